From an optimization exercise on the open Yosys and OpenROAD flow, aimed at small area; shortcuts taken in it are not production practice.
Where RTL was checked, it was by simulation tests only, not by an equivalence proof against the original.
The runs stand in the order in which they began. Some may have run side by side, so a run need not build on the results above it, and the first need not be the original design.
The series may have gaps, and a smaller design here may also do less where the tests do not look.
Only the layout flow was run in runs 1, 6, 7, 16, 17, 19, 20, 22, 23 and 26; the RTL was not checked for function there.
The clock cells of runs 13 to 26 come from the design's own scripts or RTL, not from TritonCTS.
The flow treats the clock pin as an ideal source. Dropping or thinning the clock tree relies on that and would not hold on a real chip.
Power and IR drop assume default switching activity.

**run.sh**
```bash
#!/bin/bash
# synth_recipe.tcl (not shown) runs the flow's synth.tcl, then flattens the netlist and writes it again
# the make line also repeats each setting of config.mk as NAME=value (left out here)
make -C /OpenROAD-flow-scripts/flow DESIGN_CONFIG=/design/flow/config.mk WORK_HOME=/design/flow/orfs CLKGATE_MAP_FILE= SYNTH_SCRIPT=/design/flow/synth_recipe.tcl finish
```
**config.mk**
```make
export PLATFORM = sky130hd
export DESIGN_NAME = ir_encoder
export DESIGN_NICKNAME = ir_encoder
export VERILOG_FILES = /design/flow/design.v
export SDC_FILE = /design/flow/constraint.sdc
export NUM_CORES = 4
export LEC_CHECK = 0
export CAP_MARGIN = 20
export CORE_MARGIN = 2
export CORE_UTILIZATION = 40
export PLACE_DENSITY = 0.6
export SLEW_MARGIN = 20
```
**design.v**
```verilog
module ir_encoder (
    input wire rst,         
    input wire clk,         
    input wire [31:0] cmd,  
    input wire valid,       
    output reg ready,       
    output reg ir_output    
);
localparam [2:0]
    IDLE        = 3'd0,     
    START_MOD   = 3'd1,     
    START_SPACE = 3'd2,     
    ACTIVE      = 3'd3,     
    PAUSE       = 3'd4,     
    GAP		= 3'd5;     
localparam
    CARRIER_DIV = 347,  
    DATA_DIV    = 13888,  
    START_TICKS = 112500,  
    STOP_TICKS  = 5000000;  
reg [15:0] carrier_cnt;
reg carrier_36k;
always @(posedge clk or posedge rst) begin
    if(rst) begin
        carrier_cnt <= 0;
        carrier_36k <= 0;
    end else begin
        if(carrier_cnt >= CARRIER_DIV-1) begin
            carrier_cnt <= 0;
            carrier_36k <= ~carrier_36k;
        end else begin
            carrier_cnt <= carrier_cnt + 1;
        end
    end
end
reg [31:0] shift_reg;
reg [5:0]  bit_cnt;
reg [23:0] main_cnt;
reg [27:0] gap_cnt;
reg [2:0]  state;
always @(posedge clk or posedge rst) begin
    if(rst) begin
        ready     <= 1'b1;
        ir_output <= 1'b0;
        shift_reg <= 0;
        bit_cnt   <= 0;
        main_cnt  <= 0;
	gap_cnt   <= 0;
        state     <= IDLE;
    end else begin
        case(state)
            IDLE: begin
                ir_output <= 1'b0;
                if(valid && ready) begin
                    shift_reg <= cmd;
                    ready     <= 1'b0;
                    main_cnt  <= 0;
                    state     <= START_MOD;
                end
            end
            START_MOD: begin
                ir_output <= carrier_36k;
                if(main_cnt == START_TICKS) begin
                    main_cnt <= 0;
                    state    <= START_SPACE;
                end else begin
                    main_cnt <= main_cnt + 1;
                end
            end
            START_SPACE: begin
                ir_output <= 1'b0;
                if(main_cnt == START_TICKS) begin
                    main_cnt   <= 0;
                    bit_cnt    <= 0;
                    state      <= ACTIVE;
                end else begin
                    main_cnt <= main_cnt + 1;
                end
            end
            ACTIVE: begin
                ir_output <= carrier_36k;
                if(main_cnt == DATA_DIV-1) begin
                    main_cnt <= 0;
                    state    <= PAUSE;
                end else begin
                    main_cnt <= main_cnt + 1;
                end
            end
            PAUSE: begin
                ir_output <= 1'b0;
                if(main_cnt == (shift_reg[0] ? (DATA_DIV*3)-1 : DATA_DIV-1)) begin 
                    main_cnt <= 0;
                    shift_reg <= {1'b0, shift_reg[31:1]};  
                    bit_cnt   <= bit_cnt + 1;
                    if(bit_cnt == 32) begin
                        state <= GAP; 
			gap_cnt <= 1'b0;
                    end else begin
                        state <= ACTIVE;
                    end
                end else begin
                    main_cnt <= main_cnt + 1;
                end
            end
	    GAP: begin
                ir_output <= 1'b0;
                if(gap_cnt == STOP_TICKS-1) begin
                    ready <= 1'b1;
                    state <= IDLE;
                end else begin
                    gap_cnt <= gap_cnt + 1;
                end
            end
        endcase
    end
end
endmodule                                  
```
**constraint.sdc**
```tcl
create_clock -name core_clock -period 40.0 [get_ports {clk}]
set_input_delay 8.0000 -clock core_clock [delete_from_list [all_inputs] [get_ports {clk}]]
set_output_delay 8.0000 -clock core_clock [all_outputs]
set_load 0.01 [all_outputs]
```
==> results.txt, run 1 <==
run status no timing/DRC/antenna violations; initial antenna violation count 0; # H-tree levels 3; pre-CTS worst setup slack 29.46 ns; fmax 100 MHz; Worst Setup Slack, final 30.00 ns; gr ovfl total 0; drt drc 0; Post-Syn Area 5580 um2; # resized after CTS 0; FF-to-FF End gap_cnt[0]$_DFFE_PP0P_; Hold Vio Cnt, Final 0; routed vias 4173; die area 14900 um2; Seq cells post-synth 112; Worst Clk Skew 0.00814 ns; final wirelength 11.0 mm; worst path required time 40.21 ns; Clock transition at path regs 0.08 ns; reg2reg setup slack 36.68 ns; CORE AREA 13800 um2; Worst Tran Pin Value 1.08 ns; post-synthesis async set-or-reset flop share 100%; synth warn 1; vias per cell 5.26; gp weighted congestion 0.791; 1st-pass router iterations 4; Hold Path Stages 1; Final period util 25.0%; Pins Over Slew Limit 0; cell count after synthesis 578; largest net degree at the start of global routing 85; Non-Filler Instances 794; worst skew pair latency 0.35 ns; Hold WC Path Type register to register; placed insts 777; crit path time final 10.0 ns; synth unique cells 58; Hold-fix buffers, CTS 0; Synth area leaders dfrtp_1 (50%), mux2i_1 (6.1%), nand2_1 (5.0%), xor2_1 (4.9%), nor2_1 (4.3%); Setup Buffers After CTS 0; Hold Slack 0.478 ns; PwrDens 34.1 nW/um2; Post-Layout Inst Area 6470 um2; WL per Instance 13.8 um; final core utilization 47.0%; clk buf depth 2; commonest cells in the netlist dfrtp_1 (111), nand2_1 (74), nor2_1 (64); hold endpoint carrier_36k$_DFFE_PP0N_; layout cell share with drive strength beyond 1 5.37%; RSZ-0062 raised after global routing no; Peak supply drop 0.0000230 V; Starting Density 40.5%; Yosys top cell by area dfrtp_1; total CTS buffers 9; synthesis-to-layout area growth 16.0%; critical path capture point type register; fin nets 651; number of I/O port buffers 36; Syn Area/Cell 9.65 um2; DP Wirelength 7.44 mm; row count 43; crit path DAT 10.21 ns; top-count cell post-synth dfrtp_1; CP Class input pin to register; CP startpoint kind input pin; first-pass GRT wire length 19.2 mm; drt first-iter violations 328; n_diodes 0; hold_sp carrier_36k$_DFFE_PP0N_; placed inst area 6110 um2; P_leak 2.76 nW; CTS tree done; Tot GR Track Use 15.9%; number of flops mapped to enable cells by yosys 0; clk root buf clkbuf_16; setup TNS 0 ns; max reg flops 32; CP Max Fanout 12; number of global-route vias before repair 4064; CTS Sinks 112; Die H 122 um; Critical R2R Launch main_cnt[6]$_DFFE_PP0P_; relative slew slack 28.1%; top cell type's share of synthesized area 49.8%; io pins 37; post-synthesis sequential area ratio 50.3%; total power 221 uW; Die Wd 122 um; total of max-cap violations 0; Final ANT Viol Nets 0; Setup Viol. Count Final 0; Worst R2R Path Depth 6; Post-synth top flop dfrtp_1
==> final cells by class <==
cell class,count,area (um2)
fillers,1341,7300
clock inverters,7,101
flip-flops and latches,112,2800
multi-input cells,437,2660
clock buffers,9,225
repair buffers,40,414
inverters,9,36.3
well taps,180,225
==> metal layers <==
layer | vias to the layer above | global-route usage, % | wire length [um]
met5 | - | 0 | 0
met4 | 0 | 4.09 | 89
met3 | 6 | 4.59 | 355
met2 | 52 | 25.0 | 5210
met1 | 2026 | 21.8 | 5340
li1 | 2089 | - | -
==> worst max-delay path, cell delays in order <==
cell and delay (ns):
clkdlybuf4s50_1 0.51, a2111oi_0 0.16, a21o_1 0.32, nor4_1 0.74
and4_1 0.30, xnor2_1 0.12, nor2_1 0.05
==> cells by family (layout without fill, tap and decap cells) <==
group           after synthesis  count (layout)  synth area share, %
xor+xnor                     44              44                 6.91
other cells                   1               7               0.0672
compound gates               87              87                 9.13
simple gates                256             256                 22.9
flops                       112             112                 50.3
buf+inv                      35              65                 2.65
fa+ha+maj                     7               7                 1.57
mux                          36              36                 6.51
==> worst max-delay path by stage <==
stage           from                        to  slack (ns)
3_3_place_gp   valid  main_cnt[13]$_DFFE_PP0P_       29.60
6_report       valid  main_cnt[14]$_DFFE_PP0P_       30.00
3_5_place_dp   valid  main_cnt[23]$_DFFE_PP0P_       29.46
4_1_cts        valid  main_cnt[23]$_DFFE_PP0P_       29.84
2_1_floorplan    rst    bit_cnt[0]$_DFFE_PP0P_       29.04
5_1_grt        valid  main_cnt[22]$_DFFE_PP0P_       29.74
==> cells in the final DEF (no fill, tap or decap), drive strengths merged, types with 9 or more instances in the layout <==
cell type      count
a21oi             18
and3              12
clkbuf             9
clkdlybuf4s50     36
dfrtp            111
inv               12
mux2i             34
nand2             74
nand3             27
nand4             18
nor2              65
nor3               9
nor4              11
o21ai             45
or3                9
xnor2             13
xor2              31
==> report_power, final <==
| part | internal [mW] | total (mW) | switching (mW) |
|---|---|---|---|
| Combinational | 0.00419 | 0.00783 | 0.00364 |
| Sequential | 0.114 | 0.115 | 0.000577 |
| Clock | 0.0556 | 0.0985 | 0.0429 |
| Total | 0.174 | 0.221 | 0.0471 |
==> run 2: changes to the inputs <==
==> design.v (replaced) <==
module ir_encoder (
    input wire rst,         
    input wire clk,         
    input wire [31:0] cmd,  
    input wire valid,       
    output reg ready,       
    output reg ir_output    
);
reg [8:0] cc;
reg       car;
wire cc_end = cc[8] & cc[6] & cc[4] & cc[3] & cc[1];
always @(posedge clk or posedge rst) begin
    if (rst) begin
        cc  <= 9'd0;
        car <= 1'b0;
    end else begin
        cc <= cc_end ? 9'd0 : cc + 9'd1;
        if (cc_end) car <= ~car;
    end
end
reg [16:0] m;
reg        mod, st, gap;
reg [32:0] r;
wire last  = ~|r[32:1];
wire bitv  = r[0] & ~last;
wire jdone = ~r[3] & r[2];       
wire t_start = m[16] & m[15] & m[13] & m[12] & m[10] & m[9] & m[8] & m[6] & m[5] & m[4] & m[2];  
wire t_short = m[13] & m[12] & m[10] & m[9] & m[5] & m[4] & m[3] & m[2] & m[1] & m[0];           
wire t_long  = m[15] & m[13] & m[9] & m[7] & m[5] & m[4] & m[3] & m[2] & m[1] & m[0];            
wire t_gap   = m[16] & m[13] & m[12] & m[8] & m[5] & m[3] & m[2];                                 
wire t  = st ? t_start : gap ? t_gap : (mod | ~bitv) ? t_short : t_long;
wire sh = t & ~mod & ~st;        
always @(posedge clk or posedge rst) begin
    if (rst) begin
        ready     <= 1'b1;
        ir_output <= 1'b0;
    end else begin
        ready     <= ready ? ~valid : (gap & t & jdone);
        ir_output <= mod & car;
    end
end
always @(posedge clk) begin
    m   <= (ready | t) ? 17'd0 : m + 17'd1;
    mod <= ready ? valid : (t ? (~mod & ~gap & (st | ~last)) : mod);
    st  <= ready | (st & ~(t & ~mod));
    gap <= ~ready & (gap | (t & ~st & ~mod & last));
    if (ready)
        r <= {1'b1, cmd};
    else if (sh)
        r <= {gap & ~r[0], r[32:1]};
end
endmodule
==> run 2 against run 1 <==
Net effect:
- area after synthesis decreased by 47%
- flip-flop and latch count decreased by 47
- clock skew shrank 0.0018 ns
- clock power is 44% lower
- first-iteration DRC count decreased by 66%
- via count shrank 52%
- sequential share of layout area grew 3.6 points
- largest power group unchanged
- utilization up 3.0 points
- non-clock buffer count decreased by 3
- global-route usage decreased by 1.5 points
- critical path depth shrank 6
- largest cell class unchanged
- critical path type is now register to output pin
- die area shrank 46%
==> results.txt, run 2 <==
run status no timing/DRC/antenna violations (unchanged); number of flops mapped to enable cells by yosys 33 (was 0); n_diodes 0 (unchanged); initial antenna violation count 0 (unchanged); critical path capture point type output pin (was register); CTS tree done (unchanged); clk buf depth 2 (unchanged); layout cell share with drive strength beyond 1 18.8% (was 5.37%); WL per Instance 14.1 um (was 13.8 um); Final ANT Viol Nets 0 (unchanged); commonest non-fill, non-tap cells in the layout clkdlybuf4s50_1 (36), edfxtp_1 (33), mux2_2 (31) (was dfrtp_1 (111), nand2_1 (74), nor2_1 (63)); Die Wd 89.9 um (was 122 um); die area 8080 um2 (was 14900 um2); crit path cell chain clkdlybuf4s50_1 (was clkdlybuf4s50_1 -> a2111oi_0 -> a21o_1 -> nor4_1 -> and4_1 -> xnor2_1 -> nor2_1); Post-synth top flop edfxtp_1 (was dfrtp_1); fin nets 325 (was 651); Critical Path Slowest Stage Cell dfstp_2 (was nor4_1); number of global-route vias before repair 1974 (was 4064); synth warn 1 (unchanged); Seq cells post-synth 65 (was 112); total CTS buffers 9 (unchanged); Syn Area/Cell 11.9 um2 (was 9.65 um2); Starting Density 40.9% (was 40.5%); commonest cells in the netlist edfxtp_1 (33), mux2_2 (31), dfxtp_1 (20) (was dfrtp_1 (111), nand2_1 (74), nor2_1 (64)); CP Class register to output pin (was input pin to register); # resized after CTS 0 (unchanged); Final period util 25.3% (was 25.0%); total of max-cap violations 0 (unchanged); Hold WC Path Type register to register (unchanged); CP startpoint kind register (was input pin); post-synthesis async set-or-reset flop share 18.5% (was 100%); relative slew slack 44.3% (was 28.1%); PwrDens 40.2 nW/um2 (was 34.1 nW/um2); synth unique cells 40 (was 58); P_leak 1.21 nW (was 2.76 nW); DP Wirelength 3.73 mm (was 7.44 mm); CP Max Fanout 41 (was 12); top cell type's share of synthesized area 33.6% (was 49.8%); Worst Clk Skew 0.00631 ns (was 0.00814 ns); synthesis-to-layout area growth 22.2% (was 16.0%); Setup Viol. Count Final 0 (unchanged); commonest non-fill, non-tap cell in the layout clkdlybuf4s50_1 (was dfrtp_1); post-synthesis sequential area ratio 57.4% (was 50.3%); max reg flops 33 (was 32); gr ovfl total 0 (unchanged); drt drc 0 (unchanged); Yosys top cell by area edfxtp_1 (was dfrtp_1); clk root buf clkbuf_8 (was clkbuf_16); gp weighted congestion 0.795 (was 0.791); drt first-iter violations 112 (was 328); first-pass GRT wire length 9.31 mm (was 19.2 mm); Post-Syn Area 2950 um2 (was 5580 um2); Setup Buffers After CTS 0 (unchanged); Worst Tran Pin Value 0.836 ns (was 1.08 ns); number of I/O port buffers 36 (unchanged); number of cells on the critical path 1 (was 7); Tot GR Track Use 14.4% (was 15.9%); routed vias 1999 (was 4173); largest net degree at the start of global routing 42 (was 85); row count 31 (was 43); Pins Over Slew Limit 0 (unchanged); crit path DAT 2.11 ns (was 10.21 ns); WP buf/inv 1 (unchanged); Worst R2R Path Depth 6 (unchanged); vias per cell 5.10 (was 5.26); fmax 99.0 MHz (was 100 MHz); worst path required time 32.00 ns (was 40.21 ns); cell count after synthesis 247 (was 578); Clock transition at path regs 0.07 ns (was 0.08 ns); 1st-pass router iterations 4 (unchanged); crit path time final 10.11 ns (was 10.0 ns); Peak supply drop 0.0000297 V (was 0.0000230 V); RSZ-0062 raised after global routing no (unchanged); Die H 89.9 um (was 122 um); placed insts 376 (was 777); Hold Path Stages 1 (unchanged); CTS Sinks 65 (was 112); # H-tree levels 3 (unchanged); crit-path leading delay family flip-flops (was simple AND/OR/NAND/NOR gates); final wirelength 5.54 mm (was 11.0 mm); top-count cell post-synth edfxtp_1 (was dfrtp_1); worst skew pair latency 0.33 ns (was 0.35 ns); Non-Filler Instances 392 (was 794); Hold Vio Cnt, Final 0 (unchanged); io pins 37 (unchanged); setup TNS 0 ns (unchanged); CORE AREA 7210 um2 (was 13800 um2); Hold-fix buffers, CTS 0 (unchanged); worst stage delay on the critical path 1.09 ns (was 0.74 ns); Synth area leaders edfxtp_1 (34%), dfxtp_1 (14%), mux2_2 (12%), dfrtp_1 (9.3%), xnor2_1 (3.3%) (was dfrtp_1 (50%), mux2i_1 (6.1%), nand2_1 (5.0%), xor2_1 (4.9%), nor2_1 (4.3%))
-- run 2: cell count changes in the layout (fill, tap and decap cells not counted), moves of 10 or more --
cell,delta
nand3_1,-21
dfxtp_1,+20
clkbuf_8,+10
mux2i_1,-33
mux2_2,+29
nor2_1,-44
edfxtp_1,+33
nand2_1,-60
dfrtp_1,-100
nor3_1,+10
a21oi_1,-17
and3_1,-12
xor2_1,-20
o21ai_0,-35
-- run 2: final cells by class --
class	instances	area [um2]
clock buffer	11	141
inverter	6	22.5
clock inverter	5	55.1
timing repair buffer	37	368
tap	99	124
sequential	65	1690
multi-input combinational	169	1200
fill	671	3610
-- run 2: worst paths after layout --
path                                 start         endpoint  slack [ns]
max                        ready$_DFF_PP1_            ready       29.90
min                        car$_DFFE_PP0P_  car$_DFFE_PP0P_        0.46
max reg2reg                r[15]$_DFFE_PP_  r[29]$_DFFE_PP_       37.45
min in group asynchronous              rst  cc[5]$_DFF_PP0_        7.96
max in group asynchronous              rst  ready$_DFF_PP1_       31.71
min reg2reg                car$_DFFE_PP0P_  car$_DFFE_PP0P_        0.46
-- run 2: cells by family (layout without fill, tap and decap cells) --
logic type	count (synthesis)	count (layout)	share of synthesized area (%)
AO/OA/AOI/OAI	14	14	2.97
flip-flops	65	65	57.4
buffers and inverters	13	59	1.99
AND/OR/NAND/NOR	99	99	18.1
XOR/XNOR	22	22	6.53
adder cells (fa/ha/maj)	2	2	0.848
multiplexers	32	32	12.2
-- run 2: metal layers --
| layer | global-route usage (%) | share of wire, % | wire length, um | vias to the layer above |
|---|---|---|---|---|
| met5 | 0 | 0 | 0 | - |
| met4 | 6.15 | 1.6 | 90 | 0 |
| met3 | 4.02 | 2.8 | 154 | 9 |
| met2 | 21.4 | 46 | 2540 | 26 |
| met1 | 20.0 | 50 | 2760 | 965 |
| li1 | - | - | - | 999 |
-- run 2: power breakdown --
group	total [mW]	internal, mW	switching [mW]
Clock	0.0553	0.0303	0.0250
Combinational	0.0120	0.00715	0.00485
Sequential	0.0777	0.0732	0.00454
-- run 2: through the flow --
| stage | utilization [%] | hold WS, ns | worst slack [ns] | area [um2] | power, mW |
|---|---|---|---|---|---|
| after floorplan | - | 0.434 | 31.45 | 2950 | 0.0855 |
| after global placement | 47.2 | 0.451 | 30.22 | 3400 | 0.0909 |
| after detailed placement | 47.2 | 0.453 | 30.22 | 3410 | 0.0912 |
| after CTS | 50.0 | 0.466 | 29.84 | 3600 | 0.147 |
| after global routing | 50.0 | 0.482 | 29.78 | 3600 | 0.152 |
| final | 50.0 | 0.461 | 29.90 | 3600 | 0.145 |
==> run 3: changes to the inputs <==
==> flow/run.sh (new file) <==
#!/bin/bash
set -euo pipefail
export BUFFER_PORTS_ARGS="-buffer_cell sky130_fd_sc_hd__buf_1"
export CTS_ARGS="-sink_clustering_enable -repair_clock_nets -dont_use_dummy_load -buf_list {sky130_fd_sc_hd__clkbuf_2 sky130_fd_sc_hd__clkbuf_4} -root_buf sky130_fd_sc_hd__clkbuf_4"
bash standard.sh > standard.log 2>&1
==> standard.sh (new file) <==
#!/bin/bash
# synth_recipe.tcl (not shown) runs the flow's synth.tcl, then flattens the netlist and writes it again
# the make line also repeats each setting of config.mk as NAME=value (left out here)
make -C /OpenROAD-flow-scripts/flow DESIGN_CONFIG=/design/flow/config.mk WORK_HOME=/design/flow/orfs CLKGATE_MAP_FILE= SYNTH_SCRIPT=/design/flow/synth_recipe.tcl "${@:-finish}"
removed: run.sh
==> run 3 against run 2 <==
Net effect:
- global-route usage is 0.92 points lower
- cell area is 9.7% lower
- via count is 1.0% lower
- flip-flop and latch count stayed put
- largest cell class unchanged
- clock skew is 0.019 ns higher
- non-clock buffer count is 1 higher
- total power is 19% lower
- synthesized cell count stayed put
==> results.txt, run 3 <==
M1 wire length 2.60 mm (was 2.76 mm); run status no timing/DRC/antenna violations (unchanged); number of filler cells placed in the layout 717 (was 671); Die H 89.9 um (unchanged); die area 8080 um2 (unchanged); clk root buf clkbuf_4 (was clkbuf_8); Critical Path Slowest Stage Cell dfstp_2 (unchanged); largest net degree at the start of global routing 42 (unchanged); Post-Syn Area 2950 um2 (unchanged); setup TNS 0 ns (unchanged); fmax 103 MHz (was 99.0 MHz); Synth area leaders edfxtp_1 (34%), dfxtp_1 (14%), mux2_2 (12%), dfrtp_1 (9.3%), xnor2_1 (3.3%) (unchanged); number of I/O port buffers 36 (unchanged); CP Max Fanout 41 (unchanged); critical path capture point type output pin (unchanged); commonest non-fill, non-tap cells in the layout buf_1 (36), edfxtp_1 (33), mux2_2 (31) (was clkdlybuf4s50_1 (36), edfxtp_1 (33), mux2_2 (31)); gp weighted congestion 0.787 (was 0.795); worst path required time 32.00 ns (about the same); clk buf depth 2 (unchanged); initial antenna violation count 0 (unchanged); Syn Area/Cell 11.9 um2 (unchanged); # H-tree levels 3 (unchanged); Setup Viol. Count Final 0 (unchanged); WL per Instance 13.7 um (was 14.1 um); io pins 37 (unchanged); synth warn 1 (unchanged); Setup Buffers After CTS 0 (unchanged); number of global-route vias before repair 1865 (was 1974); first-pass GRT wire length 8.67 mm (was 9.31 mm); Worst Tran Pin Value 0.847 ns (was 0.836 ns); layout cell share with drive strength beyond 1 17.1% (was 18.8%); WP buf/inv 1 (unchanged); gr ovfl total 0 (unchanged); total CTS buffers 9 (unchanged); Worst Clk Skew 0.0250 ns (was 0.00631 ns); Pins Over Slew Limit 0 (unchanged); post-synthesis sequential area ratio 57.4% (unchanged); n_diodes 0 (unchanged); vias per cell 5.13 (was 5.10); Final period util 24.2% (was 25.3%); total of max-cap violations 0 (unchanged); row count 31 (unchanged); worst skew pair latency 0.38 ns (was 0.33 ns); commonest non-fill, non-tap cell in the layout buf_1 (was clkdlybuf4s50_1); top cell type's share of synthesized area 33.6% (unchanged); crit-path leading delay family flip-flops (unchanged); synth unique cells 40 (unchanged); Post-synth top flop edfxtp_1 (unchanged); metal2 WL 2.43 mm (was 2.54 mm); Psw 28.3 uW (was 34.4 uW); CP Class register to output pin (unchanged); crit path DAT 1.67 ns (was 2.11 ns); Starting Density 40.9% (unchanged); P_leak 1.06 nW (was 1.21 nW); CP startpoint kind register (unchanged); Final ANT Viol Nets 0 (unchanged); Peak supply drop 0.0000186 V (was 0.0000297 V); drt first-iter violations 99 (was 112); Hold WC Path Type register to register (unchanged); Tot GR Track Use 13.5% (was 14.4%); max reg flops 33 (unchanged); PwrDens 36.0 nW/um2 (was 40.2 nW/um2); top-count cell post-synth edfxtp_1 (unchanged); 1st-pass router iterations 4 (unchanged); CTS Sinks 65 (unchanged); switching portion of total power 24.2% (was 23.7%); crit path time final 9.67 ns (was 10.11 ns); synthesis-to-layout area growth 10.4% (was 22.2%); worst stage delay on the critical path 1.10 ns (was 1.09 ns); relative slew slack 43.5% (was 44.3%); Hold Slack 0.465 ns (was 0.461 ns); Yosys top cell by area edfxtp_1 (unchanged); CORE AREA 7210 um2 (unchanged); Clock transition at path regs 0.08 ns (was 0.07 ns); Die Wd 89.9 um (unchanged); Routed met3 length 204 um (was 154 um); part of the power in combinational logic 8.5% (was 8.3%); commonest cells in the netlist edfxtp_1 (33), mux2_2 (31), dfxtp_1 (20) (unchanged); CTS tree done (unchanged); Hold-fix buffers, CTS 0 (unchanged); cell count after synthesis 247 (unchanged); Seq cells post-synth 65 (unchanged); fin nets 326 (was 325); RSZ-0062 raised after global routing no (unchanged); DP Wirelength 3.64 mm (was 3.73 mm); routed vias 1979 (was 1999); highest metal used met4 (unchanged); post-synthesis async set-or-reset flop share 18.5% (unchanged); sequential power share 66.3% (was 53.6%); crit path cell chain buf_1 (was clkdlybuf4s50_1); P_int 88.7 uW (was 111 uW); final wirelength 5.30 mm (was 5.54 mm); Hold Vio Cnt, Final 0 (unchanged); # resized after CTS 0 (unchanged); clock network power share 25.2% (was 38.1%); number of flops mapped to enable cells by yosys 33 (unchanged); drt drc 0 (unchanged)
-- run 3: cell count changes in the layout (fill, tap and decap cells not counted), moves of 2 or more --
cell,before,now
buf_1,0,36
clkdlybuf4s50_1,36,0
clkbuf_8,10,0
clkbuf_4,0,9
clkinv_2,2,0
clkinvlp_4,2,0
-- run 3: stage by stage --
step	utilization (%)	cells	power [mW]	instance area, um2	setup slack [ns]
after floorplan	-	247	0.0855	2950	31.45
after global placement	44.1	376	0.0885	3180	30.68
after detailed placement	44.2	377	0.0891	3190	30.69
after CTS	45.1	386	0.119	3250	30.26
after global routing	45.1	386	0.123	3250	30.21
final	45.1	386	0.117	3250	30.33
-- run 3: final cells by class --
| cell class | instances | area (um2) | share of cell area, % |
|---|---|---|---|
| Timing Repair Buffer | 38 | 150 | 4.61 |
| Clock buffer | 9 | 67.6 | 2.08 |
| Multi-Input combinational cell | 169 | 1200 | 36.8 |
| Tap cell | 99 | 124 | 3.81 |
| Inverter | 6 | 22.5 | 0.692 |
| Sequential cell | 65 | 1690 | 52.0 |
-- run 3: final timing paths --
kind / from / endpoint / slack, ns / cells after the start
min in group asynchronous: rst / cc[5]$_DFF_PP0_ / 7.58 / 2
max in group asynchronous: rst / ready$_DFF_PP1_ / 32.06 / 2
worst max-delay path: ready$_DFF_PP1_ / ready / 30.33 / 1
worst min register to register: car$_DFFE_PP0P_ / car$_DFFE_PP0P_ / 0.47 / 1
worst max register to register: r[15]$_DFFE_PP_ / r[31]$_DFFE_PP_ / 37.48 / 6
worst min-delay path: car$_DFFE_PP0P_ / car$_DFFE_PP0P_ / 0.47 / 1
-- run 3: kinds of logic (layout without fill, tap and decap cells) --
kind of cell	count (synthesis)	in the layout	synth area share, %
xor+xnor	22	22	6.53
fa+ha+maj	2	2	0.848
mux	32	32	12.2
compound gates	14	14	2.97
flops	65	65	57.4
buf+inv	13	53	1.99
simple gates	99	99	18.1
-- run 3: power groups by stage --
stage / registers, mW / logic, mW / clock network, mW
after floorplan: 0.0780 / 0.00752 / 0
after global placement: 0.0788 / 0.00966 / 0
after CTS: 0.0776 / 0.0101 / 0.0310
final: 0.0776 / 0.00998 / 0.0295
after detailed placement: 0.0791 / 0.0100 / 0
after global routing: 0.0781 / 0.0113 / 0.0335
-- run 3: layer usage --
layer	GRT usage, %	vias to the layer above
li1	-	1003
met1	18.5	935
met2	19.8	34
met3	3.69	7
met4	6.92	0
met5	0	-
==> run 4: changes to the inputs <==
==> flow/run.sh (replaced) <==
#!/bin/bash
set -euo pipefail
export BUFFER_PORTS_ARGS="-buffer_cell sky130_fd_sc_hd__buf_1"
export CTS_ARGS="-repair_clock_nets -dont_use_dummy_load -buf_list {sky130_fd_sc_hd__clkbuf_4 sky130_fd_sc_hd__clkbuf_8} -root_buf sky130_fd_sc_hd__clkbuf_4"
bash standard.sh > standard.log 2>&1
==> run 4 against run 3 <==
Net effect:
- still clean
- maximum frequency unchanged
- sequential power about the same
- sequential share of layout area unchanged
==> results.txt, run 4 <==
Peak supply drop 0.0000186 V (unchanged); largest family of logic cells by synthesized area simple AND/OR/NAND/NOR gates (unchanged); CP Max Fanout 41 (unchanged); top-count cell post-synth edfxtp_1 (unchanged); Pins Over Slew Limit 0 (unchanged); total of max-cap violations 0 (unchanged); critical path capture point type output pin (unchanged); first-pass GRT wire length 8.67 mm (unchanged); gp weighted congestion 0.787 (unchanged); Worst Tran Pin Value 0.847 ns (unchanged); vias per cell 5.13 (unchanged); FF-to-FF End r[31]$_DFFE_PP_ (unchanged); clk buf depth 2 (unchanged); crit path cell chain buf_1 (unchanged); # resized after CTS 0 (unchanged); setup TNS 0 ns (unchanged); io pins 37 (unchanged); drt first-iter violations 99 (unchanged); drt drc 0 (unchanged); clock network power share 25.2% (about the same); DP Wirelength 3.64 mm (unchanged); row count 31 (unchanged); Worst R2R Path Depth 6 (unchanged); Seq cells post-synth 65 (unchanged); relative slew slack 43.5% (unchanged); Die H 89.9 um (unchanged); Synth area leaders edfxtp_1 (34%), dfxtp_1 (14%), mux2_2 (12%), dfrtp_1 (9.3%), xnor2_1 (3.3%) (unchanged); worst path required time 32.00 ns (about the same); Starting Density 40.9% (unchanged); Critical R2R Launch r[15]$_DFFE_PP_ (unchanged); Final period util 24.2% (unchanged); clk root buf clkbuf_4 (unchanged); commonest non-fill, non-tap cells in the layout buf_1 (36), edfxtp_1 (33), mux2_2 (31) (unchanged); XOR/XNOR Fraction of Synth Area 6.53% (unchanged); Critical Path Slowest Stage Cell dfstp_2 (unchanged); n_diodes 0 (unchanged); WL per Instance 13.7 um (unchanged); PwrDens 36.0 nW/um2 (unchanged); sequential power share 66.3% (about the same); Synth Area in Simple Gates 18.1% (unchanged); Worst Clk Skew 0.0250 ns (unchanged); Post-Syn Area 2950 um2 (unchanged); reg2reg setup slack 37.48 ns (about the same); synth unique cells 40 (unchanged); Compound-Gate Fraction of Synth Area 2.97% (unchanged); final wirelength 5.30 mm (unchanged); mux cell area share after synthesis 12.2% (unchanged); CP endpoint ready (unchanged); # H-tree levels 3 (unchanged); Yosys top cell by area edfxtp_1 (unchanged); Setup Buffers After CTS 0 (unchanged); Syn Area/Cell 11.9 um2 (unchanged); part of the power in combinational logic 8.5% (about the same); commonest non-fill, non-tap cell in the layout buf_1 (unchanged); crit path time final 9.67 ns (unchanged); synthesis-to-layout area growth 10.4% (unchanged); gr ovfl total 0 (unchanged); adder-cell share of the synthesized area 0.849% (unchanged); crit path DAT 1.67 ns (about the same); WP buf/inv 1 (unchanged); cell count after synthesis 247 (unchanged); max reg flops 33 (unchanged); fmax 103 MHz (unchanged); post-synthesis async set-or-reset flop share 18.5% (unchanged); worst stage delay on the critical path 1.10 ns (about the same); Clock transition at path regs 0.08 ns (about the same); Post-synth top flop edfxtp_1 (unchanged); fin nets 326 (unchanged); number of filler cells placed in the layout 717 (unchanged); crit-path leading delay family flip-flops (unchanged); RSZ-0062 raised after global routing no (unchanged); synth warn 1 (unchanged); CP Class register to output pin (unchanged); top cell type's share of synthesized area 33.6% (unchanged); Hold-fix buffers, CTS 0 (unchanged); Worst Setup SP ready$_DFF_PP1_ (unchanged); routed vias 1979 (unchanged); Hold Slack 0.465 ns (unchanged); CTS tree done (unchanged); Hold WC Path Type register to register (unchanged); number of I/O port buffers 36 (unchanged); layout cell share with drive strength beyond 1 17.1% (unchanged); 1st-pass router iterations 4 (unchanged); Psw 28.3 uW (unchanged); P_leak 1.06 nW (unchanged); P_int 88.7 uW (unchanged); number of flops mapped to enable cells by yosys 33 (unchanged); CP startpoint kind register (unchanged); run status no timing/DRC/antenna violations (unchanged); post-synthesis sequential area ratio 57.4% (unchanged); number of global-route vias before repair 1865 (unchanged); Die Wd 89.9 um (unchanged); commonest cells in the netlist edfxtp_1 (33), mux2_2 (31), dfxtp_1 (20) (unchanged); Setup Viol. Count Final 0 (unchanged); total CTS buffers 9 (unchanged); switching portion of total power 24.2% (unchanged); Hold Vio Cnt, Final 0 (unchanged); CTS Sinks 65 (unchanged); Tot GR Track Use 13.5% (unchanged); largest net degree at the start of global routing 42 (unchanged); initial antenna violation count 0 (unchanged); number of cells on the critical path 1 (unchanged); Final ANT Viol Nets 0 (unchanged); die area 8080 um2 (unchanged); worst skew pair latency 0.38 ns (about the same); CORE AREA 7210 um2 (unchanged)
==> run 4: cell counts in the layout (fill, tap and decap cells not counted) <==
Identical to the previous run, type by type.
==> run 4: kinds of logic after synthesis <==
logic type      Yosys count
simple gates             99
flops                    65
mux                      32
xor+xnor                 22
compound gates           14
buf+inv                  13
fa+ha+maj                 2
==> run 4: power by group through the flow <==
stage / registers (mW) / clock network, mW / logic (mW)
finish: 0.0776 / 0.0295 / 0.00998
global route: 0.0781 / 0.0335 / 0.0113
detailed placement: 0.0791 / 0 / 0.0100
floorplan: 0.0780 / 0 / 0.00752
CTS: 0.0776 / 0.0310 / 0.0101
global placement: 0.0788 / 0 / 0.00966
==> run 4: layer usage <==
layer	global-route usage, %	vias to the layer above	routed length [um]
met5	0	-	0
met4	6.92	0	68
met3	3.69	7	204
met2	19.8	34	2430
met1	18.5	935	2600
li1	-	1003	-
==> run 4: area by class of cell <==
class,instances,area [um2],share of cell area (%)
Clock buffer,9,67.6,2.08
Inverter,6,22.5,0.692
Multi-Input combinational cell,169,1200,36.8
Sequential cell,65,1690,52.0
Tap cell,99,124,3.81
Timing Repair Buffer,38,150,4.61
==> run 4: worst min path at each step <==
stage | from | endpoint | slack, ns | cells past startpoint
3_3_place_gp | car$_DFFE_PP0P_ | car$_DFFE_PP0P_ | 0.45 | 1
6_report | car$_DFFE_PP0P_ | car$_DFFE_PP0P_ | 0.47 | 1
2_1_floorplan | car$_DFFE_PP0P_ | car$_DFFE_PP0P_ | 0.43 | 1
4_1_cts | car$_DFFE_PP0P_ | car$_DFFE_PP0P_ | 0.47 | 1
3_5_place_dp | car$_DFFE_PP0P_ | car$_DFFE_PP0P_ | 0.46 | 1
5_1_grt | car$_DFFE_PP0P_ | car$_DFFE_PP0P_ | 0.49 | 1
==> run 4: metrics by stage <==
step / setup WS, ns / cells / total power [mW] / cell area, um2 / utilization [%]
after global placement: 30.68 / 376 / 0.0885 / 3180 / 44.1
after detailed placement: 30.69 / 377 / 0.0891 / 3190 / 44.2
after global routing: 30.21 / 386 / 0.123 / 3250 / 45.1
after floorplan: 31.45 / 247 / 0.0855 / 2950 / -
final: 30.33 / 386 / 0.117 / 3250 / 45.1
after CTS: 30.26 / 386 / 0.119 / 3250 / 45.1
==> run 5: changes to the inputs <==
==> flow/run.sh (replaced) <==
#!/bin/bash
set -euo pipefail
export BUFFER_PORTS_ARGS="-buffer_cell sky130_fd_sc_hd__buf_1"
export CTS_ARGS="-sink_clustering_enable -sink_clustering_size 30 -sink_clustering_max_diameter 300 -repair_clock_nets -dont_use_dummy_load -buf_list {sky130_fd_sc_hd__clkbuf_4 sky130_fd_sc_hd__clkbuf_8} -root_buf sky130_fd_sc_hd__clkbuf_4"
bash standard.sh > standard.log 2>&1
==> run 5 against run 4 <==
Net effect:
- sequential power is essentially flat
- cell count is the same
- first-iteration DRC count unchanged
- via count did not move
- non-clock buffer count unchanged
- clock power barely moved
- critical path type unchanged
- critical endpoint unchanged
- largest cell class unchanged
==> results.txt, run 5 <==
Non-Filler Instances 386 (unchanged); Clock transition at path regs 0.08 ns (about the same); total of max-cap violations 0 (unchanged); Starting Density 40.9% (unchanged); CTS Sinks 65 (unchanged); Final ANT Viol Nets 0 (unchanged); post-synthesis async set-or-reset flop share 18.5% (unchanged); RSZ-0062 raised after global routing no (unchanged); final wirelength 5.30 mm (unchanged); routed vias 1979 (unchanged); largest family of logic cells by synthesized area simple AND/OR/NAND/NOR gates (unchanged); Hold-fix buffers, CTS 0 (unchanged); synth warn 1 (unchanged); n_diodes 0 (unchanged); Yosys top cell by area edfxtp_1 (unchanged); placed insts 377 (unchanged); Worst Clk Skew 0.0250 ns (unchanged); Worst Tran Pin Value 0.847 ns (unchanged); die area 8080 um2 (unchanged); max reg flops 33 (unchanged); # H-tree levels 3 (unchanged); Worst Setup Slack, final 30.33 ns (unchanged); largest net degree at the start of global routing 42 (unchanged); clk buf depth 2 (unchanged); commonest non-fill, non-tap cells in the layout buf_1 (36), edfxtp_1 (33), mux2_2 (31) (unchanged); Hold WC Path Type register to register (unchanged); Setup Buffers After CTS 0 (unchanged); synthesis-to-layout area growth 10.4% (unchanged); number of I/O port buffers 36 (unchanged); gp weighted congestion 0.787 (unchanged); top-count cell post-synth edfxtp_1 (unchanged); Die H 89.9 um (unchanged); DP Wirelength 3.64 mm (unchanged); 1st-pass router iterations 4 (unchanged); PwrDens 36.0 nW/um2 (unchanged); commonest cells in the netlist edfxtp_1 (33), mux2_2 (31), dfxtp_1 (20) (unchanged); drt first-iter violations 99 (unchanged); # resized after CTS 0 (unchanged); Critical Path Slowest Stage Cell dfstp_2 (unchanged); pre-CTS worst setup slack 30.69 ns (unchanged); number of global-route vias before repair 1865 (unchanged); synth unique cells 40 (unchanged); relative slew slack 43.5% (unchanged); first-pass GRT wire length 8.67 mm (unchanged); crit path cell chain buf_1 (unchanged); clk root buf clkbuf_4 (unchanged); Post-Syn Area 2950 um2 (unchanged); XOR/XNOR Fraction of Synth Area 6.53% (unchanged); layout cell share with drive strength beyond 1 17.1% (unchanged); commonest non-fill, non-tap cell in the layout buf_1 (unchanged); Seq cells post-synth 65 (unchanged); cell count after synthesis 247 (unchanged); crit path time final 9.67 ns (unchanged); row count 31 (unchanged); Hold Slack 0.465 ns (unchanged); Pins Over Slew Limit 0 (unchanged); crit-path leading delay family flip-flops (unchanged); worst skew pair latency 0.38 ns (about the same); io pins 37 (unchanged); mux cell area share after synthesis 12.2% (unchanged); number of flops mapped to enable cells by yosys 33 (unchanged); Compound-Gate Fraction of Synth Area 2.97% (unchanged); worst path required time 32.00 ns (about the same); Syn Area/Cell 11.9 um2 (unchanged); total power 117 uW (unchanged); critical path capture point type output pin (unchanged); Synth Area in Simple Gates 18.1% (unchanged); Tot GR Track Use 13.5% (unchanged); total CTS buffers 9 (unchanged); fin nets 326 (unchanged); CP Max Fanout 41 (unchanged); vias per cell 5.13 (unchanged); drt drc 0 (unchanged); WL per Instance 13.7 um (unchanged); fmax 103 MHz (unchanged); worst stage delay on the critical path 1.10 ns (about the same); crit path DAT 1.67 ns (about the same); Synth area leaders edfxtp_1 (34%), dfxtp_1 (14%), mux2_2 (12%), dfrtp_1 (9.3%), xnor2_1 (3.3%) (unchanged); CP startpoint kind register (unchanged); Hold Vio Cnt, Final 0 (unchanged); CORE AREA 7210 um2 (unchanged); gr ovfl total 0 (unchanged); Setup Viol. Count Final 0 (unchanged); Die Wd 89.9 um (unchanged); top cell type's share of synthesized area 33.6% (unchanged); initial antenna violation count 0 (unchanged); adder-cell share of the synthesized area 0.849% (unchanged); Final period util 24.2% (unchanged); P_leak 1.06 nW (unchanged); CP Class register to output pin (unchanged); run status no timing/DRC/antenna violations (unchanged); WP buf/inv 1 (unchanged); Post-synth top flop edfxtp_1 (unchanged); CTS tree done (unchanged); Peak supply drop 0.0000186 V (unchanged); post-synthesis sequential area ratio 57.4% (unchanged); setup TNS 0 ns (unchanged)
## run 5: logic make-up after synthesis
kind of cell,after synthesis
AND/OR/NAND/NOR,99
flip-flops,65
multiplexers,32
XOR/XNOR,22
AO/OA/AOI/OAI,14
buffers and inverters,13
adder cells (fa/ha/maj),2
## run 5: per-stage QoR
step           util, %  instance area (um2)
6_report          45.1                 3250
5_1_grt           45.1                 3250
4_1_cts           45.1                 3250
3_5_place_dp      44.2                 3190
3_3_place_gp      44.1                 3180
2_1_floorplan        -                 2950
## run 5: final timing paths
check,startpoint,end,slack [ns],cells past startpoint
min in group asynchronous,rst,cc[5]$_DFF_PP0_,7.58,2
worst max register to register,r[15]$_DFFE_PP_,r[31]$_DFFE_PP_,37.48,6
worst min register to register,car$_DFFE_PP0P_,car$_DFFE_PP0P_,0.47,1
max in group asynchronous,rst,ready$_DFF_PP1_,32.06,2
worst max-delay path,ready$_DFF_PP1_,ready,30.33,1
worst min-delay path,car$_DFFE_PP0P_,car$_DFFE_PP0P_,0.47,1
## run 5: report_power, final
part | switching (mW) | internal, mW
sequential | 0.00443 | 0.0731
combinational | 0.00488 | 0.00510
clock | 0.0190 | 0.0105
## run 5: final cells by class
cell class / count / area (um2)
Fill cell: 717 / 3960
Sequential cell: 65 / 1690
Multi-Input combinational cell: 169 / 1200
Timing Repair Buffer: 38 / 150
Tap cell: 99 / 124
Clock buffer: 9 / 67.6
Inverter: 6 / 22.5
## run 5: per-layer routing
metal  GRT usage (%)  vias up  share of wire [%]
met3            3.69        7                3.8
li1                -     1003                  -
met5               0        -                  0
met2            19.8       34                 46
met4            6.92        0                1.3
met1            18.5      935                 49
==> run 6: changes to the inputs <==
==> design.v (replaced) <==
module ir_encoder (
    input wire rst,         
    input wire clk,         
    input wire [31:0] cmd,  
    input wire valid,       
    output reg ready,       
    output reg ir_output    
);
localparam [8:0] CC_P = 9'h155;    
localparam [8:0] CC_E = 9'h1d9;    
localparam [8:0] CC_K = 9'h1db;    
reg  [8:0] ccq;
reg        car;
wire [8:0] cc     = ccq ^ CC_P;
wire       cc_end = ((cc ^ CC_E) & CC_K) == 9'd0;
always @(posedge clk or posedge rst) begin
    if (rst) begin
        ccq <= 9'd0;
        car <= 1'b0;
    end else begin
        ccq <= cc_end ? 9'd0 : ({cc[7:0], cc[8] ^ cc[4]} ^ CC_P);
        if (cc_end) car <= ~car;
    end
end
localparam [16:0] M_P  = 17'h15555;   
localparam [16:0] M_S0 = 17'd69568;
localparam [16:0] E_START = 17'd92158, K_START = 17'h1bfff;  
localparam [16:0] E_SHORT = 17'd5462,  K_SHORT = 17'h1db1e;  
localparam [16:0] E_LONG  = 17'd99312, K_LONG  = 17'h1dbbf;  
localparam [16:0] E_GAP   = 17'd50310, K_GAP   = 17'h1ddef;  
reg  [16:0] mq;
wire [16:0] m = mq ^ M_P;
reg        mod, st, gap;
reg [32:0] r;
wire last  = ~|r[32:1];
wire bitv  = r[0] & ~last;
wire jdone = ~r[3] & r[2];       
wire t_start = ((m ^ E_START) & K_START) == 17'd0;
wire t_short = ((m ^ E_SHORT) & K_SHORT) == 17'd0;
wire t_long  = ((m ^ E_LONG)  & K_LONG)  == 17'd0;
wire t_gap   = ((m ^ E_GAP)   & K_GAP)   == 17'd0;
wire t  = st ? t_start : gap ? t_gap : (mod | ~bitv) ? t_short : t_long;
wire sh = t & ~mod & ~st;        
always @(posedge clk or posedge rst) begin
    if (rst) begin
        ready     <= 1'b1;
        ir_output <= 1'b0;
    end else begin
        ready     <= ready ? ~valid : (gap & t & jdone);
        ir_output <= mod & car;
    end
end
always @(posedge clk) begin
    mq  <= ((ready | t) ? M_S0 : {m[15:0], m[16] ^ m[2]}) ^ M_P;
    mod <= ready ? valid : (t ? (~mod & ~gap & (st | ~last)) : mod);
    st  <= ready | (st & ~(t & ~mod));
    gap <= ~ready & (gap | (t & ~st & ~mod & last));
    if (ready)
        r <= {1'b1, cmd};
    else if (sh)
        r <= {gap & ~r[0], r[32:1]};
end
endmodule
==> run.sh (new file) <==
#!/bin/bash
# synth_recipe.tcl (not shown) runs the flow's synth.tcl, then flattens the netlist and writes it again
# the make line also repeats each setting of config.mk as NAME=value (left out here)
make -C /OpenROAD-flow-scripts/flow DESIGN_CONFIG=/design/flow/config.mk WORK_HOME=/design/flow/orfs CLKGATE_MAP_FILE= SYNTH_SCRIPT=/design/flow/synth_recipe.tcl finish
removed: flow/run.sh
removed: standard.sh
==> run 6 against run 5 <==
Net effect:
- worst setup slack got worse by 0.51 ns
- count of clock-buffer cells in the layout rose by 5
- combinational power is 24% higher
- critical endpoint unchanged
- highest routed layer unchanged
- cell area up 0.23%
- routed wire length decreased by 11%
- critical path depth is the same
==> results.txt, run 6 <==
initial antenna violation count 0 (unchanged); drt drc 0 (unchanged); commonest non-fill, non-tap cell in the layout clkdlybuf4s50_1 (was buf_1); io pins 37 (unchanged); Routed met3 length 201 um (was 204 um); Post-Layout Inst Area 3260 um2 (was 3250 um2); crit path DAT 2.18 ns (was 1.67 ns); Psw 35.1 uW (was 28.3 uW); Yosys top cell by area edfxtp_1 (unchanged); PwrDens 46.2 nW/um2 (was 36.0 nW/um2); number of global-route vias before repair 1610 (was 1865); CTS Sinks 65 (unchanged); Critical Path Slowest Stage Cell dfstp_2 (unchanged); Post-Syn Area 2630 um2 (was 2950 um2); highest metal used met4 (unchanged); Pins Over Slew Limit 0 (unchanged); Synth area leaders edfxtp_1 (38%), dfxtp_1 (15%), mux2_2 (14%), dfrtp_1 (10%), nor2_1 (2.9%) (was edfxtp_1 (34%), dfxtp_1 (14%), mux2_2 (12%), dfrtp_1 (9.3%), xnor2_1 (3.3%)); number of filler cells placed in the layout 543 (was 717); post-synthesis sequential area ratio 64.5% (was 57.4%); XOR/XNOR Fraction of Synth Area 1.00% (was 6.53%); critical path capture point type output pin (unchanged); part of the power in combinational logic 8.2% (was 8.5%); Setup Buffers After CTS 0 (unchanged); Setup Viol. Count Final 0 (unchanged); area of the multi-input gates 880 um2 (was 1200 um2); fin nets 272 (was 326); number of cells on the critical path 1 (unchanged); worst path required time 32.00 ns (about the same); P_leak 1.18 nW (was 1.06 nW); WL per Instance 14.7 um (was 13.7 um); Final ANT Viol Nets 0 (unchanged); clk buf depth 2 (unchanged); crit path time final 10.18 ns (was 9.67 ns); synth unique cells 38 (was 40); synth warn 1 (unchanged); Final period util 25.5% (was 24.2%); setup TNS 0 ns (unchanged); gp weighted congestion 0.755 (was 0.787); total CTS buffers 9 (unchanged); relative slew slack 39.9% (was 43.5%); Starting Density 41.4% (was 40.9%); commonest cells in the netlist edfxtp_1 (33), mux2_2 (32), dfxtp_1 (20), nor2_1 (20), nand2_1 (14) (was edfxtp_1 (33), mux2_2 (31), dfxtp_1 (20)); 1st-pass router iterations 4 (unchanged); Hold Vio Cnt, Final 0 (unchanged); placed inst area 3070 um2 (was 3190 um2); fmax 98.2 MHz (was 103 MHz); CP Max Fanout 42 (was 41); adder-cell share of the synthesized area 0% (was 0.849%); DP Wirelength 3.23 mm (was 3.64 mm); Seq cells post-synth 65 (unchanged); worst stage delay on the critical path 1.13 ns (was 1.10 ns); Die Wd 85.0 um (was 89.9 um); CTS tree done (unchanged); crit path cell chain clkdlybuf4s50_1 (was buf_1); number of flops mapped to enable cells by yosys 33 (unchanged); run status no timing/DRC/antenna violations (unchanged); Critical R2R Launch r[18]$_DFFE_PP_ (was r[15]$_DFFE_PP_); synthesis-to-layout area growth 24.2% (was 10.4%); drt first-iter violations 95 (was 99); P_int 116 uW (was 88.7 uW); Worst R2R Path Depth 7 (was 6); # resized after CTS 0 (unchanged); Compound-Gate Fraction of Synth Area 4.24% (was 2.97%); Peak supply drop 0.0000341 V (was 0.0000186 V); total power 151 uW (was 117 uW); vias per cell 4.96 (was 5.13); post-synthesis async set-or-reset flop share 18.5% (unchanged); switching portion of total power 23.3% (was 24.2%); final wirelength 4.70 mm (was 5.30 mm); Hold WC Path Type register to register (unchanged); # H-tree levels 3 (unchanged); CORE AREA 6350 um2 (was 7210 um2); Clock transition at path regs 0.07 ns (was 0.08 ns); largest net degree at the start of global routing 43 (was 42); register area 1690 um2 (unchanged); top cell type's share of synthesized area 37.7% (was 33.6%); Syn Area/Cell 13.5 um2 (was 11.9 um2); sequential power share 56.5% (was 66.3%); Hold Path Stages 1 (unchanged); placed insts 303 (was 377); RSZ-0062 raised after global routing no (unchanged); mux cell area share after synthesis 14.7% (was 12.2%); Post-synth top flop edfxtp_1 (unchanged); first-pass GRT wire length 7.53 mm (was 8.67 mm); Worst Tran Pin Value 0.902 ns (was 0.847 ns); worst skew pair latency 0.34 ns (was 0.38 ns); final core utilization 51.4% (was 45.1%); clock network power share 35.2% (was 25.2%); Synth Area in Simple Gates 13.6% (was 18.1%); top-count cell post-synth edfxtp_1 (unchanged); hold_sp ccq[3]$_DFF_PP0_ (was car$_DFFE_PP0P_); gr ovfl total 0 (unchanged); Worst Setup SP ready$_DFF_PP1_ (unchanged); layout cell share with drive strength beyond 1 22.3% (was 17.1%); CP Class register to output pin (unchanged); Hold-fix buffers, CTS 0 (unchanged); clk root buf clkbuf_8 (was clkbuf_4); Worst Clk Skew 0.00940 ns (was 0.0250 ns); number of I/O port buffers 36 (unchanged); max reg flops 33 (unchanged); cell count after synthesis 195 (was 247); M1 wire length 2.32 mm (was 2.60 mm); n_diodes 0 (unchanged); Die H 85.0 um (was 89.9 um); commonest non-fill, non-tap cells in the layout clkdlybuf4s50_1 (36), edfxtp_1 (33), mux2_2 (32) (was buf_1 (36), edfxtp_1 (33), mux2_2 (31)); metal2 WL 2.03 mm (was 2.43 mm); Tot GR Track Use 13.9% (was 13.5%); die area 7230 um2 (was 8080 um2); total of max-cap violations 0 (unchanged); routed vias 1583 (was 1979); CP startpoint kind register (unchanged); largest family of logic cells by synthesized area multiplexers (was simple AND/OR/NAND/NOR gates); crit-path leading delay family flip-flops (unchanged); WP buf/inv 1 (unchanged); row count 29 (was 31); Non-Filler Instances 319 (was 386)
run 6: logic make-up (layout without fill, tap and decap cells):
family                    Yosys count  count (layout)
muxes                              34              34
xor gates and xnor gates            3               3
DFF                                65              65
AOI/OAI and AO/OA                  14              14
buffers and inverters              13              60
and+or+nand+nor                    66              66
run 6: path summary, 6_finish.rpt:
check | endpoint | slack, ns
worst max-delay path | ready | 29.82
worst min-delay path | ccq[4]$_DFF_PP0_ | 0.39
worst max register to register | r[25]$_DFFE_PP_ | 37.41
worst min register to register | ccq[4]$_DFF_PP0_ | 0.39
max in group asynchronous | ready$_DFF_PP1_ | 31.71
min in group asynchronous | ccq[6]$_DFF_PP0_ | 7.95
run 6: layer usage:
layer | global-route usage, % | up-vias
li1 | - | 803
met1 | 17.8 | 737
met5 | 0 | -
met4 | 9.52 | 0
met2 | 20.3 | 30
met3 | 3.89 | 13
run 6: per-stage QoR:
stage               hold WS, ns  setup slack (ns)
floorplan                 0.358             31.47
global placement          0.379             30.18
detailed placement        0.377             30.18
CTS                       0.391             29.80
global route              0.403             29.72
finish                    0.393             29.82
run 6: power by group through the flow:
| stage | combinational (mW) | clock [mW] | sequential [mW] |
|---|---|---|---|
| 3_3_place_gp | 0.0122 | 0 | 0.0867 |
| 3_5_place_dp | 0.0125 | 0 | 0.0865 |
| 6_report | 0.0124 | 0.0531 | 0.0852 |
| 4_1_cts | 0.0126 | 0.0543 | 0.0852 |
| 5_1_grt | 0.0141 | 0.0573 | 0.0862 |
| 2_1_floorplan | 0.00775 | 0 | 0.0844 |
run 6: final cells by class:
class	count	area share, %
clock buffer	14	5.64
clock inverter	2	0.307
inverter	7	0.959
multi-input combinational	117	27.0
sequential	65	51.9
tap	77	2.95
timing repair buffer	37	11.3
==> run 7: changes to the inputs <==
--- a/design.v
+++ b/design.v
@@ -31,16 +31,20 @@
 reg  [16:0] mq;
 wire [16:0] m = mq ^ M_P;
 reg        mod, st, gap;
-reg [32:0] r;
-wire last  = ~|r[32:1];
-wire bitv  = r[0] & ~last;
-wire jdone = ~r[3] & r[2];       
+reg [32:0] q;                    
+wire last  = &q[32:1];           
+wire bitv  = ~q[0] & ~last;
+wire jdone = q[3] & ~q[2];       
 wire t_start = ((m ^ E_START) & K_START) == 17'd0;
 wire t_short = ((m ^ E_SHORT) & K_SHORT) == 17'd0;
 wire t_long  = ((m ^ E_LONG)  & K_LONG)  == 17'd0;
 wire t_gap   = ((m ^ E_GAP)   & K_GAP)   == 17'd0;
 wire t  = st ? t_start : gap ? t_gap : (mod | ~bitv) ? t_short : t_long;
 wire sh = t & ~mod & ~st;        
+wire        sa     = ~ready & sh;
+wire        ho     = ~ready & ~sh;
+wire [32:0] q_sh   = {~(gap & q[0]), q[32:1]};
+wire [32:0] q_keep = ~(({33{sa}} & q_sh) | ({33{ho}} & q));
 always @(posedge clk or posedge rst) begin
     if (rst) begin
         ready     <= 1'b1;
@@ -55,9 +59,6 @@
     mod <= ready ? valid : (t ? (~mod & ~gap & (st | ~last)) : mod);
     st  <= ready | (st & ~(t & ~mod));
     gap <= ~ready & (gap | (t & ~st & ~mod & last));
-    if (ready)
-        r <= {1'b1, cmd};
-    else if (sh)
-        r <= {gap & ~r[0], r[32:1]};
+    q   <= ~(({33{~ready}} | {1'b1, cmd}) & q_keep);
 end
 endmodule
==> run 7 against run 6 <==
Net effect:
- sequential power up 9.6%
- via count up 20%
- still clean on timing, DRC and antenna
- total power up 17%
- highest routed layer unchanged
- register-to-register slack worse by 0.13 ns
- clock power up 18%
- utilization about the same
==> results.txt, run 7 <==
post-synthesis async set-or-reset flop share 18.5% (unchanged); crit path cell chain clkdlybuf4s50_1 (unchanged); RSZ-0062 raised after global routing no (unchanged); register area 1370 um2 (was 1690 um2); Non-Filler Instances 358 (was 319); DP Wirelength 3.51 mm (was 3.23 mm); relative slew slack 30.6% (was 39.9%); initial antenna violation count 0 (unchanged); cell count after synthesis 238 (was 195); top-count cell post-synth mux2i_1 (was edfxtp_1); total CTS buffers 9 (unchanged); CORE AREA 6420 um2 (was 6350 um2); max reg flops 33 (unchanged); commonest non-fill, non-tap cells in the layout mux2i_1 (62), dfxtp_1 (52), clkdlybuf4s50_1 (36) (was clkdlybuf4s50_1 (36), edfxtp_1 (33), mux2_2 (32)); layout cell share with drive strength beyond 1 8.90% (was 22.3%); fmax 105 MHz (was 98.2 MHz); Worst Setup Slack, final 30.47 ns (was 29.82 ns); final core utilization 51.3% (was 51.4%); WL per Instance 14.2 um (was 14.7 um); Critical Path Slowest Stage Cell dfstp_2 (unchanged); crit path time final 9.53 ns (was 10.18 ns); vias per cell 5.29 (was 4.96); total of max-cap violations 0 (unchanged); CP startpoint kind register (unchanged); # H-tree levels 3 (unchanged); Worst Clk Skew 0.0117 ns (was 0.00940 ns); switching portion of total power 26.2% (was 23.3%); routed vias 1894 (was 1583); worst stage delay on the critical path 0.63 ns (was 1.13 ns); commonest cells in the netlist mux2i_1 (62), dfxtp_1 (52), nor2_1 (20) (was edfxtp_1 (33), mux2_2 (32), dfxtp_1 (20), nor2_1 (20), nand2_1 (14)); CTS Sinks 65 (unchanged); clk buf depth 2 (unchanged); FF-to-FF End q[29]$_DFF_P_ (was r[25]$_DFFE_PP_); hold endpoint mq[14]$_DFF_P_ (was ccq[4]$_DFF_PP0_); CP Class register to output pin (unchanged); clock network power share 35.4% (was 35.2%); Hold Path Stages 1 (unchanged); # resized after CTS 0 (unchanged); P_int 130 uW (was 116 uW); synth unique cells 45 (was 38); commonest non-fill, non-tap cell in the layout mux2i_1 (was clkdlybuf4s50_1); largest net degree at the start of global routing 36 (was 43); part of the power in combinational logic 11.6% (was 8.2%); PwrDens 53.5 nW/um2 (was 46.2 nW/um2); Hold-fix buffers, CTS 0 (unchanged); gp weighted congestion 0.804 (was 0.755); Starting Density 41.8% (was 41.4%); Post-synth top flop dfxtp_1 (was edfxtp_1); critical path capture point type output pin (unchanged); Seq cells post-synth 65 (unchanged); Final period util 23.8% (was 25.5%); Critical R2R Launch q[17]$_DFF_P_ (was r[18]$_DFFE_PP_); post-synthesis sequential area ratio 51.2% (was 64.5%); die area 7380 um2 (was 7230 um2); drt first-iter violations 65 (was 95); hold_sp mq[13]$_SDFF_PP0_ (was ccq[3]$_DFF_PP0_); Worst Tran Pin Value 1.04 ns (was 0.902 ns); synthesis-to-layout area growth 22.9% (was 24.2%); Die Wd 85.9 um (was 85.0 um); Hold Vio Cnt, Final 0 (unchanged); gr ovfl total 0 (unchanged); CP Max Fanout 9 (was 42); placed inst area 3070 um2 (unchanged); Hold WC Path Type register to register (unchanged); 1st-pass router iterations 23 (was 4); Post-Syn Area 2680 um2 (was 2630 um2); io pins 37 (unchanged); P_leak 1.68 nW (was 1.18 nW); Worst R2R Path Depth 6 (was 7); Psw 46.2 uW (was 35.1 uW); drt drc 0 (unchanged); top cell type's share of synthesized area 38.8% (was 37.7%); worst path required time 32.00 ns (about the same); first-pass GRT wire length 9.05 mm (was 7.53 mm); Tot GR Track Use 15.8% (was 13.9%); total power 176 uW (was 151 uW); Clock transition at path regs 0.07 ns (about the same); Synth area leaders dfxtp_1 (39%), mux2i_1 (23%), dfrtp_1 (10%), nand4_1 (2.8%), nor2_1 (2.8%) (was edfxtp_1 (38%), dfxtp_1 (15%), mux2_2 (14%), dfrtp_1 (10%), nor2_1 (2.9%)); Syn Area/Cell 11.3 um2 (was 13.5 um2); Peak supply drop 0.0000289 V (was 0.0000341 V); crit path DAT 1.53 ns (was 2.18 ns); Hold Slack 0.380 ns (was 0.393 ns); sequential power share 53.0% (was 56.5%); row count 29 (unchanged); setup TNS 0 ns (unchanged); number of I/O port buffers 36 (unchanged); area of the multi-input gates 1210 um2 (was 880 um2); reg2reg setup slack 37.28 ns (was 37.41 ns); Setup Viol. Count Final 0 (unchanged); Yosys top cell by area dfxtp_1 (was edfxtp_1); n_diodes 0 (unchanged); Die H 85.9 um (was 85.0 um); number of global-route vias before repair 1905 (was 1610); WP buf/inv 1 (unchanged); Final ANT Viol Nets 0 (unchanged); placed insts 342 (was 303); pre-CTS worst setup slack 30.82 ns (was 30.18 ns); fin nets 311 (was 272); CTS tree done (unchanged); Setup Buffers After CTS 0 (unchanged); final wirelength 5.10 mm (was 4.70 mm); synth warn 1 (unchanged); clk root buf clkbuf_8 (unchanged); crit-path leading delay family flip-flops (unchanged); Pins Over Slew Limit 0 (unchanged); run status no timing/DRC/antenna violations (unchanged); number of flops mapped to enable cells by yosys 1 (was 33); worst skew pair latency 0.34 ns (about the same); number of filler cells placed in the layout 610 (was 543); Post-Layout Inst Area 3300 um2 (was 3260 um2)
[run 7: cell count changes in the layout (fill, tap and decap cells not counted), sizes merged, moves of 5 or more]
| cell | change |
|---|---|
| dfxtp | +32 |
| nor4 | -5 |
| nand4 | +7 |
| edfxtp | -32 |
| mux2i | +61 |
| mux2 | -32 |
[run 7: power groups by stage]
stage | Sequential, mW | Combinational (mW) | Clock, mW
after floorplan | 0.0898 | 0.0152 | 0
after global placement | 0.0946 | 0.0202 | 0
after detailed placement | 0.0945 | 0.0207 | 0
after CTS | 0.0931 | 0.0208 | 0.0649
after global routing | 0.0954 | 0.0234 | 0.0671
final | 0.0934 | 0.0205 | 0.0624
[run 7: worst max path at each step]
stage	cells past startpoint	slack, ns	to	startpoint
finish	1	30.47	ready	ready$_DFF_PP1_
CTS	1	30.43	ready	ready$_DFF_PP1_
floorplan	0	31.47	ready	ready$_DFF_PP1_
global placement	1	30.83	ready	ready$_DFF_PP1_
global route	1	30.38	ready	ready$_DFF_PP1_
detailed placement	1	30.82	ready	ready$_DFF_PP1_
[run 7: cells by family (layout without fill, tap and decap cells)]
kind of cell | after synthesis | after routing | synth area share (%)
simple gates | 78 | 78 | 17.2
flops | 65 | 65 | 51.2
mux | 63 | 63 | 23.6
buf+inv | 15 | 58 | 3.59
compound gates | 14 | 14 | 3.55
xor+xnor | 3 | 3 | 0.980
[run 7: area by class of cell]
class                      instances  share of cell area [%]
clock buffer                      11                    4.59
tap                               77                    2.92
multi-input combinational        158                    36.8
timing repair buffer              36                    10.9
inverter                           6                   0.759
sequential                        65                    41.6
clock inverter                     5                    2.35
[run 7: layer usage]
metal  share of wire (%)  vias up  track usage (%)
met3                 5.4        7             5.00
li1                    -      941                -
met2                  45       52             23.9
met4                 1.5        0             7.36
met1                  48      894             20.7
met5                   0        -                0
==> run 8: changes to the inputs <==
--- a/design.v
+++ b/design.v
@@ -44,7 +44,19 @@
 wire        sa     = ~ready & sh;
 wire        ho     = ~ready & ~sh;
 wire [32:0] q_sh   = {~(gap & q[0]), q[32:1]};
-wire [32:0] q_keep = ~(({33{sa}} & q_sh) | ({33{ho}} & q));
+wire        nready = ~ready;
+wire [32:0] q_nx;
+genvar i;
+generate
+    for (i = 0; i < 33; i = i + 1) begin : g_r
+        ir_encoder_rbit u_rbit (
+            .nready(nready), .sa(sa), .ho(ho),
+            .ld(i == 32 ? 1'b1 : cmd[i % 32]),
+            .sh_in(q_sh[i]), .hold_in(q[i]),
+            .q_nx(q_nx[i])
+        );
+    end
+endgenerate
 always @(posedge clk or posedge rst) begin
     if (rst) begin
         ready     <= 1'b1;
@@ -59,6 +71,17 @@
     mod <= ready ? valid : (t ? (~mod & ~gap & (st | ~last)) : mod);
     st  <= ready | (st & ~(t & ~mod));
     gap <= ~ready & (gap | (t & ~st & ~mod & last));
-    q   <= ~(({33{~ready}} | {1'b1, cmd}) & q_keep);
+    q   <= q_nx;
 end
 endmodule
+module ir_encoder_rbit (
+    input  wire nready,
+    input  wire sa,
+    input  wire ho,
+    input  wire ld,
+    input  wire sh_in,
+    input  wire hold_in,
+    output wire q_nx
+);
+    assign q_nx = ~((nready | ld) & ~((sa & sh_in) | (ho & hold_in)));
+endmodule
--- a/config.mk
+++ b/config.mk
@@ -10,3 +10,4 @@
 export CORE_UTILIZATION = 40
 export PLACE_DENSITY = 0.6
 export SLEW_MARGIN = 20
+export SYNTH_HIERARCHICAL = 1
==> run 8 against run 7 <==
Net effect:
- die area down 11%
- utilization barely moved
- synthesized cell count fell by 8.4%
- still clean on timing, DRC and antenna
- area after synthesis fell by 12%
- global-route usage down 0.14 points
- clock skew shrank 0.0044 ns
- count of clock-buffer cells in the layout shrank 1
- sequential share of layout area is 4.4 points higher
==> results.txt, run 8 <==
CP startpoint kind register (unchanged); cell count after synthesis 218 (was 238); top-count cell post-synth dfxtp_1 (was mux2i_1); Final ANT Viol Nets 0 (unchanged); total of max-cap violations 0 (unchanged); layout cell share with drive strength beyond 1 14.1% (was 8.90%); synth warn 7 (was 1); DP Wirelength 3.28 mm (was 3.51 mm); Critical Path Slowest Stage Cell dfstp_2 (unchanged); routed vias 1828 (was 1894); CP endpoint ready (unchanged); RSZ-0062 raised after global routing no (unchanged); Seq cells post-synth 65 (unchanged); Setup Viol. Count Final 0 (unchanged); Die Wd 81.0 um (was 85.9 um); Non-Filler Instances 344 (was 358); number of I/O port buffers 36 (unchanged); Pins Over Slew Limit 0 (unchanged); worst stage delay on the critical path 0.66 ns (was 0.63 ns); Setup Buffers After CTS 0 (unchanged); worst path required time 32.00 ns (about the same); Hold Path Stages 1 (unchanged); FF-to-FF End q[19]$_DFF_P_ (was q[29]$_DFF_P_); WP buf/inv 1 (unchanged); number of cells on the critical path 1 (unchanged); synthesis-to-layout area growth 25.8% (was 22.9%); worst skew pair latency 0.33 ns (was 0.34 ns); Post-synth top flop dfxtp_1 (unchanged); reg2reg setup slack 37.72 ns (was 37.28 ns); vias per cell 5.31 (was 5.29); synth unique cells 41 (was 45); grt met1 use 20.2% (was 20.7%); Yosys top cell by area dfxtp_1 (unchanged); WL per Instance 13.5 um (was 14.2 um); clk buf depth 2 (unchanged); Synth area leaders dfxtp_1 (44%), dfrtp_1 (12%), a22oi_1 (10%), o21ai_1 (7.0%), nand4_1 (2.6%) (was dfxtp_1 (39%), mux2i_1 (23%), dfrtp_1 (10%), nand4_1 (2.8%), nor2_1 (2.8%)); GRT met3 Usage 4.00% (was 5.00%); gr ovfl total 0 (unchanged); Worst Clk Skew 0.00732 ns (was 0.0117 ns); Die H 81.0 um (was 85.9 um); initial antenna violation count 0 (unchanged); drt drc 0 (unchanged); Tot GR Track Use 15.7% (was 15.8%); CP Max Fanout 10 (was 9); # H-tree levels 3 (unchanged); Worst Setup SP ready$_DFF_PP1_ (unchanged); post-synthesis sequential area ratio 57.9% (was 51.2%); gp weighted congestion 0.830 (was 0.804); Top Usage Layer GRT met2 (unchanged); commonest non-fill, non-tap cell in the layout dfxtp_1 (was mux2i_1); io pins 37 (unchanged); run status no timing/DRC/antenna violations (unchanged); CP Class register to output pin (unchanged); Critical R2R Launch q[17]$_DFF_P_ (unchanged); Hold WC Path Type register to register (unchanged); CTS Sinks 65 (unchanged); fmax 105 MHz (about the same); Clock transition at path regs 0.07 ns (about the same); Global Route met2 Usage 24.0% (was 23.9%); clk root buf clkbuf_8 (unchanged); total CTS buffers 9 (unchanged); drt first-iter violations 106 (was 65); top cell type's share of synthesized area 43.9% (was 38.8%); CTS tree done (unchanged); CORE AREA 5820 um2 (was 6420 um2); Worst R2R Path Depth 9 (was 6); Starting Density 40.8% (was 41.8%); max reg flops 33 (unchanged); crit path cell chain clkdlybuf4s50_1 (unchanged); n_diodes 0 (unchanged); commonest cells in the netlist dfxtp_1 (52), a22oi_1 (33), o21ai_1 (33) (was mux2i_1 (62), dfxtp_1 (52), nor2_1 (20)); crit path time final 9.56 ns (was 9.53 ns); critical path capture point type output pin (unchanged); crit-path leading delay family flip-flops (unchanged); crit path DAT 1.56 ns (was 1.53 ns); row count 28 (was 29); number of global-route vias before repair 1709 (was 1905); Worst Tran Pin Value 0.612 ns (was 1.04 ns); Hold Vio Cnt, Final 0 (unchanged); setup TNS 0 ns (unchanged); Final period util 23.9% (was 23.8%); Post-Syn Area 2370 um2 (was 2680 um2); # resized after CTS 0 (unchanged); fin nets 299 (was 311); Hold-fix buffers, CTS 0 (unchanged); Syn Area/Cell 10.9 um2 (was 11.3 um2); 1st-pass router iterations 4 (was 23); relative slew slack 59.1% (was 30.6%); die area 6560 um2 (was 7380 um2); first-pass GRT wire length 7.81 mm (was 9.05 mm); post-synthesis async set-or-reset flop share 18.5% (unchanged); largest net degree at the start of global routing 36 (unchanged); number of filler cells placed in the layout 566 (was 610); placed insts 328 (was 342); number of flops mapped to enable cells by yosys 1 (unchanged); final wirelength 4.64 mm (was 5.10 mm); commonest non-fill, non-tap cells in the layout dfxtp_1 (52), clkdlybuf4s50_1 (36), a22oi_1 (33), o21ai_1 (33), dfrtp_1 (11) (was mux2i_1 (62), dfxtp_1 (52), clkdlybuf4s50_1 (36))
## run 8: cell types whose count changed after synthesis, sizes merged, moves of 5 or more
cell / delta
buf: -5
o21ai: +30
nand2: -5
a22oi: +33
mux2i: -61
## run 8: worst reg2reg max path: cells and delay by family, from the launching register on
kind	cells	cell delay (ns)
and+or+nand+nor	4	0.74
muxes	1	0.27
buffers and inverters	1	0.23
DFF	1	0.38
AOI/OAI and AO/OA	3	0.52
## run 8: stage by stage
stage               hold slack (ns)  area [um2]  util, %  setup slack (ns)
finish                        0.399        2980     51.3             30.44
global route                  0.414        2980     51.3             30.37
CTS                           0.399        2980     51.3             30.43
detailed placement            0.389        2820     48.5             30.79
global placement              0.381        2820     48.5             30.82
floorplan                     0.363        2370        -             31.47
## run 8: Yosys stat by module (local to each module, per instance)
module	flip-flops and latches	cells inside	times used	area (um2)
ir_encoder_rbit	0	2	33	12.5
ir_encoder	65	152	1	1960
## run 8: final cells by class
| class | instances | area (um2) | area share, % |
|---|---|---|---|
| Sequential cell | 65 | 1370 | 46.0 |
| Clock buffer | 10 | 128 | 4.28 |
| Clock inverter | 6 | 35.0 | 1.17 |
| Multi-Input combinational cell | 145 | 960 | 32.2 |
| Inverter | 5 | 18.8 | 0.629 |
| Tap cell | 75 | 93.8 | 3.15 |
| Timing Repair Buffer | 38 | 375 | 12.6 |
## run 8: layer usage
layer  wire (um)  vias up
li1            -      920
met3         182        9
met4          78        0
met5           0        -
met2        2100       41
met1        2280      858
## run 8: worst min path at each step
stage                      start          endpoint  slack [ns]
2_1_floorplan  mq[13]$_SDFF_PP0_    mq[14]$_DFF_P_        0.36
3_3_place_gp    ccq[2]$_DFF_PP0_  ccq[3]$_DFF_PP0_        0.38
3_5_place_dp    ccq[2]$_DFF_PP0_  ccq[3]$_DFF_PP0_        0.39
4_1_cts         ccq[2]$_DFF_PP0_  ccq[3]$_DFF_PP0_        0.40
5_1_grt         ccq[5]$_DFF_PP0_  ccq[6]$_DFF_PP0_        0.41
6_report        ccq[5]$_DFF_PP0_  ccq[6]$_DFF_PP0_        0.40
## run 8: cell families (layout without fill, tap and decap cells)
group / Yosys count / after routing / share of synthesized area (%)
XOR/XNOR: 3 / 3 / 1.11
other: 1 / 1 / 0.158
AND/OR/NAND/NOR: 64 / 64 / 17.2
multiplexers: 1 / 1 / 0.950
flip-flops: 65 / 65 / 57.9
buffers and inverters: 8 / 59 / 2.01
AO/OA/AOI/OAI: 76 / 76 / 20.7
Power of run 8 is not shown: the default activity estimate is doubtful for this run.
==> run 9: changes to the inputs <==
==> flow/run.sh (new file) <==
#!/bin/bash
set -euo pipefail
export BUFFER_PORTS_ARGS="-buffer_cell sky130_fd_sc_hd__buf_1"
export CTS_ARGS="-sink_clustering_enable -repair_clock_nets -dont_use_dummy_load -buf_list {sky130_fd_sc_hd__clkbuf_2 sky130_fd_sc_hd__clkbuf_4} -root_buf sky130_fd_sc_hd__clkbuf_4"
bash standard.sh > standard.log 2>&1
==> standard.sh (new file) <==
#!/bin/bash
# synth_recipe.tcl (not shown) runs the flow's synth.tcl, then flattens the netlist and writes it again
# the make line also repeats each setting of config.mk as NAME=value (left out here)
make -C /OpenROAD-flow-scripts/flow DESIGN_CONFIG=/design/flow/config.mk WORK_HOME=/design/flow/orfs CLKGATE_MAP_FILE= SYNTH_SCRIPT=/design/flow/synth_recipe.tcl "${@:-finish}"
removed: run.sh
==> run 9 against run 8 <==
Net effect:
- count of clock-buffer cells in the layout is 1 lower
- critical endpoint unchanged
- highest routed layer unchanged
- flip-flop and latch count stayed put
- maximum frequency is 3.9% higher
- still clean
- register-to-register slack hardly changed
==> results.txt, run 9 <==
run status no timing/DRC/antenna violations (unchanged); Pins Over Slew Limit 0 (unchanged); clk buf depth 2 (unchanged); DP Wirelength 3.14 mm (was 3.28 mm); fmax 109 MHz (was 105 MHz); WP buf/inv 1 (unchanged); Synth area leaders dfxtp_1 (44%), dfrtp_1 (12%), a22oi_1 (10%), o21ai_1 (7.0%), nand4_1 (2.6%) (unchanged); initial antenna violation count 0 (unchanged); Post-synth top flop dfxtp_1 (unchanged); n_diodes 0 (unchanged); Final period util 23.0% (was 23.9%); worst stage delay on the critical path 0.65 ns (was 0.66 ns); Setup Viol. Count Final 0 (unchanged); cell count after synthesis 218 (unchanged); max reg flops 33 (unchanged); gr ovfl total 0 (unchanged); die area 6560 um2 (unchanged); commonest non-fill, non-tap cell in the layout dfxtp_1 (unchanged); clk root buf clkbuf_4 (was clkbuf_8); commonest cells in the netlist dfxtp_1 (52), a22oi_1 (33), o21ai_1 (33) (unchanged); # resized after CTS 0 (unchanged); Setup Buffers After CTS 0 (unchanged); post-synthesis async set-or-reset flop share 18.5% (unchanged); Yosys top cell by area dfxtp_1 (unchanged); drt first-iter violations 156 (was 106); vias per cell 5.38 (was 5.31); layout cell share with drive strength beyond 1 12.2% (was 14.1%); # H-tree levels 3 (unchanged); Hold Vio Cnt, Final 0 (unchanged); Die Wd 81.0 um (unchanged); worst skew pair latency 0.40 ns (was 0.33 ns); Post-Syn Area 2370 um2 (unchanged); crit path time final 9.20 ns (was 9.56 ns); CP Class register to output pin (unchanged); top cell type's share of synthesized area 43.9% (unchanged); CP Max Fanout 10 (unchanged); number of global-route vias before repair 1714 (was 1709); Clock transition at path regs 0.08 ns (was 0.07 ns); drt drc 0 (unchanged); CTS Sinks 65 (unchanged); io pins 37 (unchanged); worst path required time 32.00 ns (about the same); total CTS buffers 9 (unchanged); row count 28 (unchanged); CTS tree done (unchanged); Critical Path Slowest Stage Cell dfstp_2 (unchanged); relative slew slack 64.2% (was 59.1%); routed vias 1817 (was 1828); Tot GR Track Use 16.4% (was 15.7%); total of max-cap violations 0 (unchanged); Worst Clk Skew 0.0235 ns (was 0.00732 ns); Die H 81.0 um (unchanged); Hold-fix buffers, CTS 0 (unchanged); Final ANT Viol Nets 0 (unchanged); Starting Density 40.8% (unchanged); synth unique cells 41 (unchanged); Seq cells post-synth 65 (unchanged); synth warn 7 (unchanged); Worst Tran Pin Value 0.536 ns (was 0.612 ns); CP startpoint kind register (unchanged); number of I/O port buffers 36 (unchanged); commonest non-fill, non-tap cells in the layout dfxtp_1 (52), buf_1 (36), a22oi_1 (33), o21ai_1 (33), dfrtp_1 (11) (was dfxtp_1 (52), clkdlybuf4s50_1 (36), a22oi_1 (33), o21ai_1 (33), dfrtp_1 (11)); critical path capture point type output pin (unchanged); largest net degree at the start of global routing 34 (was 36); first-pass GRT wire length 8.13 mm (was 7.81 mm); top-count cell post-synth dfxtp_1 (unchanged); 1st-pass router iterations 5 (was 4); synthesis-to-layout area growth 13.5% (was 25.8%); crit path cell chain buf_1 (was clkdlybuf4s50_1); number of flops mapped to enable cells by yosys 1 (unchanged); gp weighted congestion 0.795 (was 0.830); fin nets 300 (was 299); RSZ-0062 raised after global routing no (unchanged); crit path DAT 1.20 ns (was 1.56 ns); Syn Area/Cell 10.9 um2 (unchanged); CORE AREA 5820 um2 (unchanged); Hold WC Path Type register to register (unchanged); WL per Instance 13.7 um (was 13.5 um); final wirelength 4.64 mm (about the same); setup TNS 0 ns (unchanged); crit-path leading delay family flip-flops (unchanged); post-synthesis sequential area ratio 57.9% (unchanged)
==> run 9: cell types whose count changed in the layout (fill, tap and decap cells not counted), moves of 2 or more <==
cell	before	now
buf_1	0	36
clkdlybuf4s50_1	36	0
clkbuf_4	0	9
clkbuf_8	9	0
clkinv_2	4	0
clkinvlp_4	2	0
==> run 9: cell type report <==
type,count,area [um2]
Clock buffer,9,67.6
Fill cell,594,3130
Inverter,5,18.8
Multi-Input combinational cell,145,960
Sequential cell,65,1370
Tap cell,75,93.8
Timing Repair Buffer,39,178
==> run 9: worst paths after layout <==
path,end,cells after the start,startpoint,slack [ns]
max,ready,1,ready$_DFF_PP1_,30.80
min,ccq[6]$_DFF_PP0_,1,ccq[5]$_DFF_PP0_,0.39
max reg2reg,q[19]$_DFF_P_,9,mq[2]$_DFF_P_,37.71
min reg2reg,ccq[6]$_DFF_PP0_,1,ccq[5]$_DFF_PP0_,0.39
max in group asynchronous,ready$_DFF_PP1_,2,rst,32.09
min in group asynchronous,ir_output$_DFF_PP0_,2,rst,7.58
==> run 9: routing by layer <==
metal | global-route usage (%) | up-vias | share of wire (%)
met2 | 23.0 | 57 | 44
met3 | 5.22 | 8 | 6.0
met1 | 22.0 | 835 | 48
li1 | - | 917 | -
met4 | 9.83 | 0 | 1.7
met5 | 0 | - | 0
==> run 9: logic make-up after synthesis <==
logic type	after synthesis	share of synthesized area, %
flops	65	57.9
xor+xnor	3	1.11
simple gates	64	17.2
mux	1	0.950
buf+inv	8	2.01
compound gates	76	20.7
other cells	1	0.158
==> run 9: through the flow <==
step / cells / worst slack, ns / util, % / instance area, um2 / hold WS, ns
3_3_place_gp: 328 / 31.21 / 44.6 / 2590 / 0.379
4_1_cts: 338 / 30.77 / 46.3 / 2690 / 0.395
3_5_place_dp: 329 / 31.20 / 45.1 / 2620 / 0.381
6_report: 338 / 30.80 / 46.3 / 2690 / 0.395
2_1_floorplan: 218 / 31.47 / - / 2370 / 0.363
5_1_grt: 338 / 30.70 / 46.3 / 2690 / 0.419
==> run 9: per-module statistics from Yosys (local to each module, per instance) <==
module | flip-flops and latches | area (um2) | cells inside | copies in the design
ir_encoder | 65 | 1960 | 152 | 1
ir_encoder_rbit | 0 | 12.5 | 2 | 33
==> run 9: worst reg2reg max path, delay by kind of cell, from the launching register on <==
kind | cells | cell delay, ns
buf+inv | 1 | 0.23
flops | 1 | 0.40
simple gates | 3 | 0.71
mux | 1 | 0.16
compound gates | 4 | 0.66
Power of run 9 is not shown: the default activity estimate is doubtful for this run.
==> run 10: changes to the inputs <==
==> flow/run.sh (replaced) <==
#!/bin/bash
set -euo pipefail
here=$(pwd)
export PRE_FLOORPLAN_TCL="$here/flow/downsize.tcl"
export REMOVE_ABC_BUFFERS=1
export BUFFER_PORTS_ARGS="-buffer_cell sky130_fd_sc_hd__buf_1"
export CTS_ARGS="-sink_clustering_enable -repair_clock_nets -dont_use_dummy_load -buf_list {sky130_fd_sc_hd__clkbuf_2 sky130_fd_sc_hd__clkbuf_4} -root_buf sky130_fd_sc_hd__clkbuf_4"
bash standard.sh > standard.log 2>&1
==> flow/downsize.tcl (new file) <==
# PRE_FLOORPLAN hook: give every combinational cell from synthesis the
# smallest-area drive strength of its type; repair_design later sizes up
# whatever then needs it. Registers keep their cell types.
set db [ord::get_db]
set block [ord::get_db_block]
set nswap 0
foreach inst [$block getInsts] {
  set master [$inst getMaster]
  set name [$master getName]
  if {![regexp {^(sky130_fd_sc_hd__[a-z0-9]+)_([0-9]+)$} $name -> base drive]} { continue }
  if {[regexp {__(df|edf|sdf|sedf|dl|conb|tap|fill|decap|diode)} $name]} { continue }
  set best $master
  set best_area [expr {[$master getWidth] * [$master getHeight]}]
  foreach d {0 1 2 3 4 6 8 12 16} {
    set cand [$db findMaster "${base}_$d"]
    if {$cand eq "NULL" || $cand eq ""} { continue }
    if {[lsearch -exact $::env(DONT_USE_CELLS) [$cand getName]] >= 0} { continue }
    set a [expr {[$cand getWidth] * [$cand getHeight]}]
    if {$a < $best_area} {
      # same pin names
      set ok 1
      foreach mt [$master getMTerms] { if {[$cand findMTerm [$mt getName]] eq "NULL"} { set ok 0 } }
      if {$ok} { set best $cand; set best_area $a }
    }
  }
  if {$best ne $master} {
    $inst swapMaster $best
    incr nswap
  }
}
puts "downsize.tcl: swapped $nswap cells to smaller drive strengths"
==> run 10 against run 9 <==
Net effect:
- still clean
- cell count down 0.89%
- worst hold slack worse by 0.0072 ns
- routed wire length fell by 3.0%
- first-iteration DRC count shrank 42%
- maximum frequency up 0.18%
- worst setup slack better by 0.016 ns
- global-route usage decreased by 1.2 points
- count of clock-buffer cells in the layout unchanged
- utilization increased by 0.96 points
- via count is 0.55% higher
- synthesized cell count unchanged
==> results.txt, run 10 <==
run status no timing/DRC/antenna violations (unchanged); fmax 109 MHz (about the same); Setup Viol. Count Final 0 (unchanged); Hold-fix buffers, CTS 0 (unchanged); # H-tree levels 3 (unchanged); largest net degree at the start of global routing 36 (was 34); final wirelength 4.50 mm (was 4.64 mm); WP buf/inv 1 (unchanged); first-pass GRT wire length 7.40 mm (was 8.13 mm); Worst R2R Path Depth 9 (unchanged); synth warn 7 (unchanged); layout cell share with drive strength beyond 1 6.46% (was 12.2%); Worst Clk Skew 0.0229 ns (was 0.0235 ns); Hold WC Path Type register to register (unchanged); routed vias 1827 (was 1817); vias per cell 5.45 (was 5.38); cell count after synthesis 218 (unchanged); number of I/O port buffers 36 (unchanged); total CTS buffers 9 (unchanged); io pins 37 (unchanged); n_diodes 0 (unchanged); CP Class register to output pin (unchanged); worst stage delay on the critical path 0.64 ns (was 0.65 ns); register area 1370 um2 (unchanged); gp weighted congestion 0.749 (was 0.795); placed inst area 2510 um2 (was 2620 um2); drt first-iter violations 90 (was 156); total of max-cap violations 0 (unchanged); number of global-route vias before repair 1678 (was 1714); Pins Over Slew Limit 0 (unchanged); clk buf depth 2 (unchanged); relative slew slack 53.4% (was 64.2%); initial antenna violation count 0 (unchanged); number of cells on the critical path 1 (unchanged); crit-path leading delay family flip-flops (unchanged); Die H 79.4 um (was 81.0 um); Starting Density 41.3% (was 40.8%); CP Max Fanout 10 (unchanged); Hold Vio Cnt, Final 0 (unchanged); CTS tree done (unchanged); hold_sp mq[7]$_SDFF_PP1_ (was ccq[5]$_DFF_PP0_); Final period util 23.0% (about the same); crit path time final 9.18 ns (was 9.20 ns); Critical R2R Launch q[3]$_DFF_P_ (was mq[2]$_DFF_P_); setup TNS 0 ns (unchanged); worst path required time 32.00 ns (about the same); area of the multi-input gates 886 um2 (was 960 um2); Worst Tran Pin Value 0.693 ns (was 0.536 ns); WL per Instance 13.4 um (was 13.7 um); crit path cell chain buf_1 (unchanged); critical path capture point type output pin (unchanged); Worst Setup SP ready$_DFF_PP1_ (unchanged); Critical Path Slowest Stage Cell dfstp_2 (unchanged); Post-Layout Inst Area 2600 um2 (was 2690 um2); commonest non-fill, non-tap cells in the layout dfxtp_1 (52), buf_1 (36), a22oi_1 (33), o21ai_1 (33), nor2_1 (19) (was dfxtp_1 (52), buf_1 (36), a22oi_1 (33), o21ai_1 (33), dfrtp_1 (11)); Die Wd 79.4 um (was 81.0 um); Setup Buffers After CTS 0 (unchanged); row count 27 (was 28); Hold Path Stages 1 (unchanged); RSZ-0062 raised after global routing no (unchanged); DP Wirelength 3.07 mm (was 3.14 mm); 1st-pass router iterations 4 (was 5); # resized after CTS 0 (unchanged); CP startpoint kind register (unchanged); drt drc 0 (unchanged); die area 6300 um2 (was 6560 um2); clk root buf clkbuf_4 (unchanged); commonest non-fill, non-tap cell in the layout dfxtp_1 (unchanged); worst skew pair latency 0.38 ns (was 0.40 ns); Tot GR Track Use 15.2% (was 16.4%); crit path DAT 1.18 ns (was 1.20 ns); number of filler cells placed in the layout 548 (was 594); Clock transition at path regs 0.10 ns (was 0.08 ns); max reg flops 33 (unchanged); gr ovfl total 0 (unchanged); CORE AREA 5510 um2 (was 5820 um2); CTS Sinks 65 (unchanged); Final ANT Viol Nets 0 (unchanged); fin nets 300 (unchanged)
run 10: area by class of cell:
type / instances / share of cell area (%)
Sequential cell: 65 / 52.8
Multi-Input combinational cell: 145 / 34.1
Timing Repair Buffer: 39 / 6.35
Tap cell: 72 / 3.46
Clock buffer: 9 / 2.60
Inverter: 5 / 0.722
run 10: worst paths after layout:
check,end,slack [ns]
max,ready,30.82
min,mq[8]$_DFF_P_,0.39
max reg2reg,q[31]$_DFF_P_,37.45
min reg2reg,mq[8]$_DFF_P_,0.39
max in group asynchronous,ready$_DFF_PP1_,32.07
min in group asynchronous,ccq[2]$_DFF_PP0_,7.58
run 10: per-layer routing:
metal / track usage (%) / part of all wire [%]
met1: 19.4 / 49
met3: 4.52 / 5.2
met4: 8.97 / 1.3
met5: 0 / 0
met2: 22.7 / 44
run 10: stage by stage:
step	worst slack, ns	utilization (%)	instances	hold slack (ns)
after floorplan	31.40	-	215	0.363
after global placement	31.22	45.6	325	0.381
after detailed placement	31.21	45.6	325	0.388
after CTS	30.79	46.8	334	0.387
after global routing	30.75	47.2	335	0.389
final	30.82	47.2	335	0.388
Power of run 10 is not shown: the default activity estimate is doubtful for this run.
==> run 11: changes to the inputs <==
--- a/design.v
+++ b/design.v
@@ -6,20 +6,19 @@
     output reg ready,       
     output reg ir_output    
 );
-localparam [8:0] CC_P = 9'h155;    
-localparam [8:0] CC_E = 9'h1d9;    
-localparam [8:0] CC_K = 9'h1db;    
-reg  [8:0] ccq;
+localparam [8:0] CC_X = 9'd37;
+localparam [8:0] CC_K = 9'h1f6;    
+localparam [8:0] CC_R = 9'd75;     
+reg  [8:0] cc;
 reg        car;
-wire [8:0] cc     = ccq ^ CC_P;
-wire       cc_end = ((cc ^ CC_E) & CC_K) == 9'd0;
+wire       cc_end = ((cc ^ CC_X) & CC_K) == 9'd0;
 always @(posedge clk or posedge rst) begin
     if (rst) begin
-        ccq <= 9'd0;
+        cc  <= CC_R;
         car <= 1'b0;
     end else begin
-        ccq <= cc_end ? 9'd0 : ({cc[7:0], cc[8] ^ cc[4]} ^ CC_P);
-        if (cc_end) car <= ~car;
+        cc  <= {cc[7:0], cc[8] ^ cc[3] ^ cc_end};
+        car <= car ^ cc_end;
     end
 end
 localparam [16:0] M_P  = 17'h15555;   
@@ -48,15 +47,16 @@
 wire [32:0] q_nx;
 genvar i;
 generate
-    for (i = 0; i < 33; i = i + 1) begin : g_r
+    for (i = 0; i < 32; i = i + 1) begin : g_r
         ir_encoder_rbit u_rbit (
             .nready(nready), .sa(sa), .ho(ho),
-            .ld(i == 32 ? 1'b1 : cmd[i % 32]),
+            .ld(cmd[i]),
             .sh_in(q_sh[i]), .hold_in(q[i]),
             .q_nx(q_nx[i])
         );
     end
 endgenerate
+assign q_nx[32] = (sa & q_sh[32]) | (ho & q[32]);
 always @(posedge clk or posedge rst) begin
     if (rst) begin
         ready     <= 1'b1;
--- a/config.mk
+++ b/config.mk
@@ -5,9 +5,10 @@
 export SDC_FILE = /design/flow/constraint.sdc
 export NUM_CORES = 4
 export LEC_CHECK = 0
-export CAP_MARGIN = 20
+export CAP_MARGIN = 0
 export CORE_MARGIN = 2
 export CORE_UTILIZATION = 40
+export GPL_TIMING_DRIVEN = 0
 export PLACE_DENSITY = 0.6
-export SLEW_MARGIN = 20
+export SLEW_MARGIN = 0
 export SYNTH_HIERARCHICAL = 1
==> run 11 against run 10 <==
Net effect:
- global-route usage grew 1.7 points
- routed wire length grew 4.2%
- via count grew 0.33%
- register-to-register slack lost 0.72 ns
- critical path type unchanged
==> results.txt, run 11 <==
clk root buf clkbuf_4 (unchanged); max reg flops 33 (unchanged); CORE AREA 5470 um2 (was 5510 um2); initial antenna violation count 0 (unchanged); Clock transition at path regs 0.10 ns (about the same); crit path cell chain buf_1 (unchanged); total CTS buffers 9 (unchanged); CP Max Fanout 8 (was 10); synth warn 7 (unchanged); 1st-pass router iterations 4 (unchanged); critical path capture point type output pin (unchanged); vias per cell 5.57 (was 5.45); Setup Viol. Count Final 0 (unchanged); Tot GR Track Use 16.9% (was 15.2%); relative slew slack 18.5% (was 53.4%); WL per Instance 14.2 um (was 13.4 um); fmax 109 MHz (about the same); Worst Tran Pin Value 1.22 ns (was 0.693 ns); largest net degree at the start of global routing 39 (was 36); Final ANT Viol Nets 0 (unchanged); Die Wd 79.1 um (was 79.4 um); cell count after synthesis 211 (was 218); drt drc 0 (unchanged); total of max-cap violations 0 (unchanged); pre-CTS worst setup slack 31.22 ns (was 31.21 ns); crit-path leading delay family flip-flops (unchanged); worst stage delay on the critical path 0.63 ns (was 0.64 ns); Final period util 23.0% (about the same); run status no timing/DRC/antenna violations (unchanged); Post-Layout Inst Area 2600 um2 (about the same); DP Wirelength 3.24 mm (was 3.07 mm); worst skew pair latency 0.40 ns (was 0.38 ns); RSZ-0062 raised after global routing no (unchanged); worst path required time 32.00 ns (about the same); row count 27 (unchanged); number of filler cells placed in the layout 540 (was 548); fin nets 294 (was 300); number of global-route vias before repair 1680 (was 1678); gr ovfl total 0 (unchanged); crit path DAT 1.20 ns (was 1.18 ns); Die H 79.1 um (was 79.4 um); # resized after CTS 0 (unchanged); switching portion of total power 27.3%; Worst Clk Skew 0.0301 ns (was 0.0229 ns); final wirelength 4.69 mm (was 4.50 mm); PwrDens 52.4 nW/um2; CTS Sinks 65 (unchanged); P_leak 0.954 nW; Starting Density 41.3% (about the same); Peak supply drop 0.0000234 V; gp weighted congestion 0.839 (was 0.749); Hold-fix buffers, CTS 0 (unchanged); drt first-iter violations 67 (was 90); part of the power in combinational logic 11.3%; layout cell share with drive strength beyond 1 8.17% (was 6.46%); WP buf/inv 1 (unchanged); CP startpoint kind register (unchanged); # H-tree levels 3 (unchanged); Hold WC Path Type register to register (unchanged); Hold Vio Cnt, Final 0 (unchanged); sequential power share 66.9%; clock network power share 21.8%; Setup Buffers After CTS 0 (unchanged); CP Class register to output pin (unchanged); die area 6260 um2 (was 6300 um2); setup TNS 0 ns (unchanged); P_int 99.0 uW; total power 136 uW; commonest non-fill, non-tap cells in the layout dfxtp_1 (52), buf_1 (36), o21ai_1 (35) (was dfxtp_1 (52), buf_1 (36), a22oi_1 (33), o21ai_1 (33), nor2_1 (19)); Pins Over Slew Limit 0 (unchanged); io pins 37 (unchanged); Critical Path Slowest Stage Cell dfstp_2 (unchanged); placed inst area 2530 um2 (was 2510 um2); routed vias 1833 (was 1827); n_diodes 0 (unchanged); number of I/O port buffers 36 (unchanged); commonest non-fill, non-tap cell in the layout dfxtp_1 (unchanged); Psw 37.2 uW; CTS tree done (unchanged); first-pass GRT wire length 8.15 mm (was 7.40 mm); crit path time final 9.20 ns (was 9.18 ns); Hold Slack 0.363 ns (was 0.388 ns); Worst Setup Slack, final 30.80 ns (was 30.82 ns); clk buf depth 2 (unchanged)
-- run 11: cell types whose count changed in the layout (fill, tap and decap cells not counted), sizes merged, moves of 3 or more --
cell,delta
nor2,-7
nand2,+3
dfrtp,-4
nor3b,-3
dfstp,+4
-- run 11: per-layer routing --
layer	wire length, um	up-vias	GRT usage [%]
met2	2040	41	24.1
met3	214	8	7.39
met5	0	-	0
met4	92	0	6.38
li1	-	903	-
met1	2340	881	22.6
-- run 11: area by class of cell --
type / count / area (um2) / area share, %
tap: 72 / 90.1 / 3.47
timing repair buffer: 40 / 185 / 7.13
clock buffer: 9 / 67.6 / 2.60
multi-input combinational: 140 / 867 / 33.4
inverter: 3 / 11.3 / 0.433
sequential: 65 / 1380 / 53.0
-- run 11: worst register-to-register path, stage by stage (launching register included) --
cell and delay (ns):
dfxtp_1 0.37, or4b_1 0.56, or4_1 0.50, a2111o_1 0.41, o211a_2 0.17, nor4_2 0.56
buf_4 0.29, buf_4 0.18, a22oi_1 0.08, o21ai_1 0.07
-- run 11: final timing paths --
kind	cells after the start	slack (ns)	end	startpoint
max	1	30.80	ready	ready$_DFF_PP1_
min reg2reg	0	0.36	cc[1]$_DFF_PP1_	cc[0]$_DFF_PP1_
min in group asynchronous	2	7.56	cc[5]$_DFF_PP0_	rst
max reg2reg	9	36.73	q[7]$_DFF_P_	gap$_DFF_P_
max in group asynchronous	2	32.11	ready$_DFF_PP1_	rst
min	0	0.36	cc[1]$_DFF_PP1_	cc[0]$_DFF_PP1_
-- run 11: power by group through the flow --
| stage | Sequential (mW) | Combinational (mW) | Clock [mW] |
|---|---|---|---|
| 6_report | 0.0911 | 0.0153 | 0.0298 |
| 5_1_grt | 0.0931 | 0.0179 | 0.0338 |
| 4_1_cts | 0.0908 | 0.0157 | 0.0310 |
| 3_5_place_dp | 0.0922 | 0.0156 | 0 |
| 3_3_place_gp | 0.0922 | 0.0150 | 0 |
| 2_1_floorplan | 0.0883 | 0.0124 | 0 |
-- run 11: metrics by stage --
step                      instances  utilization, %
after floorplan                 208               -
after global placement          316            45.2
after detailed placement        320            46.3
after CTS                       329            47.5
after global routing            329            47.5
final                           329            47.5
==> run 12: changes to the inputs <==
--- a/config.mk
+++ b/config.mk
@@ -5,10 +5,9 @@
 export SDC_FILE = /design/flow/constraint.sdc
 export NUM_CORES = 4
 export LEC_CHECK = 0
-export CAP_MARGIN = 0
+export CAP_MARGIN = 20
 export CORE_MARGIN = 2
 export CORE_UTILIZATION = 40
-export GPL_TIMING_DRIVEN = 0
 export PLACE_DENSITY = 0.6
-export SLEW_MARGIN = 0
+export SLEW_MARGIN = 20
 export SYNTH_HIERARCHICAL = 1
==> run 12 against run 11 <==
Net effect:
- flip-flop and latch count stayed put
- first-iteration DRC count is 66% higher
- combinational power hardly changed
- sequential power hardly changed
- largest cell class unchanged
- non-clock buffer count is 1 lower
- highest routed layer unchanged
- worst hold slack worse by 0.0047 ns
- still clean
- utilization is 0.50 points lower
- global-route usage is 0.51 points lower
- die area stayed put
==> results.txt, run 12 <==
crit path cell chain buf_1 (unchanged); Clock transition at path regs 0.10 ns (about the same); cell count after synthesis 211 (unchanged); run status no timing/DRC/antenna violations (unchanged); setup TNS 0 ns (unchanged); Critical Path Slowest Stage Cell dfstp_2 (unchanged); vias per cell 5.44 (was 5.57); total power 135 uW (was 136 uW); CP startpoint kind register (unchanged); worst stage delay on the critical path 0.63 ns (about the same); io pins 37 (unchanged); Setup Viol. Count Final 0 (unchanged); drt drc 0 (unchanged); P_leak 0.938 nW (was 0.954 nW); clk root buf clkbuf_4 (unchanged); Non-Filler Instances 328 (was 329); initial antenna violation count 0 (unchanged); CTS tree done (unchanged); synth warn 7 (unchanged); CORE AREA 5470 um2 (unchanged); clock network power share 21.7% (was 21.8%); drt first-iter violations 111 (was 67); Tot GR Track Use 16.4% (was 16.9%); number of I/O port buffers 36 (unchanged); crit path DAT 1.17 ns (was 1.20 ns); total of max-cap violations 0 (unchanged); pre-CTS worst setup slack 31.22 ns (about the same); PwrDens 52.7 nW/um2 (was 52.4 nW/um2); gr ovfl total 0 (unchanged); die area 6260 um2 (unchanged); worst path required time 32.00 ns (about the same); reg2reg setup slack 37.01 ns (was 36.73 ns); register area 1380 um2 (unchanged); P_int 99.0 uW (about the same); CP Max Fanout 8 (unchanged); Hold-fix buffers, CTS 0 (unchanged); number of filler cells placed in the layout 552 (was 540); relative slew slack 54.6% (was 18.5%); first-pass GRT wire length 7.93 mm (was 8.15 mm); Hold Vio Cnt, Final 0 (unchanged); 1st-pass router iterations 4 (unchanged); total CTS buffers 9 (unchanged); WL per Instance 14.1 um (was 14.2 um); WP buf/inv 1 (unchanged); critical path capture point type output pin (unchanged); Peak supply drop 0.0000191 V (was 0.0000234 V); layout cell share with drive strength beyond 1 7.81% (was 8.17%); n_diodes 0 (unchanged); max reg flops 33 (unchanged); sequential power share 67.0% (was 66.9%); crit path time final 9.17 ns (was 9.20 ns); Final period util 22.9% (was 23.0%); routed vias 1783 (was 1833); fmax 109 MHz (about the same); clk buf depth 2 (unchanged); # resized after CTS 0 (unchanged); Final ANT Viol Nets 0 (unchanged); part of the power in combinational logic 11.2% (was 11.3%); Setup Buffers After CTS 0 (unchanged); commonest non-fill, non-tap cell in the layout dfxtp_1 (unchanged); final core utilization 47.0% (was 47.5%); CTS Sinks 65 (unchanged); gp weighted congestion 0.803 (was 0.839); RSZ-0062 raised after global routing no (unchanged); worst skew pair latency 0.39 ns (was 0.40 ns); area of the multi-input gates 867 um2 (unchanged); largest net degree at the start of global routing 39 (unchanged); Die H 79.1 um (unchanged); placed insts 319 (was 320); CP Class register to output pin (unchanged); fin nets 293 (was 294); crit-path leading delay family flip-flops (unchanged); Worst Setup Slack, final 30.83 ns (was 30.80 ns); Worst Tran Pin Value 0.680 ns (was 1.22 ns); commonest non-fill, non-tap cells in the layout dfxtp_1 (52), buf_1 (36), o21ai_1 (35) (unchanged); Starting Density 41.3% (unchanged); row count 27 (unchanged); # H-tree levels 3 (unchanged); Pins Over Slew Limit 0 (unchanged); final wirelength 4.63 mm (was 4.69 mm); Worst Clk Skew 0.0206 ns (was 0.0301 ns); Hold WC Path Type register to register (unchanged); switching portion of total power 26.9% (was 27.3%); Die Wd 79.1 um (unchanged); number of global-route vias before repair 1741 (was 1680); DP Wirelength 3.10 mm (was 3.24 mm); Psw 36.4 uW (was 37.2 uW)
==> run 12: final cells by class <==
cell class | instances | area share, %
Clock buffer | 9 | 2.63
Tap cell | 72 | 3.50
Timing Repair Buffer | 39 | 6.13
Multi-Input combinational cell | 140 | 33.7
Inverter | 3 | 0.438
Sequential cell | 65 | 53.6
==> run 12: per-layer routing <==
metal	vias up	track usage [%]	wire [um]
met4	0	9.31	110
met3	9	3.52	183
met1	832	21.7	2260
met5	-	0	0
met2	37	24.8	2070
li1	905	-	-
==> run 12: worst paths after layout <==
check / startpoint / to / cells past startpoint
worst max-delay path: ready$_DFF_PP1_ / ready / 1
worst min-delay path: cc[7]$_DFF_PP0_ / cc[8]$_DFF_PP0_ / 0
worst max register to register: gap$_DFF_P_ / q[4]$_DFF_P_ / 9
worst min register to register: cc[7]$_DFF_PP0_ / cc[8]$_DFF_PP0_ / 0
max in group asynchronous: rst / ready$_DFF_PP1_ / 2
min in group asynchronous: rst / cc[2]$_DFF_PP0_ / 2
==> run 12: power by group through the flow <==
| stage | registers (mW) | clock network (mW) | logic, mW |
|---|---|---|---|
| finish | 0.0908 | 0.0294 | 0.0152 |
| global route | 0.0928 | 0.0335 | 0.0177 |
| CTS | 0.0905 | 0.0311 | 0.0155 |
| detailed placement | 0.0918 | 0 | 0.0155 |
| global placement | 0.0921 | 0 | 0.0149 |
| floorplan | 0.0883 | 0 | 0.0124 |
==> run 12: stage by stage <==
stage	hold WS, ns	area (um2)
5_1_grt	0.370	2570
3_3_place_gp	0.346	2500
4_1_cts	0.360	2570
3_5_place_dp	0.349	2500
6_report	0.359	2570
2_1_floorplan	0.345	2250
==> run 13: changes to the inputs <==
==> flow/run.sh (replaced) <==
#!/bin/bash
set -euo pipefail
here=$(pwd)
export PRE_FLOORPLAN_TCL="$here/flow/downsize.tcl"
export POST_CTS_TCL="$here/flow/post_cts.tcl"
export REMOVE_ABC_BUFFERS=1
export BUFFER_PORTS_ARGS="-buffer_cell sky130_fd_sc_hd__buf_1"
export CTS_ARGS="-sink_clustering_enable -repair_clock_nets -dont_use_dummy_load -buf_list {sky130_fd_sc_hd__clkbuf_2 sky130_fd_sc_hd__clkbuf_4} -root_buf sky130_fd_sc_hd__clkbuf_4"
bash standard.sh > standard.log 2>&1
==> flow/mytree.tcl (new file) <==
proc mytree_split {g k} {
  if {$k <= 1} { return [list $g] }
  set pts {}
  set xmin 1e18; set xmax -1e18; set ymin 1e18; set ymax -1e18
  foreach it $g {
    set b [[$it getInst] getBBox]
    set x [expr {([$b xMin]+[$b xMax])/2}]; set y [expr {([$b yMin]+[$b yMax])/2}]
    lappend pts [list $it $x $y]
    set xmin [expr {min($xmin,$x)}]; set xmax [expr {max($xmax,$x)}]
    set ymin [expr {min($ymin,$y)}]; set ymax [expr {max($ymax,$y)}]
  }
  set idx [expr {($xmax-$xmin) >= ($ymax-$ymin) ? 1 : 2}]
  set pts [lsort -real -index $idx $pts]
  set k1 [expr {$k / 2}]
  set h [expr {int(round(double([llength $pts]) * $k1 / $k))}]
  set a {}; set c {}
  for {set i 0} {$i < [llength $pts]} {incr i} { if {$i < $h} { lappend a [lindex $pts $i 0] } else { lappend c [lindex $pts $i 0] } }
  return [concat [mytree_split $a $k1] [mytree_split $c [expr {$k - $k1}]]]
}
# Replace the clock tree with K leaf buffers driven straight from the clock port.
# Sinks are split into K groups by recursive median cuts of their locations.
proc mytree_build {K bufname rootbuf} {
  set db [ord::get_db]
  set block [ord::get_db_block]
  set port_net [$block findNet clk]
  # collect all register clock pins reachable through existing clock buffers
  set sinks {}
  set bufs {}
  set todo [list $port_net]
  while {[llength $todo]} {
    set net [lindex $todo 0]; set todo [lrange $todo 1 end]
    foreach it [$net getITerms] {
      set inst [$it getInst]
      set mname [[$inst getMaster] getName]
      if {[$it isInputSignal] || [$it getIoType] eq "INPUT"} {
        if {[string match "*clkbuf*" $mname] || [string match "*clkinv*" $mname] || [string match "sky130_fd_sc_hd__buf_*" $mname]} {
          if {[lsearch -exact $bufs $inst] < 0} {
            lappend bufs $inst
            set out [$inst findITerm X]
            if {$out ne "NULL" && $out ne ""} { set on [$out getNet]; if {$on ne "NULL"} { lappend todo $on } }
          }
        } else {
          lappend sinks $it
        }
      }
    }
  }
  # remove old buffers and their output nets
  foreach inst $bufs {
    set out [$inst findITerm X]
    set on [$out getNet]
    foreach it [$inst getITerms] { $it disconnect }
    odb::dbInst_destroy $inst
    if {$on ne "NULL" && $on ne $port_net} { odb::dbNet_destroy $on }
  }
  foreach it $sinks { $it disconnect }
  set groups [mytree_split $sinks $K]
  set m [$db findMaster $bufname]
  set drv_net $port_net
  if {$K > 4} {
    set rm [$db findMaster $rootbuf]
    set rnet [odb::dbNet_create $block "clknet_root"]
    $rnet setSigType CLOCK
    set rinst [odb::dbInst_create $block $rm "clkbuf_root"]
    [$rinst findITerm A] connect $port_net
    [$rinst findITerm X] connect $rnet
    set sx 0; set sy 0
    foreach it $sinks { set b [[$it getInst] getBBox]; set sx [expr {$sx + ([$b xMin]+[$b xMax])/2}]; set sy [expr {$sy + ([$b yMin]+[$b yMax])/2}] }
    $rinst setLocation [expr {int($sx/[llength $sinks])}] [expr {int($sy/[llength $sinks])}]
    $rinst setPlacementStatus PLACED
    set drv_net $rnet
  }
  set k 0
  foreach g $groups {
    set sx 0; set sy 0
    foreach it $g { set b [[$it getInst] getBBox]; set sx [expr {$sx + ([$b xMin]+[$b xMax])/2}]; set sy [expr {$sy + ([$b yMin]+[$b yMax])/2}] }
    set n [llength $g]
    set net [odb::dbNet_create $block "clknet_leaf_$k"]
    $net setSigType CLOCK
    set inst [odb::dbInst_create $block $m "clkbuf_leaf_$k"]
    [$inst findITerm A] connect $drv_net
    [$inst findITerm X] connect $net
    foreach it $g { $it connect $net }
    $inst setLocation [expr {int($sx/$n)}] [expr {int($sy/$n)}]
    $inst setPlacementStatus PLACED
    incr k
  }
  puts "mytree: [llength $bufs] old buffers removed, [llength $sinks] sinks in $K groups of $bufname"
}
==> flow/post_cts.tcl (new file) <==
# POST_CTS hook: rebuild the clock tree as one root buffer and six leaf buffers,
# then legalize the new buffers.
source [file join [file dirname [info script]] mytree.tcl]
mytree_build 6 sky130_fd_sc_hd__clkbuf_4 sky130_fd_sc_hd__clkbuf_2
detailed_placement
check_placement -verbose
estimate_parasitics -placement
report_clock_skew
==> run 13 against run 12 <==
Net effect:
- worst hold slack better by 0.0053 ns
- largest cell class unchanged
- total power is 2.8% lower
- routed wire length is 1.4% lower
- cell area is 0.68% lower
- maximum frequency is 0.82% lower
- die area stayed put
- critical path depth stayed put
- register-to-register slack hardly changed
- via count is 0.17% lower
- sequential share of layout area is 0.37 points higher
- critical endpoint unchanged
==> results.txt, run 13 <==
crit-path leading delay family flip-flops (unchanged); CP Class register to output pin (unchanged); Final period util 23.1% (was 22.9%); number of global-route vias before repair 1719 (was 1741); CTS Sinks 65 (unchanged); worst skew pair latency 0.43 ns (was 0.39 ns); initial antenna violation count 0 (unchanged); Worst Clk Skew 0.0109 ns (was 0.0206 ns); gr ovfl total 0 (unchanged); worst path required time 32.00 ns (about the same); grt met1 use 21.6% (was 21.7%); n_diodes 0 (unchanged); first-pass GRT wire length 7.96 mm (was 7.93 mm); Clock transition at path regs 0.11 ns (was 0.10 ns); Setup Viol. Count Final 0 (unchanged); Post-Layout Inst Area 2550 um2 (was 2570 um2); commonest non-fill, non-tap cells in the layout dfxtp_1 (52), buf_1 (36), o21ai_1 (35) (unchanged); Critical Path Slowest Stage Cell dfstp_2 (unchanged); Hold Vio Cnt, Final 0 (unchanged); Starting Density 41.3% (unchanged); PwrDens 51.6 nW/um2 (was 52.7 nW/um2); synth warn 7 (unchanged); relative slew slack 52.5% (was 54.6%); crit path DAT 1.24 ns (was 1.17 ns); Die H 79.1 um (unchanged); final wirelength 4.56 mm (was 4.63 mm); vias per cell 5.46 (was 5.44); max reg flops 33 (unchanged); CP Max Fanout 8 (unchanged); worst stage delay on the critical path 0.64 ns (was 0.63 ns); CORE AREA 5470 um2 (unchanged); Tot GR Track Use 15.6% (was 16.4%); crit path cell chain buf_1 (unchanged); drt first-iter violations 93 (was 111); number of I/O port buffers 36 (unchanged); run status no timing/DRC/antenna violations (unchanged); commonest non-fill, non-tap cell in the layout dfxtp_1 (unchanged); P_leak 0.928 nW (was 0.938 nW); Final ANT Viol Nets 0 (unchanged); total of max-cap violations 0 (unchanged); Die Wd 79.1 um (unchanged); placed inst area 2500 um2 (unchanged); gp weighted congestion 0.803 (unchanged); Hold WC Path Type register to register (unchanged); GRT met3 Usage 2.95% (was 3.52%); setup TNS 0 ns (unchanged); WL per Instance 14.0 um (was 14.1 um); DP Wirelength 3.10 mm (unchanged); Pins Over Slew Limit 0 (unchanged); 1st-pass router iterations 4 (unchanged); cell count after synthesis 211 (unchanged); RSZ-0062 raised after global routing no (unchanged); Worst Tran Pin Value 0.713 ns (was 0.680 ns); fin nets 291 (was 293); Peak supply drop 0.0000201 V (was 0.0000191 V); io pins 37 (unchanged); drt drc 0 (unchanged); largest net degree at the start of global routing 39 (unchanged); fmax 108 MHz (was 109 MHz); CP startpoint kind register (unchanged); die area 6260 um2 (unchanged); Global Route met2 Usage 24.8% (unchanged); row count 27 (unchanged); routed vias 1780 (was 1783); WP buf/inv 1 (unchanged); Top Usage Layer GRT met2 (unchanged); crit path time final 9.24 ns (was 9.17 ns); layout cell share with drive strength beyond 1 7.09% (was 7.81%); critical path capture point type output pin (unchanged)
## run 13: path summary, 6_finish.rpt
check / from / to / slack, ns / cells past startpoint
hold / removal: cc[0]$_DFF_PP1_ / cc[1]$_DFF_PP1_ / 0.36 / 0
setup / recovery: ready$_DFF_PP1_ / ready / 30.76 / 1
hold reg to reg: cc[0]$_DFF_PP1_ / cc[1]$_DFF_PP1_ / 0.36 / 0
setup reg to reg: gap$_DFF_P_ / q[2]$_DFF_P_ / 37.01 / 9
min in group asynchronous: rst / cc[5]$_DFF_PP0_ / 7.52 / 2
max in group asynchronous: rst / cc[1]$_DFF_PP1_ / 32.15 / 2
## run 13: stage by stage
step	utilization [%]	power (mW)	setup slack, ns	hold slack, ns	std cells
2_1_floorplan	-	0.101	31.42	0.345	208
3_3_place_gp	45.7	0.107	31.24	0.346	319
3_5_place_dp	45.7	0.107	31.22	0.349	319
5_1_grt	46.7	0.141	30.66	0.371	326
6_report	46.7	0.132	30.76	0.364	326
## run 13: per-layer routing
| layer | part of all wire, % | routed length [um] |
|---|---|---|
| met1 | 49 | 2220 |
| met4 | 2.0 | 93 |
| met5 | 0 | 0 |
| met2 | 45 | 2050 |
| met3 | 4.4 | 200 |
## run 13: area by class of cell
| class | instances | area, um2 |
|---|---|---|
| buffer | 7 | 50.0 |
| fill | 555 | 2920 |
| inverter | 3 | 11.3 |
| multi-input combinational | 140 | 867 |
| sequential | 65 | 1380 |
| tap | 72 | 90.1 |
| timing repair buffer | 39 | 158 |
## run 13: power breakdown
part           switching, mW  internal, mW  total, mW
Clock                 0.0182       0.00760     0.0258
Combinational        0.00571       0.00947     0.0152
Sequential            0.0116        0.0791     0.0907
Total                 0.0355        0.0961      0.132
==> run 14: changes to the inputs <==
--- a/config.mk
+++ b/config.mk
@@ -7,7 +7,7 @@
 export LEC_CHECK = 0
 export CAP_MARGIN = 20
 export CORE_MARGIN = 2
-export CORE_UTILIZATION = 40
-export PLACE_DENSITY = 0.6
+export CORE_UTILIZATION = 60
+export PLACE_DENSITY = 0.8
 export SLEW_MARGIN = 20
 export SYNTH_HIERARCHICAL = 1
==> run 14 against run 13 <==
Net effect:
- still clean on timing, DRC and antenna
- utilization rose by 23 points
- via count rose by 0.84%
- worst setup slack got worse by 0.0047 ns
- die area fell by 32%
- register-to-register slack got worse by 0.04 ns
- flip-flop and latch count did not move
- cell area fell by 1.3%
- first-iteration DRC count rose by 110%
- cell count fell by 7.7%
- worst hold slack barely moved
- total power fell by 0.27%
- critical path type unchanged
==> results.txt, run 14 <==
DP Wirelength 2.98 mm (was 3.10 mm); commonest non-fill, non-tap cell in the layout dfxtp_1 (unchanged); Pins Over Slew Limit 0 (unchanged); CTS Sinks 65 (unchanged); worst skew pair latency 0.43 ns (about the same); 1st-pass router iterations 4 (unchanged); Final period util 23.1% (about the same); Post-Layout Inst Area 2520 um2 (was 2550 um2); Worst Tran Pin Value 0.682 ns (was 0.713 ns); Die Wd 65.4 um (was 79.1 um); Final ANT Viol Nets 0 (unchanged); drt first-iter violations 196 (was 93); final wirelength 4.34 mm (was 4.56 mm); pre-CTS worst setup slack 31.22 ns (about the same); fmax 108 MHz (about the same); Non-Filler Instances 301 (was 326); run status no timing/DRC/antenna violations (unchanged); crit path cell chain buf_1 (unchanged); Hold WC Path Type register to register (unchanged); commonest non-fill, non-tap cells in the layout dfxtp_1 (52), buf_1 (36), o21ai_1 (35) (unchanged); row count 22 (was 27); vias per cell 5.96 (was 5.46); gr ovfl total 0 (unchanged); fin nets 290 (was 291); relative slew slack 54.4% (was 52.5%); Setup Viol. Count Final 0 (unchanged); Critical Path Slowest Stage Cell dfstp_2 (unchanged); n_diodes 0 (unchanged); placed inst area 2470 um2 (was 2500 um2); routed vias 1795 (was 1780); number of global-route vias before repair 1645 (was 1719); crit path time final 9.25 ns (was 9.24 ns); synth warn 7 (unchanged); Starting Density 62.2% (was 41.3%); Hold Vio Cnt, Final 0 (unchanged); setup TNS 0 ns (unchanged); die area 4270 um2 (was 6260 um2); Peak supply drop 0.0000394 V (was 0.0000201 V); crit-path leading delay family flip-flops (unchanged); total of max-cap violations 0 (unchanged); Die H 65.4 um (was 79.1 um); number of filler cells placed in the layout 306 (was 555); crit path DAT 1.25 ns (was 1.24 ns); Worst Clk Skew 0.0125 ns (was 0.0109 ns); CORE AREA 3630 um2 (was 5470 um2); Tot GR Track Use 21.7% (was 15.6%); CP Class register to output pin (unchanged); cell count after synthesis 211 (unchanged); reg2reg setup slack 36.97 ns (was 37.01 ns); WL per Instance 14.4 um (was 14.0 um); CP Max Fanout 8 (unchanged); RSZ-0062 raised after global routing no (unchanged); Clock transition at path regs 0.10 ns (was 0.11 ns); drt drc 0 (unchanged); io pins 37 (unchanged); max reg flops 33 (unchanged); gp weighted congestion 0.828 (was 0.803); layout cell share with drive strength beyond 1 6.72% (was 7.09%); first-pass GRT wire length 7.45 mm (was 7.96 mm); P_leak 0.926 nW (was 0.928 nW); critical path capture point type output pin (unchanged); initial antenna violation count 0 (unchanged); WP buf/inv 1 (unchanged); worst stage delay on the critical path 0.64 ns (about the same); placed insts 294 (was 319); final core utilization 69.4% (was 46.7%); largest net degree at the start of global routing 39 (unchanged); worst path required time 32.00 ns (about the same); Worst Setup Slack, final 30.75 ns (was 30.76 ns); CP startpoint kind register (unchanged); number of I/O port buffers 36 (unchanged); PwrDens 52.1 nW/um2 (was 51.6 nW/um2)
==> run 14: through the flow <==
step	hold WS [ns]	power [mW]
detailed placement	0.350	0.107
floorplan	0.345	0.101
global placement	0.348	0.106
global route	0.367	0.140
finish	0.364	0.131
==> run 14: where the power goes <==
part	internal (mW)	switching, mW	leakage (nW)
sequential	0.0791	0.0114	0.595
combinational	0.00947	0.00596	0.299
clock	0.00759	0.0178	0.0318
total	0.0961	0.0352	0.926
==> run 14: final cells by class <==
cell class,instances,area (um2),share of cell area (%)
sequential,65,1380,54.6
buffer,7,50.0,1.99
timing repair buffer,38,150,5.96
tap,48,60.1,2.38
inverter,3,11.3,0.447
multi-input combinational,140,872,34.6
==> run 14: path summary, 6_finish.rpt <==
check	from	endpoint	cells after the start
min in group asynchronous	rst	car$_DFF_PP0_	2
worst min-delay path	cc[0]$_DFF_PP1_	cc[1]$_DFF_PP1_	0
max in group asynchronous	rst	cc[1]$_DFF_PP1_	2
worst max register to register	gap$_DFF_P_	q[28]$_DFF_P_	8
worst min register to register	cc[0]$_DFF_PP1_	cc[1]$_DFF_PP1_	0
worst max-delay path	ready$_DFF_PP1_	ready	1
==> run 14: per-layer routing <==
metal | wire (um) | vias to the layer above | GRT usage, % | share of wire, %
met5 | 0 | - | 0 | 0
met4 | 68 | 0 | 4.69 | 1.6
met3 | 230 | 7 | 4.28 | 5.3
met2 | 2030 | 41 | 35.6 | 47
met1 | 2020 | 849 | 30.1 | 46
li1 | - | 898 | - | -
==> run 15: changes to the inputs <==
==> config.mk (replaced) <==
export PLATFORM = sky130hd
export DESIGN_NAME = ir_encoder
export DESIGN_NICKNAME = ir_encoder
export VERILOG_FILES = /design/flow/design.v
export SDC_FILE = /design/flow/constraint.sdc
export NUM_CORES = 4
export LEC_CHECK = 0
export CAP_MARGIN = 0
export CORE_MARGIN = 2
export CORE_UTILIZATION = 40
export PLACE_DENSITY = 0.6
export SLEW_MARGIN = 0
export SYNTH_HIERARCHICAL = 1
==> run 15 against run 14 <==
Net effect:
- still clean on timing, DRC and antenna
- worst hold slack about the same
- clock skew down 0.0017 ns
- first-iteration DRC count down 53%
- combinational power is essentially flat
- sequential power is essentially flat
- global-route usage shrank 6.1 points
- clock power rose by 2%
- synthesized cell count is the same
- critical endpoint unchanged
- highest routed layer unchanged
==> results.txt, run 15 <==
run status no timing/DRC/antenna violations (unchanged); WP buf/inv 1 (unchanged); fmax 108 MHz (about the same); RSZ-0062 raised after global routing no (unchanged); Routed met3 length 200 um (was 230 um); row count 27 (was 22); fin nets 291 (was 290); sequential power share 68.9% (about the same); commonest non-fill, non-tap cells in the layout dfxtp_1 (52), buf_1 (36), o21ai_1 (35) (unchanged); 1st-pass router iterations 4 (unchanged); CORE AREA 5470 um2 (was 3630 um2); Final period util 23.1% (about the same); Tot GR Track Use 15.6% (was 21.7%); Psw 35.5 uW (was 35.2 uW); worst skew pair latency 0.43 ns (about the same); cell count after synthesis 211 (unchanged); number of global-route vias before repair 1719 (was 1645); gr ovfl total 0 (unchanged); crit path time final 9.24 ns (was 9.25 ns); Starting Density 41.3% (was 62.2%); gp weighted congestion 0.803 (was 0.828); M1 wire length 2.22 mm (was 2.02 mm); setup TNS 0 ns (unchanged); Setup Viol. Count Final 0 (unchanged); Die H 79.1 um (was 65.4 um); layout cell share with drive strength beyond 1 7.09% (was 6.72%); Clock transition at path regs 0.11 ns (was 0.10 ns); DP Wirelength 3.10 mm (was 2.98 mm); clock network power share 19.6% (was 19.3%); max reg flops 33 (unchanged); switching portion of total power 27.0% (was 26.8%); Worst Clk Skew 0.0109 ns (was 0.0125 ns); P_leak 0.928 nW (was 0.926 nW); Worst Setup Slack, final 30.76 ns (was 30.75 ns); largest net degree at the start of global routing 39 (unchanged); total power 132 uW (was 131 uW); Hold Slack 0.364 ns (about the same); total of max-cap violations 0 (unchanged); worst path required time 32.00 ns (about the same); metal2 WL 2.05 mm (was 2.03 mm); initial antenna violation count 0 (unchanged); Hold Vio Cnt, Final 0 (unchanged); CTS Sinks 65 (unchanged); crit-path leading delay family flip-flops (unchanged); Final ANT Viol Nets 0 (unchanged); Die Wd 79.1 um (was 65.4 um); synth warn 7 (unchanged); final wirelength 4.56 mm (was 4.34 mm); worst stage delay on the critical path 0.64 ns (about the same); CP startpoint kind register (unchanged); P_int 96.1 uW (about the same); PwrDens 51.6 nW/um2 (was 52.1 nW/um2); critical path capture point type output pin (unchanged); highest metal used met4 (unchanged); Worst Tran Pin Value 0.713 ns (was 0.682 ns); first-pass GRT wire length 7.96 mm (was 7.45 mm); number of I/O port buffers 36 (unchanged); crit path DAT 1.24 ns (was 1.25 ns); crit path cell chain buf_1 (unchanged); part of the power in combinational logic 11.5% (was 11.8%); CP Class register to output pin (unchanged); routed vias 1780 (was 1795); pre-CTS worst setup slack 31.22 ns (about the same); relative slew slack 52.5% (was 54.4%); Hold WC Path Type register to register (unchanged); Peak supply drop 0.0000201 V (was 0.0000394 V); io pins 37 (unchanged); n_diodes 0 (unchanged); commonest non-fill, non-tap cell in the layout dfxtp_1 (unchanged); drt drc 0 (unchanged); vias per cell 5.46 (was 5.96); WL per Instance 14.0 um (was 14.4 um); Critical Path Slowest Stage Cell dfstp_2 (unchanged); die area 6260 um2 (was 4270 um2); Pins Over Slew Limit 0 (unchanged); drt first-iter violations 93 (was 196); CP Max Fanout 8 (unchanged)
[run 15: cell count changes in the layout (fill, tap and decap cells not counted)]
cell / change
buf_4: +1
nor2_2: +1
nor2_4: -1
[run 15: layer usage]
layer	vias to the layer above	global-route usage, %
li1	898	-
met1	842	21.6
met2	33	24.8
met3	7	2.95
met4	0	4.83
met5	-	0
[run 15: final timing paths]
check                           startpoint               to  slack (ns)  cells after the start
setup / recovery           ready$_DFF_PP1_            ready       30.76                      1
hold / removal             cc[0]$_DFF_PP1_  cc[1]$_DFF_PP1_        0.36                      0
setup reg to reg               gap$_DFF_P_     q[2]$_DFF_P_       37.01                      9
hold reg to reg            cc[0]$_DFF_PP1_  cc[1]$_DFF_PP1_        0.36                      0
max in group asynchronous              rst  cc[1]$_DFF_PP1_       32.15                      2
min in group asynchronous              rst  cc[5]$_DFF_PP0_        7.52                      2
[run 15: per-stage QoR]
stage               util (%)  area [um2]  cells
detailed placement      45.7        2500    319
finish                  46.7        2550    326
global placement        45.7        2500    319
floorplan                  -        2250    208
global route            46.7        2550    326
[run 15: final cells by class]
| type | instances | area, um2 |
|---|---|---|
| timing repair buffer | 39 | 158 |
| multi-input combinational | 140 | 867 |
| tap | 72 | 90.1 |
| inverter | 3 | 11.3 |
| buffer | 7 | 50.0 |
| fill | 555 | 2920 |
| sequential | 65 | 1380 |
[run 15: power by group through the flow]
stage / Clock [mW] / Combinational [mW] / Sequential, mW
2_1_floorplan: 0 / 0.0124 / 0.0883
3_3_place_gp: 0 / 0.0149 / 0.0921
3_5_place_dp: 0 / 0.0155 / 0.0918
5_1_grt: 0.0303 / 0.0177 / 0.0928
6_report: 0.0258 / 0.0152 / 0.0907
==> run 16: changes to the inputs <==
--- a/design.v
+++ b/design.v
@@ -25,7 +25,6 @@
 localparam [16:0] M_S0 = 17'd69568;
 localparam [16:0] E_START = 17'd92158, K_START = 17'h1bfff;  
 localparam [16:0] E_SHORT = 17'd5462,  K_SHORT = 17'h1db1e;  
-localparam [16:0] E_LONG  = 17'd99312, K_LONG  = 17'h1dbbf;  
 localparam [16:0] E_GAP   = 17'd50310, K_GAP   = 17'h1ddef;  
 reg  [16:0] mq;
 wire [16:0] m = mq ^ M_P;
@@ -36,10 +35,14 @@
 wire jdone = q[3] & ~q[2];       
 wire t_start = ((m ^ E_START) & K_START) == 17'd0;
 wire t_short = ((m ^ E_SHORT) & K_SHORT) == 17'd0;
-wire t_long  = ((m ^ E_LONG)  & K_LONG)  == 17'd0;
 wire t_gap   = ((m ^ E_GAP)   & K_GAP)   == 17'd0;
-wire t  = st ? t_start : gap ? t_gap : (mod | ~bitv) ? t_short : t_long;
-wire sh = t & ~mod & ~st;        
+wire s_start = st & ~gap;               
+wire s_gap   = gap & ~st & ~mod;         
+wire p0      = ~st & ~mod & ~gap;        
+wire p1      = st & gap;                 
+wire p2      = mod & gap;                
+wire t  = s_start ? t_start : s_gap ? t_gap : t_short;
+wire sh = t & ((p0 & ~bitv) | p2 | s_gap);
 wire        sa     = ~ready & sh;
 wire        ho     = ~ready & ~sh;
 wire [32:0] q_sh   = {~(gap & q[0]), q[32:1]};
@@ -62,15 +65,21 @@
         ready     <= 1'b1;
         ir_output <= 1'b0;
     end else begin
-        ready     <= ready ? ~valid : (gap & t & jdone);
-        ir_output <= mod & car;
+        ready     <= ready ? ~valid : (s_gap & t & jdone);
+        ir_output <= mod & ~gap & car;
     end
 end
 always @(posedge clk) begin
     mq  <= ((ready | t) ? M_S0 : {m[15:0], m[16] ^ m[2]}) ^ M_P;
-    mod <= ready ? valid : (t ? (~mod & ~gap & (st | ~last)) : mod);
-    st  <= ready | (st & ~(t & ~mod));
-    gap <= ~ready & (gap | (t & ~st & ~mod & last));
+    if (ready) begin
+        st  <= 1'b1;
+        mod <= valid;
+        gap <= 1'b0;
+    end else if (t) begin
+        st  <= (st & mod) | (p0 & bitv);
+        mod <= (st & ~mod & ~gap) | (p0 & ~bitv & ~last) | p1 | p2;
+        gap <= (p0 & (bitv | last)) | p1 | s_gap;
+    end
     q   <= q_nx;
 end
 endmodule
--- a/config.mk
+++ b/config.mk
@@ -5,9 +5,9 @@
 export SDC_FILE = /design/flow/constraint.sdc
 export NUM_CORES = 4
 export LEC_CHECK = 0
-export CAP_MARGIN = 0
+export CAP_MARGIN = 20
 export CORE_MARGIN = 2
 export CORE_UTILIZATION = 40
 export PLACE_DENSITY = 0.6
-export SLEW_MARGIN = 0
+export SLEW_MARGIN = 20
 export SYNTH_HIERARCHICAL = 1
==> run 16 against run 15 <==
Net effect:
- flip-flop and latch count did not move
- first-iteration DRC count fell by 7.5%
- worst hold slack got worse by 0.0029 ns
- maximum frequency rose by 0.12%
- cell count rose by 2.1%
- utilization fell by 0.10 points
- critical path type unchanged
- largest power group unchanged
==> results.txt, run 16 <==
worst path required time 32.00 ns (about the same); synth unique cells 38; crit path DAT 1.23 ns (was 1.24 ns); Hold Slack 0.361 ns (was 0.364 ns); Hold WC Path Type register to register (unchanged); first-pass GRT wire length 7.58 mm (was 7.96 mm); Worst Setup Slack, final 30.77 ns (was 30.76 ns); Tot GR Track Use 14.8% (was 15.6%); CP startpoint kind register (unchanged); Worst Clk Skew 0.0145 ns (was 0.0109 ns); CORE AREA 5510 um2 (was 5470 um2); critical path capture point type output pin (unchanged); WP buf/inv 1 (unchanged); Worst Tran Pin Value 0.624 ns (was 0.713 ns); WL per Instance 13.4 um (was 14.0 um); post-synthesis async set-or-reset flop share 18.5%; FF-to-FF End q[20]$_DFF_P_ (was q[2]$_DFF_P_); commonest cells in the netlist dfxtp_1 (52), a22oi_1 (32), o21ai_1 (32); Yosys chip area 2290 um2; XOR/XNOR Fraction of Synth Area 1.15%; Yosys top cell by area dfxtp_1; largest family of logic cells by synthesized area compound AO/OA/AOI/OAI gates; relative slew slack 58.2% (was 52.5%); Critical Path Slowest Stage Cell dfstp_2 (unchanged); hold_sp cc[0]$_DFF_PP1_ (unchanged); Hold Vio Cnt, Final 0 (unchanged); PwrDens 50.6 nW/um2 (was 51.6 nW/um2); top cell type's share of synthesized area 45.5%; fin nets 298 (was 291); commonest non-fill, non-tap cells in the layout dfxtp_1 (52), buf_1 (36), a22oi_1 (32), o21ai_1 (32), nor2_1 (14) (was dfxtp_1 (52), buf_1 (36), o21ai_1 (35)); top-count cell post-synth dfxtp_1; Worst R2R Path Depth 8 (was 9); fmax 108 MHz (about the same); Non-Filler Instances 333 (was 326); max reg flops 33 (unchanged); hold endpoint cc[1]$_DFF_PP1_ (unchanged); synth warn 7 (unchanged); vias per cell 5.39 (was 5.46); Peak supply drop 0.0000178 V (was 0.0000201 V); Synth Area in Simple Gates 14.6%; largest net degree at the start of global routing 37 (was 39); Final period util 23.1% (about the same); Setup Viol. Count Final 0 (unchanged); gp weighted congestion 0.768 (was 0.803); layout cell share with drive strength beyond 1 6.51% (was 7.09%); gr ovfl total 0 (unchanged); number of global-route vias before repair 1640 (was 1719); total power 130 uW (was 132 uW); cell count after synthesis 218 (was 211); Seq cells post-synth 65; final wirelength 4.48 mm (was 4.56 mm); worst stage delay on the critical path 0.63 ns (was 0.64 ns); io pins 37 (unchanged); Die H 79.5 um (was 79.1 um); Hold Path Stages 0 (unchanged); Final ANT Viol Nets 0 (unchanged); crit path cell chain buf_1 (unchanged); worst skew pair latency 0.44 ns (was 0.43 ns); Pins Over Slew Limit 0 (unchanged); drt first-iter violations 86 (was 93); Synth area leaders dfxtp_1 (45%), a22oi_1 (10%), dfrtp_1 (7.7%), o21ai_1 (7.0%), dfstp_2 (5.7%); CP Max Fanout 8 (unchanged); CTS Sinks 65 (unchanged); crit path time final 9.23 ns (was 9.24 ns); Die Wd 79.5 um (was 79.1 um); commonest non-fill, non-tap cell in the layout dfxtp_1 (unchanged); n_diodes 0 (unchanged); number of I/O port buffers 36 (unchanged); Post-synth top flop dfxtp_1; placed inst area 2510 um2 (was 2500 um2); DP Wirelength 3.02 mm (was 3.10 mm); Post-Layout Inst Area 2560 um2 (was 2550 um2); mux cell area share after synthesis 0%; Critical R2R Launch st$_SDFFE_PP1P_ (was gap$_DFF_P_); Compound-Gate Fraction of Synth Area 22.2%; run status no timing/DRC/antenna violations (unchanged); post-synthesis sequential area ratio 60.2%; Starting Density 41.4% (was 41.3%); P_leak 0.949 nW (was 0.928 nW); setup TNS 0 ns (unchanged); initial antenna violation count 0 (unchanged); routed vias 1796 (was 1780); RSZ-0062 raised after global routing no (unchanged); reg2reg setup slack 37.37 ns (was 37.01 ns); number of flops mapped to enable cells by yosys 1; CP Class register to output pin (unchanged); drt drc 0 (unchanged); adder-cell share of the synthesized area 0%; die area 6310 um2 (was 6260 um2); placed insts 326 (was 319); total of max-cap violations 0 (unchanged); Clock transition at path regs 0.10 ns (was 0.11 ns); 1st-pass router iterations 4 (unchanged); crit-path leading delay family flip-flops (unchanged); final core utilization 46.6% (was 46.7%); pre-CTS worst setup slack 31.24 ns (was 31.22 ns); row count 27 (unchanged)
run 16: cell types whose count changed in the layout (fill, tap and decap cells not counted), moves of 3 or more:
cell     change
inv_1        +6
nand2_1      -4
nand4_1      +3
nor2b_1      +3
nor3b_1      +3
o21ai_1      -3
run 16: where the power goes:
group          switching, mW  leakage (nW)  internal [mW]  total, mW
Combinational        0.00605         0.322        0.00854     0.0146
Clock                 0.0186        0.0318        0.00759     0.0262
Sequential           0.00993         0.595         0.0790     0.0890
run 16: area by class of cell:
class	instances	area, um2
multi-input cells	142	862
plain buffers	7	50.0
repair buffers	38	150
flip-flops and latches	65	1380
inverters	9	33.8
fillers	567	2940
well taps	72	90.1
run 16: worst max-delay path by stage:
stage | start | endpoint | slack (ns) | cells past startpoint
2_1_floorplan | ready$_DFF_PP1_ | ready | 31.42 | 0
3_3_place_gp | ready$_DFF_PP1_ | ready | 31.25 | 1
3_5_place_dp | ready$_DFF_PP1_ | ready | 31.24 | 1
5_1_grt | ready$_DFF_PP1_ | ready | 30.71 | 1
6_report | ready$_DFF_PP1_ | ready | 30.77 | 1
run 16: per-layer routing:
metal	vias up	routed length, um	global-route usage, %
li1	917	-	-
met1	835	2250	21.3
met2	36	1900	22.3
met3	8	196	2.60
met4	0	123	5.17
met5	-	0	0
run 16: Yosys stat by module, one instance, submodules excluded:
module,copies in the design,flip-flops and latches
ir_encoder,1,65
ir_encoder_rbit,32,0
run 16: kinds of logic after synthesis:
| kind of cell | after synthesis |
|---|---|
| xor gates and xnor gates | 3 |
| and+or+nand+nor | 61 |
| DFF | 65 |
| AOI/OAI and AO/OA | 78 |
| buffers and inverters | 11 |
==> run 17: changes to the inputs <==
--- a/design.v
+++ b/design.v
@@ -3,7 +3,7 @@
     input wire clk,         
     input wire [31:0] cmd,  
     input wire valid,       
-    output reg ready,       
+    output wire ready,      
     output reg ir_output    
 );
 localparam [8:0] CC_X = 9'd37;
@@ -25,24 +25,22 @@
 localparam [16:0] M_S0 = 17'd69568;
 localparam [16:0] E_START = 17'd92158, K_START = 17'h1bfff;  
 localparam [16:0] E_SHORT = 17'd5462,  K_SHORT = 17'h1db1e;  
+localparam [16:0] E_LONG  = 17'd99312, K_LONG  = 17'h1dbbf;  
 localparam [16:0] E_GAP   = 17'd50310, K_GAP   = 17'h1ddef;  
 reg  [16:0] mq;
 wire [16:0] m = mq ^ M_P;
 reg        mod, st, gap;
+assign ready = st & gap;
 reg [32:0] q;                    
 wire last  = &q[32:1];           
 wire bitv  = ~q[0] & ~last;
 wire jdone = q[3] & ~q[2];       
 wire t_start = ((m ^ E_START) & K_START) == 17'd0;
 wire t_short = ((m ^ E_SHORT) & K_SHORT) == 17'd0;
+wire t_long  = ((m ^ E_LONG)  & K_LONG)  == 17'd0;
 wire t_gap   = ((m ^ E_GAP)   & K_GAP)   == 17'd0;
-wire s_start = st & ~gap;               
-wire s_gap   = gap & ~st & ~mod;         
-wire p0      = ~st & ~mod & ~gap;        
-wire p1      = st & gap;                 
-wire p2      = mod & gap;                
-wire t  = s_start ? t_start : s_gap ? t_gap : t_short;
-wire sh = t & ((p0 & ~bitv) | p2 | s_gap);
+wire t  = (st & ~gap) ? t_start : gap ? t_gap : (mod | ~bitv) ? t_short : t_long;
+wire sh = t & ~mod & ~st;        
 wire        sa     = ~ready & sh;
 wire        ho     = ~ready & ~sh;
 wire [32:0] q_sh   = {~(gap & q[0]), q[32:1]};
@@ -62,24 +60,18 @@
 assign q_nx[32] = (sa & q_sh[32]) | (ho & q[32]);
 always @(posedge clk or posedge rst) begin
     if (rst) begin
-        ready     <= 1'b1;
+        st        <= 1'b1;
+        gap       <= 1'b1;
         ir_output <= 1'b0;
     end else begin
-        ready     <= ready ? ~valid : (s_gap & t & jdone);
-        ir_output <= mod & ~gap & car;
+        st        <= ready | (st & ~(t & ~mod)) | (gap & ~mod & t & jdone);
+        gap       <= ready ? ~valid : (gap | (t & ~st & ~mod & last));
+        ir_output <= mod & car;
     end
 end
 always @(posedge clk) begin
     mq  <= ((ready | t) ? M_S0 : {m[15:0], m[16] ^ m[2]}) ^ M_P;
-    if (ready) begin
-        st  <= 1'b1;
-        mod <= valid;
-        gap <= 1'b0;
-    end else if (t) begin
-        st  <= (st & mod) | (p0 & bitv);
-        mod <= (st & ~mod & ~gap) | (p0 & ~bitv & ~last) | p1 | p2;
-        gap <= (p0 & (bitv | last)) | p1 | s_gap;
-    end
+    mod <= ready ? valid : (t ? (~mod & ~gap & (st | ~last)) : mod);
     q   <= q_nx;
 end
 endmodule
==> run 17 against run 16 <==
Net effect:
- cell area rose by 0.93%
- critical path depth rose by 3
- flip-flop and latch count fell by 1
- routed wire length rose by 4.7%
- critical path type unchanged
- via count rose by 2.8%
- critical endpoint unchanged
- worst setup slack got worse by 0.74 ns
- die area rose by 0.63%
- clock skew fell by 0.0014 ns
==> results.txt, run 17 <==
Hold Vio Cnt, Final 0 (unchanged); die area 6350 um2 (was 6310 um2); Clock transition at path regs 0.11 ns (was 0.10 ns); run status no timing/DRC/antenna violations (unchanged); Hold Slack 0.359 ns (was 0.361 ns); worst path required time 32.00 ns (about the same); CTS Sinks 64 (was 65); reg2reg setup slack 37.33 ns (was 37.37 ns); n_diodes 0 (unchanged); Starting Density 41.6% (was 41.4%); final wirelength 4.69 mm (was 4.48 mm); vias per cell 5.56 (was 5.39); first-pass GRT wire length 7.90 mm (was 7.58 mm); CORE AREA 5510 um2 (unchanged); CP startpoint kind register (unchanged); Die H 79.7 um (was 79.5 um); commonest non-fill, non-tap cells in the layout dfxtp_1 (50), buf_1 (36), o21ai_1 (33), a22oi_1 (33) (was dfxtp_1 (52), buf_1 (36), a22oi_1 (32), o21ai_1 (32), nor2_1 (14)); placed insts 325 (was 326); RSZ-0062 raised after global routing no (unchanged); 1st-pass router iterations 4 (unchanged); register area 1360 um2 (was 1380 um2); drt first-iter violations 127 (was 86); Hold Path Stages 0 (unchanged); gp weighted congestion 0.853 (was 0.768); fmax 100 MHz (was 108 MHz); Worst R2R Path Depth 8 (unchanged); commonest non-fill, non-tap cell in the layout dfxtp_1 (unchanged); crit path time final 9.97 ns (was 9.23 ns); number of filler cells placed in the layout 548 (was 567); initial antenna violation count 0 (unchanged); Worst Clk Skew 0.0131 ns (was 0.0145 ns); Worst Tran Pin Value 1.04 ns (was 0.624 ns); Hold WC Path Type register to register (unchanged); DP Wirelength 3.23 mm (was 3.02 mm); drt drc 0 (unchanged); number of global-route vias before repair 1694 (was 1640); row count 27 (unchanged); Tot GR Track Use 15.5% (was 14.8%); Final period util 24.9% (was 23.1%); Final ANT Viol Nets 0 (unchanged); Non-Filler Instances 332 (was 333); relative slew slack 30.1% (was 58.2%); io pins 37 (unchanged); crit path DAT 1.97 ns (was 1.23 ns); Die Wd 79.7 um (was 79.5 um); routed vias 1846 (was 1796); critical path capture point type output pin (unchanged); total of max-cap violations 0 (unchanged); Critical R2R Launch q[15]$_DFF_P_ (was st$_SDFFE_PP1P_); WL per Instance 14.1 um (was 13.4 um); worst skew pair latency 0.44 ns (about the same); gr ovfl total 0 (unchanged); fin nets 297 (was 298); max reg flops 33 (unchanged); cell count after synthesis 219 (was 218); CP endpoint ready (unchanged); setup TNS 0 ns (unchanged); Setup Viol. Count Final 0 (unchanged); FF-to-FF End q[30]$_DFF_P_ (was q[20]$_DFF_P_); layout cell share with drive strength beyond 1 6.92% (was 6.51%); synth warn 7 (unchanged); number of I/O port buffers 36 (unchanged); area of the multi-input gates 922 um2 (was 862 um2); Pins Over Slew Limit 0 (unchanged); CP Max Fanout 42 (was 8); largest net degree at the start of global routing 43 (was 37); CP Class register to output pin (unchanged); Worst Setup SP st$_DFF_PP1_ (was ready$_DFF_PP1_)
==> run 17: routing by layer <==
metal	global-route usage, %	up-vias	share of wire, %
li1	-	932	-
met1	21.8	856	48
met2	24.1	49	45
met3	2.71	9	4.9
met4	4.83	0	2.0
met5	0	-	0
==> run 17: worst max-delay path: stages (launching register included) <==
cell and delay [ns]:
dfstp_2 0.64, nand2_1 0.08, buf_4 0.27, inv_1 0.35, buf_1 0.19
==> run 17: through the flow <==
step                      cell area (um2)  setup slack [ns]  util, %
final                                2590             30.03     47.0
after global routing                 2590             29.88     47.0
after detailed placement             2540             30.49     46.1
after global placement               2530             30.55     46.0
after floorplan                      2280             30.40        -
==> run 17: cell type report <==
| class | instances | area share (%) |
|---|---|---|
| flip-flops and latches | 64 | 52.7 |
| well taps | 72 | 3.48 |
| multi-input cells | 148 | 35.6 |
| plain buffers | 7 | 1.93 |
| repair buffers | 38 | 5.80 |
| inverters | 3 | 0.435 |
==> run 17: worst min-delay path by stage <==
stage                          from              end  slack, ns
floorplan           cc[0]$_DFF_PP1_  cc[1]$_DFF_PP1_       0.35
global placement    cc[0]$_DFF_PP1_  cc[1]$_DFF_PP1_       0.35
global route        cc[0]$_DFF_PP1_  cc[1]$_DFF_PP1_       0.38
detailed placement  cc[0]$_DFF_PP1_  cc[1]$_DFF_PP1_       0.35
finish              cc[0]$_DFF_PP1_  cc[1]$_DFF_PP1_       0.36
Power of run 17 is not shown: the default activity estimate is doubtful for this run.
==> run 18: changes to the inputs <==
--- a/design.v
+++ b/design.v
@@ -58,6 +58,19 @@
     end
 endgenerate
 assign q_nx[32] = (sa & q_sh[32]) | (ho & q[32]);
+wire        m_clr  = ready | t;
+wire        m_nclr = ~m_clr;
+wire [16:0] m_in   = {m[15:0], m[16] ^ m[2]} ^ M_P;    
+wire [16:0] mq_nx;
+generate
+    for (i = 0; i < 17; i = i + 1) begin : g_m
+        if (((M_S0 ^ M_P) >> i) & 1) begin : g_set
+            ir_encoder_stage1 u_st (.nclr(m_nclr), .dn(~m_in[i]), .y(mq_nx[i]));
+        end else begin : g_rst
+            ir_encoder_stage0 u_st (.clr(m_clr), .dn(~m_in[i]), .y(mq_nx[i]));
+        end
+    end
+endgenerate
 always @(posedge clk or posedge rst) begin
     if (rst) begin
         st        <= 1'b1;
@@ -70,7 +83,7 @@
     end
 end
 always @(posedge clk) begin
-    mq  <= ((ready | t) ? M_S0 : {m[15:0], m[16] ^ m[2]}) ^ M_P;
+    mq  <= mq_nx;
     mod <= ready ? valid : (t ? (~mod & ~gap & (st | ~last)) : mod);
     q   <= q_nx;
 end
@@ -86,3 +99,17 @@
 );
     assign q_nx = ~((nready | ld) & ~((sa & sh_in) | (ho & hold_in)));
 endmodule
+module ir_encoder_stage0 (
+    input  wire clr,
+    input  wire dn,
+    output wire y
+);
+    assign y = ~(clr | dn);
+endmodule
+module ir_encoder_stage1 (
+    input  wire nclr,
+    input  wire dn,
+    output wire y
+);
+    assign y = ~(nclr & dn);
+endmodule
==> run 18 against run 17 <==
Net effect:
- global-route usage shrank 0.33 points
- flip-flop and latch count is the same
- first-iteration DRC count shrank 42%
- highest routed layer unchanged
- critical path depth is the same
- utilization shrank 0.27 points
==> results.txt, run 18 <==
n_diodes 0 (unchanged); placed insts 316 (was 325); Non-Filler Instances 323 (was 332); Post-Layout Inst Area 2540 um2 (was 2590 um2); fin nets 288 (was 297); worst path required time 32.00 ns (about the same); post-synthesis async set-or-reset flop share 20.3%; Final period util 24.2% (was 24.9%); Critical R2R Launch q[3]$_DFF_P_ (was q[15]$_DFF_P_); Hold Slack 0.360 ns (was 0.359 ns); Worst R2R Path Depth 9 (was 8); Synth Area in Simple Gates 15.4%; DP Wirelength 3.01 mm (was 3.23 mm); number of global-route vias before repair 1620 (was 1694); post-synthesis sequential area ratio 60.5%; commonest cells in the netlist dfxtp_1 (50), a22oi_1 (32), o21ai_1 (32); Die H 78.8 um (was 79.7 um); fmax 103 MHz (was 100 MHz); crit path DAT 1.67 ns (was 1.97 ns); Synth area leaders dfxtp_1 (44%), a22oi_1 (11%), dfrtp_1 (7.8%), o21ai_1 (7.1%), dfstp_2 (7.0%); reg2reg setup slack 37.14 ns (was 37.33 ns); drt first-iter violations 74 (was 127); setup TNS 0 ns (unchanged); gp weighted congestion 0.748 (was 0.853); commonest non-fill, non-tap cell in the layout dfxtp_1 (unchanged); row count 27 (unchanged); number of flops mapped to enable cells by yosys 1; FF-to-FF End q[15]$_DFF_P_ (was q[30]$_DFF_P_); Die Wd 78.8 um (was 79.7 um); Clock transition at path regs 0.11 ns (about the same); commonest non-fill, non-tap cells in the layout dfxtp_1 (50), buf_1 (36), a22oi_1 (32), o21ai_1 (32), nor2_1 (12) (was dfxtp_1 (50), buf_1 (36), o21ai_1 (33), a22oi_1 (33)); 1st-pass router iterations 4 (unchanged); WL per Instance 13.8 um (was 14.1 um); drt drc 0 (unchanged); die area 6210 um2 (was 6350 um2); top-count cell post-synth dfxtp_1; Hold WC Path Type register to register (unchanged); cell count after synthesis 207 (was 219); Tot GR Track Use 15.1% (was 15.5%); XOR/XNOR Fraction of Synth Area 1.17%; RSZ-0062 raised after global routing no (unchanged); WP buf/inv 3 (unchanged); number of I/O port buffers 36 (unchanged); Pins Over Slew Limit 0 (unchanged); CP Max Fanout 34 (was 42); initial antenna violation count 0 (unchanged); Worst Clk Skew 0.0132 ns (was 0.0131 ns); hold endpoint cc[1]$_DFF_PP1_ (unchanged); Critical Path Slowest Stage Cell dfstp_2 (unchanged); Hold Vio Cnt, Final 0 (unchanged); CTS Sinks 64 (unchanged); Worst Tran Pin Value 0.723 ns (was 1.04 ns); CP Class register to output pin (unchanged); Compound-Gate Fraction of Synth Area 22.0%; largest net degree at the start of global routing 35 (was 43); Starting Density 41.2% (was 41.6%); Hold Path Stages 0 (unchanged); relative slew slack 51.7% (was 30.1%); crit path cell chain nand2_1 -> buf_4 -> inv_1 -> buf_1 (unchanged); Seq cells post-synth 64; CP startpoint kind register (unchanged); top cell type's share of synthesized area 44.4%; largest family of logic cells by synthesized area compound AO/OA/AOI/OAI gates; placed inst area 2490 um2 (was 2540 um2); final wirelength 4.46 mm (was 4.69 mm); max reg flops 33 (unchanged); Post-synth top flop dfxtp_1; run status no timing/DRC/antenna violations (unchanged); vias per cell 5.34 (was 5.56); total of max-cap violations 0 (unchanged); gr ovfl total 0 (unchanged); Yosys chip area 2250 um2; routed vias 1724 (was 1846); first-pass GRT wire length 7.70 mm (was 7.90 mm); mux cell area share after synthesis 0%; io pins 37 (unchanged); synth warn 7 (unchanged); Yosys top cell by area dfxtp_1; CORE AREA 5440 um2 (was 5510 um2); Final ANT Viol Nets 0 (unchanged); layout cell share with drive strength beyond 1 7.57% (was 6.92%); adder-cell share of the synthesized area 0%; synth unique cells 35; worst skew pair latency 0.43 ns (was 0.44 ns); Setup Viol. Count Final 0 (unchanged); crit-path leading delay family flip-flops (was buffers and inverters); crit path time final 9.67 ns (was 9.97 ns); hold_sp cc[0]$_DFF_PP1_ (unchanged); worst stage delay on the critical path 0.62 ns (was 0.64 ns); critical path capture point type output pin (unchanged); Worst Setup SP st$_DFF_PP1_ (unchanged)
run 18: layout make-up:
class,instances,area [um2]
Buffer,7,50.0
Timing Repair Buffer,39,158
Tap cell,72,90.1
Sequential cell,64,1360
Fill cell,536,2900
Inverter,3,11.3
Multi-Input combinational cell,138,868
run 18: kinds of logic after synthesis:
family,Yosys count
AO/OA/AOI/OAI,77
flip-flops,64
AND/OR/NAND/NOR,58
buffers and inverters,5
XOR/XNOR,3
run 18: routing by layer:
metal | up-vias | track usage, % | share of wire (%)
met2 | 33 | 22.9 | 44
met3 | 4 | 3.52 | 5.0
li1 | 882 | - | -
met5 | - | 0 | 0
met4 | 0 | 3.51 | 0.99
met1 | 805 | 22.0 | 50
run 18: worst max-delay path by stage:
| stage | to | cells after the start |
|---|---|---|
| final | ready | 4 |
| after global routing | ready | 4 |
| after detailed placement | ready | 4 |
| after global placement | ready | 4 |
| after floorplan | ready | 2 |
run 18: metrics by stage:
step                util, %  setup slack [ns]
finish                 46.7             30.33
global route           46.7             30.17
detailed placement     45.8             30.78
global placement       45.7             30.83
floorplan                 -             30.73
run 18: per-module statistics from Yosys, one instance, submodules excluded:
module             flip-flops and latches  copies in the design  cells inside  area, um2
ir_encoder                             64                     1           126       1790
ir_encoder_rbit                         0                    32             2       12.5
ir_encoder_stage0                       0                     9             1       3.75
ir_encoder_stage1                       0                     8             1       3.75
Power of run 18 is not shown: the default activity estimate is doubtful for this run.
==> run 19: changes to the inputs <==
--- a/design.v
+++ b/design.v
@@ -41,23 +41,24 @@
 wire t_gap   = ((m ^ E_GAP)   & K_GAP)   == 17'd0;
 wire t  = (st & ~gap) ? t_start : gap ? t_gap : (mod | ~bitv) ? t_short : t_long;
 wire sh = t & ~mod & ~st;        
-wire        sa     = ~ready & sh;
-wire        ho     = ~ready & ~sh;
+wire [1:0]  sa, ho, nready;
 wire [32:0] q_sh   = {~(gap & q[0]), q[32:1]};
-wire        nready = ~ready;
 wire [32:0] q_nx;
 genvar i;
 generate
+    for (i = 0; i < 2; i = i + 1) begin : g_sel
+        ir_encoder_sel u_sel (.ready(ready), .sh(sh), .sa(sa[i]), .ho(ho[i]), .nready(nready[i]));
+    end
     for (i = 0; i < 32; i = i + 1) begin : g_r
         ir_encoder_rbit u_rbit (
-            .nready(nready), .sa(sa), .ho(ho),
+            .nready(nready[i / 16]), .sa(sa[i / 16]), .ho(ho[i / 16]),
             .ld(cmd[i]),
             .sh_in(q_sh[i]), .hold_in(q[i]),
             .q_nx(q_nx[i])
         );
     end
 endgenerate
-assign q_nx[32] = (sa & q_sh[32]) | (ho & q[32]);
+assign q_nx[32] = (sa[1] & q_sh[32]) | (ho[1] & q[32]);
 wire        m_clr  = ready | t;
 wire        m_nclr = ~m_clr;
 wire [16:0] m_in   = {m[15:0], m[16] ^ m[2]} ^ M_P;    
@@ -113,3 +114,14 @@
 );
     assign y = ~(nclr & dn);
 endmodule
+module ir_encoder_sel (
+    input  wire ready,
+    input  wire sh,
+    output wire sa,
+    output wire ho,
+    output wire nready
+);
+    assign sa     = ~ready & sh;
+    assign ho     = ~ready & ~sh;
+    assign nready = ~ready;
+endmodule
==> run 19 against run 18 <==
Net effect:
- register-to-register slack lost 0.84 ns
- critical endpoint unchanged
- flip-flop and latch count did not move
- global-route usage down 0.67 points
- utilization decreased by 0.46 points
- worst hold slack improved by 0.013 ns
- worst setup slack gained 0.14 ns
- clock skew increased by 0.0012 ns
- maximum frequency grew 1.5%
- die area is 1.4% higher
- sequential share of layout area is 0.13 points lower
- routed wire length fell by 2.7%
==> results.txt, run 19 <==
Setup Viol. Count Final 0 (unchanged); cell count after synthesis 211 (was 207); worst path required time 32.00 ns (about the same); critical path capture point type output pin (unchanged); Pins Over Slew Limit 0 (unchanged); Starting Density 41.3% (was 41.2%); Clock transition at path regs 0.10 ns (was 0.11 ns); Die H 79.4 um (was 78.8 um); n_diodes 0 (unchanged); crit-path leading delay family flip-flops (unchanged); die area 6300 um2 (was 6210 um2); Hold WC Path Type register to register (unchanged); layout cell share with drive strength beyond 1 7.11% (was 7.57%); gp weighted congestion 0.770 (was 0.748); hold_sp cc[0]$_DFF_PP1_ (unchanged); Die Wd 79.4 um (was 78.8 um); hold endpoint cc[1]$_DFF_PP1_ (unchanged); Hold Path Stages 0 (unchanged); routed vias 1727 (was 1724); relative slew slack 26.1% (was 51.7%); reg2reg setup slack 36.30 ns (was 37.14 ns); first-pass GRT wire length 7.40 mm (was 7.70 mm); largest net degree at the start of global routing 18 (was 35); number of I/O port buffers 36 (unchanged); number of global-route vias before repair 1651 (was 1620); Worst Setup Slack, final 30.47 ns (was 30.33 ns); drt first-iter violations 76 (was 74); crit path DAT 1.53 ns (was 1.67 ns); worst stage delay on the critical path 0.62 ns (about the same); io pins 37 (unchanged); Worst R2R Path Depth 8 (was 9); commonest non-fill, non-tap cells in the layout dfxtp_1 (50), buf_1 (36), a22oi_1 (32), o21ai_1 (32), nor2_1 (15) (was dfxtp_1 (50), buf_1 (36), a22oi_1 (32), o21ai_1 (32), nor2_1 (12)); total of max-cap violations 0 (unchanged); DP Wirelength 3.10 mm (was 3.01 mm); final wirelength 4.34 mm (was 4.46 mm); CTS Sinks 64 (unchanged); gr ovfl total 0 (unchanged); setup TNS 0 ns (unchanged); fin nets 290 (was 288); Critical R2R Launch q[3]$_DFF_P_ (unchanged); Hold Vio Cnt, Final 0 (unchanged); pre-CTS worst setup slack 30.94 ns (was 30.78 ns); CP Max Fanout 10 (was 34); WP buf/inv 1 (was 3); Final ANT Viol Nets 0 (unchanged); crit path time final 9.53 ns (was 9.67 ns); worst skew pair latency 0.43 ns (about the same); Final period util 23.8% (was 24.2%); Critical Path Slowest Stage Cell dfstp_2 (unchanged); vias per cell 5.31 (was 5.34); CP Class register to output pin (unchanged); FF-to-FF End q[23]$_DFF_P_ (was q[15]$_DFF_P_); drt drc 0 (unchanged); final core utilization 46.3% (was 46.7%); max reg flops 33 (unchanged); Worst Setup SP gap$_DFF_PP1_ (was st$_DFF_PP1_); Worst Tran Pin Value 1.11 ns (was 0.723 ns); RSZ-0062 raised after global routing no (unchanged); crit path cell chain and2_1 -> buf_1 (was nand2_1 -> buf_4 -> inv_1 -> buf_1); initial antenna violation count 0 (unchanged); WL per Instance 13.3 um (was 13.8 um); Worst Clk Skew 0.0145 ns (was 0.0132 ns); row count 27 (unchanged); CP startpoint kind register (unchanged); Tot GR Track Use 14.5% (was 15.1%); synth warn 7 (unchanged); CORE AREA 5510 um2 (was 5440 um2); fmax 105 MHz (was 103 MHz); run status no timing/DRC/antenna violations (unchanged); 1st-pass router iterations 4 (unchanged); commonest non-fill, non-tap cell in the layout dfxtp_1 (unchanged)
[run 19: cell count changes in the layout (fill, tap and decap cells not counted), moves of 3 or more]
cell,change
nand3b_1,-3
nor2_1,+3
nand2b_1,-3
nand3_1,+3
nor4b_1,-3
buf_4,-3
and4bb_2,+3
[run 19: worst max path at each step]
stage                       end  cells past startpoint
final                     ready                      2
after global routing      ready                      2
after detailed placement  ready                      2
after global placement    ready                      2
after floorplan           ready                      1
[run 19: area by class of cell]
class                      count  area, um2
fill                         553       2960
sequential                    64       1360
multi-input combinational    142        892
timing repair buffer          37        140
tap                           72       90.1
buffer                         7       50.0
inverter                       3       11.3
[run 19: worst reg2reg max path, cell delays in order, from the launching register on]
cell	delay, ns
dfxtp_1	0.40
nand4_1	0.12
nor4_1	0.61
a211oi_1	0.16
o211a_1	0.28
a2111oi_0	0.83
nor2b_1	0.96
a22oi_1	0.16
o21ai_1	0.13
[run 19: per-layer routing]
layer | vias up | routed length [um] | track usage (%)
li1 | 894 | - | -
met1 | 792 | 2150 | 20.5
met2 | 35 | 1900 | 22.3
met3 | 6 | 217 | 3.39
met4 | 0 | 72 | 3.79
met5 | - | 0 | 0
[run 19: per-stage QoR]
step / hold slack, ns / cell area (um2) / instances
6_report: 0.373 / 2550 / 325
5_1_grt: 0.386 / 2550 / 325
3_5_place_dp: 0.347 / 2490 / 318
3_3_place_gp: 0.346 / 2490 / 317
2_1_floorplan: 0.345 / 2260 / 209
Power of run 19 is not shown: the default activity estimate is doubtful for this run.
==> run 20: changes to the inputs <==
--- a/design.v
+++ b/design.v
@@ -32,33 +32,32 @@
 reg        mod, st, gap;
 assign ready = st & gap;
 reg [32:0] q;                    
-wire last  = &q[32:1];           
-wire bitv  = ~q[0] & ~last;
-wire jdone = q[3] & ~q[2];       
+wire last  = ~|q[32:1];          
+wire bitv  = ~q[0];              
+wire jdone = ~q[3] & q[2];       
 wire t_start = ((m ^ E_START) & K_START) == 17'd0;
 wire t_short = ((m ^ E_SHORT) & K_SHORT) == 17'd0;
 wire t_long  = ((m ^ E_LONG)  & K_LONG)  == 17'd0;
 wire t_gap   = ((m ^ E_GAP)   & K_GAP)   == 17'd0;
-wire t  = (st & ~gap) ? t_start : gap ? t_gap : (mod | ~bitv) ? t_short : t_long;
+wire t  = st ? t_start : gap ? t_gap : (mod | ~bitv) ? t_short : t_long;
 wire sh = t & ~mod & ~st;        
-wire [1:0]  sa, ho, nready;
-wire [32:0] q_sh   = {~(gap & q[0]), q[32:1]};
+wire        sa     = sh;
+wire        ho     = ~ready & ~sh;
+wire [32:0] q_sh   = {gap & ~q[0], q[32:1]};
+wire        nready = ~ready;
 wire [32:0] q_nx;
 genvar i;
 generate
-    for (i = 0; i < 2; i = i + 1) begin : g_sel
-        ir_encoder_sel u_sel (.ready(ready), .sh(sh), .sa(sa[i]), .ho(ho[i]), .nready(nready[i]));
-    end
     for (i = 0; i < 32; i = i + 1) begin : g_r
         ir_encoder_rbit u_rbit (
-            .nready(nready[i / 16]), .sa(sa[i / 16]), .ho(ho[i / 16]),
+            .nready(nready), .sa(sa), .ho(ho),
             .ld(cmd[i]),
             .sh_in(q_sh[i]), .hold_in(q[i]),
             .q_nx(q_nx[i])
         );
     end
 endgenerate
-assign q_nx[32] = (sa[1] & q_sh[32]) | (ho[1] & q[32]);
+assign q_nx[32] = ~nready | (sa & q_sh[32]) | (ho & q[32]);
 wire        m_clr  = ready | t;
 wire        m_nclr = ~m_clr;
 wire [16:0] m_in   = {m[15:0], m[16] ^ m[2]} ^ M_P;    
@@ -78,7 +77,7 @@
         gap       <= 1'b1;
         ir_output <= 1'b0;
     end else begin
-        st        <= ready | (st & ~(t & ~mod)) | (gap & ~mod & t & jdone);
+        st        <= ready | (st & ~(t & ~mod)) | (gap & t & jdone);
         gap       <= ready ? ~valid : (gap | (t & ~st & ~mod & last));
         ir_output <= mod & car;
     end
@@ -114,14 +113,3 @@
 );
     assign y = ~(nclr & dn);
 endmodule
-module ir_encoder_sel (
-    input  wire ready,
-    input  wire sh,
-    output wire sa,
-    output wire ho,
-    output wire nready
-);
-    assign sa     = ~ready & sh;
-    assign ho     = ~ready & ~sh;
-    assign nready = ~ready;
-endmodule
==> run 20 against run 19 <==
Net effect:
- synthesized cell count unchanged
- sequential share of layout area increased by 0.11 points
- clock skew rose by 0.00099 ns
- maximum frequency shrank 4.3%
- via count rose by 0.64%
- largest cell class unchanged
- flip-flop and latch count is the same
- highest routed layer unchanged
- still clean
- critical endpoint unchanged
- cell area is 0.20% lower
- critical path depth is 1 higher
- register-to-register slack better by 1.4 ns
- worst setup slack lost 0.43 ns
- worst hold slack worse by 0.011 ns
==> results.txt, run 20 <==
run status no timing/DRC/antenna violations (unchanged); worst path required time 32.00 ns (about the same); gr ovfl total 0 (unchanged); crit path DAT 1.96 ns (was 1.53 ns); die area 6210 um2 (was 6300 um2); max reg flops 33 (unchanged); Clock transition at path regs 0.12 ns (was 0.10 ns); first-pass GRT wire length 7.77 mm (was 7.40 mm); CP Max Fanout 35 (was 10); fmax 100 MHz (was 105 MHz); Worst Setup SP st$_DFF_PP1_ (was gap$_DFF_PP1_); fin nets 292 (was 290); initial antenna violation count 0 (unchanged); WL per Instance 14.0 um (was 13.3 um); Critical R2R Launch mod$_DFFE_PN_ (was q[3]$_DFF_P_); top cell type's share of synthesized area 44.4%; Seq cells post-synth 64; number of filler cells placed in the layout 560 (was 553); Final ANT Viol Nets 0 (unchanged); worst skew pair latency 0.43 ns (about the same); Post-synth top flop dfxtp_1; GRT met3 Usage 3.64% (was 3.39%); number of I/O port buffers 36 (unchanged); layout cell share with drive strength beyond 1 7.06% (was 7.11%); Worst Tran Pin Value 0.675 ns (was 1.11 ns); largest net degree at the start of global routing 36 (was 18); drt first-iter violations 65 (was 76); crit path cell chain nand2_2 -> inv_1 -> buf_1 (was and2_1 -> buf_1); register area 1360 um2 (unchanged); drt drc 0 (unchanged); post-synthesis async set-or-reset flop share 20.3%; Die H 78.8 um (was 79.4 um); Top Usage Layer GRT met2 (unchanged); Tot GR Track Use 15.4% (was 14.5%); vias per cell 5.31 (about the same); gp weighted congestion 0.715 (was 0.770); Starting Density 41.1% (was 41.3%); setup TNS 0 ns (unchanged); CP startpoint kind register (unchanged); post-synthesis sequential area ratio 60.5%; final wirelength 4.59 mm (was 4.34 mm); Setup Viol. Count Final 0 (unchanged); Yosys chip area 2250 um2; total of max-cap violations 0 (unchanged); Worst Clk Skew 0.0154 ns (was 0.0145 ns); cell count after synthesis 211 (unchanged); CP Class register to output pin (unchanged); synth warn 7 (unchanged); commonest cells in the netlist dfxtp_1 (50), o21ai_1 (33), a22oi_1 (32); commonest non-fill, non-tap cell in the layout dfxtp_1 (unchanged); row count 27 (unchanged); hold_sp cc[0]$_DFF_PP1_ (unchanged); Hold WC Path Type register to register (unchanged); Hold Vio Cnt, Final 0 (unchanged); crit-path leading delay family flip-flops (unchanged); FF-to-FF End mq[14]$_DFF_P_ (was q[23]$_DFF_P_); io pins 37 (unchanged); worst stage delay on the critical path 0.70 ns (was 0.62 ns); Yosys top cell by area dfxtp_1; crit path time final 9.96 ns (was 9.53 ns); Final period util 24.9% (was 23.8%); CTS Sinks 64 (unchanged); hold endpoint cc[1]$_DFF_PP1_ (unchanged); WP buf/inv 2 (was 1); Critical Path Slowest Stage Cell dfstp_2 (unchanged); reg2reg setup slack 37.71 ns (was 36.30 ns); grt met1 use 22.6% (was 20.5%); routed vias 1738 (was 1727); Global Route met2 Usage 23.0% (was 22.3%); Hold Path Stages 0 (unchanged); relative slew slack 55.0% (was 26.1%); critical path capture point type output pin (unchanged); top-count cell post-synth dfxtp_1; number of global-route vias before repair 1670 (was 1651); commonest non-fill, non-tap cells in the layout dfxtp_1 (50), buf_1 (36), o21ai_1 (33) (was dfxtp_1 (50), buf_1 (36), a22oi_1 (32), o21ai_1 (32), nor2_1 (15)); DP Wirelength 3.20 mm (was 3.10 mm); n_diodes 0 (unchanged); area of the multi-input gates 877 um2 (was 892 um2); Die Wd 78.8 um (was 79.4 um); Synth area leaders dfxtp_1 (44%), a22oi_1 (11%), dfrtp_1 (7.8%), o21ai_1 (7.3%), dfstp_2 (7.0%); synth unique cells 37; RSZ-0062 raised after global routing no (unchanged); Pins Over Slew Limit 0 (unchanged); 1st-pass router iterations 4 (unchanged); number of flops mapped to enable cells by yosys 1; CORE AREA 5440 um2 (was 5510 um2); Worst R2R Path Depth 6 (was 8)
[run 20: worst max path at each step]
stage,end,slack (ns),cells after the start
2_1_floorplan,ready,30.66,2
3_3_place_gp,ready,30.13,3
3_5_place_dp,ready,30.48,3
5_1_grt,ready,29.83,3
6_report,ready,30.04,3
[run 20: per-stage QoR]
step | hold slack (ns) | utilization (%) | worst slack (ns) | cell area, um2 | std cells
floorplan | 0.345 | - | 30.66 | 2230 | 210
global route | 0.372 | 46.7 | 29.83 | 2540 | 327
detailed placement | 0.347 | 45.8 | 30.48 | 2490 | 320
finish | 0.363 | 46.7 | 30.04 | 2540 | 327
global placement | 0.346 | 45.8 | 30.13 | 2490 | 320
[run 20: layer usage]
metal	vias to the layer above	wire length, um
met5	-	0
met4	0	53
met1	805	2360
met2	36	1970
met3	5	213
li1	892	-
[run 20: layout make-up]
type / instances / area share, %
Multi-Input combinational cell: 143 / 34.5
Inverter: 3 / 0.443
Tap cell: 72 / 3.54
Sequential cell: 64 / 53.6
Timing Repair Buffer: 38 / 5.91
Buffer: 7 / 1.97
[run 20: cell families (layout without fill, tap and decap cells)]
kind of cell | after synthesis | count (layout) | synth area share (%)
AOI/OAI and AO/OA | 77 | 77 | 21.4
xor gates and xnor gates | 3 | 3 | 1.17
buffers and inverters | 4 | 48 | 0.666
DFF | 64 | 64 | 60.5
and+or+nand+nor | 63 | 63 | 16.3
[run 20: modules after synthesis (local to each module, per instance)]
module             flops+latches  times used  cell area, um2
ir_encoder                    64           1            1790
ir_encoder_rbit                0          32            12.5
ir_encoder_stage0              0           9            3.75
ir_encoder_stage1              0           8            3.75
Power of run 20 is not shown: the default activity estimate is doubtful for this run.
==> run 21: changes to the inputs <==
--- a/design.v
+++ b/design.v
@@ -39,9 +39,9 @@
 wire t_short = ((m ^ E_SHORT) & K_SHORT) == 17'd0;
 wire t_long  = ((m ^ E_LONG)  & K_LONG)  == 17'd0;
 wire t_gap   = ((m ^ E_GAP)   & K_GAP)   == 17'd0;
-wire t  = st ? t_start : gap ? t_gap : (mod | ~bitv) ? t_short : t_long;
+wire t  = (st & ~gap) ? t_start : gap ? t_gap : (mod | ~bitv) ? t_short : t_long;
 wire sh = t & ~mod & ~st;        
-wire        sa     = sh;
+wire        sa     = ~ready & sh;
 wire        ho     = ~ready & ~sh;
 wire [32:0] q_sh   = {gap & ~q[0], q[32:1]};
 wire        nready = ~ready;
@@ -77,7 +77,7 @@
         gap       <= 1'b1;
         ir_output <= 1'b0;
     end else begin
-        st        <= ready | (st & ~(t & ~mod)) | (gap & t & jdone);
+        st        <= ready | (st & ~(t & ~mod)) | (gap & ~mod & t & jdone);
         gap       <= ready ? ~valid : (gap | (t & ~st & ~mod & last));
         ir_output <= mod & car;
     end
==> run 21 against run 20 <==
Net effect:
- maximum frequency rose by 0.65%
- worst hold slack improved by 0.00068 ns
- routed wire length fell by 1.7%
- critical path type unchanged
- first-iteration DRC count rose by 120%
==> results.txt, run 21 <==
run status no timing/DRC/antenna violations (unchanged); CORE AREA 5440 um2 (unchanged); crit path time final 9.90 ns (was 9.96 ns); CP Max Fanout 34 (was 35); pre-CTS worst setup slack 30.58 ns (was 30.48 ns); Pins Over Slew Limit 0 (unchanged); critical path capture point type output pin (unchanged); Compound-Gate Fraction of Synth Area 21.1% (was 21.4%); Die Wd 78.5 um (was 78.8 um); gr ovfl total 0 (unchanged); XOR/XNOR Fraction of Synth Area 1.18% (was 1.17%); post-synthesis async set-or-reset flop share 20.3% (unchanged); 1st-pass router iterations 4 (unchanged); Clock transition at path regs 0.11 ns (was 0.12 ns); fin nets 291 (was 292); Tot GR Track Use 15.8% (was 15.4%); reg2reg setup slack 37.59 ns (was 37.71 ns); io pins 37 (unchanged); largest family of logic cells by synthesized area compound AO/OA/AOI/OAI gates (unchanged); fmax 101 MHz (was 100 MHz); commonest cells in the netlist dfxtp_1 (50), a22oi_1 (32), o21ai_1 (32) (was dfxtp_1 (50), o21ai_1 (33), a22oi_1 (32)); worst path required time 32.00 ns (about the same); routed vias 1726 (was 1738); row count 27 (unchanged); die area 6170 um2 (was 6210 um2); Synth area leaders dfxtp_1 (45%), a22oi_1 (11%), dfrtp_1 (7.9%), o21ai_1 (7.2%), dfstp_2 (7.1%) (was dfxtp_1 (44%), a22oi_1 (11%), dfrtp_1 (7.8%), o21ai_1 (7.3%), dfstp_2 (7.0%)); cell count after synthesis 210 (was 211); CTS Sinks 64 (unchanged); CP startpoint kind register (unchanged); synth warn 7 (unchanged); first-pass GRT wire length 7.92 mm (was 7.77 mm); mux cell area share after synthesis 0% (unchanged); WL per Instance 13.8 um (was 14.0 um); initial antenna violation count 0 (unchanged); number of flops mapped to enable cells by yosys 1 (unchanged); hold_sp cc[0]$_DFF_PP1_ (unchanged); DP Wirelength 3.07 mm (was 3.20 mm); Starting Density 40.9% (was 41.1%); top cell type's share of synthesized area 44.9% (was 44.4%); worst skew pair latency 0.43 ns (about the same); FF-to-FF End mq[4]$_DFF_P_ (was mq[14]$_DFF_P_); n_diodes 0 (unchanged); relative slew slack 54.1% (was 55.0%); layout cell share with drive strength beyond 1 6.69% (was 7.06%); setup TNS 0 ns (unchanged); Worst Setup SP gap$_DFF_PP1_ (was st$_DFF_PP1_); Yosys chip area 2230 um2 (was 2250 um2); Hold Vio Cnt, Final 0 (unchanged); adder-cell share of the synthesized area 0% (unchanged); number of I/O port buffers 36 (unchanged); Non-Filler Instances 326 (was 327); top-count cell post-synth dfxtp_1 (unchanged); drt drc 0 (unchanged); placed insts 319 (was 320); Critical R2R Launch gap$_DFF_PP1_ (was mod$_DFFE_PN_); Worst Setup Slack, final 30.10 ns (was 30.04 ns); crit path DAT 1.90 ns (was 1.96 ns); final wirelength 4.51 mm (was 4.59 mm); CP Class register to output pin (unchanged); Yosys top cell by area dfxtp_1 (unchanged); Final ANT Viol Nets 0 (unchanged); RSZ-0062 raised after global routing no (unchanged); Synth Area in Simple Gates 15.5% (was 16.3%); drt first-iter violations 140 (was 65); commonest non-fill, non-tap cell in the layout dfxtp_1 (unchanged); number of global-route vias before repair 1702 (was 1670); post-synthesis sequential area ratio 61.1% (was 60.5%); gp weighted congestion 0.914 (was 0.715); max reg flops 33 (unchanged); Worst Clk Skew 0.0122 ns (was 0.0154 ns); placed inst area 2460 um2 (was 2490 um2); commonest non-fill, non-tap cells in the layout dfxtp_1 (50), buf_1 (36), a22oi_1 (32), o21ai_1 (32), nor2_1 (19) (was dfxtp_1 (50), buf_1 (36), o21ai_1 (33)); Seq cells post-synth 64 (unchanged); Die H 78.5 um (was 78.8 um); Final period util 24.7% (was 24.9%); Setup Viol. Count Final 0 (unchanged); total of max-cap violations 0 (unchanged); CP endpoint ready (unchanged); Post-synth top flop dfxtp_1 (unchanged); largest net degree at the start of global routing 35 (was 36); vias per cell 5.29 (was 5.31); Hold WC Path Type register to register (unchanged); Post-Layout Inst Area 2510 um2 (was 2540 um2); Worst Tran Pin Value 0.687 ns (was 0.675 ns); Worst R2R Path Depth 5 (was 6); synth unique cells 32 (was 37)
run 21: cell types whose count changed after synthesis, sizes merged, moves of 3 or more:
| cell | previous run | this run |
|---|---|---|
| o21ai | 36 | 32 |
| nor2 | 13 | 20 |
| nand2b | 3 | 0 |
| or4 | 0 | 3 |
| nor4b | 3 | 0 |
run 21: modules after synthesis (local to each module, per instance):
module | times used | area [um2] | flip-flops and latches | cells inside
ir_encoder | 1 | 1770 | 64 | 129
ir_encoder_rbit | 32 | 12.5 | 0 | 2
ir_encoder_stage0 | 9 | 3.75 | 0 | 1
ir_encoder_stage1 | 8 | 3.75 | 0 | 1
run 21: kinds of logic after synthesis:
kind of cell / after synthesis
AO/OA/AOI/OAI: 73
flip-flops: 64
AND/OR/NAND/NOR: 64
buffers and inverters: 6
XOR/XNOR: 3
run 21: worst min path at each step:
stage / to / slack [ns] / depth (start not counted)
2_1_floorplan: cc[1]$_DFF_PP1_ / 0.35 / 0
3_3_place_gp: cc[1]$_DFF_PP1_ / 0.35 / 0
3_5_place_dp: cc[1]$_DFF_PP1_ / 0.35 / 0
5_1_grt: cc[1]$_DFF_PP1_ / 0.37 / 0
6_report: cc[1]$_DFF_PP1_ / 0.36 / 0
run 21: area by class of cell:
type,instances,area [um2]
inverter,5,18.8
fill,541,2930
sequential,64,1360
buffer,7,50.0
tap,72,90.1
timing repair buffer,38,150
multi-input combinational,140,841
run 21: per-layer routing:
metal,track usage [%],routed length [um],vias to the layer above
met4,5.26,93,0
met2,24.1,1960,41
met1,22.0,2230,776
met3,3.68,224,10
li1,-,-,899
met5,0,0,-
run 21: worst max-delay path, stage by stage (launching register included):
cell	delay [ns]
dfstp_2	0.62
nand2_2	0.42
inv_1	0.25
buf_1	0.18
run 21: per-stage QoR:
stage          hold slack (ns)  utilization, %
3_3_place_gp             0.346            45.2
3_5_place_dp             0.348            45.3
5_1_grt                  0.372            46.2
6_report                 0.363            46.2
2_1_floorplan            0.345               -
Power of run 21 is not shown: the default activity estimate is doubtful for this run.
==> run 22: changes to the inputs <==
--- a/design.v
+++ b/design.v
@@ -29,8 +29,10 @@
 localparam [16:0] E_GAP   = 17'd50310, K_GAP   = 17'h1ddef;  
 reg  [16:0] mq;
 wire [16:0] m = mq ^ M_P;
-reg        mod, st, gap;
-assign ready = st & gap;
+reg        mod, nst, ngap;         
+wire       st  = ~nst;
+wire       gap = ~ngap;
+assign ready = ~(nst | ngap);
 reg [32:0] q;                    
 wire last  = ~|q[32:1];          
 wire bitv  = ~q[0];              
@@ -39,9 +41,9 @@
 wire t_short = ((m ^ E_SHORT) & K_SHORT) == 17'd0;
 wire t_long  = ((m ^ E_LONG)  & K_LONG)  == 17'd0;
 wire t_gap   = ((m ^ E_GAP)   & K_GAP)   == 17'd0;
-wire t  = (st & ~gap) ? t_start : gap ? t_gap : (mod | ~bitv) ? t_short : t_long;
+wire t  = st ? t_start : gap ? t_gap : (mod | ~bitv) ? t_short : t_long;
 wire sh = t & ~mod & ~st;        
-wire        sa     = ~ready & sh;
+wire        sa     = sh;
 wire        ho     = ~ready & ~sh;
 wire [32:0] q_sh   = {gap & ~q[0], q[32:1]};
 wire        nready = ~ready;
@@ -73,12 +75,12 @@
 endgenerate
 always @(posedge clk or posedge rst) begin
     if (rst) begin
-        st        <= 1'b1;
-        gap       <= 1'b1;
+        nst       <= 1'b0;
+        ngap      <= 1'b0;
         ir_output <= 1'b0;
     end else begin
-        st        <= ready | (st & ~(t & ~mod)) | (gap & ~mod & t & jdone);
-        gap       <= ready ? ~valid : (gap | (t & ~st & ~mod & last));
+        nst       <= ~(ready | (st & ~(t & ~mod)) | (gap & t & jdone));
+        ngap      <= ~(ready ? ~valid : (gap | (t & ~st & ~mod & last)));
         ir_output <= mod & car;
     end
 end
==> run 22 against run 21 <==
Net effect:
- still clean on timing, DRC and antenna
- clock skew down 0.0010 ns
- via count up 1.2%
- cell count is 0.92% lower
- largest cell class unchanged
==> results.txt, run 22 <==
1st-pass router iterations 4 (unchanged); top-count cell post-synth dfxtp_1 (unchanged); Final ANT Viol Nets 0 (unchanged); Pins Over Slew Limit 0 (unchanged); number of flops mapped to enable cells by yosys 1 (unchanged); initial antenna violation count 0 (unchanged); Clock transition at path regs 0.11 ns (about the same); CP startpoint kind register (unchanged); Worst Clk Skew 0.0112 ns (was 0.0122 ns); PwrDens 51.9 nW/um2; worst path required time 32.00 ns (about the same); placed inst area 2460 um2 (unchanged); fmax 107 MHz (was 101 MHz); commonest non-fill, non-tap cells in the layout dfxtp_1 (50), buf_1 (36), a22oi_1 (32), o21ai_1 (32), nor2_1 (13) (was dfxtp_1 (50), buf_1 (36), a22oi_1 (32), o21ai_1 (32), nor2_1 (19)); Setup Viol. Count Final 0 (unchanged); Tot GR Track Use 15.1% (was 15.8%); sequential power share 68.5%; switching portion of total power 27.3%; die area 6150 um2 (was 6170 um2); Starting Density 40.7% (was 40.9%); DP Wirelength 3.09 mm (was 3.07 mm); clock network power share 19.8%; Post-Layout Inst Area 2510 um2 (unchanged); P_int 94.9 uW; Die H 78.4 um (was 78.5 um); fin nets 288 (was 291); crit path DAT 1.31 ns (was 1.90 ns); Final period util 23.3% (was 24.7%); Psw 35.7 uW; vias per cell 5.41 (was 5.29); crit-path leading delay family flip-flops (unchanged); Yosys chip area 2220 um2 (was 2230 um2); total of max-cap violations 0 (unchanged); Peak supply drop 0.0000219 V; Post-Syn Area 2210 um2; crit path time final 9.31 ns (was 9.90 ns); gr ovfl total 0 (unchanged); io pins 37 (unchanged); number of global-route vias before repair 1631 (was 1702); CP Class register to output pin (unchanged); part of the power in combinational logic 11.7%; n_diodes 0 (unchanged); P_leak 0.941 nW; synthesis-to-layout area growth 13.5%; row count 27 (unchanged); gp weighted congestion 0.815 (was 0.914); top cell type's share of synthesized area 45.1% (was 44.9%); setup TNS 0 ns (unchanged); CTS Sinks 64 (unchanged); crit path cell chain nor2_1 -> buf_1 (was nand2_2 -> inv_1 -> buf_1); Yosys top cell by area dfxtp_1 (unchanged); WP buf/inv 1 (was 2); Critical Path Slowest Stage Cell dfrtp_1 (was dfstp_2); post-synthesis sequential area ratio 61.3% (was 61.1%); run status no timing/DRC/antenna violations (unchanged); Post-synth top flop dfxtp_1 (unchanged); number of I/O port buffers 36 (unchanged); Worst Tran Pin Value 0.997 ns (was 0.687 ns); worst stage delay on the critical path 0.45 ns (was 0.62 ns); commonest non-fill, non-tap cell in the layout dfxtp_1 (unchanged); drt first-iter violations 87 (was 140); Seq cells post-synth 64 (unchanged); synth warn 7 (unchanged); RSZ-0062 raised after global routing no (unchanged); layout cell share with drive strength beyond 1 6.37% (was 6.69%); WL per Instance 13.7 um (was 13.8 um); final wirelength 4.44 mm (was 4.51 mm); Die Wd 78.4 um (was 78.5 um); CP Max Fanout 7 (was 34); first-pass GRT wire length 7.57 mm (was 7.92 mm); synth unique cells 36 (was 32); critical path capture point type output pin (unchanged); CORE AREA 5440 um2 (unchanged); max reg flops 33 (unchanged); largest net degree at the start of global routing 33 (was 35); cell count after synthesis 206 (was 210); Hold WC Path Type register to register (unchanged); drt drc 0 (unchanged); worst skew pair latency 0.44 ns (was 0.43 ns); Syn Area/Cell 10.8 um2; Synth area leaders dfxtp_1 (45%), a22oi_1 (11%), dfrtp_1 (10%), o21ai_1 (7.2%), dfstp_2 (4.7%) (was dfxtp_1 (45%), a22oi_1 (11%), dfrtp_1 (7.9%), o21ai_1 (7.2%), dfstp_2 (7.1%)); relative slew slack 32.8% (was 54.1%); Hold Vio Cnt, Final 0 (unchanged); post-synthesis async set-or-reset flop share 20.3% (unchanged); routed vias 1747 (was 1726); commonest cells in the netlist dfxtp_1 (50), a22oi_1 (32), o21ai_1 (32) (unchanged)
==> run 22: final timing paths <==
| path | from | endpoint | cells past startpoint | slack [ns] |
|---|---|---|---|---|
| setup reg to reg | mq[2]$_DFF_P_ | q[4]$_DFF_P_ | 8 | 37.17 |
| hold / removal | cc[0]$_DFF_PP1_ | cc[1]$_DFF_PP1_ | 0 | 0.36 |
| max in group asynchronous | rst | cc[6]$_DFF_PP1_ | 2 | 32.13 |
| min in group asynchronous | rst | cc[2]$_DFF_PP0_ | 2 | 7.52 |
| hold reg to reg | cc[0]$_DFF_PP1_ | cc[1]$_DFF_PP1_ | 0 | 0.36 |
| setup / recovery | nst$_DFF_PP0_ | ready | 2 | 30.69 |
==> run 22: per-module statistics from Yosys (local to each module, per instance) <==
| module | copies in the design | cells inside | flops+latches |
|---|---|---|---|
| ir_encoder | 1 | 125 | 64 |
| ir_encoder_rbit | 32 | 2 | 0 |
| ir_encoder_stage0 | 9 | 1 | 0 |
| ir_encoder_stage1 | 8 | 1 | 0 |
==> run 22: final cells by class <==
type | count | area (um2)
timing repair buffer | 38 | 150
buffer | 7 | 50.0
multi-input combinational | 138 | 847
sequential | 64 | 1360
inverter | 4 | 15.0
fill | 562 | 2930
tap | 72 | 90.1
==> run 22: metrics by stage <==
step           util [%]  std cells  total power, mW  setup WS, ns  hold WS (ns)
6_report           46.2        323            0.131         30.69         0.363
5_1_grt            46.2        323            0.139         30.55         0.368
3_5_place_dp       45.3        316            0.106         31.16         0.348
3_3_place_gp       45.3        316            0.106         31.16         0.346
2_1_floorplan         -        206           0.0997         31.34         0.345
==> run 22: power groups by stage <==
stage               sequential [mW]  combinational [mW]  clock [mW]
finish                       0.0894              0.0153      0.0259
global placement             0.0909              0.0149           0
detailed placement           0.0907              0.0155           0
global route                 0.0916              0.0178      0.0298
floorplan                    0.0872              0.0125           0
==> run 22: per-layer routing <==
| layer | vias up | share of wire, % | GRT usage, % |
|---|---|---|---|
| met5 | - | 0 | 0 |
| met4 | 0 | 0.95 | 3.16 |
| met3 | 4 | 5.6 | 3.45 |
| met2 | 41 | 47 | 24.4 |
| met1 | 818 | 47 | 20.9 |
| li1 | 884 | - | - |
==> run 22: cell families (layout without fill, tap and decap cells) <==
family,after synthesis,count (layout),share of synthesized area (%)
AO/OA/AOI/OAI,77,77,21.7
flip-flops,64,64,61.3
AND/OR/NAND/NOR,58,58,15.1
buffers and inverters,4,49,0.676
XOR/XNOR,3,3,1.18
==> run 22: worst register-to-register path: stages (launching register included) <==
cell and delay, ns:
dfxtp_1 0.37, or4b_1 0.55, or4_1 0.56, and2_0 0.27, nor4_2 0.34, nor2_2 0.07, buf_4 0.23, a22oi_1 0.23
o21ai_1 0.09
==> run 23: changes to the inputs <==
==> design.v (replaced) <==
module ir_encoder (
    input wire rst,         
    input wire clk,         
    input wire [31:0] cmd,  
    input wire valid,       
    output wire ready,      
    output reg ir_output    
);
localparam [8:0] CC_X = 9'd37;
localparam [8:0] CC_K = 9'h1f6;    
localparam [8:0] CC_R = 9'd75;     
reg  [8:0] cc;
reg        car;
wire       cc_end = ((cc ^ CC_X) & CC_K) == 9'd0;
always @(posedge clk or posedge rst) begin
    if (rst) begin
        cc  <= CC_R;
        car <= 1'b0;
    end else begin
        cc  <= {cc[7:0], cc[8] ^ cc[3] ^ cc_end};
        car <= car ^ cc_end;
    end
end
localparam [16:0] M_P     = 17'h15555;   
localparam [16:0] M_E     = 17'd58546;
localparam [16:0] S_START = 17'd91814;   
localparam [16:0] S_SHORT = 17'd83596;   
localparam [16:0] S_LONG  = 17'd85548;   
localparam [16:0] S_GAP   = 17'd91798;   
reg  [16:0] mq;
wire [16:0] m = mq ^ M_P;
reg        mod, st, gap;
assign ready = st & gap;
reg [32:0] q;                    
wire last  = ~|q[32:1];          
wire bitv  = ~q[0];              
wire jdone = ~q[27] & q[26];     
wire t  = m == M_E;               
wire sh = t & ~mod & ~st;        
wire        sa     = ~ready & sh;
wire        ho     = ~ready & ~sh;
wire [32:0] q_sh   = {gap & ~q[0], q[32:1]};
wire        nready = ~ready;
wire [32:0] q_nx;
genvar i;
generate
    for (i = 0; i < 32; i = i + 1) begin : g_r
        ir_encoder_rbit u_rbit (
            .nready(nready), .sa(sa), .ho(ho),
            .ld(cmd[i]),
            .sh_in(q_sh[i]), .hold_in(q[i]),
            .q_nx(q_nx[i])
        );
    end
endgenerate
assign q_nx[32] = ~nready | (sa & q_sh[32]) | (ho & q[32]);
wire        n_start = ready | (st & mod);              
wire        n_gap   = gap | (~st & ~mod & last);       
wire        n_long  = ~st & mod & bitv;                
wire [16:0] s_nx    = (n_start ? S_START : n_gap ? S_GAP : n_long ? S_LONG : S_SHORT) ^ M_P;
wire        m_clr   = ready | t;
wire        m_nclr  = ~m_clr;
wire [16:0] m_kg    = ~({17{m_clr}} & s_nx);
wire [16:0] m_in    = {m[15:0], m[16] ^ m[13]} ^ M_P;    
wire [16:0] mq_nx;
localparam [16:0] V_START = S_START ^ M_P, V_SHORT = S_SHORT ^ M_P,
                  V_LONG  = S_LONG  ^ M_P, V_GAP   = S_GAP   ^ M_P;
generate
    for (i = 0; i < 17; i = i + 1) begin : g_m
        if (V_START[i] == V_SHORT[i] && V_START[i] == V_LONG[i] && V_START[i] == V_GAP[i]) begin : g_c
            if (V_START[i]) begin : g_set
                ir_encoder_stage1 u_st (.nclr(m_nclr), .dn(~m_in[i]), .y(mq_nx[i]));
            end else begin : g_rst
                ir_encoder_stage0 u_st (.clr(m_clr), .dn(~m_in[i]), .y(mq_nx[i]));
            end
        end else begin : g_v
            ir_encoder_stagev u_st (.clr(m_clr), .dn(~m_in[i]), .kg(m_kg[i]), .y(mq_nx[i]));
        end
    end
endgenerate
always @(posedge clk or posedge rst) begin
    if (rst) begin
        st        <= 1'b1;
        gap       <= 1'b1;
        ir_output <= 1'b0;
    end else begin
        st        <= ready | (st & ~(t & ~mod)) | (gap & ~mod & t & jdone);
        gap       <= ready ? ~valid : (gap | (t & ~st & ~mod & last));
        ir_output <= mod & car;
    end
end
always @(posedge clk) begin
    mq  <= mq_nx;
    mod <= ready ? valid : (t ? (~mod & ~gap & (st | ~last)) : mod);
    q   <= q_nx;
end
endmodule
module ir_encoder_rbit (
    input  wire nready,
    input  wire sa,
    input  wire ho,
    input  wire ld,
    input  wire sh_in,
    input  wire hold_in,
    output wire q_nx
);
    assign q_nx = ~((nready | ld) & ~((sa & sh_in) | (ho & hold_in)));
endmodule
module ir_encoder_stage0 (
    input  wire clr,
    input  wire dn,
    output wire y
);
    assign y = ~(clr | dn);
endmodule
module ir_encoder_stage1 (
    input  wire nclr,
    input  wire dn,
    output wire y
);
    assign y = ~(nclr & dn);
endmodule
module ir_encoder_stagev (
    input  wire clr,
    input  wire dn,
    input  wire kg,
    output wire y
);
    assign y = ~((clr | dn) & kg);
endmodule
==> run 23 against run 22 <==
Net effect:
- still clean
- highest routed layer unchanged
- die area up 1.7%
- first-iteration DRC count up 32%
- flip-flop and latch count unchanged
- critical path depth up 1
- utilization up 0.54 points
- register-to-register slack better by 0.74 ns
==> results.txt, run 23 <==
Worst Clk Skew 0.0148 ns (was 0.0112 ns); Final period util 23.7% (was 23.3%); Hold Vio Cnt, Final 0 (unchanged); layout cell share with drive strength beyond 1 8.98% (was 6.37%); total of max-cap violations 0 (unchanged); fmax 106 MHz (was 107 MHz); CP Max Fanout 13 (was 7); relative slew slack 61.2% (was 32.8%); setup TNS 0 ns (unchanged); number of global-route vias before repair 1721 (was 1631); Worst Setup SP gap$_DFF_PP1_ (was nst$_DFF_PP0_); commonest non-fill, non-tap cells in the layout dfxtp_1 (50), o21ai_1 (39), buf_1 (36) (was dfxtp_1 (50), buf_1 (36), a22oi_1 (32), o21ai_1 (32), nor2_1 (13)); first-pass GRT wire length 7.93 mm (was 7.57 mm); crit path cell chain nand2_1 -> inv_1 -> buf_1 (was nor2_1 -> buf_1); CTS Sinks 64 (unchanged); fin nets 293 (was 288); WL per Instance 13.8 um (was 13.7 um); area of the multi-input gates 871 um2 (was 847 um2); DP Wirelength 3.13 mm (was 3.09 mm); synth warn 7 (unchanged); number of cells on the critical path 3 (was 2); Worst Tran Pin Value 0.576 ns (was 0.997 ns); max reg flops 33 (unchanged); cell count after synthesis 212 (was 206); CP Class register to output pin (unchanged); crit path time final 9.47 ns (was 9.31 ns); worst skew pair latency 0.44 ns (about the same); run status no timing/DRC/antenna violations (unchanged); Setup Viol. Count Final 0 (unchanged); Pins Over Slew Limit 0 (unchanged); CORE AREA 5470 um2 (was 5440 um2); crit path DAT 1.47 ns (was 1.31 ns); 1st-pass router iterations 5 (was 4); WP buf/inv 2 (was 1); initial antenna violation count 0 (unchanged); gp weighted congestion 0.850 (was 0.815); Critical R2R Launch mq[4]$_DFF_P_ (was mq[2]$_DFF_P_); Hold WC Path Type register to register (unchanged); Die H 79.1 um (was 78.4 um); worst path required time 32.00 ns (about the same); critical path capture point type output pin (unchanged); final wirelength 4.51 mm (was 4.44 mm); Starting Density 41.2% (was 40.7%); largest net degree at the start of global routing 35 (was 33); Final ANT Viol Nets 0 (unchanged); commonest non-fill, non-tap cell in the layout dfxtp_1 (unchanged); CP startpoint kind register (unchanged); io pins 37 (unchanged); Critical Path Slowest Stage Cell dfstp_2 (was dfrtp_1); number of I/O port buffers 36 (unchanged); drt first-iter violations 115 (was 87); row count 27 (unchanged); Clock transition at path regs 0.11 ns (about the same); reg2reg setup slack 37.91 ns (was 37.17 ns); vias per cell 5.47 (was 5.41); register area 1360 um2 (about the same); gr ovfl total 0 (unchanged); Tot GR Track Use 15.4% (was 15.1%); Die Wd 79.1 um (was 78.4 um); die area 6250 um2 (was 6150 um2); routed vias 1795 (was 1747); RSZ-0062 raised after global routing no (unchanged); worst stage delay on the critical path 0.68 ns (was 0.45 ns); FF-to-FF End q[9]$_DFF_P_ (was q[4]$_DFF_P_); drt drc 0 (unchanged); crit-path leading delay family flip-flops (unchanged); n_diodes 0 (unchanged); Worst R2R Path Depth 7 (was 8); number of filler cells placed in the layout 561 (was 562); CP endpoint ready (unchanged)
[run 23: cell type report]
class,instances,area share (%)
tap,72,3.52
timing repair buffer,40,6.45
multi-input combinational,140,34.0
inverter,5,0.733
sequential,64,53.3
buffer,7,1.96
[run 23: per-stage QoR]
step	std cells	setup slack [ns]	utilization, %	area, um2	hold WS (ns)
final	328	30.53	46.8	2560	0.347
after global routing	328	30.42	46.8	2560	0.338
after detailed placement	321	31.01	45.8	2510	0.349
after global placement	321	31.03	45.8	2510	0.346
after floorplan	209	30.65	-	2240	0.345
[run 23: per-layer routing]
metal,vias to the layer above,GRT usage (%),share of wire [%]
met1,832,23.2,49
met4,0,3.62,1.8
li1,903,-,-
met5,-,0,0
met3,8,2.61,6.1
met2,52,23.2,43
[run 23: worst min path at each step]
stage | startpoint | endpoint | slack, ns | cells after the start
6_report | cc[0]$_DFF_PP1_ | cc[1]$_DFF_PP1_ | 0.35 | 0
3_3_place_gp | cc[0]$_DFF_PP1_ | cc[1]$_DFF_PP1_ | 0.35 | 0
3_5_place_dp | cc[0]$_DFF_PP1_ | cc[1]$_DFF_PP1_ | 0.35 | 0
5_1_grt | cc[0]$_DFF_PP1_ | cc[1]$_DFF_PP1_ | 0.34 | 0
2_1_floorplan | cc[0]$_DFF_PP1_ | cc[1]$_DFF_PP1_ | 0.35 | 0
Power of run 23 is not shown: the default activity estimate is doubtful for this run.
==> run 24: changes to the inputs <==
==> design.v: back to that of run 21 <==
==> flow/post_cts.tcl (replaced) <==
# POST_CTS hook: rebuild the clock tree as one root buffer and five leaf buffers,
# then legalize the new buffers.
source [file join [file dirname [info script]] mytree.tcl]
mytree_build 5 sky130_fd_sc_hd__clkbuf_4 sky130_fd_sc_hd__clkbuf_2
detailed_placement
check_placement -verbose
estimate_parasitics -placement
report_clock_skew
--- a/config.mk
+++ b/config.mk
@@ -7,7 +7,7 @@
 export LEC_CHECK = 0
 export CAP_MARGIN = 20
 export CORE_MARGIN = 2
-export CORE_UTILIZATION = 40
-export PLACE_DENSITY = 0.6
+export CORE_UTILIZATION = 60
+export PLACE_DENSITY = 0.85
 export SLEW_MARGIN = 20
 export SYNTH_HIERARCHICAL = 1
==> run 24 against run 23 <==
Net effect:
- still clean
- sequential share of layout area increased by 1.6 points
- cell area is 2.9% lower
- synthesized cell count decreased by 0.94%
- critical path depth unchanged
- routed wire length increased by 2.5%
- via count rose by 1.7%
- maximum frequency decreased by 4.2%
- worst setup slack worse by 0.42 ns
- die area shrank 33%
- critical path type unchanged
- critical endpoint unchanged
==> results.txt, run 24 <==
initial antenna violation count 0 (unchanged); CTS Sinks 64 (unchanged); Final period util 24.7% (was 23.7%); crit path time final 9.89 ns (was 9.47 ns); WL per Instance 15.4 um (was 13.8 um); Seq cells post-synth 64; CORE AREA 3610 um2 (was 5470 um2); Yosys top cell by area dfxtp_1; final wirelength 4.62 mm (was 4.51 mm); layout cell share with drive strength beyond 1 6.32% (was 8.98%); relative slew slack 56.8% (was 61.2%); top-count cell post-synth dfxtp_1; drt first-iter violations 105 (was 115); io pins 37 (unchanged); number of I/O port buffers 36 (unchanged); Tot GR Track Use 24.4% (was 15.4%); critical path capture point type output pin (unchanged); fmax 101 MHz (was 106 MHz); Final ANT Viol Nets 0 (unchanged); area of the multi-input gates 841 um2 (was 871 um2); CP startpoint kind register (unchanged); RSZ-0062 raised after global routing no (unchanged); commonest cells in the netlist dfxtp_1 (50), a22oi_1 (32), o21ai_1 (32); number of global-route vias before repair 1807 (was 1721); Yosys chip area 2230 um2; Clock transition at path regs 0.12 ns (was 0.11 ns); gr ovfl total 0 (unchanged); number of filler cells placed in the layout 293 (was 561); gp weighted congestion 0.886 (was 0.850); Pins Over Slew Limit 0 (unchanged); Worst Clk Skew 0.00457 ns (was 0.0148 ns); Setup Viol. Count Final 0 (unchanged); cell count after synthesis 210 (was 212); post-synthesis async set-or-reset flop share 20.3%; die area 4210 um2 (was 6250 um2); commonest non-fill, non-tap cells in the layout dfxtp_1 (50), buf_1 (36), a22oi_1 (32), o21ai_1 (32), nor2_1 (19) (was dfxtp_1 (50), o21ai_1 (39), buf_1 (36)); commonest non-fill, non-tap cell in the layout dfxtp_1 (unchanged); row count 22 (was 27); CP Max Fanout 34 (was 13); post-synthesis sequential area ratio 61.1%; Post-synth top flop dfxtp_1; setup TNS 0 ns (unchanged); DP Wirelength 3.26 mm (was 3.13 mm); crit path DAT 1.89 ns (was 1.47 ns); fin nets 290 (was 293); total of max-cap violations 0 (unchanged); Hold WC Path Type register to register (unchanged); largest net degree at the start of global routing 35 (unchanged); run status no timing/DRC/antenna violations (unchanged); Worst Tran Pin Value 0.646 ns (was 0.576 ns); synth unique cells 32; Die H 64.9 um (was 79.1 um); routed vias 1826 (was 1795); Hold Vio Cnt, Final 0 (unchanged); worst path required time 32.00 ns (about the same); top cell type's share of synthesized area 44.9%; synth warn 7 (unchanged); Die Wd 64.9 um (was 79.1 um); drt drc 0 (unchanged); vias per cell 6.07 (was 5.47); worst skew pair latency 0.44 ns (about the same); register area 1360 um2 (unchanged); CP Class register to output pin (unchanged); max reg flops 33 (unchanged); Synth area leaders dfxtp_1 (45%), a22oi_1 (11%), dfrtp_1 (7.9%), o21ai_1 (7.2%), dfstp_2 (7.1%); first-pass GRT wire length 8.10 mm (was 7.93 mm); number of flops mapped to enable cells by yosys 1; 1st-pass router iterations 5 (unchanged); n_diodes 0 (unchanged); Starting Density 61.6% (was 41.2%)
==> run 24: routing by layer <==
layer	GRT usage (%)	wire length [um]
met5	0	0
met4	12.5	178
met3	4.51	269
met2	39.6	2220
met1	31.2	1960
==> run 24: final cells by class <==
type | count | area share [%]
Sequential cell | 64 | 54.9
Multi-Input combinational cell | 140 | 33.9
Timing Repair Buffer | 38 | 6.35
Tap cell | 48 | 2.42
Buffer | 6 | 1.71
Inverter | 5 | 0.756
==> run 24: metrics by stage <==
| step | worst slack, ns | cells | utilization [%] | instance area, um2 | hold slack, ns |
|---|---|---|---|---|---|
| global route | 30.01 | 301 | 68.9 | 2480 | 0.374 |
| detailed placement | 30.25 | 295 | 67.6 | 2440 | 0.349 |
| global placement | 30.27 | 294 | 67.2 | 2420 | 0.346 |
| finish | 30.11 | 301 | 68.9 | 2480 | 0.368 |
| floorplan | 30.71 | 209 | - | 2220 | 0.345 |
==> run 24: path summary, 6_finish.rpt <==
kind                                         to  slack (ns)             from  cells after the start
worst max-delay path                      ready       30.11    gap$_DFF_PP1_                      3
worst min-delay path            cc[1]$_DFF_PP1_        0.37  cc[0]$_DFF_PP1_                      0
max in group asynchronous         gap$_DFF_PP1_       32.13              rst                      2
worst max register to register    mq[9]$_DFF_P_       37.60     st$_DFF_PP1_                      6
worst min register to register  cc[1]$_DFF_PP1_        0.37  cc[0]$_DFF_PP1_                      0
min in group asynchronous       cc[4]$_DFF_PP0_        7.52              rst                      2
==> run 24: cells by family (layout without fill, tap and decap cells) <==
kind of cell,after synthesis,in the layout,synth area share (%)
AND/OR/NAND/NOR,64,64,15.5
XOR/XNOR,3,3,1.18
AO/OA/AOI/OAI,73,73,21.1
buffers and inverters,6,49,1.07
flip-flops,64,64,61.1
==> run 24: per-module statistics from Yosys (local to each module, per instance) <==
module,area [um2],cells,times used,flip-flops and latches
ir_encoder_stage1,3.75,1,8,0
ir_encoder,1770,129,1,64
ir_encoder_stage0,3.75,1,9,0
ir_encoder_rbit,12.5,2,32,0
==> run 24: critical path, stage by stage, from the launching register on <==
cell and delay [ns]:
dfstp_2 0.62, nand2_2 0.39, inv_1 0.25, buf_1 0.17
Power of run 24 is not shown: the default activity estimate is doubtful for this run.
==> run 25: changes to the inputs <==
--- a/design.v
+++ b/design.v
@@ -41,23 +41,24 @@
 wire t_gap   = ((m ^ E_GAP)   & K_GAP)   == 17'd0;
 wire t  = (st & ~gap) ? t_start : gap ? t_gap : (mod | ~bitv) ? t_short : t_long;
 wire sh = t & ~mod & ~st;        
-wire        sa     = ~ready & sh;
-wire        ho     = ~ready & ~sh;
+wire [1:0]  sa, ho, nready;
 wire [32:0] q_sh   = {gap & ~q[0], q[32:1]};
-wire        nready = ~ready;
 wire [32:0] q_nx;
 genvar i;
 generate
+    for (i = 0; i < 2; i = i + 1) begin : g_sel
+        ir_encoder_sel u_sel (.ready(ready), .sh(sh), .sa(sa[i]), .ho(ho[i]), .nready(nready[i]));
+    end
     for (i = 0; i < 32; i = i + 1) begin : g_r
         ir_encoder_rbit u_rbit (
-            .nready(nready), .sa(sa), .ho(ho),
+            .nready(nready[i / 16]), .sa(sa[i / 16]), .ho(ho[i / 16]),
             .ld(cmd[i]),
             .sh_in(q_sh[i]), .hold_in(q[i]),
             .q_nx(q_nx[i])
         );
     end
 endgenerate
-assign q_nx[32] = ~nready | (sa & q_sh[32]) | (ho & q[32]);
+assign q_nx[32] = ready | (sa[1] & q_sh[32]) | (ho[1] & q[32]);
 wire        m_clr  = ready | t;
 wire        m_nclr = ~m_clr;
 wire [16:0] m_in   = {m[15:0], m[16] ^ m[2]} ^ M_P;    
@@ -113,3 +114,14 @@
 );
     assign y = ~(nclr & dn);
 endmodule
+module ir_encoder_sel (
+    input  wire ready,
+    input  wire sh,
+    output wire sa,
+    output wire ho,
+    output wire nready
+);
+    assign sa     = ~ready & sh;
+    assign ho     = ~ready & ~sh;
+    assign nready = ~ready;
+endmodule
==> flow/post_cts.tcl (replaced) <==
# POST_CTS hook: rebuild the clock tree as one root buffer and six leaf buffers,
# then legalize the new buffers.
source [file join [file dirname [info script]] mytree.tcl]
mytree_build 6 sky130_fd_sc_hd__clkbuf_4 sky130_fd_sc_hd__clkbuf_2
detailed_placement
check_placement -verbose
estimate_parasitics -placement
report_clock_skew
--- a/config.mk
+++ b/config.mk
@@ -7,7 +7,7 @@
 export LEC_CHECK = 0
 export CAP_MARGIN = 20
 export CORE_MARGIN = 2
-export CORE_UTILIZATION = 60
-export PLACE_DENSITY = 0.85
+export CORE_UTILIZATION = 40
+export PLACE_DENSITY = 0.6
 export SLEW_MARGIN = 20
 export SYNTH_HIERARCHICAL = 1
==> run 25 against run 24 <==
Net effect:
- worst setup slack improved by 0.34 ns
- utilization decreased by 23 points
- synthesized cell count increased by 3.3%
- critical endpoint unchanged
- routed wire length decreased by 1.7%
- highest routed layer unchanged
==> results.txt, run 25 <==
run status no timing/DRC/antenna violations (unchanged); vias per cell 5.29 (was 6.07); routed vias 1750 (was 1826); worst skew pair latency 0.43 ns (was 0.44 ns); number of filler cells placed in the layout 563 (was 293); Die Wd 78.8 um (was 64.9 um); relative slew slack 28.1% (was 56.8%); CP Class register to output pin (unchanged); Pins Over Slew Limit 0 (unchanged); setup TNS 0 ns (unchanged); max reg flops 33 (unchanged); hold endpoint cc[1]$_DFF_PP1_ (unchanged); DP Wirelength 3.17 mm (was 3.26 mm); first-pass GRT wire length 7.88 mm (was 8.10 mm); WL per Instance 13.7 um (was 15.4 um); synth warn 7 (unchanged); commonest non-fill, non-tap cell in the layout dfxtp_1 (unchanged); die area 6210 um2 (was 4210 um2); drt first-iter violations 86 (was 105); Hold Vio Cnt, Final 0 (unchanged); final wirelength 4.54 mm (was 4.62 mm); placed inst area 2460 um2 (was 2440 um2); Hold WC Path Type register to register (unchanged); 1st-pass router iterations 4 (was 5); CTS Sinks 64 (unchanged); Worst Tran Pin Value 1.08 ns (was 0.646 ns); Worst Clk Skew 0.0147 ns (was 0.00457 ns); RSZ-0062 raised after global routing no (unchanged); initial antenna violation count 0 (unchanged); Hold Path Stages 0 (unchanged); largest net degree at the start of global routing 18 (was 35); critical path capture point type output pin (unchanged); gp weighted congestion 0.794 (was 0.886); fmax 105 MHz (was 101 MHz); Clock transition at path regs 0.11 ns (was 0.12 ns); gr ovfl total 0 (unchanged); cell count after synthesis 217 (was 210); commonest non-fill, non-tap cells in the layout dfxtp_1 (50), buf_1 (36), o21ai_1 (33) (was dfxtp_1 (50), buf_1 (36), a22oi_1 (32), o21ai_1 (32), nor2_1 (19)); io pins 37 (unchanged); row count 27 (was 22); Setup Viol. Count Final 0 (unchanged); crit path DAT 1.54 ns (was 1.89 ns); number of I/O port buffers 36 (unchanged); reg2reg setup slack 36.91 ns (was 37.60 ns); CP startpoint kind register (unchanged); Worst R2R Path Depth 9 (was 6); Hold Slack 0.365 ns (was 0.368 ns); layout cell share with drive strength beyond 1 5.79% (was 6.32%); number of global-route vias before repair 1630 (was 1807); Post-Layout Inst Area 2510 um2 (was 2480 um2); worst path required time 32.00 ns (about the same); fin nets 296 (was 290); Critical R2R Launch mq[15]$_DFF_P_ (was st$_DFF_PP1_); Die H 78.8 um (was 64.9 um); Tot GR Track Use 15.7% (was 24.4%); total of max-cap violations 0 (unchanged); hold_sp cc[0]$_DFF_PP1_ (unchanged); Final ANT Viol Nets 0 (unchanged); final core utilization 46.2% (was 68.9%); FF-to-FF End q[32]$_DFF_P_ (was mq[9]$_DFF_P_); crit path time final 9.54 ns (was 9.89 ns); CP Max Fanout 8 (was 34); drt drc 0 (unchanged); Starting Density 41.2% (was 61.6%); CORE AREA 5440 um2 (was 3610 um2); n_diodes 0 (unchanged); Final period util 23.9% (was 24.7%)
run 25: layout make-up:
class                           instances  area [um2]  share of cell area [%]
Buffer                                  7        50.0                    1.99
Sequential cell                        64        1360                    54.3
Multi-Input combinational cell        148         858                    34.2
Inverter                                4        15.0                   0.598
Tap cell                               72        90.1                    3.59
Timing Repair Buffer                   36         135                    5.38
run 25: through the flow:
step                setup WS, ns  std cells
global placement           30.96        324
global route               30.30        331
detailed placement         30.94        324
finish                     30.46        331
floorplan                  31.17        216
run 25: layer usage:
layer | global-route usage (%) | share of wire [%]
met5 | 0 | 0
met4 | 3.16 | 1.0
met3 | 3.98 | 6.3
met2 | 25.1 | 45
met1 | 21.8 | 47
run 25: worst max path at each step:
stage	start	to	cells after the start	slack [ns]
after floorplan	st$_DFF_PP1_	ready	2	31.17
after detailed placement	st$_DFF_PP1_	ready	3	30.94
after global routing	st$_DFF_PP1_	ready	3	30.30
final	st$_DFF_PP1_	ready	3	30.46
after global placement	st$_DFF_PP1_	ready	3	30.96
run 25: worst max-delay path: stages (launching register included):
cell and delay [ns]:
dfstp_2 0.62, nand2_1 0.10, inv_1 0.21, buf_1 0.19
Power of run 25 is not shown: the default activity estimate is doubtful for this run.
==> run 26: changes to the inputs <==
--- a/design.v
+++ b/design.v
@@ -23,10 +23,10 @@
 end
 localparam [16:0] M_P  = 17'h15555;   
 localparam [16:0] M_S0 = 17'd69568;
+localparam [16:0] M_S0G = 17'd44573;                         
 localparam [16:0] E_START = 17'd92158, K_START = 17'h1bfff;  
 localparam [16:0] E_SHORT = 17'd5462,  K_SHORT = 17'h1db1e;  
 localparam [16:0] E_LONG  = 17'd99312, K_LONG  = 17'h1dbbf;  
-localparam [16:0] E_GAP   = 17'd50310, K_GAP   = 17'h1ddef;  
 reg  [16:0] mq;
 wire [16:0] m = mq ^ M_P;
 reg        mod, st, gap;
@@ -34,12 +34,11 @@
 reg [32:0] q;                    
 wire last  = ~|q[32:1];          
 wire bitv  = ~q[0];              
-wire jdone = ~q[3] & q[2];       
+wire jdone = ~q[17] & q[16];     
 wire t_start = ((m ^ E_START) & K_START) == 17'd0;
 wire t_short = ((m ^ E_SHORT) & K_SHORT) == 17'd0;
 wire t_long  = ((m ^ E_LONG)  & K_LONG)  == 17'd0;
-wire t_gap   = ((m ^ E_GAP)   & K_GAP)   == 17'd0;
-wire t  = (st & ~gap) ? t_start : gap ? t_gap : (mod | ~bitv) ? t_short : t_long;
+wire t  = (st | gap) ? t_start : (mod | ~bitv) ? t_short : t_long;
 wire sh = t & ~mod & ~st;        
 wire [1:0]  sa, ho, nready;
 wire [32:0] q_sh   = {gap & ~q[0], q[32:1]};
@@ -61,11 +60,18 @@
 assign q_nx[32] = ready | (sa[1] & q_sh[32]) | (ho[1] & q[32]);
 wire        m_clr  = ready | t;
 wire        m_nclr = ~m_clr;
+wire        g_nx   = ~st & (gap | (~mod & last));       
+wire        kg_g   = ~(m_clr & g_nx);                    
+wire        kg_ng  = ~(m_clr & ~g_nx);                   
 wire [16:0] m_in   = {m[15:0], m[16] ^ m[2]} ^ M_P;    
 wire [16:0] mq_nx;
 generate
     for (i = 0; i < 17; i = i + 1) begin : g_m
-        if (((M_S0 ^ M_P) >> i) & 1) begin : g_set
+        if ((((M_S0 ^ M_S0G) >> i) & 1) && (((M_S0G ^ M_P) >> i) & 1)) begin : g_g
+            ir_encoder_stagev u_st (.clr(m_clr), .dn(~m_in[i]), .kg(kg_g), .y(mq_nx[i]));
+        end else if (((M_S0 ^ M_S0G) >> i) & 1) begin : g_ng
+            ir_encoder_stagev u_st (.clr(m_clr), .dn(~m_in[i]), .kg(kg_ng), .y(mq_nx[i]));
+        end else if (((M_S0 ^ M_P) >> i) & 1) begin : g_set
             ir_encoder_stage1 u_st (.nclr(m_nclr), .dn(~m_in[i]), .y(mq_nx[i]));
         end else begin : g_rst
             ir_encoder_stage0 u_st (.clr(m_clr), .dn(~m_in[i]), .y(mq_nx[i]));
@@ -125,3 +131,11 @@
     assign ho     = ~ready & ~sh;
     assign nready = ~ready;
 endmodule
+module ir_encoder_stagev (
+    input  wire clr,
+    input  wire dn,
+    input  wire kg,
+    output wire y
+);
+    assign y = ~((clr | dn) & kg);
+endmodule
==> run 26 against run 25 <==
Net effect:
- first-iteration DRC count increased by 13%
- sequential share of layout area shrank 1.3 points
- die area up 2.7%
- synthesized cell count up 1.4%
- critical path depth stayed put
- largest cell class unchanged
==> results.txt, run 26 <==
run status no timing/DRC/antenna violations (unchanged); Hold WC Path Type register to register (unchanged); Yosys top cell by area dfxtp_1; critical path capture point type output pin (unchanged); mux cell area share after synthesis 0%; drt drc 0 (unchanged); Setup Viol. Count Final 0 (unchanged); Final period util 24.5% (was 23.9%); Clock transition at path regs 0.11 ns (about the same); fin nets 298 (was 296); routed vias 1836 (was 1750); die area 6380 um2 (was 6210 um2); 1st-pass router iterations 4 (unchanged); synth unique cells 42; gr ovfl total 0 (unchanged); WL per Instance 14.5 um (was 13.7 um); CORE AREA 5540 um2 (was 5440 um2); post-synthesis async set-or-reset flop share 20.3%; layout cell share with drive strength beyond 1 6.13% (was 5.79%); max reg flops 33 (unchanged); number of flops mapped to enable cells by yosys 1; row count 27 (unchanged); worst skew pair latency 0.46 ns (was 0.43 ns); Synth area leaders dfxtp_1 (43%), a22oi_1 (10%), o21ai_1 (9.5%), dfrtp_1 (7.6%), dfstp_2 (6.8%); setup TNS 0 ns (unchanged); CP Class register to output pin (unchanged); fmax 102 MHz (was 105 MHz); commonest cells in the netlist dfxtp_1 (50), o21ai_1 (44), a22oi_1 (32); Final ANT Viol Nets 0 (unchanged); crit path time final 9.81 ns (was 9.54 ns); relative slew slack 29.7% (was 28.1%); largest family of logic cells by synthesized area compound AO/OA/AOI/OAI gates; Compound-Gate Fraction of Synth Area 25.5%; Die H 79.9 um (was 78.8 um); initial antenna violation count 0 (unchanged); Hold Vio Cnt, Final 0 (unchanged); Global Route met2 Usage 24.6% (was 25.1%); commonest non-fill, non-tap cell in the layout dfxtp_1 (unchanged); number of I/O port buffers 36 (unchanged); Worst Tran Pin Value 1.05 ns (was 1.08 ns); grt met1 use 22.4% (was 21.8%); Die Wd 79.9 um (was 78.8 um); top-count cell post-synth dfxtp_1; GRT met3 Usage 2.60% (was 3.98%); register area 1360 um2 (unchanged); area of the multi-input gates 913 um2 (was 858 um2); Synth Area in Simple Gates 13.1%; CP startpoint kind register (unchanged); Yosys chip area 2310 um2; Starting Density 41.6% (was 41.2%); vias per cell 5.51 (was 5.29); worst path required time 32.00 ns (about the same); number of global-route vias before repair 1711 (was 1630); DP Wirelength 3.31 mm (was 3.17 mm); Top Usage Layer GRT met2 (unchanged); Worst Clk Skew 0.0125 ns (was 0.0147 ns); io pins 37 (unchanged); number of filler cells placed in the layout 588 (was 563); Hold Slack 0.373 ns (was 0.365 ns); final wirelength 4.82 mm (was 4.54 mm); CP Max Fanout 11 (was 8); total of max-cap violations 0 (unchanged); Post-synth top flop dfxtp_1; CTS Sinks 64 (unchanged); gp weighted congestion 0.824 (was 0.794); RSZ-0062 raised after global routing no (unchanged); Seq cells post-synth 64; cell count after synthesis 220 (was 217); drt first-iter violations 97 (was 86); top cell type's share of synthesized area 43.2%; XOR/XNOR Fraction of Synth Area 1.14%; crit path DAT 1.81 ns (was 1.54 ns); Tot GR Track Use 15.8% (was 15.7%); commonest non-fill, non-tap cells in the layout dfxtp_1 (50), o21ai_1 (44), buf_1 (36) (was dfxtp_1 (50), buf_1 (36), o21ai_1 (33)); first-pass GRT wire length 8.05 mm (was 7.88 mm); Pins Over Slew Limit 0 (unchanged); synth warn 7 (unchanged); adder-cell share of the synthesized area 0%; largest net degree at the start of global routing 18 (unchanged); post-synthesis sequential area ratio 58.9%; n_diodes 0 (unchanged)
## run 26: cell type report
cell class,count,share of cell area (%)
tap,72,3.50
timing repair buffer,36,5.25
inverter,6,0.875
sequential,64,53.0
multi-input combinational,148,35.5
buffer,7,1.94
## run 26: metrics by stage
step / util [%] / instances / setup WS, ns / cell area [um2]
2_1_floorplan: - / 218 / 30.96 / 2290
3_3_place_gp: 45.5 / 326 / 30.75 / 2520
3_5_place_dp: 45.5 / 326 / 30.74 / 2520
5_1_grt: 46.5 / 333 / 30.07 / 2570
6_report: 46.5 / 333 / 30.19 / 2570
## run 26: kinds of logic (layout without fill, tap and decap cells)
| family | after synthesis | after routing |
|---|---|---|
| AOI/OAI and AO/OA | 92 | 92 |
| DFF | 64 | 64 |
| buffers and inverters | 8 | 49 |
| xor gates and xnor gates | 3 | 3 |
| and+or+nand+nor | 53 | 53 |
## run 26: worst paths after layout
| check | slack (ns) | endpoint | from | cells after the start |
|---|---|---|---|---|
| setup / recovery | 30.19 | ready | st$_DFF_PP1_ | 3 |
| setup reg to reg | 37.28 | q[2]$_DFF_P_ | mq[4]$_DFF_P_ | 7 |
| hold reg to reg | 0.37 | mq[14]$_DFF_P_ | mq[13]$_DFF_P_ | 1 |
| min in group asynchronous | 7.51 | ir_output$_DFF_PP0_ | rst | 2 |
| max in group asynchronous | 32.13 | cc[6]$_DFF_PP1_ | rst | 2 |
| hold / removal | 0.37 | mq[14]$_DFF_P_ | mq[13]$_DFF_P_ | 1 |
## run 26: worst max-delay path, cell delays in order (launching register included)
cell and delay, ns:
dfstp_2 0.66, inv_2 0.07, nor2_1 0.41, buf_1 0.22
## run 26: modules after synthesis, one instance, submodules excluded
| module | times used | cells inside |
|---|---|---|
| ir_encoder | 1 | 133 |
| ir_encoder_stagev | 10 | 1 |
| ir_encoder_stage0 | 3 | 1 |
| ir_encoder_stage1 | 4 | 1 |
| ir_encoder_sel | 2 | 3 |
| ir_encoder_rbit | 32 | 2 |
## run 26: routing by layer
metal / wire length, um / share of wire [%]
met1: 2310 / 48
met2: 2130 / 44
met3: 234 / 4.9
met4: 143 / 3.0
met5: 0 / 0
Power of run 26 is not shown: the default activity estimate is doubtful for this run.

-- port drivers added, routing unchanged --
The flow's constraints put no driver on any port. The routed layouts listed below were extracted and timed again, unchanged, in two steps. Step 1 assumes that a clkbuf_16 drives the clock port and a buf_2 every other input. Step 2, shift: input delay + t, output delay - t, t = (earliest + latest rising clock arrival at the registers) / 2. This alone moves slack from input paths to output paths. Three values: ideal, step 1, step 2; two values: the first two.
run	t (ns)	setup WS [ns]	slew at the worst register clock pin (ns)
run 1	0.387	30.003 / 30.022 / 29.635	0.08 / 0.08
run 2	0.359	29.895 / 29.866 / 30.225	0.07 / 0.07
run 3	0.397	30.325 / 30.296 / 30.694	0.10 / 0.10
run 4	0.397	30.325 / 30.296 / 30.694	0.10 / 0.10
run 5	0.397	30.325 / 30.296 / 30.694	0.10 / 0.10
run 6	0.365	29.816 / 29.787 / 30.152	0.07 / 0.07
run 7	0.362	30.471 / 30.442 / 30.804	0.07 / 0.07
run 8	0.354	30.443 / 30.416 / 30.770	0.07 / 0.07
run 9	0.409	30.803 / 30.778 / 31.187	0.10 / 0.10
run 10	0.390	30.819 / 30.794 / 31.183	0.10 / 0.10
run 11	0.406	30.805 / 30.778 / 31.185	0.11 / 0.11
run 12	0.403	30.834 / 30.806 / 31.210	0.10 / 0.10
run 13	0.452	30.759 / 30.731 / 31.183	0.11 / 0.11
run 14	0.452	30.754 / 30.731 / 31.183	0.11 / 0.11
run 15	0.452	30.759 / 30.731 / 31.183	0.11 / 0.11
run 16	0.463	30.770 / 30.744 / 31.207	0.11 / 0.11
run 17	0.455	30.031 / 30.006 / 30.460	0.11 / 0.11
run 18	0.449	30.328 / 30.299 / 30.748	0.11 / 0.11
run 19	0.452	30.469 / 30.444 / 30.896	0.11 / 0.11
run 20	0.447	30.038 / 30.013 / 30.460	0.12 / 0.12
run 21	0.445	30.102 / 30.078 / 30.522	0.11 / 0.11
run 22	0.461	30.692 / 30.666 / 31.127	0.11 / 0.11
run 23	0.456	30.534 / 30.511 / 30.966	0.11 / 0.11
run 24	0.465	30.115 / 30.089 / 30.554	0.12 / 0.12
run 25	0.450	30.458 / 30.433 / 30.882	0.11 / 0.11
run 26	0.474	30.185 / 30.161 / 30.634	0.11 / 0.11
After both steps setup and hold are still met in every run listed. For run 1, which loses most, drivers alone change the setup slack by +0.019 ns; drivers and shift together by -0.368 ns.
